Source: an optimization exercise on an open RTL-to-GDS flow (aim: small area). Production flows keep margins and buffers that such runs may drop.
Where RTL was checked, it was by simulation tests only, not by an equivalence proof against the original.
Runs are listed by start time; runs that overlapped did not see each other's results, and the first one shown may already differ from the original design.
The series may have gaps, and a smaller design here may also do less where the tests do not look.
Only the layout flow was run in runs 3 to 8 and 10; the RTL was not checked for function there.
No driver is modelled on the clock port, so clocking that relies on it looks cheaper here than on a real chip.
No activity file was given, so power comes from the tool's default toggle rates.

<file path="design/flow/config.mk">
export PLATFORM = sky130hd
export DESIGN_NAME = breakthecode
export DESIGN_NICKNAME = breakthecode
export VERILOG_FILES = /design/flow/design.v
export SDC_FILE = /design/flow/constraint.sdc
export NUM_CORES = 4
export LEC_CHECK = 0
export CAP_MARGIN = 20
export CORE_MARGIN = 2
export CORE_UTILIZATION = 40
export SLEW_MARGIN = 20
</file>
<file path="design/flow/constraint.sdc">
create_clock -name core_clock -period 10.0 [get_ports {clk}]
set_input_delay 2.0000 -clock core_clock [delete_from_list [all_inputs] [get_ports {clk}]]
set_output_delay 2.0000 -clock core_clock [all_outputs]
set_load 0.01 [all_outputs]
</file>
<file path="design/flow/design.v">
`timescale 1ns / 1ps
module prbs_gen
 #(
  parameter BIT_COUNT = 16,
  parameter  REMAINDER_SIZE = 11,
  parameter [REMAINDER_SIZE:0] CRC_POLYNOMIAL = 'b1010_0000_0001  
) (
  input clk,
  input resetb,
  input [REMAINDER_SIZE-1:0] seed_in,     
  output reg [BIT_COUNT-1:0] datout
);
reg [REMAINDER_SIZE:0] nCRC;                        
reg [REMAINDER_SIZE-1:0] poly_ip;
reg load_seed;
reg [(BIT_COUNT-1):0] data;
always_ff @(posedge clk or negedge resetb)
  if (!resetb) begin
    datout <= 'b0;
    poly_ip <= 'b0;
    load_seed <= 'b1;
  end else begin
    load_seed <= 'b0;
    datout <= data; 
    if (load_seed) poly_ip <= seed_in;
    else poly_ip <= nCRC[REMAINDER_SIZE:1];   
  end 
integer i;
always @ * begin
  nCRC = {poly_ip,^(CRC_POLYNOMIAL & {poly_ip,1'b0})};   
  for(i=1;i<BIT_COUNT;i=i+1) begin                      
    data[i-1] = nCRC[0];                                  
    nCRC = {nCRC,^(CRC_POLYNOMIAL & {nCRC[(REMAINDER_SIZE-1):0],1'b0})};   
  end
  data[(BIT_COUNT-1)] = nCRC[0];   
end
endmodule
`timescale 1ns / 1ps
module pulse_synchronizer(
    input clk,
    input in,
    output outb
    );
logic [1:0] ff_delay;
    always_ff @(posedge clk or posedge in)
      if (in) ff_delay <= 2'b00;
      else ff_delay <= {ff_delay[0],1'b1};
assign outb = ff_delay[1];
endmodule
`timescale 1ns / 1ps
module timer (
    input  wire  clk,
    input  wire  resetb,
    input  wire  enable,
    input  wire  reset_timer,
    output reg  timer_expires,
    output reg [31:0] display_digit    
    );
  localparam SEC_DIV100_CNT = 5;   
  localparam CLOCK_CNT_WIDTH = $clog2(SEC_DIV100_CNT);
  localparam  COUNTTIME = 180;
  localparam TIME_COUNT_WIDTH = $clog2(180);
  integer i;
  logic [CLOCK_CNT_WIDTH-1:0] second_cnt;   
  logic [6:0] loop_cnt;
  logic [TIME_COUNT_WIDTH-1:0] timer_cnt;
  wire  timer_finished = (timer_cnt == 0) && (loop_cnt == 0);
  always_ff @(posedge clk or negedge resetb)
    if (!resetb ) begin
      timer_expires <= 1'b0;
      second_cnt <= {CLOCK_CNT_WIDTH{1'b0}}; 
      loop_cnt <= 7'b0;
      display_digit <= 32'b0;
      timer_cnt <= COUNTTIME;   
    end else if (reset_timer) begin
      timer_expires <= 1'b0;
      second_cnt <= {CLOCK_CNT_WIDTH{1'b0}}; 
      loop_cnt <= 7'b0;
      display_digit <= 32'b0;
      timer_cnt <= COUNTTIME;    
    end else begin
       timer_expires <= timer_finished;
       for (i=0; i <= 5;i++) display_digit[4*(i+2) +: 4] <= (timer_cnt % (10**(i+1))) / (10 ** i);
	   for (i=0; i <= 1;i++) display_digit[4*i +: 4] <= (loop_cnt % (10**(i+1))) / (10 ** i);
       if (enable & ~timer_finished) begin
         if (second_cnt == SEC_DIV100_CNT) begin
             second_cnt <= {CLOCK_CNT_WIDTH{1'b0}};
            if (loop_cnt == 'd0) begin
              loop_cnt <= 'd99;
              if (timer_cnt != 0) timer_cnt <= timer_cnt - 1;
              else timer_cnt <= 0;            
            end else loop_cnt <= loop_cnt - 1;   
          end else second_cnt <= second_cnt + 1;  
        end   
      end
endmodule
`timescale 1ns / 1ps
module gameLogic(
    clk,
    resetb,
    start,              
    confirmSel,         
    switches,     
    timer_enable,
    timer_expires,       
    reset_timer,
    correctCode,   
    correctLoc,    
    gameStart,    
    codeBreak     
    );
    (* mark_debug = "true" *) input   clk;
    (* mark_debug = "true" *) input   resetb;
    (* mark_debug = "true" *) input   start;              
    (* mark_debug = "true" *) input   confirmSel;         
    input [15:0]  switches;     
    (* mark_debug = "true" *) output reg timer_enable;
    input  timer_expires;       
    output reg reset_timer;
    output reg [3:0] correctCode;  
    output reg [3:0] correctLoc;    
 (* mark_debug = "true" *) output reg       gameStart;    
 (* mark_debug = "true" *) output reg       codeBreak;     
 localparam [1:0] PREGAME = 0, GAMERUN = 1, CHECKCODE = 2, DONE =3;
 (* mark_debug = "true" *) logic [1:0] state;
 (* mark_debug = "true" *) logic [15:0] breakcode;   
 integer i,j;
 logic       userSetCode;
 logic [3:0] matchPt[4];
 logic [31:0] rotated_Code;
 logic [15:0] random_code;
 logic [15:0] playercode;
  prbs_gen i_prbs_gen(
    .clk (clk),
    .resetb (resetb),
    .seed_in(11'b111_1111_1110),   
    .datout(random_code)
    );
 assign rotated_Code = {playercode, playercode};
  always_comb begin
    for (i=0;i<4;i++)
      for (j=0;j<4;j++) matchPt[i][j] = ~|(rotated_Code[(i*4+(4*j)) +: 4] ^ breakcode[4*j +:4]);   
 end  
 always_ff @(posedge clk or negedge resetb)
   if (!resetb) begin
     correctCode <= 4'b0000;
     correctLoc <= 4'b0000;
     gameStart <= 1'b0;
     timer_enable <= 1'b0;
     codeBreak <= 1'b0;
     state <= PREGAME;
     breakcode <= 16'h0000;  
     playercode <= 16'h0000;
     reset_timer <= 1'b0;
     userSetCode <= 1'b0;
   end else begin
     case (state)
     PREGAME:
       begin
         if (start) begin
           state <= GAMERUN;
           reset_timer <= 1'b1;
           timer_enable <= 1'b1;
           gameStart <= 1'b0;
           breakcode <= (userSetCode) ? playercode : random_code;
         end else begin
           state <= PREGAME;
           if (confirmSel) begin
             playercode <= switches;
             userSetCode <= 1'b1;
           end
         end
       end
      GAMERUN:
        begin
          reset_timer <= 1'b0;
          userSetCode <= 1'b0;
          if (timer_expires) begin
            state <= DONE;
            timer_enable <= 1'b0;
          end else if (confirmSel) begin 
            playercode <= switches;
            state <= CHECKCODE;
          end
        end
      CHECKCODE:
        begin
          if (timer_expires) begin 
            state <= DONE;
            timer_enable <= 1'b0;
          end
          else begin
            gameStart <= 1'b1;
            correctLoc <= remapLED(matchPt[0]);
            correctCode <= remapLED(matchPt[0] | matchPt[1] | matchPt[2] | matchPt[3]);
            if (playercode == breakcode) begin
              state <= DONE;
              codeBreak <= 1'b1;
              timer_enable <= 1'b0;
            end else begin
              state <= GAMERUN;
              codeBreak <= 1'b0;
            end
          end
        end
       DONE: 
       begin
         if (start) begin
           state <= GAMERUN;
           reset_timer <= 1'b1;
           timer_enable <= 1'b1;
           gameStart <= 1'b0;
         end else state <= DONE;
       end
      endcase;
    end
function [3:0] remapLED;
  input [3:0] in;
  case(in)
    4'b0001, 4'b0010, 4'b0100, 4'b1000: remapLED = 4'b0001;
    4'b0011, 4'b0101, 4'b1001, 4'b0110, 4'b1010, 4'b1100: remapLED = 4'b0011; 
    4'b0111, 4'b1101, 4'b1110, 4'b1011: remapLED = 4'b0111;
    4'b1111: remapLED = 4'b1111;
    default: remapLED = 4'b0000;
  endcase
endfunction
endmodule
`timescale 1ns / 1ps
module colorLEDDriver(
    input  clk,
    input  resetb,
    input  startgame,
    input  breakcode,
    output logic green,
    output logic red,
    output logic blue
    );
    localparam PULSE_COUNT = 6;   
    localparam PULSE_CNT_WIDTH = $clog2(PULSE_COUNT);
    logic [PULSE_CNT_WIDTH-1:0]  pulse_cnt;
    always_ff @(posedge clk or negedge resetb)
      if (!resetb) begin
        pulse_cnt <= {PULSE_CNT_WIDTH{1'b0}};
        green <= 1'b0;
        red   <= 1'b0;
        blue  <= 1'b0;
      end else begin
        if (startgame) begin
          if (pulse_cnt == PULSE_COUNT) begin
            pulse_cnt <= {PULSE_CNT_WIDTH{1'b0}};
            if (breakcode) begin
              green <= ~green;
              red  <= 1'b0;
              blue <= 1'b0;
            end else begin
              green <= 1'b0;
              red <= ~red;
              blue <= 1'b0;
            end
          end else pulse_cnt <= pulse_cnt + 1;
        end
      end
endmodule
module eightSegmentLEDdriver (
  input  wire clk,
  input  wire resetb,
  input wire [31:0] digits,    
  output reg [7:0] AN,
  output [7:0] COUT
);
    localparam POSITION_CHANGE_CYCLE = 11;   
    localparam POSITION_CNT_WIDTH = $clog2(POSITION_CHANGE_CYCLE);
    logic [POSITION_CNT_WIDTH-1:0] change_position_cnt;  
    logic [2:0] digit_cnt;
    always_ff @(posedge clk or negedge resetb)
      if (!resetb) begin
        AN <= 8'b1111_1110;
        change_position_cnt <= {POSITION_CNT_WIDTH{1'b0}};
        digit_cnt <= 3'b000;
      end else begin
        if (change_position_cnt == POSITION_CHANGE_CYCLE) begin
           change_position_cnt <= {POSITION_CNT_WIDTH{1'b0}};
           digit_cnt <= digit_cnt + 1;
           AN <= {AN[6:0],AN[7]};
        end else change_position_cnt <= change_position_cnt + 1;
      end
     assign COUT = digitDisplayConvert(digits[4*digit_cnt +: 4],(digit_cnt == 'd2)); 
   function [7:0] digitDisplayConvert;
     input [3:0] value;
     input withDot;
     case (value)
        0:  digitDisplayConvert = {7'b0000001,~withDot}; 
        1:  digitDisplayConvert = {7'b1001111,~withDot}; 
        2:  digitDisplayConvert = {7'b0010010,~withDot}; 
        3:  digitDisplayConvert = {7'b0000110,~withDot}; 
        4:  digitDisplayConvert = {7'b1001100,~withDot}; 
        5:  digitDisplayConvert = {7'b0100100,~withDot}; 
        6:  digitDisplayConvert = {7'b0100000,~withDot}; 
        7:  digitDisplayConvert = {7'b0001111,~withDot}; 
        8:  digitDisplayConvert = {7'b0000000,~withDot}; 
        9:  digitDisplayConvert = {7'b0001100,~withDot};
        default: digitDisplayConvert = 8'b11111111;
      endcase
   endfunction 
endmodule     
`timescale 1ns / 1ps
module breakthecode(
    input clk,            
    input reset,
    input confirm,
    input start,
    input [15:0] switches,
    output [3:0] A,
    output [3:0] B,
    output [7:0] AN,
    output [7:0] CN,
    output red,
    output blue,
    output green
    );
wire [31:0] display_digit;
wire timer_expires;
wire timer_enable;
wire reset_timer;
wire reset_b;
wire reset_dclk_b;
wire confirm_b;
wire start_b;
wire select_timerDisplay;
wire codeBreak;
wire gameStart;
pulse_synchronizer isync_reset   (.clk(clk), .in(reset), .outb (reset_b));
pulse_synchronizer isync_confirm (.clk(clk), .in(confirm), .outb (confirm_b));
pulse_synchronizer isync_start   (.clk(clk), .in(start), .outb (start_b));
timer i_timer (
    .clk    (clk),
    .resetb (reset_b),
    .enable (timer_enable),           
    .reset_timer (reset_timer),
    .timer_expires (timer_expires),    
    .display_digit (display_digit)     
);
gameLogic i_gameLogic (
     .clk    (clk),
     .resetb (reset_b),
     .start  (~start_b),
     .confirmSel (~confirm_b),
     .switches (switches),
     .timer_enable (timer_enable),  
     .timer_expires (timer_expires),
     .reset_timer  (reset_timer),
     .correctCode (A),
     .correctLoc  (B),
     .gameStart   (gameStart),
     .codeBreak   (codeBreak)
);
eightSegmentLEDdriver i_LEDDriver (
    .clk    (clk),
    .resetb (reset_b),
    .digits(display_digit),
    .AN (AN),
    .COUT (CN)
);
colorLEDDriver i_colorLEDDriver (
    .clk  (clk),
    .resetb (reset_b),
    .startgame (gameStart),    
    .breakcode (codeBreak),    
    .green (green),   
    .red (red),     
    .blue (blue)     
 );
endmodule
</file>
<file path="design/flow/run.sh">
#!/bin/bash
# synth_recipe.tcl (not shown) runs the flow's synth.tcl, then flattens the netlist and writes it again
# the make line also repeats each setting of config.mk as NAME=value (left out here)
make -C /OpenROAD-flow-scripts/flow DESIGN_CONFIG=/design/flow/config.mk WORK_HOME=/design/flow/orfs CLKGATE_MAP_FILE= SYNTH_SCRIPT=/design/flow/synth_recipe.tcl finish
</file>
==> results of run 1 <==
-- cells by family (layout without fill, tap and decap cells) --
kind of cell / after synthesis / count (layout) / synth area share, %
xor+xnor: 108 / 108 / 9.648
fa+ha+maj: 30 / 30 / 3.765
buf+inv: 126 / 124 / 5.321
compound gates: 294 / 294 / 21.57
simple gates: 365 / 365 / 18.80
flops: 138 / 138 / 35.38
other cells: 2 / 5 / 0.07660
mux: 46 / 46 / 5.449
-- power breakdown --
part,switching [µW],internal [µW]
sequential,315,744
clock,275,356
combinational,790,700
total,1380,1800
-- state kept, by name (all words and copies together), names as in the netlist, 2 cells and up --
register                         count
isync_reset.ff_delay                 2
i_gameLogic.i_prbs_gen.poly_ip      11
i_timer.timer_cnt                    8
isync_confirm.ff_delay               2
i_timer.second_cnt                   3
i_LEDDriver.digit_cnt                3
i_LEDDriver.AN                       8
i_colorLEDDriver.pulse_cnt           3
isync_start.ff_delay                 2
i_gameLogic.correctLoc               4
i_timer.loop_cnt                     7
i_gameLogic.playercode              16
i_gameLogic.breakcode               16
i_gameLogic.state                    2
i_gameLogic.i_prbs_gen.datout       16
i_timer.display_digit               18
i_gameLogic.correctCode              4
i_LEDDriver.change_position_cnt      4
-- synth_stat cells (all sizes together) (6+ instances only) --
master and n:
nor4 13, nand3 22, inv 40, nand4 21, a2111oi 8, nand2b 14, o21a 10, mux2 19
ha 27, clkbuf 54, a21oi 51, xnor2 73, and3 6, or2 17, nor2 83, a211oi 18
a22oi 7, mux2i 23, nand2 113, buf 32, xor2 35, o31ai 9, nor3 30, o22ai 8
o211ai 13, a21o 11, and2 9, o21ai 87, dfstp 12, a31oi 16, dfrtp 126, nor2b 7
or3 7
-- routing by layer --
layer	share of wire (%)	vias up
met3	2.4	19
met2	47	131
li1	-	3932
met1	50	3767
met4	0.95	0
met5	0	-
-- how the worst min path moves through the flow --
stage / from / to / slack [ns]
after floorplan: isync_confirm.ff_delay[0] / isync_confirm.ff_delay[1] / 0.33
after global placement: isync_reset.ff_delay[0] / isync_reset.ff_delay[1] / 0.33
after detailed placement: isync_reset.ff_delay[0] / isync_reset.ff_delay[1] / 0.33
after CTS: isync_reset.ff_delay[0] / isync_reset.ff_delay[1] / 0.35
after global routing: isync_confirm.ff_delay[0] / isync_confirm.ff_delay[1] / 0.35
final: isync_reset.ff_delay[1] / i_timer.timer_cnt[6] / 0.34
-- worst reg2reg max path, cell delays in order, from the launching register on --
cell and delay (ns):
dfrtp_1 0.75, inv_1 0.20, ha_1 0.30, o21ai_1 0.14, nand2b_1 0.22, ha_1 0.38, a21o_1 0.20, maj3_2 0.33
o22ai_2 0.51, nor2_4 0.09, xnor2_1 0.16, a2111oi_2 0.44, o21ai_0 0.17, and4_1 0.24, o31ai_1 0.24, a211oi_1 0.11
or3_1 0.38
-- final cells by class --
class	count	area [µm²]	area share [%]
clock buffer	17	425.4	3.875
tap	324	405.4	3.693
multi-input combinational	848	5838	53.18
clock inverter	15	172.7	1.573
sequential	138	3472	31.63
inverter	40	150.1	1.368
timing repair buffer	52	514.2	4.684
-- metrics by stage --
stage | setup slack (ns) | hold WS, ns
6_report | 4.163 | 0.3434
5_1_grt | 3.889 | 0.3549
4_1_cts | 4.169 | 0.3494
3_5_place_dp | 4.647 | 0.3347
3_3_place_gp | 4.745 | 0.3327
2_1_floorplan | 5.672 | 0.3312
==> impl_metrics.toml, run 1 <==
[floorplan]
start_util_pct = 40.55
std_cell_rows = 57
die_area_mm2 = 0.02578
pin_count = 47
die_y_um = 160.6
design.core.area_mm2 = 0.02418
fp.dieW_um = 160.6

[cells_and_area]
nets = 1144
drive_gt1_share_pct = 12.16
fin_util_pct = 45.41
antennaDiodeCount = 0
syn_to_final_growth_pct = 11.97
final_common_cell = "dfrtp_1"
final_cell_mix = "dfrtp_1, nand2_1, nor2_1, o21ai_0, xnor2_1"
n_fill_cell = 2340
stdcell_count = 1434
design_area_mm2 = 0.01098

[route]
drtIter0Drc = 715
wl_mm = 22.08
post_drt_wl_per_cell_um = 15.40
drc = 0
drt-pass1-iter-count = 5
vias = 7849
detail_route.vias_per_cell = 5.474
ant_nets = 0

[clocking]
holdBufCountCts = 0
cts_setup_buffers = 0
clk_path_buf_depth = 2
root_buffer = "clkbuf_16"
htree_levels = 4
clk-insertion-delay-late_ns = 0.43
cts_tree = "built"
numClockSinks = 138
cts_resized = 0
cts_inserted_buffers = 17
clk_pin_slew_ns = 0.07

[placement]
port_buffers = 45
placedCellCount = 1401
placed_area_mm2 = 0.01035
gp_congestion = 0.8719
dp_hpwl_mm = 15.40

[synthesis]
syn_avg_cell_area_um2 = 8.841
synth_edf_count = 0
synth_top_area_share_pct = 32.16
synthTopCellsByArea = "dfrtp_1, xnor2_1, nand2_1"
async_flop_share_pct = 100.0
yosysUniqueCellTypes = 100
postSynth.topFlopCell = "dfrtp_1"
synth-seq-cells = 138
yosysWarnings = 7
yosysTopAreaCell = "dfrtp_1"
syn_inst = 1109
yosysSeqAreaShare_pct = 35.38
syn_area_mm2 = 0.009804

[power_and_ir_drop]
power_leakage_uw = 0.004477
power_density_mw_per_mm2 = 289.7
peakVddDrop_mv = 0.1361
p_total_uw = 3180

[setup_path]
worstPathMaxFanout = 12
cpPeakStageDelay_ns = 0.68
critical-path-slowest-cell = "a31oi_1"
crit_family = "compound AO/OA/AOI/OAI gates"
cp.arrival_ns = 3.84
cp.required_ns = 8.00
startpoint = "i_LEDDriver.digit_cnt[0]"
start_kind = "flip-flop"
crit_end = "CN[7]"
path_class = "flip-flop to output pin"
timing.rr.start = "i_timer.loop_cnt[3]"
ff2ff_path_depth = 16
path_buf_inv = 2
critical_path_depth = 8
end_kind = "output pin"
crit_chain = "mux4_2, nor2b_1, a31oi_1, inv_1, o21ai_0, a21boi_0, o22ai_1, clkdlybuf4s50_1"
r2r_end = "i_timer.display_digit[4]"
r2r_slack_ns = 5.02

[timing]
final_max_slew_viol_count = 0
setup_tns_ns = 0
relSlewSlack_pct = 31.48
rsz0062_at_grt = "false"
max_freq_ghz = 0.1713
period_minus_slack_ns = 5.837
fin_skew_ns = 0.01526
tightest_slew_ns = 1.028
min_period_over_period_pct = 58.37
setup_violations = 0
hold_violations = 0

[grt]
grt_pass1_vias = 7471
antenna_found_initial = 0
grt_pass1_wl_mm = 37.59
grt.busiest_layer = "met2"
gr-usage-met3_pct = 2.789
gr-total-overflow = 0
grt_use_met2_pct = 28.47
grt_use_total_pct = 17.58
use_met1_pct = 24.70
grt_max_degree = 86

[outcome]
outcome = "no timing/DRC/antenna violations"

[job]
drv_cap = 0

[worst_hold_path]
hold_path.class = "flip-flop to asynchronous set/reset pin"
==> run 2: changes to the inputs <==
==> design/flow/design.v (replaced) <==
module prbs_gen (
  input         clk,
  input         resetb,
  input         first,
  output [15:0] code
);
  function [10:0] adv;
    input [10:0] w;
    reg [11:0] n;
    integer i;
    begin
      n = {w, w[10] ^ w[8]};
      for (i = 1; i < 15; i = i + 1) n = {n[10:0], n[10] ^ n[8]};
      adv = n[10:0];
    end
  endfunction
  localparam [10:0] SEED_NEXT = adv(11'b111_1111_1110);
  reg  [10:0] q;
  wire        load = ~|q & ~first;
  always @(posedge clk or negedge resetb)
    if (!resetb) q <= 11'b0;
    else q <= load ? SEED_NEXT : adv(q);
  wire s4 = q[0] ^ q[9];
  wire s3 = q[1] ^ q[10];
  assign code = {q[10] ^ q[8], q[0], q[1], q[2], q[3], q[4], q[5], q[6], q[7], q[8], q[9], q[10],
                 s4, s3, q[2] ^ s4, q[3] ^ s3};
endmodule
`timescale 1ns / 1ps
module pulse_synchronizer(
    input clk,
    input in,
    output outb
    );
logic [1:0] ff_delay;
    always_ff @(posedge clk or posedge in)
      if (in) ff_delay <= 2'b00;
      else ff_delay <= {ff_delay[0],1'b1};
assign outb = ff_delay[1];
endmodule
module timer (
    input  wire        clk,
    input  wire        resetb,
    input  wire        enable,
    input  wire        reset_timer,
    output wire        timer_expires,
    output wire        zero,           
    output wire [16:0] digits          
    );
  localparam [2:0] PH_LAST = 5;
  localparam [2:0] PH_DEC  = 3'd6;
  localparam [2:0] PH_ZERO = 3'd7;
  reg [2:0]  ph;
  reg        h;
  reg [3:0]  t, u, d1, d0;
  wire dec  = (ph == PH_DEC);
  assign zero = (ph == PH_ZERO);
  wire hi_zero = ~h & (t == 4'd0) & (u == 4'd0) & (d1 == 4'd0);
  wire finished = ~zero & hi_zero & (d0 == {3'b000, dec});
  assign timer_expires = ~zero & hi_zero & (d0 == 4'd0);
  wire run = enable & ~finished;
  always @(posedge clk or negedge resetb)
    if (!resetb) ph <= PH_ZERO;
    else if (reset_timer) ph <= PH_ZERO;
    else if (run) ph <= (ph[2] & ph[1]) ? 3'd1 : ph + 3'd1;
    else if (ph[2] & ph[1]) ph <= 3'd0;
  wire b0 = (d0 == 4'd0);
  wire b1 = b0 & (d1 == 4'd0);
  wire b2 = b1 & (u == 4'd0);
  wire b3 = b2 & (t == 4'd0);
  always @(posedge clk)
    if (zero) begin
      h  <= 1'b1;
      t  <= 4'd8;
      u  <= 4'd0;
      d1 <= 4'd0;
      d0 <= 4'd0;
    end else if (dec) begin
      d0 <= b0 ? 4'd9 : d0 - 4'd1;
      if (b0) d1 <= (d1 == 4'd0) ? 4'd9 : d1 - 4'd1;
      if (b1) u  <= (u  == 4'd0) ? 4'd9 : u  - 4'd1;
      if (b2) t  <= (t  == 4'd0) ? 4'd9 : t  - 4'd1;
      if (b3) h  <= 1'b0;
    end
  assign digits = {h, t, u, d1, d0};
endmodule
module gameLogic(
    input             clk,
    input             resetb,
    input             start,
    input             confirmSel,
    input      [15:0] switches,
    input      [15:0] random_code,
    output            timer_enable,
    input             timer_expires,
    output            reset_timer,
    output reg [3:0]  correctCode,
    output reg [3:0]  correctLoc,
    output reg        gameStart
    );
 localparam [2:0] PRE0 = 3'd0, PRE1 = 3'd1, RUN1 = 3'd4, RUN = 3'd5, CHK = 3'd6, DONE = 3'd2;
 reg [2:0]  state;
 reg [15:0] breakcode;
 reg [3:0]  pend_code, pend_loc;
 assign reset_timer  = (state == RUN1);
 assign timer_enable = state[2];
 wire pregame = (state == PRE0) | (state == PRE1);
 wire running = (state == RUN1) | (state == RUN);
 reg [3:0] loc, found;
 integer i, j;
 always @* begin
   for (j = 0; j < 4; j = j + 1) begin
     loc[j] = (switches[4*j +: 4] == breakcode[4*j +: 4]);
     found[j] = 1'b0;
     for (i = 0; i < 4; i = i + 1)
       found[j] = found[j] | (switches[4*i +: 4] == breakcode[4*j +: 4]);
   end
 end
 always @(posedge clk) begin
   pend_loc  <= thermo(loc);
   pend_code <= thermo(found);
 end
 always @(posedge clk)
   if (pregame & start) begin
     if (state == PRE0) breakcode <= random_code;
   end else if (pregame & confirmSel) breakcode <= switches;
 wire check = (state == CHK) & ~timer_expires;
 always @(posedge clk or negedge resetb)
   if (!resetb) begin
     correctCode <= 4'b0000;
     correctLoc  <= 4'b0000;
     gameStart   <= 1'b0;
     state       <= PRE0;
   end else begin
     if (check) begin
       correctCode <= pend_code;
       correctLoc  <= pend_loc;
     end
     if (check) gameStart <= 1'b1;
     else if (start & (pregame | (state == DONE))) gameStart <= 1'b0;
     case (state)
       PRE0, PRE1:
         if (start) state <= RUN1;
         else if (confirmSel) state <= PRE1;
       RUN1, RUN:
         if (timer_expires) state <= DONE;
         else if (confirmSel) state <= CHK;
         else state <= RUN;
       CHK:
         if (timer_expires | pend_loc[3]) state <= DONE;
         else state <= RUN;
       DONE:
         if (start) state <= RUN1;
       default: state <= PRE0;
     endcase
   end
 function [3:0] thermo;
   input [3:0] v;
   thermo = {&v,
             (v[0] & v[1] & (v[2] | v[3])) | (v[2] & v[3] & (v[0] | v[1])),
             (v[0] & v[1]) | (v[2] & v[3]) | ((v[0] | v[1]) & (v[2] | v[3])),
             |v};
 endfunction
endmodule
module colorLEDDriver(
    input  clk,
    input  resetb,
    input  startgame,
    input  breakcode,
    output reg green,
    output reg red,
    output     blue
    );
    localparam PULSE_COUNT = 6;
    localparam PULSE_CNT_WIDTH = $clog2(PULSE_COUNT);
    reg [PULSE_CNT_WIDTH-1:0] pulse_cnt;
    assign blue = 1'b0;
    always @(posedge clk or negedge resetb)
      if (!resetb) begin
        pulse_cnt <= {PULSE_CNT_WIDTH{1'b0}};
        green <= 1'b0;
        red   <= 1'b0;
      end else if (startgame) begin
        if (pulse_cnt == PULSE_COUNT) begin
          pulse_cnt <= {PULSE_CNT_WIDTH{1'b0}};
          green <= breakcode & ~green;
          red   <= ~breakcode & ~red;
        end else pulse_cnt <= pulse_cnt + 1'b1;
      end
endmodule
module eightSegmentLEDdriver (
  input  wire        clk,
  input  wire        resetb,
  input  wire        zero,
  input  wire [16:0] digits,    
  output wire [7:0]  AN,
  output wire [7:0]  COUT
);
    localparam POSITION_CHANGE_CYCLE = 11;
    localparam POSITION_CNT_WIDTH = $clog2(POSITION_CHANGE_CYCLE);
    reg [POSITION_CNT_WIDTH-1:0] change_position_cnt;
    reg [2:0] digit_cnt;
    always @(posedge clk or negedge resetb)
      if (!resetb) begin
        change_position_cnt <= {POSITION_CNT_WIDTH{1'b0}};
        digit_cnt <= 3'b000;
      end else if (change_position_cnt == POSITION_CHANGE_CYCLE) begin
        change_position_cnt <= {POSITION_CNT_WIDTH{1'b0}};
        digit_cnt <= digit_cnt + 3'd1;
      end else change_position_cnt <= change_position_cnt + 1'b1;
    assign AN = ~(8'b1 << digit_cnt);
    reg [3:0] value;
    always @* begin
      case (digit_cnt)
        3'd0: value = digits[3:0];
        3'd1: value = digits[7:4];
        3'd2: value = digits[11:8];
        3'd3: value = digits[15:12];
        3'd4: value = {3'b000, digits[16]};
        default: value = 4'd0;
      endcase
      if (zero) value = 4'd0;
    end
    assign COUT = {seg(value), digit_cnt != 3'd2};
   function [6:0] seg;
     input [3:0] v;
     case (v)
        0: seg = 7'b0000001;
        1: seg = 7'b1001111;
        2: seg = 7'b0010010;
        3: seg = 7'b0000110;
        4: seg = 7'b1001100;
        5: seg = 7'b0100100;
        6: seg = 7'b0100000;
        7: seg = 7'b0001111;
        8: seg = 7'b0000000;
        9: seg = 7'b0001100;
        default: seg = 7'b1111111;
     endcase
   endfunction
endmodule
`timescale 1ns / 1ps
module breakthecode(
    input clk,
    input reset,
    input confirm,
    input start,
    input [15:0] switches,
    output [3:0] A,
    output [3:0] B,
    output [7:0] AN,
    output [7:0] CN,
    output red,
    output blue,
    output green
    );
wire [16:0] digits;
wire [15:0] random_code;
wire timer_expires;
wire timer_enable;
wire reset_timer;
wire zero;
wire reset_b;
wire confirm_b;
wire start_b;
wire gameStart;
pulse_synchronizer isync_reset   (.clk(clk), .in(reset), .outb (reset_b));
pulse_synchronizer isync_confirm (.clk(clk), .in(confirm), .outb (confirm_b));
pulse_synchronizer isync_start   (.clk(clk), .in(start), .outb (start_b));
timer i_timer (
    .clk           (clk),
    .resetb        (reset_b),
    .enable        (timer_enable),
    .reset_timer   (reset_timer),
    .timer_expires (timer_expires),
    .zero          (zero),
    .digits        (digits)
);
prbs_gen i_prbs_gen (
    .clk    (clk),
    .resetb (reset_b),
    .first  (zero),
    .code   (random_code)
);
gameLogic i_gameLogic (
     .clk           (clk),
     .resetb        (reset_b),
     .start         (~start_b),
     .confirmSel    (~confirm_b),
     .switches      (switches),
     .random_code   (random_code),
     .timer_enable  (timer_enable),
     .timer_expires (timer_expires),
     .reset_timer   (reset_timer),
     .correctCode   (A),
     .correctLoc    (B),
     .gameStart     (gameStart)
);
eightSegmentLEDdriver i_LEDDriver (
    .clk    (clk),
    .resetb (reset_b),
    .zero   (zero),
    .digits (digits),
    .AN     (AN),
    .COUT   (CN)
);
colorLEDDriver i_colorLEDDriver (
    .clk       (clk),
    .resetb    (reset_b),
    .startgame (gameStart),
    .breakcode (B[3]),
    .green     (green),
    .red       (red),
    .blue      (blue)
);
endmodule
==> run 2 against run 1 <==
Against the previous run:
- via count fell by 56%
- cell area fell by 49%
- setup slack improved by 0.49 ns
- highest routed layer unchanged
==> impl_metrics.toml, run 2 <==
[outcome]
outcome = "no timing/DRC/antenna violations"

[job]
drv_cap = 0

[synthesis]
yosysTopAreaCell = "dfrtp_1"
synth_compound_gate_area_share_pct = 10.33
syn_avg_cell_area_um2 = 9.873
syn_inst = 487
syn_area_mm2 = 0.004808
yosysSeqAreaShare_pct = 43.38
postSynth.topFlopCell = "dfrtp_1"
synth.most_common_cell = "xnor2_1"
synthTopCellsByArea = "dfrtp_1, xnor2_1, dfxtp_1"
yosys.area_share.adder_pct = 4.137
synth_xor_area_share_pct = 15.66
synth-simple-area-share_pct = 14.88
synth_top_family_by_area = "XOR/XNOR gates"
synthTopCellsByCount = "xnor2_1, dfrtp_1, nand2_1"
yosysWarnings = 6
muxShareOfSynthArea_pct = 6.011
synth_top_area_share_pct = 21.34
yosysUniqueCellTypes = 58
async_flop_share_pct = 51.76
synth_edf_count = 16
synth-seq-cells = 85

[cells_and_area]
top_regs = "i_gameLogic.breakcode: 16 flops, i_prbs_gen.q: 11 flops"
multi_input_area_mm2 = 0.002475
n_fill_cell = 1097
regMostFlops = "i_gameLogic.breakcode"
regArea_mm2 = 0.002086
antennaDiodeCount = 0
syn_to_final_growth_pct = 16.84
largest_reg_flops = 16
drive_gt1_share_pct = 10.51
final_cell_mix = "xnor2_1, clkdlybuf4s50_1, nand2_1, dfrtp_1, xor2_1"
nets = 544
final_common_cell = "xnor2_1"

[power_and_ir_drop]
power_density_mw_per_mm2 = 227.5
p_total_uw = 1278
power_leakage_uw = 0.002227
peakVddDrop_mv = 0.09889

[setup_path]
start_kind = "flip-flop"
cp.required_ns = 8.00
path_class = "flip-flop to output pin"
cp.arrival_ns = 3.35
end_kind = "output pin"
timing.rr.start = "i_timer.ph[1]"
r2r_slack_ns = 7.34
ff2ff_path_depth = 7
r2r_end = "i_gameLogic.correctCode[0]"
worstPathMaxFanout = 21

[timing]
relSlewSlack_pct = 49.28
fin_skew_ns = 0.008767
setup_tns_ns = 0
final_max_slew_viol_count = 0
tightest_slew_ns = 0.7608
period_minus_slack_ns = 5.346
fin_ws_ns = 4.654
setup_violations = 0
min_period_over_period_pct = 53.46
rsz0062_at_grt = "false"
max_freq_ghz = 0.1871
hold_violations = 0

[grt]
antenna_found_initial = 0
grt_max_degree = 39
grt_use_met2_pct = 25.23
grt.busiest_layer = "met2"
gr-total-overflow = 0
gr-usage-met3_pct = 2.869
grt_pass1_wl_mm = 16.25
grt_pass1_vias = 3212
use_met1_pct = 22.41
grt_use_total_pct = 15.98

[route]
post_drt_wl_per_cell_um = 14.90
ant_nets = 0
detail_route.vias_per_cell = 5.227
drt-pass1-iter-count = 8
wl_mm = 9.851
drc = 0
drtIter0Drc = 248
vias = 3455

[clocking]
cts_resized = 0
cts_tree = "built"
clk_path_buf_depth = 2
clk-insertion-delay-late_ns = 0.33
clk_pin_slew_ns = 0.06
root_buffer = "clkbuf_16"
cts_setup_buffers = 0
htree_levels = 3
holdBufCountCts = 0
numClockSinks = 85
cts_inserted_buffers = 9

[floorplan]
fp.dieW_um = 113.6
die_y_um = 113.6
pin_count = 47
start_util_pct = 40.54
design.core.area_mm2 = 0.01186
die_area_mm2 = 0.01291
std_cell_rows = 40

[placement]
port_buffers = 45
place_ws_ns = 5.038
dp_hpwl_mm = 7.351
gp_congestion = 0.8684

[worst_hold_path]
hold_path.class = "flip-flop to asynchronous set/reset pin"
run 2: power breakdown:
| part | internal, µW | switching (µW) |
|---|---|---|
| sequential | 436 | 96.9 |
| clock | 225 | 129 |
| combinational | 198 | 194 |
| total | 858 | 420 |
run 2: kinds of logic (layout without fill, tap and decap cells):
kind of cell    count (synthesis)  after routing
fa+ha+maj                      16             16
buf+inv                        59             84
mux                            26             26
other cells                     2              4
compound gates                 81             81
flops                          85             85
xor+xnor                       86             86
simple gates                  132            132
run 2: worst max path at each step:
stage	startpoint	end	slack (ns)
4_1_cts	i_timer.ph[1]	CN[4]	4.66
6_report	i_timer.ph[1]	CN[4]	4.65
5_1_grt	i_timer.ph[1]	CN[4]	4.48
3_3_place_gp	i_timer.ph[1]	CN[4]	5.10
3_5_place_dp	i_timer.ph[1]	CN[4]	5.04
2_1_floorplan	i_LEDDriver.digit_cnt[2]	CN[4]	5.81
run 2: final cells by class:
class | instances | share of cell area, %
tap | 147 | 3.274
sequential | 85 | 37.13
clock inverter | 6 | 1.537
inverter | 20 | 1.336
timing repair buffer | 48 | 8.419
clock buffer | 10 | 4.254
multi-input combinational | 345 | 44.05
run 2: stage by stage:
| step | area [µm²] | std cells | hold slack (ns) | util (%) |
|---|---|---|---|---|
| final | 5618 | 661 | 0.2870 | 47.36 |
| after CTS | 5618 | 661 | 0.3180 | 47.36 |
| after global routing | 5618 | 661 | 0.3587 | 47.36 |
| after floorplan | 4816 | 489 | 0.3312 | - |
| after detailed placement | 5293 | 645 | 0.3115 | 44.62 |
| after global placement | 5293 | 645 | 0.3049 | 44.62 |
run 2: critical path, stage by stage, from the launching register on:
cell and delay (ns):
dfstp_2 0.58, ha_1 0.16, ha_1 0.65, a21oi_1 0.21, nand2_1 0.23, ha_1 0.26, nand2_1 0.09, o22ai_1 0.09
a2bb2oi_1 0.17, clkdlybuf4s50_1 0.56
run 2: layer usage:
layer,wire (µm),up-vias
met5,0,-
met4,142,0
met3,323,11
met2,4690,57
met1,4694,1662
li1,-,1725
==> run 3: changes to the inputs <==
--- a/design/flow/design.v
+++ b/design/flow/design.v
@@ -1,27 +1,34 @@
 module prbs_gen (
-  input         clk,
-  input         resetb,
-  input         first,
-  output [15:0] code
+  input  [15:0] word,
+  output [15:0] next_word,
+  output        state_zero,
+  output [15:0] seed_word
 );
-  function [10:0] adv;
-    input [10:0] w;
-    reg [11:0] n;
+  localparam REMAINDER_SIZE = 11;
+  localparam [REMAINDER_SIZE:0] CRC_POLYNOMIAL = 'b1010_0000_0001;
+  function [15:0] data_of;
+    input [REMAINDER_SIZE-1:0] poly_ip;
+    reg [REMAINDER_SIZE:0] nCRC;
     integer i;
     begin
-      n = {w, w[10] ^ w[8]};
-      for (i = 1; i < 15; i = i + 1) n = {n[10:0], n[10] ^ n[8]};
-      adv = n[10:0];
+      nCRC = {poly_ip, ^(CRC_POLYNOMIAL & {poly_ip, 1'b0})};
+      for (i = 1; i < 16; i = i + 1) begin
+        data_of[i-1] = nCRC[0];
+        nCRC = {nCRC, ^(CRC_POLYNOMIAL & {nCRC[REMAINDER_SIZE-1:0], 1'b0})};
+      end
+      data_of[15] = nCRC[0];
     end
   endfunction
-  localparam [10:0] SEED_NEXT = adv(11'b111_1111_1110);
-  reg  [10:0] q;
-  wire        load = ~|q & ~first;
-  always @(posedge clk or negedge resetb)
-    if (!resetb) q <= 11'b0;
-    else q <= load ? SEED_NEXT : adv(q);
-  wire s4 = q[0] ^ q[9];
-  wire s3 = q[1] ^ q[10];
-  assign code = {q[10] ^ q[8], q[0], q[1], q[2], q[3], q[4], q[5], q[6], q[7], q[8], q[9], q[10],
-                 s4, s3, q[2] ^ s4, q[3] ^ s3};
+  wire [31:0] s;
+  assign s[4:0]  = 5'b0;
+  assign s[16:5] = word[15:4];
+  genvar n;
+  generate
+    for (n = 17; n < 32; n = n + 1) begin : g_seq
+      assign s[n] = s[n-11] ^ s[n-9];
+    end
+  endgenerate
+  assign next_word = s[31:16];
+  assign state_zero = ~|word[14:4];
+  assign seed_word  = data_of(11'b111_1111_1110);
 endmodule
@@ -56,15 +63,27 @@
   assign zero = (ph == PH_ZERO);
-  wire hi_zero = ~h & (t == 4'd0) & (u == 4'd0) & (d1 == 4'd0);
+  wire z0 = (d0 == 4'd0);
+  wire z1 = (d1 == 4'd0);
+  wire z2 = (u == 4'd0);
+  wire z3 = (t == 4'd0);
+  wire hi_zero = ~h & z3 & z2 & z1;
   wire finished = ~zero & hi_zero & (d0 == {3'b000, dec});
-  assign timer_expires = ~zero & hi_zero & (d0 == 4'd0);
+  assign timer_expires = ~zero & hi_zero & z0;
   wire run = enable & ~finished;
+  reg [2:0] ph_next;
+  always @* begin
+    case (ph)
+      3'd0: ph_next = 3'd1;
+      3'd1: ph_next = 3'd2;
+      3'd2: ph_next = 3'd3;
+      3'd3: ph_next = 3'd4;
+      3'd4: ph_next = 3'd5;
+      3'd5: ph_next = PH_DEC;
+      default: ph_next = 3'd1;
+    endcase
+    if (!run) ph_next = (ph[2] & ph[1]) ? 3'd0 : ph;
+    if (reset_timer) ph_next = PH_ZERO;
+  end
   always @(posedge clk or negedge resetb)
     if (!resetb) ph <= PH_ZERO;
-    else if (reset_timer) ph <= PH_ZERO;
-    else if (run) ph <= (ph[2] & ph[1]) ? 3'd1 : ph + 3'd1;
-    else if (ph[2] & ph[1]) ph <= 3'd0;
-  wire b0 = (d0 == 4'd0);
-  wire b1 = b0 & (d1 == 4'd0);
-  wire b2 = b1 & (u == 4'd0);
-  wire b3 = b2 & (t == 4'd0);
+    else ph <= ph_next;
   always @(posedge clk)
@@ -77,9 +96,16 @@
     end else if (dec) begin
-      d0 <= b0 ? 4'd9 : d0 - 4'd1;
-      if (b0) d1 <= (d1 == 4'd0) ? 4'd9 : d1 - 4'd1;
-      if (b1) u  <= (u  == 4'd0) ? 4'd9 : u  - 4'd1;
-      if (b2) t  <= (t  == 4'd0) ? 4'd9 : t  - 4'd1;
-      if (b3) h  <= 1'b0;
+      d0 <= bcd_dec(d0);
+      if (z0) d1 <= bcd_dec(d1);
+      if (z0 & z1) u <= bcd_dec(u);
+      if (z0 & z1 & z2) t <= bcd_dec(t);
+      if (z0 & z1 & z2 & z3) h <= 1'b0;
     end
   assign digits = {h, t, u, d1, d0};
+  function [3:0] bcd_dec;
+    input [3:0] b;
+    bcd_dec = {b[3] ? b[0] : ~(b[2] | b[1] | b[0]),
+               (b[2] & (b[1] | b[0])) | (b[3] & ~b[0]),
+               b[0] ? b[1] : (~b[1] & (b[2] | b[3])),
+               ~b[0]};
+  endfunction
 endmodule
@@ -88,2 +114,3 @@
     input             resetb,
+    input             first,         
     input             start,
@@ -91,3 +118,2 @@
     input      [15:0] switches,
-    input      [15:0] random_code,
     output            timer_enable,
@@ -106,3 +132,7 @@
  wire pregame = (state == PRE0) | (state == PRE1);
- wire running = (state == RUN1) | (state == RUN);
+ wire [15:0] next_word;
+ wire [15:0] seed_word;
+ wire        state_zero;
+ prbs_gen i_prbs_gen (.word(breakcode), .next_word(next_word), .state_zero(state_zero),
+                      .seed_word(seed_word));
  reg [3:0] loc, found;
@@ -121,6 +151,2 @@
  end
- always @(posedge clk)
-   if (pregame & start) begin
-     if (state == PRE0) breakcode <= random_code;
-   end else if (pregame & confirmSel) breakcode <= switches;
  wire check = (state == CHK) & ~timer_expires;
@@ -132,3 +158,7 @@
      state       <= PRE0;
+     breakcode   <= 16'h0000;
    end else begin
+     if (pregame & ~start & confirmSel) breakcode <= switches;
+     else if ((state == PRE0) & ~start)
+       breakcode <= (state_zero & ~first) ? seed_word : next_word;
      if (check) begin
@@ -186,3 +216,3 @@
           red   <= ~breakcode & ~red;
-        end else pulse_cnt <= pulse_cnt + 1'b1;
+        end else pulse_cnt <= {pulse_cnt[2] ^ (pulse_cnt[1] & pulse_cnt[0]), pulse_cnt[1] ^ pulse_cnt[0], ~pulse_cnt[0]};
       end
@@ -201,2 +231,3 @@
     reg [2:0] digit_cnt;
+    wire last = (change_position_cnt == POSITION_CHANGE_CYCLE);
     always @(posedge clk or negedge resetb)
@@ -205,36 +236,32 @@
         digit_cnt <= 3'b000;
-      end else if (change_position_cnt == POSITION_CHANGE_CYCLE) begin
-        change_position_cnt <= {POSITION_CNT_WIDTH{1'b0}};
-        digit_cnt <= digit_cnt + 3'd1;
-      end else change_position_cnt <= change_position_cnt + 1'b1;
-    assign AN = ~(8'b1 << digit_cnt);
-    reg [3:0] value;
-    always @* begin
-      case (digit_cnt)
-        3'd0: value = digits[3:0];
-        3'd1: value = digits[7:4];
-        3'd2: value = digits[11:8];
-        3'd3: value = digits[15:12];
-        3'd4: value = {3'b000, digits[16]};
-        default: value = 4'd0;
-      endcase
-      if (zero) value = 4'd0;
-    end
-    assign COUT = {seg(value), digit_cnt != 3'd2};
-   function [6:0] seg;
-     input [3:0] v;
-     case (v)
-        0: seg = 7'b0000001;
-        1: seg = 7'b1001111;
-        2: seg = 7'b0010010;
-        3: seg = 7'b0000110;
-        4: seg = 7'b1001100;
-        5: seg = 7'b0100100;
-        6: seg = 7'b0100000;
-        7: seg = 7'b0001111;
-        8: seg = 7'b0000000;
-        9: seg = 7'b0001100;
-        default: seg = 7'b1111111;
-     endcase
-   endfunction
+      end else begin
+        change_position_cnt <= last ? {POSITION_CNT_WIDTH{1'b0}} : inc4(change_position_cnt);
+        digit_cnt <= digit_cnt ^ {last & digit_cnt[1] & digit_cnt[0], last & digit_cnt[0], last};
+      end
+    function [3:0] inc4;
+      input [3:0] c;
+      inc4 = {c[3] ^ (c[2] & c[1] & c[0]), c[2] ^ (c[1] & c[0]), c[1] ^ c[0], ~c[0]};
+    endfunction
+    wire [7:0] sel;
+    genvar k;
+    generate
+      for (k = 0; k < 8; k = k + 1) begin : g_sel
+        assign sel[k] = (digit_cnt == k);
+      end
+    endgenerate
+    assign AN = ~sel;
+    wire [3:0] s = sel[3:0] & {4{~zero}};
+    wire [3:0] v;
+    assign v[3:1] = ({3{s[0]}} & digits[3:1])  | ({3{s[1]}} & digits[7:5]) |
+                    ({3{s[2]}} & digits[11:9]) | ({3{s[3]}} & digits[15:13]);
+    assign v[0]   = (s[0] & digits[0])  | (s[1] & digits[4]) | (s[2] & digits[8]) |
+                    (s[3] & digits[12]) | (sel[4] & ~zero & digits[16]);
+    wire sa = ~v[1] & (v[2] ? ~v[0] : (v[0] & ~v[3]));
+    wire sb = v[2] & (v[1] ^ v[0]);
+    wire sc = ~v[2] & v[1] & ~v[0];
+    wire sd = v[2] ? ~(v[1] ^ v[0]) : (~v[1] & v[0]);
+    wire se = v[0] | (v[2] & ~v[1]);
+    wire sf = (~v[2] & ~v[3] & (v[1] | v[0])) | (v[1] & v[0]);
+    wire sg = (~v[3] & ~v[2] & ~v[1]) | (v[2] & v[1] & v[0]);
+    assign COUT = {sa, sb, sc, sd, se, sf, sg, ~sel[2]};
 endmodule
@@ -256,3 +283,2 @@
 wire [16:0] digits;
-wire [15:0] random_code;
 wire timer_expires;
@@ -277,8 +303,2 @@
 );
-prbs_gen i_prbs_gen (
-    .clk    (clk),
-    .resetb (reset_b),
-    .first  (zero),
-    .code   (random_code)
-);
 gameLogic i_gameLogic (
@@ -286,2 +306,3 @@
      .resetb        (reset_b),
+     .first         (zero),
      .start         (~start_b),
@@ -289,3 +310,2 @@
      .switches      (switches),
-     .random_code   (random_code),
      .timer_enable  (timer_enable),
==> design/flow/flow/run.sh (new file) <==
#!/bin/bash
# The standard layout (standard.sh), with small port buffers and a clock tree
# of small buffers without dummy loads.
set -euo pipefail
export BUFFER_PORTS_ARGS="-buffer_cell sky130_fd_sc_hd__buf_1"
export CTS_ARGS="-sink_clustering_enable -repair_clock_nets -buf_list sky130_fd_sc_hd__clkbuf_4 -dont_use_dummy_load"
bash standard.sh > standard.log 2>&1
==> design/flow/standard.sh (new file) <==
#!/bin/bash
# synth_recipe.tcl (not shown) runs the flow's synth.tcl, then flattens the netlist and writes it again
# the make line also repeats each setting of config.mk as NAME=value (left out here)
make -C /OpenROAD-flow-scripts/flow DESIGN_CONFIG=/design/flow/config.mk WORK_HOME=/design/flow/orfs CLKGATE_MAP_FILE= SYNTH_SCRIPT=/design/flow/synth_recipe.tcl "${@:-finish}"
removed: design/flow/run.sh
==> run 3 against run 2 <==
Against the previous run:
- clock skew increased by 0.029 ns
- area after synthesis decreased by 8.8%
- highest routed layer unchanged
- clock power decreased by 63%
- setup slack improved by 0.69 ns
- largest power group unchanged
- via count decreased by 4.3%
==> impl_metrics.toml, run 3 <==
[clocking]
numClockSinks = 74
cts_tree = "built"
clk_pin_slew_ns = 0.10
holdBufCountCts = 0
cts_inserted_buffers = 9
htree_levels = 3
cts_setup_buffers = 0
cts_resized = 0
clk_path_buf_depth = 2
clk-insertion-delay-late_ns = 0.41
root_buffer = "clkbuf_4"

[route]
post_drt_wl_per_cell_um = 14.98
detail_route.vias_per_cell = 5.357
drtIter0Drc = 212
ant_nets = 0
vias = 3305
wl_mm = 9.241
drt-pass1-iter-count = 4
drc = 0

[floorplan]
die_y_um = 108.7
std_cell_rows = 38
pin_count = 47
start_util_pct = 40.79
fp.dieW_um = 108.7
die_area_mm2 = 0.01181
design.core.area_mm2 = 0.01075

[setup_path]
r2r_end = "i_gameLogic.correctLoc[2]"
r2r_slack_ns = 7.29
path_class = "flip-flop to output pin"
start_kind = "flip-flop"
startpoint = "i_timer.ph[0]"
end_kind = "output pin"
ff2ff_path_depth = 5
timing.rr.start = "i_timer.u[0]"
cp.required_ns = 8.00
cp.arrival_ns = 2.65
worstPathMaxFanout = 14

[cells_and_area]
antennaDiodeCount = 0
drive_gt1_share_pct = 7.338
regMostFlops = "i_gameLogic.breakcode"
final_common_cell = "xnor2_1"
syn_to_final_growth_pct = 3.426
nets = 505
final_cell_mix = "xnor2_1, dfrtp_1, buf_1, o21ai_0, nand2_1"
largest_reg_flops = 16

[grt]
grt_pass1_vias = 3124
antenna_found_initial = 0
gr-total-overflow = 0
grt_max_degree = 44
grt_use_total_pct = 16.70
grt_pass1_wl_mm = 15.59

[synthesis]
synth.most_common_cell = "xnor2_1"
synthTopCellsByArea = "dfrtp_1, xnor2_1, dfxtp_1"
async_flop_share_pct = 66.22
yosysWarnings = 5
syn_avg_cell_area_um2 = 9.112
yosysSeqAreaShare_pct = 39.48
synth_edf_count = 0
postSynth.topFlopCell = "dfrtp_1"
synth_top_area_share_pct = 26.26
yosysTopAreaCell = "dfrtp_1"
yosysUniqueCellTypes = 53
synthTopCellsByCount = "xnor2_1, dfrtp_1, clkbuf_1"
syn_area_mm2 = 0.004383
synth-seq-cells = 74
syn_inst = 481

[power_and_ir_drop]
power_frac_seq_pct = 46.7
clkPwrFrac_pct = 10.7
power_leakage_uw = 0.001756
switching_share_pct = 42.71
internal_power_uw = 706.0
p_comb_share_pct = 42.6
p_sw_uw = 526.4
power_density_mw_per_mm2 = 271.9
p_total_uw = 1232
peakVddDrop_mv = 0.09280

[timing]
final_max_slew_viol_count = 0
setup_violations = 0
relSlewSlack_pct = 37.75
setup_tns_ns = 0
period_minus_slack_ns = 4.655
hold_violations = 0
fin_skew_ns = 0.03786
max_freq_ghz = 0.2148
min_period_over_period_pct = 46.55
rsz0062_at_grt = "false"
tightest_slew_ns = 0.9338

[outcome]
outcome = "no timing/DRC/antenna violations"

[placement]
gp_congestion = 0.8891
port_buffers = 45
dp_hpwl_mm = 6.698

[worst_hold_path]
hold_path.class = "flip-flop to flip-flop"
hp-start = "isync_reset.ff_delay[0]"
holdPathEnd = "isync_reset.ff_delay[1]"
whs_path_depth = 0

[job]
drv_cap = 0
==> run 3: cell types whose count changed in the layout (fill, tap and decap cells not counted), moves of 10 or more <==
cell             previous run  this run
buf_1                       0        45
edfxtp_1                   16         0
clkdlybuf4s50_1            45         0
mux2_2                     23         9
o21ai_0                    22        32
a22oi_1                     2        15
nand2_1                    41        31
a21oi_1                    26        13
==> run 3: through the flow <==
step                      cells  setup slack, ns  utilization, %  hold WS, ns  instance area, µm²
after floorplan             483            5.919               -       0.3312                4390
after global placement      608            5.840           41.56       0.3324                4466
after detailed placement    608            5.779           41.56       0.3357                4466
after CTS                   617            5.316           42.19       0.3586                4533
after global routing        617            5.071           42.19       0.3700                4533
final                       617            5.345           42.19       0.3550                4533
==> run 3: power groups by stage <==
stage	sequential, µW	clock [µW]	combinational [µW]
2_1_floorplan	451	0	555
3_3_place_gp	577	0	508
3_5_place_dp	580	0	524
4_1_cts	574	138	527
5_1_grt	595	153	596
6_report	576	132	525
==> run 3: cell type report <==
type                    instances  area [µm²]
well taps                     140       175.2
flip-flops and latches         74        1732
fillers                      1073        6212
multi-input cells             337        2345
inverters                      12       45.04
clock buffers                   9       67.56
repair buffers                 45       168.9
==> run 3: kinds of logic after synthesis <==
group / Yosys count / share of synthesized area (%)
buffers and inverters: 72 / 7.194
adder cells (fa/ha/maj): 6 / 1.713
XOR/XNOR: 82 / 16.39
AO/OA/AOI/OAI: 85 / 12.25
other: 2 / 0.1713
multiplexers: 15 / 4.539
AND/OR/NAND/NOR: 145 / 18.27
flip-flops: 74 / 39.48
==> run 3: critical path: stages, from the launching register on <==
cell and delay, ns:
dfstp_2 0.61, and3_1 0.57, nor2_1 0.16, and2_1 0.25, ha_1 0.33, o21ai_0 0.17, buf_1 0.17
==> run 3: worst max-delay path by stage <==
stage / to / slack (ns)
floorplan: CN[4] / 5.92
global placement: CN[4] / 5.84
detailed placement: CN[4] / 5.78
CTS: CN[4] / 5.32
global route: CN[4] / 5.07
finish: CN[4] / 5.35
==> run 3: metal layers <==
metal | global-route usage (%) | share of wire, % | up-vias
met3 | 3.766 | 5.3 | 13
met2 | 26.52 | 45 | 73
met4 | 5.311 | 1.5 | 0
met5 | 0 | 0 | -
met1 | 22.64 | 48 | 1600
li1 | - | - | 1619
==> run 4: changes to the inputs <==
==> design/flow/flow/run.sh (replaced) <==
#!/bin/bash
# The standard layout (standard.sh), with small port buffers and a clock tree
# of small buffers without dummy loads.
set -euo pipefail
export BUFFER_PORTS_ARGS="-buffer_cell sky130_fd_sc_hd__buf_1"
export CTS_ARGS="-sink_clustering_enable -repair_clock_nets -buf_list sky130_fd_sc_hd__clkbuf_8 -dont_use_dummy_load"
bash standard.sh > standard.log 2>&1
==> run 4 against run 3 <==
Against the previous run:
- non-clock buffer count stayed put
- synthesized cell count is the same
- global-route usage about the same
- critical endpoint unchanged
==> impl_metrics.toml, run 4 <==
[worst_hold_path]
whs_path_depth = 0
hp-start = "isync_reset.ff_delay[0]"
holdPathEnd = "isync_reset.ff_delay[1]"
hold_path.class = "flip-flop to flip-flop"

[cells_and_area]
drive_gt1_share_pct = 7.338
syn_to_final_growth_pct = 4.710
nets = 505
regMostFlops = "i_gameLogic.breakcode"
design_area_mm2 = 0.004589
final_common_cell = "xnor2_1"
largest_reg_flops = 16
final_cell_mix = "xnor2_1, dfrtp_1, buf_1, o21ai_0, nand2_1"
antennaDiodeCount = 0

[synthesis]
synth_top_area_share_pct = 26.26
postSynth.topFlopCell = "dfrtp_1"
yosysUniqueCellTypes = 53
yosysTopAreaCell = "dfrtp_1"
syn_area_mm2 = 0.004383
synthTopCellsByCount = "xnor2_1, dfrtp_1, clkbuf_1"
yosysWarnings = 5
synthTopCellsByArea = "dfrtp_1, xnor2_1, dfxtp_1"
synth.most_common_cell = "xnor2_1"
synth-simple-area-share_pct = 18.27
synth_edf_count = 0
syn_avg_cell_area_um2 = 9.112
synth-seq-cells = 74
synth_top_family_by_area = "simple AND/OR/NAND/NOR gates"
syn_inst = 481
async_flop_share_pct = 66.22
yosysSeqAreaShare_pct = 39.48
synth_xor_area_share_pct = 16.39
yosys.area_share.adder_pct = 1.713
synth_compound_gate_area_share_pct = 12.25
muxShareOfSynthArea_pct = 4.539

[floorplan]
design.core.area_mm2 = 0.01075
start_util_pct = 40.79
die_area_mm2 = 0.01181
fp.dieW_um = 108.7
pin_count = 47
die_y_um = 108.7
std_cell_rows = 38

[timing]
relSlewSlack_pct = 37.29
period_minus_slack_ns = 4.588
rsz0062_at_grt = "false"
max_freq_ghz = 0.2180
whs_ns = 0.3468
hold_violations = 0
tightest_slew_ns = 0.9406
min_period_over_period_pct = 45.88
setup_violations = 0
final_max_slew_viol_count = 0
setup_tns_ns = 0
fin_skew_ns = 0.02454

[route]
vias = 3299
drt-pass1-iter-count = 4
post_drt_wl_per_cell_um = 14.99
drtIter0Drc = 186
detail_route.vias_per_cell = 5.347
drc = 0
ant_nets = 0
wl_mm = 9.251

[power_and_ir_drop]
p_total_uw = 1273
peakVddDrop_mv = 0.08283
power_leakage_uw = 0.001779
power_density_mw_per_mm2 = 277.4

[grt]
use_met1_pct = 22.68
gr-total-overflow = 0
grt_pass1_wl_mm = 15.59
grt_pass1_vias = 3133
antenna_found_initial = 0
grt_use_met2_pct = 26.56
gr-usage-met3_pct = 3.527
grt_max_degree = 44
grt.busiest_layer = "met2"
grt_use_total_pct = 16.73

[setup_path]
worstPathMaxFanout = 14
timing.rr.start = "i_timer.u[0]"
r2r_slack_ns = 7.32
r2r_end = "i_gameLogic.correctLoc[2]"
ff2ff_path_depth = 5
path_class = "flip-flop to output pin"
cp.arrival_ns = 2.59
start_kind = "flip-flop"
cp.required_ns = 8.00
end_kind = "output pin"

[job]
drv_cap = 0

[clocking]
cts_resized = 0
numClockSinks = 74
clk-insertion-delay-late_ns = 0.33
clk_pin_slew_ns = 0.07
cts_setup_buffers = 0
root_buffer = "clkbuf_8"
cts_tree = "built"
htree_levels = 3
holdBufCountCts = 0
cts_inserted_buffers = 9
clk_path_buf_depth = 2

[placement]
port_buffers = 45
placed_area_mm2 = 0.004466
gp_congestion = 0.8891
dp_hpwl_mm = 6.698

[outcome]
outcome = "no timing/DRC/antenna violations"
## run 4: cell counts after synthesis
Identical to the previous run, type by type.
## run 4: critical path, cell delays in order (launching register included)
cell     delay (ns)
dfstp_2        0.60
and3_1         0.58
nor2_1         0.16
and2_1         0.25
ha_1           0.33
o21ai_0        0.17
buf_1          0.17
## run 4: layout make-up
class,count,area [µm²]
multi-input cells,337,2345
repair buffers,45,168.9
clock buffers,9,123.9
inverters,12,45.04
well taps,140,175.2
flip-flops and latches,74,1732
fillers,1064,6156
## run 4: worst max-delay path by stage
stage                   from  endpoint  slack [ns]  cells after the start
2_1_floorplan  i_timer.ph[0]     CN[4]        5.92                      9
3_3_place_gp   i_timer.ph[0]     CN[4]        5.84                      6
3_5_place_dp   i_timer.ph[0]     CN[4]        5.78                      6
4_1_cts        i_timer.ph[0]     CN[4]        5.40                      6
5_1_grt        i_timer.ph[0]     CN[4]        5.17                      6
6_report       i_timer.ph[0]     CN[4]        5.41                      6
## run 4: metrics by stage
step | utilization [%] | instances | setup WS (ns)
global placement | 41.56 | 608 | 5.840
floorplan | - | 483 | 5.919
global route | 42.71 | 617 | 5.170
finish | 42.71 | 617 | 5.412
detailed placement | 41.56 | 608 | 5.779
CTS | 42.71 | 617 | 5.403
## run 4: logic make-up (layout without fill, tap and decap cells)
family,count (synthesis),after routing
buf+inv,72,66
compound gates,85,85
xor+xnor,82,82
flops,74,74
mux,15,15
simple gates,145,145
fa+ha+maj,6,6
other cells,2,4
## run 4: report_power, final
group	switching (µW)	internal, µW	total (µW)
Combinational	254	270	524
Clock	91.6	80.3	172
Sequential	182	395	577
Total	528	745	1270
## run 4: per-layer routing
| layer | up-vias | wire, µm |
|---|---|---|
| met5 | - | 0 |
| met4 | 0 | 57 |
| met3 | 4 | 483 |
| met2 | 68 | 4232 |
| met1 | 1607 | 4478 |
| li1 | 1620 | - |
==> run 5: changes to the inputs <==
==> design/flow/flow/run.sh (replaced) <==
#!/bin/bash
# The standard layout (standard.sh), with small port buffers, a clock tree of
# small buffers without dummy loads, and non-critical cells downsized after
# global routing.
set -euo pipefail
export BUFFER_PORTS_ARGS="-buffer_cell sky130_fd_sc_hd__buf_1"
export CTS_ARGS="-sink_clustering_enable -repair_clock_nets -buf_list sky130_fd_sc_hd__clkbuf_4 -dont_use_dummy_load"
export RECOVER_POWER=100
bash standard.sh > standard.log 2>&1
==> run 5 against run 4 <==
Against the previous run:
- the layout now fails its checks (max-capacitance violations, max-slew violations)
- highest routed layer unchanged
- clock power fell by 23%
- cell area down 1.8%
- fmax fell by 2.8%
- synthesized cell count stayed put
- worst hold slack better by 0.0083 ns
- wire length is essentially flat
- count of clock-buffer cells in the layout unchanged
- global-route usage hardly changed
- critical path depth did not move
- critical path type unchanged
- final cell count unchanged
- first-iteration DRC count up 33%
- setup slack lost 0.13 ns
==> impl_metrics.toml, run 5 <==
[route]
drtIter0Drc = 248
wl_mm = 9.252
vias = 3302
post_drt_wl_per_cell_um = 15.00
drc = 0
ant_nets = 0
drt-pass1-iter-count = 5
detail_route.vias_per_cell = 5.352

[placement]
dp_hpwl_mm = 6.698
placed_area_mm2 = 0.004466
port_buffers = 45
gp_congestion = 0.8891

[clocking]
clk_pin_slew_ns = 0.10
htree_levels = 3
cts_setup_buffers = 0
clk_path_buf_depth = 2
cts_resized = 0
cts_inserted_buffers = 9
root_buffer = "clkbuf_4"
holdBufCountCts = 0
cts_tree = "built"
numClockSinks = 74
clk-insertion-delay-late_ns = 0.41

[power_and_ir_drop]
p_comb_share_pct = 42.4
power_density_mw_per_mm2 = 271.6
clkPwrFrac_pct = 10.8
power_frac_seq_pct = 46.9
peakVddDrop_mv = 0.09184
switching_share_pct = 42.72
power_leakage_uw = 0.001751
internal_power_uw = 701.0
p_sw_uw = 522.8

[timing]
rsz0062_at_grt = "false"
setup_tns_ns = 0
setup_violations = 0
min_period_over_period_pct = 47.19
period_minus_slack_ns = 4.719
hold_violations = 0
whs_ns = 0.3551
relSlewSlack_pct = -14.86
fin_skew_ns = 0.03913
final_max_slew_viol_count = 44
max_freq_ghz = 0.2119
tightest_slew_ns = 1.723

[synthesis]
async_flop_share_pct = 66.22
synth-seq-cells = 74
synthTopCellsByArea = "dfrtp_1, xnor2_1, dfxtp_1"
yosysWarnings = 5
synth_edf_count = 0
synth_top_area_share_pct = 26.26
postSynth.topFlopCell = "dfrtp_1"
yosysTopAreaCell = "dfrtp_1"
yosysUniqueCellTypes = 53
synthTopCellsByCount = "xnor2_1, dfrtp_1, clkbuf_1"
syn_area_mm2 = 0.004383
yosysSeqAreaShare_pct = 39.48
syn_inst = 481
syn_avg_cell_area_um2 = 9.112
synth.most_common_cell = "xnor2_1"

[setup_path]
cpPeakStageDelay_ns = 0.66
startpoint = "i_timer.ph[0]"
critical_path_depth = 6
worstPathMaxFanout = 14
path_class = "flip-flop to output pin"
start_kind = "flip-flop"
crit_family = "simple AND/OR/NAND/NOR gates"
ff2ff_path_depth = 5
path_buf_inv = 1
cp.arrival_ns = 2.72
end_kind = "output pin"
crit_chain = "and3_1, nor2_1, and2_0, ha_1, o21ai_0, buf_1"
timing.rr.start = "i_timer.u[0]"
critical-path-slowest-cell = "dfstp_1"
cp.required_ns = 8.00

[cells_and_area]
fin_util_pct = 41.93
regMostFlops = "i_gameLogic.breakcode"
antennaDiodeCount = 0
nets = 505
largest_reg_flops = 16
drive_gt1_share_pct = 6.080
syn_to_final_growth_pct = 2.798
design_area_mm2 = 0.004506
final_common_cell = "xnor2_1"
final_cell_mix = "xnor2_1, dfrtp_1, buf_1, o21ai_0, nand2_1"

[worst_hold_path]
hp-start = "isync_reset.ff_delay[0]"
hold_path.class = "flip-flop to flip-flop"
whs_path_depth = 0

[floorplan]
std_cell_rows = 38
design.core.area_mm2 = 0.01075
die_area_mm2 = 0.01181
die_y_um = 108.7
pin_count = 47
fp.dieW_um = 108.7
start_util_pct = 40.79

[grt]
grt_use_total_pct = 16.70
antenna_found_initial = 0
grt_max_degree = 44
gr-total-overflow = 0
grt_pass1_vias = 3124
grt_pass1_wl_mm = 15.59

[outcome]
failed_checks = "max-capacitance violations, max-slew violations"
outcome = "complete, but fails checks"

[job]
drv_cap = 1
-- run 5: changes by cell type in the layout (fill, tap and decap cells not counted), sizes merged --
cell and delta:
clkbuf +2, buf -2
-- run 5: logic make-up (layout without fill, tap and decap cells) --
logic type	after synthesis	in the layout	share of synthesized area [%]
buffers and inverters	72	66	7.194
muxes	15	15	4.539
adders and majority gates	6	6	1.713
AOI/OAI and AO/OA	85	85	12.25
xor gates and xnor gates	82	82	16.39
other	2	4	0.1713
DFF	74	74	39.48
and+or+nand+nor	145	145	18.27
-- run 5: path summary, 6_finish.rpt --
path,endpoint,slack (ns)
max,CN[4],5.28
min,isync_reset.ff_delay[1],0.36
max reg2reg,i_gameLogic.correctLoc[2],6.96
min reg2reg,isync_reset.ff_delay[1],0.36
max in group asynchronous,i_gameLogic.state[1],8.24
min in group asynchronous,i_LEDDriver.change_position_cnt[3],0.71
-- run 5: layout make-up --
type | instances | area, µm²
clock buffer | 9 | 67.56
fill | 1076 | 6240
inverter | 12 | 45.04
multi-input combinational | 337 | 2318
sequential | 74 | 1730
tap | 140 | 175.2
timing repair buffer | 45 | 168.9
-- run 5: power groups by stage --
stage | Clock [µW] | Sequential [µW] | Combinational [µW]
floorplan | 0 | 451 | 555
global placement | 0 | 577 | 508
detailed placement | 0 | 580 | 524
CTS | 138 | 574 | 527
global route | 153 | 593 | 590
finish | 132 | 574 | 519
-- run 5: metrics by stage --
stage | setup slack (ns) | cells | power, µW
CTS | 5.316 | 617 | 1239
finish | 5.281 | 617 | 1224
global route | 5.013 | 617 | 1336
floorplan | 5.919 | 483 | 1006
detailed placement | 5.779 | 608 | 1104
global placement | 5.840 | 608 | 1085
-- run 5: layer usage --
metal | wire, µm | GRT usage, % | vias to the layer above | part of all wire (%)
li1 | - | - | 1613 | -
met1 | 4516 | 22.64 | 1599 | 49
met5 | 0 | 0 | - | 0
met3 | 476 | 3.766 | 9 | 5.1
met4 | 96 | 5.311 | 0 | 1.0
met2 | 4163 | 26.52 | 81 | 45
==> run 6: changes to the inputs <==
==> design/flow/flow/run.sh (replaced) <==
#!/bin/bash
# The standard layout (standard.sh), with small port buffers and a clock tree
# of small buffers without dummy loads.
set -euo pipefail
export BUFFER_PORTS_ARGS="-buffer_cell sky130_fd_sc_hd__buf_1"
export CTS_ARGS="-sink_clustering_enable -repair_clock_nets -buf_list sky130_fd_sc_hd__clkbuf_4 -dont_use_dummy_load"
bash standard.sh > standard.log 2>&1
--- a/design/flow/config.mk
+++ b/design/flow/config.mk
@@ -9,3 +9,3 @@
 export CORE_MARGIN = 2
-export CORE_UTILIZATION = 40
+export CORE_UTILIZATION = 70
 export SLEW_MARGIN = 20
==> run 6 against run 5 <==
Against the previous run:
- now clean on timing, DRC and antenna
- synthesized cell count did not move
- clock skew fell by 0.0048 ns
- global-route usage rose by 11 points
- sequential share of layout area rose by 0.49 points
- sequential cell count did not move
- register-to-register slack improved by 0.38 ns
- final cell count fell by 11%
- fmax rose by 3.2%
- first-iteration DRC count fell by 11%
- combinational power rose by 1%
- highest routed layer unchanged
- wire length fell by 4.0%
==> impl_metrics.toml, run 6 <==
[route]
dr_wl_met3_um = 536
post_drt_wl_per_cell_um = 16.09
drt-pass1-iter-count = 5
ant_nets = 0
detail_route.vias_per_cell = 6.103
wl_met2_mm = 4.176
wl_met1_mm = 4.029
drtIter0Drc = 220
highest_layer = "met4"
wl_mm = 8.883
vias = 3369
drc = 0

[timing]
rsz0062_at_grt = "false"
max_freq_ghz = 0.2186
final_max_slew_viol_count = 0
min_period_over_period_pct = 45.74
relSlewSlack_pct = 36.02
period_minus_slack_ns = 4.574
fin_skew_ns = 0.03428
setup_tns_ns = 0
tightest_slew_ns = 0.9598
setup_violations = 0
hold_violations = 0

[cells_and_area]
regMostFlops = "i_gameLogic.breakcode"
final_cell_mix = "xnor2_1, dfrtp_1, buf_1, o21ai_0, nand2_1"
drive_gt1_share_pct = 7.338
nets = 505
fin_util_pct = 74.31
syn_to_final_growth_pct = 1.570
stdcell_count = 552
design_area_mm2 = 0.004452
final_common_cell = "xnor2_1"
antennaDiodeCount = 0
largest_reg_flops = 16

[grt]
antenna_found_initial = 0
grt_pass1_wl_mm = 15.45
grt_max_degree = 44
grt_use_total_pct = 27.46
grt_pass1_vias = 3201
gr-total-overflow = 0

[floorplan]
design.core.area_mm2 = 0.005991
start_util_pct = 73.16
fp.dieW_um = 83.13
pin_count = 47
die_y_um = 83.13
std_cell_rows = 28
die_area_mm2 = 0.006911

[synthesis]
yosysSeqAreaShare_pct = 39.48
synthTopCellsByCount = "xnor2_1, dfrtp_1, clkbuf_1"
synth-seq-cells = 74
syn_area_mm2 = 0.004383
postSynth.topFlopCell = "dfrtp_1"
syn_inst = 481
yosysTopAreaCell = "dfrtp_1"
synth_top_area_share_pct = 26.26
yosysWarnings = 5
yosysUniqueCellTypes = 53
synthTopCellsByArea = "dfrtp_1, xnor2_1, dfxtp_1"
syn_avg_cell_area_um2 = 9.112
synth.most_common_cell = "xnor2_1"
synth_edf_count = 0
async_flop_share_pct = 66.22

[clocking]
clk-insertion-delay-late_ns = 0.40
clk_path_buf_depth = 2
cts_setup_buffers = 0
holdBufCountCts = 0
clk_pin_slew_ns = 0.12
cts_resized = 0
cts_tree = "built"
cts_inserted_buffers = 9
numClockSinks = 74
htree_levels = 3
root_buffer = "clkbuf_4"

[worst_hold_path]
hold_path.class = "flip-flop to flip-flop"

[outcome]
outcome = "no timing/DRC/antenna violations"

[setup_path]
worstPathMaxFanout = 14
start_kind = "flip-flop"
path_class = "flip-flop to output pin"
crit_chain = "and3_1, nor2_1, and2_1, ha_1, o21ai_0, buf_1"
cp.arrival_ns = 2.57
cpPeakStageDelay_ns = 0.59
cp.required_ns = 8.00
end_kind = "output pin"
critical-path-slowest-cell = "dfstp_2"

[power_and_ir_drop]
power_density_mw_per_mm2 = 276.1
power_leakage_uw = 0.001756
peakVddDrop_mv = 0.1811

[placement]
dp_hpwl_mm = 6.436
port_buffers = 45
placed_area_mm2 = 0.004384
placedCellCount = 543
gp_congestion = 0.9498

[job]
drv_cap = 0
-- run 6: cell count changes in the layout (fill, tap and decap cells not counted), sizes merged --
cell    delta
clkbuf     -2
buf        +2
-- run 6: stage by stage --
step,total power [µW],hold slack (ns),setup WS [ns]
4_1_cts,1230,0.3532,5.396
6_report,1229,0.3502,5.426
5_1_grt,1329,0.3450,5.191
3_5_place_dp,1103,0.3347,5.821
2_1_floorplan,1006,0.3312,5.919
3_3_place_gp,1076,0.3345,5.859
-- run 6: metal layers --
| layer | track usage (%) | vias to the layer above |
|---|---|---|
| li1 | - | 1633 |
| met1 | 38.48 | 1608 |
| met2 | 43.77 | 110 |
| met3 | 4.970 | 18 |
| met4 | 8.197 | 0 |
| met5 | 0 | - |
-- run 6: cell families (layout without fill, tap and decap cells) --
family	Yosys count	after routing	synth area share [%]
AND/OR/NAND/NOR	145	145	18.27
AO/OA/AOI/OAI	85	85	12.25
XOR/XNOR	82	82	16.39
flip-flops	74	74	39.48
buffers and inverters	72	66	7.194
multiplexers	15	15	4.539
adder cells (fa/ha/maj)	6	6	1.713
other	2	4	0.1713
-- run 6: path summary, 6_finish.rpt --
check,startpoint,to,slack (ns),cells past startpoint
max in group asynchronous,reset,isync_reset.ff_delay[1],8.46,2
min in group asynchronous,isync_reset.ff_delay[1],i_gameLogic.breakcode[12],0.42,0
max,i_timer.ph[1],CN[4],5.43,6
min,isync_start.ff_delay[0],isync_start.ff_delay[1],0.35,0
min reg2reg,isync_start.ff_delay[0],isync_start.ff_delay[1],0.35,0
max reg2reg,i_timer.u[0],i_gameLogic.correctLoc[1],7.34,5
-- run 6: final cells by class --
type | instances | area, µm²
repair buffers | 45 | 168.9
clock buffers | 9 | 67.56
well taps | 75 | 93.84
multi-input cells | 337 | 2345
inverters | 12 | 45.04
fillers | 465 | 1539
flip-flops and latches | 74 | 1732
-- run 6: report_power, final --
part / internal [µW] / switching [µW]
Clock: 41.9 / 85.0
Combinational: 270 / 256
Sequential: 394 / 182
Total: 706 / 523
-- run 6: worst max-delay path: cells and delay by family, from the launching register on --
kind,cells,cell delay (ns)
AOI/OAI and AO/OA,1,0.16
adders and majority gates,1,0.32
buffers and inverters,1,0.17
DFF,1,0.59
and+or+nand+nor,3,0.95
==> run 7: changes to the inputs <==
==> design/flow/flow/run.sh (replaced) <==
#!/bin/bash
# The standard layout (standard.sh) with three changes:
# - synthesis maps with flow/abc_speed.script, ORFS's own ABC script with
#   pin permutation and delay relaxation in &nf and without the buffering and
#   upsizing at its end (the design has several ns of slack);
# - ports get the smallest buffer, sky130_fd_sc_hd__buf_1;
# - the clock tree uses clkbuf_8 and no dummy loads.
set -euo pipefail
here=$(pwd)
cp -r "$FLOW_HOME/scripts" "$here/orfs_scripts"
cp "$here/flow/abc_speed.script" "$here/orfs_scripts/abc_speed.script"
SCRIPTS_DIR="$here/orfs_scripts" bash standard.sh synth > synth.log 2>&1
export BUFFER_PORTS_ARGS="-buffer_cell sky130_fd_sc_hd__buf_1"
export CTS_ARGS="-sink_clustering_enable -repair_clock_nets -buf_list sky130_fd_sc_hd__clkbuf_8 -dont_use_dummy_load"
bash standard.sh > layout.log 2>&1
==> design/flow/flow/abc_speed.script (new file) <==
&get -n
&st
&dch
&nf -R 1000 -p
&st
&syn2
&if -g -K 6
&synch2
&nf -R 1000 -p
&st
&syn2
&if -g -K 6
&synch2
&nf -R 1000 -p
&st
&syn2
&if -g -K 6
&synch2
&nf -R 1000 -p
&st
&syn2
&if -g -K 6
&synch2
&nf -R 1000 -p
&st
&syn2
&if -g -K 6
&synch2
&nf -R 1000 -p
&put
--- a/design/flow/config.mk
+++ b/design/flow/config.mk
@@ -9,3 +9,3 @@
 export CORE_MARGIN = 2
-export CORE_UTILIZATION = 70
+export CORE_UTILIZATION = 40
 export SLEW_MARGIN = 20
==> run 7 against run 6 <==
Against the previous run:
- total power increased by 2.4%
- clock skew down 0.0045 ns
- still clean on timing, DRC and antenna
- final cell count up 12%
- highest routed layer unchanged
- die area up 60%
- largest power group unchanged
- global-route usage decreased by 9.6 points
==> impl_metrics.toml, run 7 <==
[clocking]
cts_inserted_buffers = 9
cts_tree = "built"
cts_resized = 0
numClockSinks = 74
root_buffer = "clkbuf_8"
holdBufCountCts = 0
htree_levels = 3
clk-insertion-delay-late_ns = 0.36
cts_setup_buffers = 0
clk_path_buf_depth = 2
clk_pin_slew_ns = 0.08

[cells_and_area]
syn_to_final_growth_pct = 9.774
antennaDiodeCount = 0
final_cell_mix = "xnor2_1, dfrtp_1, buf_1, nand2_1, o21ai_0"
final_common_cell = "xnor2_1"
largest_reg_flops = 16
regMostFlops = "i_gameLogic.breakcode"
drive_gt1_share_pct = 3.520
nets = 511
n_fill_cell = 993

[synthesis]
synth_top_area_share_pct = 28.10
syn_avg_cell_area_um2 = 9.395
yosysTopAreaCell = "dfrtp_1"
synth_compound_gate_area_share_pct = 13.87
synthTopCellsByArea = "dfrtp_1, xnor2_1, dfxtp_1"
yosysWarnings = 5
synth-simple-area-share_pct = 17.44
syn_area_mm2 = 0.004096
synth.most_common_cell = "xnor2_1"
synthTopCellsByCount = "xnor2_1, dfrtp_1, nand2_1"
synth-seq-cells = 74
yosysSeqAreaShare_pct = 42.24
synth_xor_area_share_pct = 17.32
syn_inst = 436
postSynth.topFlopCell = "dfrtp_1"
synth_edf_count = 0
yosys.area_share.adder_pct = 1.833
synth_top_family_by_area = "simple AND/OR/NAND/NOR gates"
async_flop_share_pct = 66.22
muxShareOfSynthArea_pct = 4.093
yosysUniqueCellTypes = 42

[route]
wl_mm = 9.263
vias = 3326
drtIter0Drc = 190
drc = 0
drt-pass1-iter-count = 4
detail_route.vias_per_cell = 5.399
post_drt_wl_per_cell_um = 15.04
ant_nets = 0

[setup_path]
path_class = "flip-flop to output pin"
critical-path-slowest-cell = "dfrtp_1"
path_buf_inv = 2
cpMostUsedCell = "o21ai_0"
start_kind = "flip-flop"
crit_chain = "mux2_1, a22oi_1, nor2_1, o21ai_0, clkinv_1, ha_1, o21ai_0, buf_1"
startpoint = "i_LEDDriver.digit_cnt[0]"
crit_family = "compound AO/OA/AOI/OAI gates"
worstPathMaxFanout = 16
cp.arrival_ns = 2.99
cp.required_ns = 8.00
end_kind = "output pin"
timing.rr.start = "i_timer.d1[0]"
cpPeakStageDelay_ns = 0.63

[floorplan]
pin_count = 47
start_util_pct = 41.53
std_cell_rows = 36
design.core.area_mm2 = 0.009864
die_area_mm2 = 0.01107
fp.dieW_um = 105.2
die_y_um = 105.2

[power_and_ir_drop]
p_total_uw = 1259
peakVddDrop_mv = 0.1320
p_comb_share_pct = 40.0
power_density_mw_per_mm2 = 279.9
power_frac_seq_pct = 45.6
p_sw_uw = 531.0
internal_power_uw = 727.8
switching_share_pct = 42.18
power_leakage_uw = 0.001694
clkPwrFrac_pct = 14.4

[worst_hold_path]
hold_path.class = "flip-flop to flip-flop"
hp-start = "isync_confirm.ff_delay[0]"

[timing]
setup_tns_ns = 0
period_minus_slack_ns = 4.991
setup_violations = 0
rsz0062_at_grt = "false"
final_max_slew_viol_count = 0
hold_violations = 0
whs_ns = 0.3568
max_freq_ghz = 0.2004
relSlewSlack_pct = 35.62
fin_ws_ns = 5.009
tightest_slew_ns = 0.9656
min_period_over_period_pct = 49.91
fin_skew_ns = 0.02979

[placement]
gp_congestion = 0.8711
dp_hpwl_mm = 6.606
place_ws_ns = 5.374
port_buffers = 45

[outcome]
outcome = "no timing/DRC/antenna violations"

[grt]
antenna_found_initial = 0
grt_pass1_vias = 3218
gr-total-overflow = 0
grt_pass1_wl_mm = 15.90
grt_use_total_pct = 17.83
grt_max_degree = 44

[job]
drv_cap = 0
run 7: cell count changes after synthesis, moves of 9 or more:
cell,previous run,this run
xor2_1,20,8
clkinv_1,0,13
buf_1,15,0
mux2_2,9,0
clkbuf_1,34,0
inv_1,12,0
xnor2_1,62,73
run 7: cell type report:
type / instances / area [µm²] / share of cell area (%)
flip-flops and latches: 74 / 1732 / 38.51
inverters: 13 / 48.80 / 1.085
well taps: 133 / 166.4 / 3.701
clock buffers: 9 / 123.9 / 2.755
multi-input cells: 341 / 2250 / 50.03
repair buffers: 46 / 176.4 / 3.923
run 7: kinds of logic (layout without fill, tap and decap cells):
family                     Yosys count  in the layout
AOI/OAI and AO/OA                   96             96
DFF                                 74             74
xor gates and xnor gates            81             81
buffers and inverters               23             68
other                                2              4
and+or+nand+nor                    142            142
muxes                               12             12
adders and majority gates            6              6
run 7: per-stage QoR:
stage               utilization, %  std cells  cell area (µm²)
finish                       45.59        616             4497
global route                 45.59        616             4497
CTS                          45.59        616             4497
detailed placement           44.33        607             4373
global placement             44.33        607             4373
floorplan                        -        438             4104
run 7: path summary, 6_finish.rpt:
check                                                end  slack, ns  cells past startpoint
max reg2reg                   i_gameLogic.correctCode[3]       7.48                      7
min                            isync_confirm.ff_delay[1]       0.36                      0
min in group asynchronous  i_colorLEDDriver.pulse_cnt[0]       0.42                      0
max                                                CN[4]       5.01                      8
max in group asynchronous      isync_confirm.ff_delay[1]       8.45                      2
min reg2reg                    isync_confirm.ff_delay[1]       0.36                      0
run 7: power groups by stage:
stage	clock, µW	sequential (µW)	combinational [µW]
5_1_grt	202	595	574
4_1_cts	187	574	506
6_report	181	575	503
3_3_place_gp	0	577	488
3_5_place_dp	0	579	504
2_1_floorplan	0	532	416
run 7: metal layers:
| metal | global-route usage, % | part of all wire (%) |
|---|---|---|
| met4 | 5.238 | 1.6 |
| met1 | 23.73 | 47 |
| met5 | 0 | 0 |
| met2 | 28.89 | 47 |
| met3 | 4.055 | 4.6 |
==> run 8: changes to the inputs <==
--- a/design/flow/flow/run.sh
+++ b/design/flow/flow/run.sh
@@ -6,3 +6,3 @@
 # - ports get the smallest buffer, sky130_fd_sc_hd__buf_1;
-# - the clock tree uses clkbuf_8 and no dummy loads.
+# - the clock tree uses clkbuf_4 below a clkbuf_8 root, in clusters of at most 8 sinks, and no dummy loads.
 set -euo pipefail
@@ -13,3 +13,3 @@
 export BUFFER_PORTS_ARGS="-buffer_cell sky130_fd_sc_hd__buf_1"
-export CTS_ARGS="-sink_clustering_enable -repair_clock_nets -buf_list sky130_fd_sc_hd__clkbuf_8 -dont_use_dummy_load"
+export CTS_ARGS="-sink_clustering_enable -repair_clock_nets -root_buf sky130_fd_sc_hd__clkbuf_8 -buf_list sky130_fd_sc_hd__clkbuf_4 -dont_use_dummy_load -sink_clustering_size 8"
 bash standard.sh > layout.log 2>&1
--- a/design/flow/flow/abc_speed.script
+++ b/design/flow/flow/abc_speed.script
@@ -30 +30,4 @@
 &put
+topo
+stime -c
+dnsize -c
==> run 8 against run 7 <==
Against the previous run:
- still clean
- die area stayed put
- setup slack got worse by 0.0059 ns
- area after synthesis stayed put
- worst hold slack got worse by 0.020 ns
- via count shrank 0.93%
- critical path type unchanged
- critical endpoint unchanged
- highest routed layer unchanged
==> impl_metrics.toml, run 8 <==
[timing]
max_freq_ghz = 0.2001
relSlewSlack_pct = 41.12
period_minus_slack_ns = 4.997
min_period_over_period_pct = 49.97
fin_skew_ns = 0.03406
final_max_slew_viol_count = 0
tightest_slew_ns = 0.8799
setup_violations = 0
rsz0062_at_grt = "false"
hold_violations = 0
setup_tns_ns = 0

[cells_and_area]
syn_to_final_growth_pct = 9.835
largest_reg_flops = 16
final_common_cell = "xnor2_1"
design_area_mm2 = 0.004499
regMostFlops = "i_gameLogic.breakcode"
final_cell_mix = "xnor2_1, dfrtp_1, buf_1, nand2_1, o21ai_0"
drive_gt1_share_pct = 3.520
nets = 511
antennaDiodeCount = 0

[route]
drtIter0Drc = 201
wl_mm = 9.195
detail_route.vias_per_cell = 5.349
ant_nets = 0
drt-pass1-iter-count = 5
post_drt_wl_per_cell_um = 14.93
drc = 0
vias = 3295

[placement]
port_buffers = 45
placed_area_mm2 = 0.004373
dp_hpwl_mm = 6.613
gp_congestion = 0.8469

[grt]
gr-total-overflow = 0
grt_max_degree = 44
grt_pass1_wl_mm = 15.41
grt_pass1_vias = 3122
grt_use_total_pct = 17.15
antenna_found_initial = 0

[floorplan]
std_cell_rows = 36
design.core.area_mm2 = 0.009864
die_y_um = 105.2
fp.dieW_um = 105.2
die_area_mm2 = 0.01107
pin_count = 47
start_util_pct = 41.53

[synthesis]
synthTopCellsByCount = "xnor2_1, dfrtp_1, nand2_1"
syn_inst = 436
yosysWarnings = 5
yosysSeqAreaShare_pct = 42.24
synth-seq-cells = 74
synth.most_common_cell = "xnor2_1"
async_flop_share_pct = 66.22
syn_area_mm2 = 0.004096
synth_edf_count = 0
yosysTopAreaCell = "dfrtp_1"
synthTopCellsByArea = "dfrtp_1, xnor2_1, dfxtp_1"
synth_top_area_share_pct = 28.10
syn_avg_cell_area_um2 = 9.395
yosysUniqueCellTypes = 42
postSynth.topFlopCell = "dfrtp_1"

[power_and_ir_drop]
p_total_uw = 1255
peakVddDrop_mv = 0.1240
power_density_mw_per_mm2 = 279.0
power_leakage_uw = 0.001694

[setup_path]
path_class = "flip-flop to output pin"
crit_chain = "mux2_1, a22oi_1, nor2_1, o21ai_0, clkinv_1, ha_1, o21ai_0, buf_1"
ff2ff_path_depth = 8
cpPeakStageDelay_ns = 0.65
cp.arrival_ns = 3.00
cpMostUsedCell = "o21ai_0"
critical-path-slowest-cell = "dfrtp_1"
end_kind = "output pin"
worstPathMaxFanout = 16
cp.required_ns = 8.00
start_kind = "flip-flop"

[outcome]
outcome = "no timing/DRC/antenna violations"

[worst_hold_path]
hold_path.class = "flip-flop to asynchronous set/reset pin"

[clocking]
clk-insertion-delay-late_ns = 0.34
cts_tree = "built"
root_buffer = "clkbuf_8"
cts_inserted_buffers = 9
cts_resized = 0
numClockSinks = 74
holdBufCountCts = 0
clk_pin_slew_ns = 0.09
htree_levels = 3
cts_setup_buffers = 0
clk_path_buf_depth = 2

[job]
drv_cap = 0
[run 8: cell count changes in the layout (fill, tap and decap cells not counted)]
cell / previous run / this run
dfrtp_2: 1 / 0
dfrtp_4: 0 / 1
[run 8: worst paths after layout]
| kind | endpoint | slack, ns | start |
|---|---|---|---|
| worst max register to register | i_timer.t[2] | 7.50 | i_timer.ph[1] |
| min in group core_clock | isync_reset.ff_delay[1] | 0.35 | isync_reset.ff_delay[0] |
| worst min-delay path | i_colorLEDDriver.pulse_cnt[0] | 0.34 | isync_reset.ff_delay[1] |
| max in group asynchronous | isync_confirm.ff_delay[1] | 8.43 | confirm |
| worst max-delay path | CN[4] | 5.00 | i_LEDDriver.digit_cnt[0] |
| worst min register to register | i_colorLEDDriver.pulse_cnt[0] | 0.34 | isync_reset.ff_delay[1] |
[run 8: worst max-delay path: cells and delay by family (launching register included)]
kind                     cells  cell delay [ns]
multiplexers                 1             0.37
flip-flops                   1             0.65
AO/OA/AOI/OAI                3             0.86
AND/OR/NAND/NOR              1             0.05
buffers and inverters        2             0.39
adder cells (fa/ha/maj)      1             0.34
[run 8: per-stage QoR]
stage / cells / hold slack [ns] / setup slack (ns) / utilization, %
6_report: 616 / 0.3365 / 5.003 / 45.61
5_1_grt: 616 / 0.3767 / 4.722 / 45.61
4_1_cts: 616 / 0.3585 / 4.984 / 45.59
3_5_place_dp: 607 / 0.3370 / 5.368 / 44.33
3_3_place_gp: 607 / 0.3396 / 5.487 / 44.33
2_1_floorplan: 438 / 0.3312 / 5.715 / -
[run 8: layer usage]
metal / GRT usage [%] / share of wire (%) / routed length (µm)
met2: 27.14 / 47 / 4354
met3: 4.492 / 4.4 / 409
met4: 5.333 / 1.3 / 120
met5: 0 / 0 / 0
met1: 22.88 / 47 / 4310
[run 8: cells by family (layout without fill, tap and decap cells)]
group                      Yosys count  after routing  share of synthesized area [%]
other                                2              4                         0.1833
DFF                                 74             74                          42.24
AOI/OAI and AO/OA                   96             96                          13.87
muxes                               12             12                          4.093
and+or+nand+nor                    142            142                          17.44
adders and majority gates            6              6                          1.833
buffers and inverters               23             68                          3.024
xor gates and xnor gates            81             81                          17.32
[run 8: power by group]
group | switching [µW] | total [µW] | internal (µW)
registers | 178 | 573 | 396
clock network | 97.5 | 178 | 80.4
logic | 252 | 504 | 252
[run 8: layout make-up]
class                      instances  area, µm²
multi-input combinational        341       2250
fill                             957       5365
sequential                        74       1734
tap                              133      166.4
clock buffer                       9      123.9
timing repair buffer              46      176.4
inverter                          13      48.80
==> run 9: changes to the inputs <==
--- a/design/flow/design.v
+++ b/design/flow/design.v
@@ -55,5 +55,4 @@
     );
-  localparam [2:0] PH_LAST = 5;
-  localparam [2:0] PH_DEC  = 3'd6;
-  localparam [2:0] PH_ZERO = 3'd7;
+  localparam [2:0] PH_ZERO = 3'd0;
+  localparam [2:0] PH_DEC  = 3'd7;
   reg [2:0]  ph;
@@ -74,3 +73,2 @@
     case (ph)
-      3'd0: ph_next = 3'd1;
       3'd1: ph_next = 3'd2;
@@ -79,6 +77,7 @@
       3'd4: ph_next = 3'd5;
-      3'd5: ph_next = PH_DEC;
-      default: ph_next = 3'd1;
+      3'd5: ph_next = 3'd6;
+      3'd6: ph_next = PH_DEC;    
+      default: ph_next = 3'd2;
     endcase
-    if (!run) ph_next = (ph[2] & ph[1]) ? 3'd0 : ph;
+    if (!run) ph_next = (zero | dec) ? 3'd1 : ph;
     if (reset_timer) ph_next = PH_ZERO;
@@ -88,16 +87,14 @@
     else ph <= ph_next;
-  always @(posedge clk)
-    if (zero) begin
-      h  <= 1'b1;
-      t  <= 4'd8;
-      u  <= 4'd0;
-      d1 <= 4'd0;
-      d0 <= 4'd0;
-    end else if (dec) begin
-      d0 <= bcd_dec(d0);
-      if (z0) d1 <= bcd_dec(d1);
-      if (z0 & z1) u <= bcd_dec(u);
-      if (z0 & z1 & z2) t <= bcd_dec(t);
-      if (z0 & z1 & z2 & z3) h <= 1'b0;
-    end
+  wire e0 = dec;
+  wire e1 = e0 & z0;
+  wire e2 = e1 & z1;
+  wire e3 = e2 & z2;
+  wire e4 = e3 & z3;
+  always @(posedge clk) begin
+    d0 <= zero ? 4'd0 : e0 ? bcd_dec(d0) : d0;
+    d1 <= zero ? 4'd0 : e1 ? bcd_dec(d1) : d1;
+    u  <= zero ? 4'd0 : e2 ? bcd_dec(u)  : u;
+    t  <= zero ? 4'd8 : e3 ? bcd_dec(t)  : t;
+    h  <= zero | (h & ~e4);
+  end
   assign digits = {h, t, u, d1, d0};
@@ -202,5 +199,4 @@
     );
-    localparam PULSE_COUNT = 6;
-    localparam PULSE_CNT_WIDTH = $clog2(PULSE_COUNT);
-    reg [PULSE_CNT_WIDTH-1:0] pulse_cnt;
+    reg [2:0] pulse_cnt;
+    wire last = pulse_cnt[2] & ~pulse_cnt[1] & ~pulse_cnt[0];
     assign blue = 1'b0;
@@ -208,3 +204,3 @@
       if (!resetb) begin
-        pulse_cnt <= {PULSE_CNT_WIDTH{1'b0}};
+        pulse_cnt <= 3'b000;
         green <= 1'b0;
@@ -212,7 +208,7 @@
       end else if (startgame) begin
-        if (pulse_cnt == PULSE_COUNT) begin
-          pulse_cnt <= {PULSE_CNT_WIDTH{1'b0}};
+        pulse_cnt <= {pulse_cnt[1:0], ~(pulse_cnt[2] ^ pulse_cnt[1])};
+        if (last) begin
           green <= breakcode & ~green;
           red   <= ~breakcode & ~red;
-        end else pulse_cnt <= {pulse_cnt[2] ^ (pulse_cnt[1] & pulse_cnt[0]), pulse_cnt[1] ^ pulse_cnt[0], ~pulse_cnt[0]};
+        end
       end
@@ -227,19 +223,14 @@
 );
-    localparam POSITION_CHANGE_CYCLE = 11;
-    localparam POSITION_CNT_WIDTH = $clog2(POSITION_CHANGE_CYCLE);
-    reg [POSITION_CNT_WIDTH-1:0] change_position_cnt;
+    reg [3:0] change_position_cnt;
     reg [2:0] digit_cnt;
-    wire last = (change_position_cnt == POSITION_CHANGE_CYCLE);
+    wire last = change_position_cnt[3] & ~change_position_cnt[1] & ~change_position_cnt[0];
     always @(posedge clk or negedge resetb)
       if (!resetb) begin
-        change_position_cnt <= {POSITION_CNT_WIDTH{1'b0}};
+        change_position_cnt <= 4'b0000;
         digit_cnt <= 3'b000;
       end else begin
-        change_position_cnt <= last ? {POSITION_CNT_WIDTH{1'b0}} : inc4(change_position_cnt);
+        change_position_cnt <= {change_position_cnt[2:0],
+                                ~(change_position_cnt[3] ^ change_position_cnt[2] ^ change_position_cnt[0])};
         digit_cnt <= digit_cnt ^ {last & digit_cnt[1] & digit_cnt[0], last & digit_cnt[0], last};
       end
-    function [3:0] inc4;
-      input [3:0] c;
-      inc4 = {c[3] ^ (c[2] & c[1] & c[0]), c[2] ^ (c[1] & c[0]), c[1] ^ c[0], ~c[0]};
-    endfunction
     wire [7:0] sel;
--- a/design/flow/flow/run.sh
+++ b/design/flow/flow/run.sh
@@ -6,3 +6,3 @@
 # - ports get the smallest buffer, sky130_fd_sc_hd__buf_1;
-# - the clock tree uses clkbuf_4 below a clkbuf_8 root, in clusters of at most 8 sinks, and no dummy loads.
+# - the clock tree uses clkbuf_8 and no dummy loads.
 set -euo pipefail
@@ -13,3 +13,3 @@
 export BUFFER_PORTS_ARGS="-buffer_cell sky130_fd_sc_hd__buf_1"
-export CTS_ARGS="-sink_clustering_enable -repair_clock_nets -root_buf sky130_fd_sc_hd__clkbuf_8 -buf_list sky130_fd_sc_hd__clkbuf_4 -dont_use_dummy_load -sink_clustering_size 8"
+export CTS_ARGS="-sink_clustering_enable -repair_clock_nets -buf_list sky130_fd_sc_hd__clkbuf_8 -dont_use_dummy_load"
 bash standard.sh > layout.log 2>&1
--- a/design/flow/flow/abc_speed.script
+++ b/design/flow/flow/abc_speed.script
@@ -30,4 +30 @@
 &put
-topo
-stime -c
-dnsize -c
==> run 9 against run 8 <==
Against the previous run:
- worst hold slack got worse by 0.010 ns
- sequential share of layout area rose by 0.36 points
- via count fell by 5.4%
- clock skew fell by 0.0062 ns
- count of clock-buffer cells in the layout did not move
- critical path depth fell by 2
- cell area fell by 1.1%
- setup slack improved by 0.56 ns
- sequential power fell by 3%
- largest power group unchanged
==> impl_metrics.toml, run 9 <==
[outcome]
outcome = "no timing/DRC/antenna violations"

[synthesis]
yosysTopAreaCell = "dfrtp_1"
synth.most_common_cell = "xnor2_1"
syn_avg_cell_area_um2 = 9.451
synth-seq-cells = 74
syn_inst = 428
yosysUniqueCellTypes = 36
syn_area_mm2 = 0.004045
synthTopCellsByArea = "dfrtp_1, xnor2_1, dfxtp_1"
synthTopCellsByCount = "xnor2_1, dfrtp_1, nand2_1"
async_flop_share_pct = 66.22
yosysWarnings = 5
yosysSeqAreaShare_pct = 42.68
postSynth.topFlopCell = "dfrtp_1"
synth_edf_count = 0
synth_top_area_share_pct = 30.31

[setup_path]
start_kind = "flip-flop"
crit_family = "compound AO/OA/AOI/OAI gates"
end_kind = "output pin"
cp.required_ns = 8.00
worstPathMaxFanout = 13
path_class = "flip-flop to output pin"
path_buf_inv = 1
crit_chain = "mux4_2, nand2b_1, a21oi_1, ha_1, o21ai_0, buf_1"
cpPeakStageDelay_ns = 0.53
cp.arrival_ns = 2.44
critical-path-slowest-cell = "dfrtp_1"

[route]
drtIter0Drc = 234
vias = 3116
drt-pass1-iter-count = 4
detail_route.vias_per_cell = 5.125
drc = 0
ant_nets = 0
wl_mm = 8.776
post_drt_wl_per_cell_um = 14.43

[placement]
gp_congestion = 0.8751
port_buffers = 45
dp_hpwl_mm = 6.362
placed_area_mm2 = 0.004322
place_ws_ns = 5.933

[floorplan]
start_util_pct = 41.39
fp.dieW_um = 104.6
pin_count = 47
die_y_um = 104.6
std_cell_rows = 36
design.core.area_mm2 = 0.009774
die_area_mm2 = 0.01093

[job]
drv_cap = 0

[clocking]
clk_path_buf_depth = 2
cts_resized = 0
cts_inserted_buffers = 9
clk_pin_slew_ns = 0.08
clk-insertion-delay-late_ns = 0.34
numClockSinks = 74
cts_tree = "built"
cts_setup_buffers = 0
root_buffer = "clkbuf_8"
holdBufCountCts = 0
htree_levels = 3

[timing]
final_max_slew_viol_count = 0
fin_skew_ns = 0.02790
period_minus_slack_ns = 4.438
rsz0062_at_grt = "false"
fin_ws_ns = 5.562
hold_violations = 0
tightest_slew_ns = 0.8695
whs_ns = 0.3261
setup_tns_ns = 0
max_freq_ghz = 0.2254
min_period_over_period_pct = 44.38
setup_violations = 0
relSlewSlack_pct = 41.82

[worst_hold_path]
hold_path.class = "flip-flop to asynchronous set/reset pin"

[cells_and_area]
design_area_mm2 = 0.004448
final_cell_mix = "xnor2_1, dfrtp_1, buf_1, nand2_1, o21ai_0"
drive_gt1_share_pct = 2.947
final_common_cell = "xnor2_1"
syn_to_final_growth_pct = 9.960
regMostFlops = "i_gameLogic.breakcode"
largest_reg_flops = 16
antennaDiodeCount = 0
n_fill_cell = 985
nets = 503

[grt]
antenna_found_initial = 0
grt_pass1_vias = 2959
grt.busiest_layer = "met1"
gr-total-overflow = 0
grt_use_met2_pct = 24.70
grt_use_total_pct = 16.81
use_met1_pct = 24.86
grt_pass1_wl_mm = 14.95
grt_max_degree = 44
gr-usage-met3_pct = 3.493

[power_and_ir_drop]
power_leakage_uw = 0.001718
peakVddDrop_mv = 0.09585
power_density_mw_per_mm2 = 276.6
run 9: cell count changes after synthesis, moves of 4 or more:
cell      before  now
xor2_1         8   21
nor3_1         4   15
xnor2_1       73   63
o22ai_1        8    1
nand2_1       39   34
o21ai_0       37   32
nand2b_1       9    5
run 9: final cells by class:
type                       instances  area (µm²)  area share, %
multi-input combinational        330        2191          49.25
sequential                        74        1730          38.90
timing repair buffer              46       176.4          3.966
tap                              133       166.4          3.741
clock buffer                       9       123.9          2.785
inverter                          16       60.06          1.350
run 9: kinds of logic after synthesis:
kind of cell / synth area share [%]
other cells: 0.1857
fa+ha+maj: 1.856
simple gates: 16.95
mux: 4.732
buf+inv: 3.341
flops: 42.68
xor+xnor: 18.19
compound gates: 12.06
run 9: worst register-to-register path: stages, from the launching register on:
cell,delay (ns)
dfxtp_1,0.32
or2_0,0.29
nor3_1,0.23
nand2_1,0.13
or2_0,0.33
nor2_1,0.33
nand2_1,0.20
nor4_1,0.38
nor2_1,0.10
a21o_1,0.17
run 9: per-layer routing:
metal  vias to the layer above  routed length, µm
met3                        11                390
met2                        67               3692
met1                      1462               4572
met4                         0                121
met5                         -                  0
li1                       1576                  -
run 9: final timing paths:
path | from | end | slack [ns] | depth (start not counted)
worst max-delay path | i_LEDDriver.digit_cnt[0] | CN[4] | 5.56 | 6
worst min-delay path | isync_reset.ff_delay[1] | i_LEDDriver.digit_cnt[0] | 0.33 | 0
worst max register to register | i_timer.d0[2] | i_timer.t[0] | 7.44 | 9
worst min register to register | isync_reset.ff_delay[1] | i_LEDDriver.digit_cnt[0] | 0.33 | 0
max in group asynchronous | start | isync_start.ff_delay[0] | 8.41 | 2
min in group core_clock | isync_start.ff_delay[0] | isync_start.ff_delay[1] | 0.34 | 0
run 9: metrics by stage:
| step | utilization (%) | cells | power (µW) |
|---|---|---|---|
| CTS | 45.48 | 608 | 1240 |
| detailed placement | 44.21 | 599 | 1062 |
| global placement | 44.21 | 599 | 1044 |
| floorplan | - | 430 | 933.4 |
| finish | 45.51 | 608 | 1230 |
| global route | 45.51 | 608 | 1339 |
run 9: power by group:
group	internal (µW)	switching, µW
logic	250	248
registers	389	170
clock network	80.4	93.6
==> run 10: changes to the inputs <==
==> design/flow/design.v: back to that of run 3 <==
--- a/design/flow/flow/run.sh
+++ b/design/flow/flow/run.sh
@@ -6,3 +6,3 @@
 # - ports get the smallest buffer, sky130_fd_sc_hd__buf_1;
-# - the clock tree uses clkbuf_8 and no dummy loads.
+# - the clock tree uses clkbuf_16, and no dummy loads.
 set -euo pipefail
@@ -13,3 +13,3 @@
 export BUFFER_PORTS_ARGS="-buffer_cell sky130_fd_sc_hd__buf_1"
-export CTS_ARGS="-sink_clustering_enable -repair_clock_nets -buf_list sky130_fd_sc_hd__clkbuf_8 -dont_use_dummy_load"
+export CTS_ARGS="-sink_clustering_enable -repair_clock_nets -buf_list sky130_fd_sc_hd__clkbuf_16 -dont_use_dummy_load"
 bash standard.sh > layout.log 2>&1
--- a/design/flow/flow/abc_speed.script
+++ b/design/flow/flow/abc_speed.script
@@ -30 +30,4 @@
 &put
+topo
+stime -c
+dnsize -c
==> run 10 against run 9 <==
Against the previous run:
- setup slack got worse by 0.56 ns
- still clean on timing, DRC and antenna
- critical path type unchanged
- worst hold slack better by 0.0098 ns
- largest cell class unchanged
- cell area increased by 3.4%
- first-iteration DRC count is 7.3% lower
- register-to-register slack improved by 0.06 ns
- critical endpoint unchanged
- core utilization rose by 1.1 points
- clock skew shrank 0.0055 ns
- die area up 1.2%
==> impl_metrics.toml, run 10 <==
[outcome]
outcome = "no timing/DRC/antenna violations"

[clocking]
root_buffer = "clkbuf_16"
cts_tree = "built"
clk_pin_slew_ns = 0.06
cts_inserted_buffers = 9
cts_resized = 0
numClockSinks = 74
htree_levels = 3
clk-insertion-delay-late_ns = 0.33
cts_setup_buffers = 0
clk_path_buf_depth = 2
holdBufCountCts = 0

[grt]
grt_use_total_pct = 17.24
grt_pass1_vias = 3117
grt_max_degree = 44
grt_pass1_wl_mm = 15.43
gr-total-overflow = 0
antenna_found_initial = 0

[synthesis]
yosysTopAreaCell = "dfrtp_1"
synth-seq-cells = 74
syn_area_mm2 = 0.004096
synthTopCellsByArea = "dfrtp_1, xnor2_1, dfxtp_1"
yosysSeqAreaShare_pct = 42.24
synth_edf_count = 0
yosysWarnings = 5
syn_avg_cell_area_um2 = 9.395
postSynth.topFlopCell = "dfrtp_1"
syn_inst = 436
async_flop_share_pct = 66.22
synth_top_area_share_pct = 28.10
yosysUniqueCellTypes = 42
synth.most_common_cell = "xnor2_1"
synthTopCellsByCount = "xnor2_1, dfrtp_1, nand2_1"

[setup_path]
worstPathMaxFanout = 16
start_kind = "flip-flop"
path_class = "flip-flop to output pin"
cp.required_ns = 8.00
cpPeakStageDelay_ns = 0.65
cp.arrival_ns = 2.99
crit_chain = "mux2_1, a22oi_1, nor2_1, o21ai_0, clkinv_1, ha_1, o21ai_0, buf_1"
cpMostUsedCell = "o21ai_0"
end_kind = "output pin"
critical-path-slowest-cell = "dfrtp_1"

[cells_and_area]
regMostFlops = "i_gameLogic.breakcode"
final_cell_mix = "xnor2_1, dfrtp_1, buf_1, nand2_1, o21ai_0"
final_common_cell = "xnor2_1"
syn_to_final_growth_pct = 12.31
largest_reg_flops = 16
antennaDiodeCount = 0
nets = 511
design_area_mm2 = 0.004601
n_fill_cell = 947
drive_gt1_share_pct = 3.520
fin_util_pct = 46.64

[route]
highest_layer = "met4"
drc = 0
vias = 3312
drtIter0Drc = 217
wl_met1_mm = 4.246
dr_wl_met3_um = 437
detail_route.vias_per_cell = 5.377
drt-pass1-iter-count = 4
wl_mm = 9.228
ant_nets = 0
post_drt_wl_per_cell_um = 14.98
wl_met2_mm = 4.393

[floorplan]
die_area_mm2 = 0.01107
pin_count = 47
std_cell_rows = 36
start_util_pct = 41.53
die_y_um = 105.2
fp.dieW_um = 105.2
design.core.area_mm2 = 0.009864

[timing]
hold_violations = 0
fin_skew_ns = 0.02236
period_minus_slack_ns = 4.994
tightest_slew_ns = 0.8309
final_max_slew_viol_count = 0
setup_violations = 0
rsz0062_at_grt = "false"
min_period_over_period_pct = 49.94
relSlewSlack_pct = 44.40
setup_tns_ns = 0
max_freq_ghz = 0.2002

[worst_hold_path]
hold_path.class = "flip-flop to asynchronous set/reset pin"

[placement]
port_buffers = 45
placed_area_mm2 = 0.004373
gp_congestion = 0.8469
dp_hpwl_mm = 6.613

[power_and_ir_drop]
power_leakage_uw = 0.001740
peakVddDrop_mv = 0.1225
power_density_mw_per_mm2 = 292.0

[job]
drv_cap = 0
==> run 10: cell types whose count changed after synthesis, sizes merged, moves of 4 or more <==
cell    previous run  this run
nand2b             5         9
o21ai             32        37
xor2              21         8
xnor2             63        73
nand2             34        39
nor3              15         4
o22ai              1         8
==> run 10: worst max-delay path, delay by kind of cell (launching register included) <==
family	cells	cell delay, ns
multiplexers	1	0.37
AO/OA/AOI/OAI	3	0.86
adder cells (fa/ha/maj)	1	0.34
buffers and inverters	2	0.39
flip-flops	1	0.65
AND/OR/NAND/NOR	1	0.05
==> run 10: where the power goes <==
group	leakage [µW]	switching [µW]	total [µW]	internal (µW)
registers	0.000808	178	575	396
clock network	0.000111	107	264	157
logic	0.000822	252	504	252
==> run 10: metrics by stage <==
stage | total power (µW) | hold slack (ns) | std cells | setup slack, ns
5_1_grt | 1447 | 0.3692 | 616 | 4.753
2_1_floorplan | 948.2 | 0.3312 | 438 | 5.715
6_report | 1343 | 0.3359 | 616 | 5.006
3_3_place_gp | 1060 | 0.3396 | 607 | 5.487
4_1_cts | 1353 | 0.3521 | 616 | 5.009
3_5_place_dp | 1082 | 0.3370 | 607 | 5.368
==> run 10: cells by family (layout without fill, tap and decap cells) <==
| kind of cell | after synthesis | in the layout | synth area share (%) |
|---|---|---|---|
| AO/OA/AOI/OAI | 96 | 96 | 13.87 |
| XOR/XNOR | 81 | 81 | 17.32 |
| adder cells (fa/ha/maj) | 6 | 6 | 1.833 |
| buffers and inverters | 23 | 68 | 3.024 |
| flip-flops | 74 | 74 | 42.24 |
| multiplexers | 12 | 12 | 4.093 |
| other | 2 | 4 | 0.1833 |
| AND/OR/NAND/NOR | 142 | 142 | 17.44 |
==> run 10: worst paths after layout <==
| kind | to | cells after the start | startpoint | slack, ns |
|---|---|---|---|---|
| hold / removal | i_colorLEDDriver.pulse_cnt[0] | 0 | isync_reset.ff_delay[1] | 0.34 |
| setup / recovery | CN[4] | 8 | i_LEDDriver.digit_cnt[0] | 5.01 |
| min in group core_clock | isync_reset.ff_delay[1] | 0 | isync_reset.ff_delay[0] | 0.35 |
| max in group asynchronous | isync_confirm.ff_delay[1] | 2 | confirm | 8.42 |
| setup reg to reg | i_timer.t[2] | 8 | i_timer.ph[1] | 7.50 |
| hold reg to reg | i_colorLEDDriver.pulse_cnt[0] | 0 | isync_reset.ff_delay[1] | 0.34 |
==> run 10: layout make-up <==
| class | instances | area (µm²) | share of cell area [%] |
|---|---|---|---|
| clock buffers | 9 | 225.2 | 4.895 |
| inverters | 13 | 48.80 | 1.061 |
| multi-input cells | 341 | 2250 | 48.90 |
| flip-flops and latches | 74 | 1734 | 37.69 |
| well taps | 133 | 166.4 | 3.617 |
| repair buffers | 46 | 176.4 | 3.835 |
==> run 10: layer usage <==
layer,GRT usage (%),vias to the layer above
li1,-,1632
met1,22.84,1591
met2,27.10,74
met3,3.930,15
met4,7.048,0
met5,0,-
==> run 11: changes to the inputs <==
==> design/flow/design.v: back to that of run 9 <==
--- a/design/flow/flow/run.sh
+++ b/design/flow/flow/run.sh
@@ -6,3 +6,4 @@
 # - ports get the smallest buffer, sky130_fd_sc_hd__buf_1;
-# - the clock tree uses clkbuf_16, and no dummy loads.
+# - the clock tree uses clkbuf_4 and no dummy loads, and flow/post_cts.tcl
+#   upsizes the clkbuf_4 that drive many flip-flops to clkbuf_8.
 set -euo pipefail
@@ -13,3 +14,4 @@
 export BUFFER_PORTS_ARGS="-buffer_cell sky130_fd_sc_hd__buf_1"
-export CTS_ARGS="-sink_clustering_enable -repair_clock_nets -buf_list sky130_fd_sc_hd__clkbuf_16 -dont_use_dummy_load"
+export CTS_ARGS="-sink_clustering_enable -repair_clock_nets -buf_list sky130_fd_sc_hd__clkbuf_4 -dont_use_dummy_load"
+export POST_CTS_TCL="$here/flow/post_cts.tcl"
 bash standard.sh > layout.log 2>&1
--- a/design/flow/flow/abc_speed.script
+++ b/design/flow/flow/abc_speed.script
@@ -30,4 +30 @@
 &put
-topo
-stime -c
-dnsize -c
==> design/flow/flow/post_cts.tcl (new file) <==
# Sourced by ORFS at the end of CTS (POST_CTS_TCL): the clock tree is built of
# clkbuf_4; a clkbuf_4 that drives more than 10 clock pins becomes a clkbuf_8,
# so that the clock slew at every flip-flop stays well below the limit.
set block [ord::get_db_block]
set resized 0
foreach inst [$block getInsts] {
  if {[[$inst getMaster] getName] != "sky130_fd_sc_hd__clkbuf_4"} { continue }
  foreach iterm [$inst getITerms] {
    if {![$iterm isOutputSignal]} { continue }
    set net [$iterm getNet]
    if {$net == "NULL"} { continue }
    if {[llength [$net getITerms]] > 11} {
      puts "post_cts: [$inst getName] drives [expr {[llength [$net getITerms]] - 1}] pins, now clkbuf_8"
      replace_cell [$inst getName] sky130_fd_sc_hd__clkbuf_8
      incr resized
    }
  }
}
if {$resized > 0} {
  detailed_placement
  check_placement -verbose
  estimate_parasitics -placement
}
==> run 11 against run 10 <==
Against the previous run:
- critical path depth down 2
- setup slack gained 0.52 ns
- sequential share of layout area rose by 1.6 points
- die area shrank 1.2%
- sequential cell count stayed put
- critical endpoint unchanged
- global-route usage is 0.34 points lower
- critical path type unchanged
- synthesized cell count shrank 1.8%
- via count decreased by 5.4%
- largest power group unchanged
==> impl_metrics.toml, run 11 <==
[synthesis]
yosysTopAreaCell = "dfrtp_1"
syn_avg_cell_area_um2 = 9.451
synth_edf_count = 0
async_flop_share_pct = 66.22
yosysUniqueCellTypes = 36
yosysSeqAreaShare_pct = 42.68
synth.most_common_cell = "xnor2_1"
synth-seq-cells = 74
synthTopCellsByArea = "dfrtp_1, xnor2_1, dfxtp_1"
synth_top_family_by_area = "XOR/XNOR gates"
synth_xor_area_share_pct = 18.19
yosysWarnings = 5
postSynth.topFlopCell = "dfrtp_1"
syn_area_mm2 = 0.004045
muxShareOfSynthArea_pct = 4.732
syn_inst = 428
synthTopCellsByCount = "xnor2_1, dfrtp_1, nand2_1"
synth_compound_gate_area_share_pct = 12.06
synth-simple-area-share_pct = 16.95
yosys.area_share.adder_pct = 1.856
synth_top_area_share_pct = 30.31

[worst_hold_path]
hold_path.class = "flip-flop to asynchronous set/reset pin"

[grt]
grt_use_total_pct = 16.90
gr-total-overflow = 0
grt_max_degree = 44
gr-usage-met3_pct = 4.055
antenna_found_initial = 0
grt.busiest_layer = "met1"
grt_pass1_wl_mm = 14.97
grt_pass1_vias = 2951
grt_use_met2_pct = 24.84
use_met1_pct = 24.90

[route]
wl_mm = 8.799
post_drt_wl_per_cell_um = 14.47
drc = 0
drt-pass1-iter-count = 5
detail_route.vias_per_cell = 5.153
drtIter0Drc = 241
ant_nets = 0
vias = 3133

[power_and_ir_drop]
power_density_mw_per_mm2 = 271.5
p_total_uw = 1196
peakVddDrop_mv = 0.09518
power_leakage_uw = 0.001700

[timing]
setup_violations = 0
max_freq_ghz = 0.2233
period_minus_slack_ns = 4.477
relSlewSlack_pct = 42.47
setup_tns_ns = 0
whs_ns = 0.3291
fin_skew_ns = 0.03820
tightest_slew_ns = 0.8598
min_period_over_period_pct = 44.77
final_max_slew_viol_count = 0
hold_violations = 0
rsz0062_at_grt = "false"

[clocking]
clk_pin_slew_ns = 0.11
numClockSinks = 74
clk-insertion-delay-late_ns = 0.40
cts_tree = "built"

[floorplan]
design.core.area_mm2 = 0.009774
die_area_mm2 = 0.01093
die_y_um = 104.6
start_util_pct = 41.39
std_cell_rows = 36
fp.dieW_um = 104.6
pin_count = 47

[cells_and_area]
stdcell_count = 608
largest_reg_flops = 16
nets = 503
final_cell_mix = "xnor2_1, dfrtp_1, buf_1, nand2_1, o21ai_0"
antennaDiodeCount = 0
final_common_cell = "xnor2_1"
drive_gt1_share_pct = 2.947
regMostFlops = "i_gameLogic.breakcode"
fin_util_pct = 45.06
syn_to_final_growth_pct = 8.877

[setup_path]
worstPathMaxFanout = 13
cp.required_ns = 8.00
path_class = "flip-flop to output pin"
end_kind = "output pin"
start_kind = "flip-flop"
cp.arrival_ns = 2.48

[placement]
dp_hpwl_mm = 6.362
port_buffers = 45
placedCellCount = 599
gp_congestion = 0.8751

[outcome]
outcome = "no timing/DRC/antenna violations"

[job]
drv_cap = 0
## run 11: cell count changes after synthesis, sizes merged, moves of 4 or more
cell    delta
nand2      -5
xnor2     -10
nand2b     -4
o21ai      -5
nor3      +11
xor2      +13
o22ai      -7
## run 11: layer usage
metal	part of all wire (%)	routed length [µm]
met1	52	4569
met5	0	0
met3	4.1	363
met2	43	3750
met4	1.3	116
## run 11: final timing paths
kind	cells past startpoint	from	slack, ns	endpoint
hold / removal	0	isync_reset.ff_delay[1]	0.33	i_gameLogic.breakcode[5]
setup reg to reg	9	i_timer.d0[2]	7.41	i_timer.t[0]
min in group core_clock	0	isync_start.ff_delay[0]	0.34	isync_start.ff_delay[1]
hold reg to reg	0	isync_reset.ff_delay[1]	0.33	i_gameLogic.breakcode[5]
max in group asynchronous	2	start	8.48	isync_start.ff_delay[0]
setup / recovery	6	i_LEDDriver.digit_cnt[0]	5.52	CN[4]
## run 11: worst max-delay path, cell delays in order, from the launching register on
cell	delay (ns)
dfrtp_1	0.53
mux4_2	0.39
nand2b_1	0.05
a21oi_1	0.43
ha_1	0.34
o21ai_0	0.18
buf_1	0.17
## run 11: cells by family (layout without fill, tap and decap cells)
logic type	Yosys count	count (layout)
AND/OR/NAND/NOR	139	139
XOR/XNOR	84	84
AO/OA/AOI/OAI	83	83
flip-flops	74	74
buffers and inverters	26	71
multiplexers	14	14
adder cells (fa/ha/maj)	6	6
other	2	4
## run 11: where the power goes
| part | internal (µW) | switching (µW) |
|---|---|---|
| logic | 250 | 249 |
| registers | 388 | 169 |
| clock network | 50.4 | 89.8 |
| total | 689 | 507 |
## run 11: cell type report
class,instances,area (µm²)
fill,988,5370
multi-input combinational,330,2191
sequential,74,1730
timing repair buffer,46,176.4
tap,133,166.4
clock buffer,9,80.08
inverter,16,60.06
## run 11: per-stage QoR
stage	instance area (µm²)	setup WS (ns)
2_1_floorplan	4053	5.611
3_3_place_gp	4322	5.999
5_1_grt	4404	5.303
3_5_place_dp	4322	5.933
6_report	4404	5.523
==> run 12: changes to the inputs <==
--- a/design/flow/design.v
+++ b/design/flow/design.v
@@ -118,4 +118,4 @@
     output            reset_timer,
-    output reg [3:0]  correctCode,
-    output reg [3:0]  correctLoc,
+    output     [3:0]  correctCode,
+    output     [3:0]  correctLoc,
     output reg        gameStart
@@ -125,3 +125,5 @@
  reg [15:0] breakcode;
- reg [3:0]  pend_code, pend_loc;
+ reg [4:0]  pend, cnt;
+ assign correctCode = to_thermo(cnt[4:2]);
+ assign correctLoc  = to_thermo({cnt[4] & cnt[2], cnt[1:0]});
  assign reset_timer  = (state == RUN1);
@@ -144,6 +146,5 @@
  end
- always @(posedge clk) begin
-   pend_loc  <= thermo(loc);
-   pend_code <= thermo(found);
- end
+ wire [2:0] na = count4(found);
+ wire [2:0] nb = count4(loc);
+ always @(posedge clk) pend <= {na[2:1], na[0] | nb[2], nb[1:0]};
  wire check = (state == CHK) & ~timer_expires;
@@ -151,4 +152,3 @@
    if (!resetb) begin
-     correctCode <= 4'b0000;
-     correctLoc  <= 4'b0000;
+     cnt <= 5'd0;
      gameStart   <= 1'b0;
@@ -160,6 +160,3 @@
        breakcode <= (state_zero & ~first) ? seed_word : next_word;
-     if (check) begin
-       correctCode <= pend_code;
-       correctLoc  <= pend_loc;
-     end
+     if (check) cnt <= pend;
      if (check) gameStart <= 1'b1;
@@ -175,3 +172,3 @@
        CHK:
-         if (timer_expires | pend_loc[3]) state <= DONE;
+         if (timer_expires | (pend[4] & pend[2])) state <= DONE;
          else state <= RUN;
@@ -182,8 +179,9 @@
    end
- function [3:0] thermo;
+ function [2:0] count4;
    input [3:0] v;
-   thermo = {&v,
-             (v[0] & v[1] & (v[2] | v[3])) | (v[2] & v[3] & (v[0] | v[1])),
-             (v[0] & v[1]) | (v[2] & v[3]) | ((v[0] | v[1]) & (v[2] | v[3])),
-             |v};
+   count4 = {&v, (^v[1:0] & ^v[3:2]) | (&v[1:0] ^ &v[3:2]), ^v};
+ endfunction
+ function [3:0] to_thermo;
+   input [2:0] c;
+   to_thermo = {c[2], c[2] | (c[1] & c[0]), c[2] | c[1], |c};
  endfunction
==> run 12 against run 11 <==
Against the previous run:
- still clean on timing, DRC and antenna
- clock power decreased by 4%
- area after synthesis unchanged
- cell area fell by 0.23%
- critical endpoint unchanged
- largest cell class unchanged
- largest power group unchanged
==> impl_metrics.toml, run 12 <==
[cells_and_area]
multi_input_area_mm2 = 0.002330
final_common_cell = "xnor2_1"
antennaDiodeCount = 0
regArea_mm2 = 0.001592
nets = 508
top_regs = "i_gameLogic.breakcode: 16 flops, i_gameLogic.cnt: 5 flops, i_gameLogic.pend: 5 flops"
regMostFlops = "i_gameLogic.breakcode"
final_cell_mix = "xnor2_1, dfrtp_1, buf_1, nand2_1, o21ai_0"
largest_reg_flops = 16
fin_util_pct = 44.96
n_fill_cell = 979
stdcell_count = 605
drive_gt1_share_pct = 2.966
design_area_mm2 = 0.004394
syn_to_final_growth_pct = 8.630

[route]
drc = 0
ant_nets = 0
drtIter0Drc = 143
wl_mm = 9.128
drt-pass1-iter-count = 5
detail_route.vias_per_cell = 5.417
vias = 3277
post_drt_wl_per_cell_um = 15.09

[clocking]
cts_tree = "built"
numClockSinks = 68
clk-insertion-delay-late_ns = 0.42
clk_pin_slew_ns = 0.11

[placement]
gp_congestion = 0.8775
place_ws_ns = 5.661
port_buffers = 45
placed_area_mm2 = 0.004320
dp_hpwl_mm = 6.560
placedCellCount = 596

[power_and_ir_drop]
power_density_mw_per_mm2 = 266.2
power_leakage_uw = 0.001743
peakVddDrop_mv = 0.1443

[synthesis]
synth-simple-area-share_pct = 18.34
synthTopCellsByCount = "xnor2_1, dfrtp_1, nand2_1"
syn_avg_cell_area_um2 = 9.518
synth_top_area_share_pct = 28.46
synth_edf_count = 0
synthTopCellsByArea = "dfrtp_1, xnor2_1, dfxtp_1"
postSynth.topFlopCell = "dfrtp_1"
yosysSeqAreaShare_pct = 39.34
async_flop_share_pct = 67.65
yosysTopAreaCell = "dfrtp_1"
syn_area_mm2 = 0.004045
yosysWarnings = 5
synth.most_common_cell = "xnor2_1"
syn_inst = 425
synth_xor_area_share_pct = 18.62
synth_compound_gate_area_share_pct = 11.51
yosysUniqueCellTypes = 41
synth-seq-cells = 68
synth_top_family_by_area = "XOR/XNOR gates"
muxShareOfSynthArea_pct = 4.423
yosys.area_share.adder_pct = 4.330

[setup_path]
startpoint = "i_LEDDriver.digit_cnt[0]"
worstPathMaxFanout = 16
end_kind = "output pin"
r2r_end = "i_timer.t[1]"
cp.arrival_ns = 2.76
cp.required_ns = 8.00
ff2ff_path_depth = 9
timing.rr.start = "i_timer.ph[0]"
start_kind = "flip-flop"
path_class = "flip-flop to output pin"
crit_end = "CN[4]"
r2r_slack_ns = 7.44

[timing]
min_period_over_period_pct = 47.63
period_minus_slack_ns = 4.763
final_max_slew_viol_count = 0
setup_tns_ns = 0
rsz0062_at_grt = "false"
max_freq_ghz = 0.2100
tightest_slew_ns = 0.8836
fin_ws_ns = 5.237
setup_violations = 0
fin_skew_ns = 0.03422
hold_violations = 0
relSlewSlack_pct = 40.88

[floorplan]
fp.dieW_um = 104.6
std_cell_rows = 36
die_area_mm2 = 0.01093
pin_count = 47
die_y_um = 104.6
design.core.area_mm2 = 0.009774
start_util_pct = 41.39

[grt]
antenna_found_initial = 0
gr-total-overflow = 0
grt_max_degree = 41
grt_pass1_vias = 3247
grt_use_total_pct = 17.52
grt_pass1_wl_mm = 15.51

[job]
drv_cap = 0

[outcome]
outcome = "no timing/DRC/antenna violations"

[worst_hold_path]
hold_path.class = "flip-flop to asynchronous set/reset pin"
[run 12: stage by stage]
step	power [µW]	hold WS, ns
final	1170	0.2749
after global routing	1277	0.3612
after detailed placement	1040	0.3271
after global placement	1020	0.3217
after floorplan	900.7	0.3312
[run 12: layout make-up]
cell class	count	area share, %
multi-input cells	335	53.02
flip-flops and latches	68	36.22
repair buffers	47	4.186
well taps	133	3.787
clock buffers	9	1.680
inverters	13	1.110
[run 12: cell families after synthesis]
logic type               count (synthesis)
flip-flops                              68
AND/OR/NAND/NOR                        141
buffers and inverters                   24
other                                    2
multiplexers                            13
adder cells (fa/ha/maj)                 14
AO/OA/AOI/OAI                           77
XOR/XNOR                                86
[run 12: worst min-delay path by stage]
| stage | endpoint | slack [ns] | cells past startpoint |
|---|---|---|---|
| 3_3_place_gp | i_LEDDriver.change_position_cnt[2] | 0.32 | 1 |
| 3_5_place_dp | i_LEDDriver.change_position_cnt[1] | 0.33 | 1 |
| 6_report | i_gameLogic.breakcode[7] | 0.27 | 1 |
| 2_1_floorplan | isync_confirm.ff_delay[1] | 0.33 | 0 |
| 5_1_grt | i_gameLogic.cnt[0] | 0.36 | 1 |
[run 12: critical path: stages (launching register included)]
cell and delay [ns]:
dfrtp_1 0.69, mux2_1 0.37, a22oi_1 0.14, o22ai_1 0.10, nand2_1 0.22, clkinv_1 0.14, ha_1 0.28, and3_1 0.16
a21oi_1 0.12, buf_1 0.17
[run 12: power by group]
part	leakage (µW)	internal (µW)	total, µW	switching, µW
logic	0.000953	261	503	242
registers	0.000746	359	533	174
clock network	0.0000440	46.0	134	88.2
total	0.00174	666	1170	504
[run 12: layer usage]
layer  up-vias  part of all wire (%)  track usage, %
met5         -                     0               0
met4         0                   2.5           8.977
met3        19                   4.4           3.431
met2        80                    48           28.34
met1      1586                    45           22.23
li1       1592                     -               -
==> run 13: changes to the inputs <==
--- a/design/flow/design.v
+++ b/design/flow/design.v
@@ -43,3 +43,3 @@
       if (in) ff_delay <= 2'b00;
-      else ff_delay <= {ff_delay[0],1'b1};
+      else ff_delay <= {ff_delay[0],~in};    
 assign outb = ff_delay[1];
@@ -56,3 +56,3 @@
   localparam [2:0] PH_ZERO = 3'd0;
-  localparam [2:0] PH_DEC  = 3'd7;
+  localparam [2:0] PH_DEC  = 3'd2;
   reg [2:0]  ph;
@@ -73,11 +73,11 @@
     case (ph)
-      3'd1: ph_next = 3'd2;
-      3'd2: ph_next = 3'd3;
-      3'd3: ph_next = 3'd4;
+      3'd7: ph_next = 3'd6;
+      3'd6: ph_next = 3'd4;
       3'd4: ph_next = 3'd5;
-      3'd5: ph_next = 3'd6;
-      3'd6: ph_next = PH_DEC;    
-      default: ph_next = 3'd2;
+      3'd5: ph_next = 3'd1;
+      3'd1: ph_next = 3'd3;
+      3'd3: ph_next = PH_DEC;    
+      default: ph_next = 3'd6;
     endcase
-    if (!run) ph_next = (zero | dec) ? 3'd1 : ph;
+    if (!run) ph_next = (zero | dec) ? 3'd7 : ph;
     if (reset_timer) ph_next = PH_ZERO;
==> run 13 against run 12 <==
Against the previous run:
- clock power is essentially flat
- global-route usage shrank 0.83 points
- core utilization shrank 0.52 points
- highest routed layer unchanged
- fmax grew 0.37%
- final cell count shrank 2.0%
- critical path depth shrank 2
- cell area shrank 1.6%
- via count shrank 4.6%
- area after synthesis shrank 1.6%
- largest power group unchanged
- still clean
- sequential cell count is the same
- combinational power grew 3%
- register-to-register slack gained 0.09 ns
==> impl_metrics.toml, run 13 <==
[outcome]
outcome = "no timing/DRC/antenna violations"

[timing]
rsz0062_at_grt = "false"
hold_violations = 0
min_period_over_period_pct = 47.45
setup_violations = 0
relSlewSlack_pct = 32.72
setup_tns_ns = 0
fin_skew_ns = 0.02290
period_minus_slack_ns = 4.745
final_max_slew_viol_count = 0
tightest_slew_ns = 1.005
whs_ns = 0.3235
max_freq_ghz = 0.2107

[synthesis]
yosysWarnings = 5
yosysSeqAreaShare_pct = 39.97
yosysUniqueCellTypes = 38
syn_inst = 415
synth_top_area_share_pct = 28.91
synthTopCellsByArea = "dfrtp_1, xnor2_1, dfxtp_1"
postSynth.topFlopCell = "dfrtp_1"
syn_avg_cell_area_um2 = 9.594
synthTopCellsByCount = "xnor2_1, dfrtp_1, o21ai_0"
async_flop_share_pct = 67.65
synth.most_common_cell = "xnor2_1"
yosysTopAreaCell = "dfrtp_1"
synth_edf_count = 0
synth-seq-cells = 68
syn_area_mm2 = 0.003981

[route]
wl_mm = 8.576
drt-pass1-iter-count = 4
drtIter0Drc = 151
ant_nets = 0
post_drt_wl_per_cell_um = 14.46
vias = 3126
drc = 0
detail_route.vias_per_cell = 5.272

[power_and_ir_drop]
power_leakage_uw = 0.001717
p_sw_uw = 507.6
power_density_mw_per_mm2 = 274.9
p_total_uw = 1188
clkPwrFrac_pct = 11.0
power_frac_seq_pct = 45.2
p_comb_share_pct = 43.8
switching_share_pct = 42.71
internal_power_uw = 680.7
peakVddDrop_mv = 0.1459

[cells_and_area]
nets = 496
largest_reg_flops = 16
final_common_cell = "xnor2_1"
stdcell_count = 593
regMostFlops = "i_gameLogic.breakcode"
top_regs = "i_gameLogic.breakcode: 16 flops, i_gameLogic.cnt: 5 flops, i_gameLogic.pend: 5 flops"
syn_to_final_growth_pct = 8.580
final_cell_mix = "xnor2_1, dfrtp_1, buf_1, o21ai_0, a21oi_1"
drive_gt1_share_pct = 3.043
design_area_mm2 = 0.004323
antennaDiodeCount = 0

[placement]
placedCellCount = 584
port_buffers = 45
placed_area_mm2 = 0.004249
gp_congestion = 0.8482
dp_hpwl_mm = 6.330

[job]
drv_cap = 0

[floorplan]
std_cell_rows = 36
design.core.area_mm2 = 0.009729
die_area_mm2 = 0.01077
start_util_pct = 40.92
die_y_um = 103.8
pin_count = 47
fp.dieW_um = 103.8

[grt]
grt_use_total_pct = 16.69
grt_pass1_vias = 2932
antenna_found_initial = 0
grt_max_degree = 41
gr-total-overflow = 0
grt_pass1_wl_mm = 14.59

[clocking]
clk_pin_slew_ns = 0.10
numClockSinks = 68
clk-insertion-delay-late_ns = 0.41
cts_tree = "built"

[setup_path]
ff2ff_path_depth = 8
path_class = "flip-flop to output pin"
worstPathMaxFanout = 15
r2r_slack_ns = 7.53
timing.rr.start = "i_timer.ph[0]"
cp.arrival_ns = 2.75
end_kind = "output pin"
r2r_end = "i_timer.t[0]"
cp.required_ns = 8.00
start_kind = "flip-flop"

[worst_hold_path]
hold_path.class = "flip-flop to asynchronous set/reset pin"
## run 13: cells by family (layout without fill, tap and decap cells)
kind of cell | count (synthesis) | after routing | synth area share [%]
XOR/XNOR | 85 | 85 | 18.70
AND/OR/NAND/NOR | 131 | 131 | 17.50
multiplexers | 12 | 12 | 4.180
AO/OA/AOI/OAI | 80 | 80 | 11.85
buffers and inverters | 24 | 69 | 3.300
flip-flops | 68 | 68 | 39.97
adder cells (fa/ha/maj) | 14 | 14 | 4.400
other | 1 | 1 | 0.09419
## run 13: power groups by stage
stage / Clock, µW / Combinational, µW / Sequential (µW)
6_report: 131 / 520 / 537
5_1_grt: 147 / 604 / 557
3_5_place_dp: 0 / 525 / 541
3_3_place_gp: 0 / 511 / 539
2_1_floorplan: 0 / 434 / 493
## run 13: cell type report
cell class	count	area (µm²)
repair buffers	47	183.9
well taps	133	166.4
multi-input cells	323	2258
clock buffers	9	73.82
flip-flops and latches	68	1592
inverters	13	48.80
fillers	977	5406
## run 13: worst max-delay path: stages (launching register included)
cell and delay, ns:
dfrtp_1 0.63, mux4_2 0.54, nor2b_1 0.15, and2_0 0.26, ha_1 0.32, and3_1 0.16, a21oi_1 0.11, buf_1 0.17
## run 13: through the flow
stage | setup slack, ns | utilization [%]
after floorplan | 5.903 | -
after global placement | 5.781 | 43.67
after detailed placement | 5.709 | 43.67
after global routing | 5.099 | 44.43
final | 5.255 | 44.43
## run 13: routing by layer
layer	GRT usage, %	wire [µm]
met5	0	0
met4	7.336	210
met3	3.210	277
met2	26.68	4053
met1	22.06	4035
## run 13: how the worst max path moves through the flow
stage / start / to / slack [ns] / depth (start not counted)
final: i_LEDDriver.digit_cnt[1] / CN[4] / 5.25 / 7
after detailed placement: i_LEDDriver.digit_cnt[1] / CN[4] / 5.71 / 7
after floorplan: i_LEDDriver.digit_cnt[1] / CN[4] / 5.90 / 7
after global placement: i_LEDDriver.digit_cnt[1] / CN[4] / 5.78 / 7
after global routing: i_LEDDriver.digit_cnt[1] / CN[4] / 5.10 / 7
==> run 14: changes to the inputs <==
--- a/design/flow/flow/run.sh
+++ b/design/flow/flow/run.sh
@@ -14,3 +14,3 @@
 export BUFFER_PORTS_ARGS="-buffer_cell sky130_fd_sc_hd__buf_1"
-export CTS_ARGS="-sink_clustering_enable -repair_clock_nets -buf_list sky130_fd_sc_hd__clkbuf_4 -dont_use_dummy_load"
+export CTS_ARGS="-repair_clock_nets -buf_list sky130_fd_sc_hd__clkbuf_4 -dont_use_dummy_load"
 export POST_CTS_TCL="$here/flow/post_cts.tcl"
==> run 14 against run 13 <==
Against the previous run:
- area after synthesis stayed put
- still clean
- largest power group unchanged
- clock skew did not move
- sequential power about the same
- wire length stayed put
- critical path type unchanged
- sequential cell count unchanged
- cell area unchanged
- via count unchanged
- highest routed layer unchanged
- combinational power about the same
- total power unchanged
- worst hold slack did not move
- synthesized cell count unchanged
- register-to-register slack barely moved
==> impl_metrics.toml, run 14 <==
[outcome]
outcome = "no timing/DRC/antenna violations"

[setup_path]
end_kind = "output pin"
worstPathMaxFanout = 15
startpoint = "i_LEDDriver.digit_cnt[1]"
cp.arrival_ns = 2.75
path_class = "flip-flop to output pin"
timing.rr.start = "i_timer.ph[0]"
start_kind = "flip-flop"
cp.required_ns = 8.00

[power_and_ir_drop]
power_frac_seq_pct = 45.2
p_comb_share_pct = 43.8
switching_share_pct = 42.71
peakVddDrop_mv = 0.1459
power_density_mw_per_mm2 = 274.9
internal_power_uw = 680.7
clkPwrFrac_pct = 11.0
p_sw_uw = 507.6
power_leakage_uw = 0.001717

[synthesis]
synth_top_area_share_pct = 28.91
syn_area_mm2 = 0.003981
synth_edf_count = 0
synth-seq-cells = 68
postSynth.topFlopCell = "dfrtp_1"
yosysTopAreaCell = "dfrtp_1"
synthTopCellsByArea = "dfrtp_1, xnor2_1, dfxtp_1"
yosysUniqueCellTypes = 38
syn_inst = 415
async_flop_share_pct = 67.65
syn_avg_cell_area_um2 = 9.594
yosysSeqAreaShare_pct = 39.97
synthTopCellsByCount = "xnor2_1, dfrtp_1, o21ai_0"
synth.most_common_cell = "xnor2_1"
yosysWarnings = 5

[cells_and_area]
stdcell_count = 593
final_cell_mix = "xnor2_1, dfrtp_1, buf_1, o21ai_0, a21oi_1"
syn_to_final_growth_pct = 8.580
regMostFlops = "i_gameLogic.breakcode"
n_fill_cell = 977
regArea_mm2 = 0.001592
multi_input_area_mm2 = 0.002258
antennaDiodeCount = 0
drive_gt1_share_pct = 3.043
nets = 496
top_regs = "i_gameLogic.breakcode: 16 flops, i_gameLogic.cnt: 5 flops, i_gameLogic.pend: 5 flops"
final_common_cell = "xnor2_1"
largest_reg_flops = 16

[floorplan]
design.core.area_mm2 = 0.009729
pin_count = 47
fp.dieW_um = 103.8
std_cell_rows = 36
start_util_pct = 40.92
die_y_um = 103.8
die_area_mm2 = 0.01077

[route]
detail_route.vias_per_cell = 5.272
drtIter0Drc = 151
drt-pass1-iter-count = 4
ant_nets = 0
wl_mm = 8.576
post_drt_wl_per_cell_um = 14.46
vias = 3126
drc = 0

[grt]
grt_max_degree = 41
grt_pass1_vias = 2932
grt_pass1_wl_mm = 14.59
grt_use_total_pct = 16.69
gr-total-overflow = 0
antenna_found_initial = 0

[placement]
port_buffers = 45
dp_hpwl_mm = 6.330
gp_congestion = 0.8482
placedCellCount = 584
place_ws_ns = 5.709

[timing]
final_max_slew_viol_count = 0
setup_tns_ns = 0
max_freq_ghz = 0.2107
rsz0062_at_grt = "false"
relSlewSlack_pct = 32.72
period_minus_slack_ns = 4.745
tightest_slew_ns = 1.005
fin_ws_ns = 5.255
fin_skew_ns = 0.02290
min_period_over_period_pct = 47.45
hold_violations = 0
setup_violations = 0

[clocking]
cts_tree = "built"
clk-insertion-delay-late_ns = 0.41
clk_pin_slew_ns = 0.10
numClockSinks = 68

[worst_hold_path]
hold_path.class = "flip-flop to asynchronous set/reset pin"

[job]
drv_cap = 0
## run 14: cell counts after synthesis
No cell type changed its count.
## run 14: worst max-delay path, cell delays in order, from the launching register on
cell and delay, ns:
dfrtp_1 0.63, mux4_2 0.54, nor2b_1 0.15, and2_0 0.26
ha_1 0.32, and3_1 0.16, a21oi_1 0.11, buf_1 0.17
## run 14: cells by family after synthesis
family                     synth area share [%]
buffers and inverters                     3.300
and+or+nand+nor                           17.50
muxes                                     4.180
DFF                                       39.97
other                                   0.09419
AOI/OAI and AO/OA                         11.85
xor gates and xnor gates                  18.70
adders and majority gates                 4.400
## run 14: cell type report
| cell class | count | share of cell area [%] |
|---|---|---|
| inverters | 13 | 1.129 |
| well taps | 133 | 3.849 |
| flip-flops and latches | 68 | 36.82 |
| clock buffers | 9 | 1.708 |
| multi-input cells | 323 | 52.24 |
| repair buffers | 47 | 4.255 |
## run 14: worst paths after layout
check	slack (ns)	to	cells after the start
max	5.25	CN[4]	7
min	0.32	i_timer.ph[2]	1
max reg2reg	7.53	i_timer.t[0]	8
min reg2reg	0.32	i_timer.ph[2]	1
max in group asynchronous	8.48	isync_start.ff_delay[0]	2
min in group core_clock	0.35	isync_reset.ff_delay[1]	0
## run 14: power by group through the flow
stage	registers [µW]	logic, µW	clock network, µW
finish	537	520	131
global route	557	604	147
detailed placement	541	525	0
global placement	539	511	0
floorplan	493	434	0
## run 14: layer usage
layer | part of all wire, % | global-route usage (%)
met1 | 47 | 22.06
met5 | 0 | 0
met2 | 47 | 26.68
met4 | 2.4 | 7.336
met3 | 3.2 | 3.210
## run 14: stage by stage
stage	util [%]	cell area, µm²	hold slack [ns]	total power [µW]
3_5_place_dp	43.67	4249	0.3394	1067
5_1_grt	44.43	4323	0.3666	1308
3_3_place_gp	43.67	4249	0.3321	1050
2_1_floorplan	-	3981	0.3312	927.4
6_report	44.43	4323	0.3235	1188
==> run 15: changes to the inputs <==
--- a/design/flow/flow/run.sh
+++ b/design/flow/flow/run.sh
@@ -3,4 +3,5 @@
 # - synthesis maps with flow/abc_speed.script, ORFS's own ABC script with
-#   pin permutation and delay relaxation in &nf and without the buffering and
-#   upsizing at its end (the design has several ns of slack);
+#   pin permutation and delay relaxation in &nf, an extra &dc2 after each
+#   &synch2, and without the buffering and upsizing at its end (the design
+#   has several ns of slack);
 # - ports get the smallest buffer, sky130_fd_sc_hd__buf_1;
@@ -14,3 +15,3 @@
 export BUFFER_PORTS_ARGS="-buffer_cell sky130_fd_sc_hd__buf_1"
-export CTS_ARGS="-repair_clock_nets -buf_list sky130_fd_sc_hd__clkbuf_4 -dont_use_dummy_load"
+export CTS_ARGS="-sink_clustering_enable -repair_clock_nets -buf_list sky130_fd_sc_hd__clkbuf_4 -dont_use_dummy_load"
 export POST_CTS_TCL="$here/flow/post_cts.tcl"
==> design/flow/flow/abc_speed.script (replaced) <==
&get -n
&st
&dch
&nf -R 1000 -p
&st
&syn2
&if -g -K 6
&synch2
&dc2
&nf -R 1000 -p
&st
&syn2
&if -g -K 6
&synch2
&dc2
&nf -R 1000 -p
&st
&syn2
&if -g -K 6
&synch2
&dc2
&nf -R 1000 -p
&st
&syn2
&if -g -K 6
&synch2
&dc2
&nf -R 1000 -p
&st
&syn2
&if -g -K 6
&synch2
&dc2
&nf -R 1000 -p
&put
==> run 15 against run 14 <==
Against the previous run:
- final cell count shrank 1.2%
- sequential cell count is the same
- fmax shrank 1.8%
- wire length grew 2.5%
- still clean on timing, DRC and antenna
- global-route usage grew 1.2 points
- non-clock buffer count is the same
- core utilization is essentially flat
- highest routed layer unchanged
- critical path depth grew 1
- via count shrank 1.3%
- count of clock-buffer cells in the layout is the same
- first-iteration DRC count shrank 16%
==> impl_metrics.toml, run 15 <==
[outcome]
outcome = "no timing/DRC/antenna violations"

[synthesis]
yosysSeqAreaShare_pct = 40.51
yosysUniqueCellTypes = 40
syn_avg_cell_area_um2 = 9.629
muxShareOfSynthArea_pct = 3.153
synth_compound_gate_area_share_pct = 13.50
synth_top_family_by_area = "XOR/XNOR gates"
synth-simple-area-share_pct = 15.92
syn_inst = 408
synthTopCellsByCount = "xnor2_1, dfrtp_1, nor2_1"
yosys.area_share.adder_pct = 4.459
syn_area_mm2 = 0.003929
synth-seq-cells = 68
yosysWarnings = 5
synthTopCellsByArea = "dfrtp_1, xnor2_1, dfxtp_1"
yosysTopAreaCell = "dfrtp_1"
async_flop_share_pct = 67.65
synth_top_area_share_pct = 29.30
synth_xor_area_share_pct = 18.73
postSynth.topFlopCell = "dfrtp_1"
synth.most_common_cell = "xnor2_1"
synth_edf_count = 0

[timing]
period_minus_slack_ns = 4.833
whs_ns = 0.3146
min_period_over_period_pct = 48.33
tightest_slew_ns = 1.039
max_freq_ghz = 0.2069
fin_skew_ns = 0.03077
setup_violations = 0
hold_violations = 0
setup_tns_ns = 0
relSlewSlack_pct = 30.34
final_max_slew_viol_count = 0
rsz0062_at_grt = "false"

[cells_and_area]
final_cell_mix = "xnor2_1, dfrtp_1, buf_1, nor2_1"
top_regs = "i_gameLogic.breakcode: 16 flops, i_gameLogic.cnt: 5 flops, i_gameLogic.pend: 5 flops"
largest_reg_flops = 16
nets = 489
syn_to_final_growth_pct = 8.949
final_common_cell = "xnor2_1"
drive_gt1_share_pct = 3.311
regMostFlops = "i_gameLogic.breakcode"
antennaDiodeCount = 0

[setup_path]
path_class = "flip-flop to output pin"
worstPathMaxFanout = 13
cp.arrival_ns = 2.83
cpMostUsedCell = "and3_1"
crit_family = "flip-flops"
end_kind = "output pin"
path_buf_inv = 2
cpPeakStageDelay_ns = 0.60
critical-path-slowest-cell = "dfrtp_1"
ff2ff_path_depth = 8
cp.required_ns = 8.00
crit_chain = "clkinv_1, and3_1, a221oi_1, nor2_1, ha_1, and3_1, a21oi_1, buf_1"
critical_path_depth = 8
start_kind = "flip-flop"

[power_and_ir_drop]
power_density_mw_per_mm2 = 275.3
switching_share_pct = 42.67
p_comb_share_pct = 43.8
power_frac_seq_pct = 44.7
power_leakage_uw = 0.001649
peakVddDrop_mv = 0.1564
clkPwrFrac_pct = 11.5
p_sw_uw = 502.9
internal_power_uw = 675.6

[clocking]
cts_tree = "built"
clk-insertion-delay-late_ns = 0.41
clk_pin_slew_ns = 0.11
numClockSinks = 68

[floorplan]
std_cell_rows = 36
die_y_um = 103.1
fp.dieW_um = 103.1
design.core.area_mm2 = 0.009639
die_area_mm2 = 0.01063
pin_count = 47
start_util_pct = 40.76

[route]
ant_nets = 0
drc = 0
vias = 3085
drtIter0Drc = 127
drt-pass1-iter-count = 4
wl_mm = 8.794
post_drt_wl_per_cell_um = 15.01
detail_route.vias_per_cell = 5.265

[grt]
antenna_found_initial = 0
gr-total-overflow = 0
grt_use_total_pct = 17.93
grt_pass1_wl_mm = 14.79
grt_pass1_vias = 2934
grt_max_degree = 41

[placement]
gp_congestion = 0.8750
dp_hpwl_mm = 6.412
port_buffers = 45

[worst_hold_path]
hold_path.class = "flip-flop to asynchronous set/reset pin"

[job]
drv_cap = 0
## run 15: through the flow
stage | instance area [µm²] | cells | total power, µW | util [%] | setup WS (ns)
global placement | 4207 | 577 | 1030 | 43.64 | 5.785
global route | 4280 | 586 | 1294 | 44.41 | 4.859
detailed placement | 4207 | 577 | 1047 | 43.64 | 5.639
floorplan | 3929 | 408 | 910.6 | - | 5.378
finish | 4280 | 586 | 1178 | 44.41 | 5.167
## run 15: cell families (layout without fill, tap and decap cells)
group,after synthesis,count (layout)
fa+ha+maj,14,14
xor+xnor,84,84
buf+inv,27,72
mux,9,9
flops,68,68
simple gates,122,122
compound gates,83,83
other cells,1,1
## run 15: final timing paths
| kind | start | end | slack (ns) |
|---|---|---|---|
| worst max-delay path | i_LEDDriver.digit_cnt[0] | CN[4] | 5.17 |
| worst min-delay path | isync_reset.ff_delay[1] | i_colorLEDDriver.red | 0.31 |
| worst max register to register | i_timer.ph[2] | i_timer.t[1] | 7.38 |
| worst min register to register | isync_reset.ff_delay[1] | i_colorLEDDriver.red | 0.31 |
| max in group asynchronous | start | isync_start.ff_delay[0] | 8.50 |
| min in group core_clock | isync_start.ff_delay[0] | isync_start.ff_delay[1] | 0.34 |
## run 15: power groups by stage
stage | Combinational [µW] | Clock (µW) | Sequential [µW]
after floorplan | 426 | 0 | 485
after global placement | 501 | 0 | 528
after detailed placement | 516 | 0 | 530
after global routing | 595 | 156 | 542
final | 516 | 136 | 526
## run 15: per-layer routing
| layer | global-route usage (%) | share of wire [%] | up-vias |
|---|---|---|---|
| li1 | - | - | 1530 |
| met1 | 25.54 | 49 | 1470 |
| met2 | 27.17 | 45 | 74 |
| met3 | 4.339 | 5.2 | 11 |
| met4 | 5.061 | 1.3 | 0 |
| met5 | 0 | 0 | - |
## run 15: final cells by class
type                       instances  area (µm²)
fill                             976        5359
inverter                          16       60.06
tap                              133       166.4
sequential                        68        1592
timing repair buffer              47       183.9
clock buffer                       9       73.82
multi-input combinational        313        2205

==> what the ideal ports hide <==
In the flow no input, the clock included, has a driving cell. The finished layouts below were timed again as built, in two steps.
Step 1 sets driving cells, clkbuf_16 on the clock port and buf_2 on the other inputs (assumed; they add their load-dependent delay and slew).
Step 2 times the ports against the registers' clock, not the clock port: input delays grow and output delays shrink by t, the midpoint of the rising clock arrivals with the driver on.
Slacks: ideal / step 1 / step 2; pairs: ideal / step 1.
| run | t, ns | slack for setup (ns) | hold WS [ns] | clock arrival spread, ns | slew at the worst register clock pin (ns) |
|---|---|---|---|---|---|
| run 1 | 0.464 | 4.163 / 4.117 / 4.581 | 0.343 / 0.343 / 0.343 | 0.016 / 0.016 | 0.07 / 0.07 |
| run 2 | 0.368 | 4.654 / 4.616 / 4.984 | 0.287 / 0.287 / 0.287 | 0.009 / 0.009 | 0.06 / 0.06 |
| run 3 | 0.421 | 5.345 / 5.313 / 5.734 | 0.355 / 0.355 / 0.355 | 0.038 / 0.038 | 0.12 / 0.12 |
| run 4 | 0.355 | 5.412 / 5.378 / 5.733 | 0.347 / 0.347 / 0.347 | 0.024 / 0.025 | 0.08 / 0.08 |
| run 5 | 0.418 | 5.281 / 5.249 / 5.667 | 0.355 / 0.355 / 0.355 | 0.039 / 0.039 | 0.12 / 0.12 |
| run 6 | 0.414 | 5.426 / 5.397 / 5.811 | 0.350 / 0.350 / 0.350 | 0.034 / 0.034 | 0.12 / 0.12 |
| run 7 | 0.382 | 5.009 / 4.976 / 5.358 | 0.357 / 0.357 / 0.357 | 0.030 / 0.030 | 0.09 / 0.09 |
| run 8 | 0.360 | 5.003 / 4.970 / 5.330 | 0.337 / 0.337 / 0.337 | 0.035 / 0.034 | 0.09 / 0.09 |
| run 9 | 0.357 | 5.562 / 5.529 / 5.886 | 0.326 / 0.326 / 0.326 | 0.028 / 0.028 | 0.08 / 0.08 |
| run 10 | 0.355 | 5.006 / 4.969 / 5.324 | 0.336 / 0.336 / 0.336 | 0.023 / 0.023 | 0.06 / 0.06 |
| run 11 | 0.416 | 5.523 / 5.492 / 5.908 | 0.329 / 0.329 / 0.329 | 0.038 / 0.038 | 0.11 / 0.11 |
| run 12 | 0.434 | 5.237 / 5.205 / 5.639 | 0.275 / 0.275 / 0.275 | 0.034 / 0.034 | 0.11 / 0.11 |
| run 13 | 0.429 | 5.255 / 5.225 / 5.655 | 0.324 / 0.324 / 0.324 | 0.023 / 0.023 | 0.10 / 0.10 |
| run 14 | 0.429 | 5.255 / 5.225 / 5.655 | 0.324 / 0.324 / 0.324 | 0.023 / 0.023 | 0.10 / 0.10 |
| run 15 | 0.421 | 5.167 / 5.140 / 5.562 | 0.315 / 0.315 / 0.315 | 0.031 / 0.031 | 0.11 / 0.11 |
